This is an optimization exercise on Yosys and OpenROAD, whose aim is small area, not a production implementation.
Where RTL was checked, it was by simulation tests only, not by an equivalence proof against the original.
Order is by start time. A run may have started before the one above it ended, and the first run may already hold edits.
Not every run is shown, and edits may drop behaviour that the tests do not exercise.
For run 16, only the layout was checked, not whether the RTL still works.
No driver is modelled on the clock port, so clocking that relies on it looks cheaper here than on a real chip.
Power and IR drop assume default switching activity.

==> flow/design.v <==
module apb_slave#(
    parameter DATA_SIZE     = 32    ,
    parameter ADDR_SIZE     = 32    ,
    parameter PSTRB_SIZE    = 4     
)
(
    input                           pclk        ,
    input                           prst_n      ,
    input                           pwrite      ,
    input                           psel        ,
    input                           penable     ,
    input                           err_en      ,  
    input [DATA_SIZE -  1 : 0  ]    pwdata      ,
    input [PSTRB_SIZE - 1 : 0  ]    pstrb       ,
    input [ADDR_SIZE -  1 : 0  ]    addr        ,
    output[DATA_SIZE -  1 : 0  ]    wdata       ,
    output                          wr_en       , 
    output                          rd_en       ,
    output                          pready      ,
    output                          pslverr
);
    reg     pready_r    ;
    wire    pready_tmp  ;
    assign pready_tmp = !pready_r ? psel && penable : ~pready_r;
    always@(posedge pclk or negedge prst_n) begin
        if(!prst_n)
            pready_r <= 0;
        else 
            pready_r <= pready_tmp;
    end
    assign wdata   = pwdata;
    assign pready  = pready_r;
    assign wr_en   = pready_r && psel && penable && pwrite;
    assign rd_en   = pready_r && psel && penable && !pwrite;
    assign pslverr = err_en;
endmodule
module counter#
(
    parameter DATA_SIZE = 32,
    parameter CNT_SIZE  = 64
)
(
    input clk, rst_n,
    input cnt_en,
    input [DATA_SIZE-1 : 0] wdata,
    input [7 : 0] reg_sel,
    input wr_en,
    input timer_en,
    output [CNT_SIZE-1 : 0] cnt
);
    reg                      timer_en_d;
    reg     [CNT_SIZE-1 : 0] cnt_r;
    wire    [CNT_SIZE-1 : 0] cnt_tmp;
    wire    [CNT_SIZE-1 : 0] cnt_nxt;
    wire tdr0_sel, tdr1_sel;
    assign tdr0_sel = wr_en && reg_sel[1];
    assign tdr1_sel = wr_en && reg_sel[2];
    assign cnt_tmp[31 :  0] = tdr0_sel ? wdata : cnt_r[31 :  0]  ;
    assign cnt_tmp[63 : 32] = tdr1_sel ? wdata : cnt_r[63 : 32]  ;
    assign cnt_nxt          = timer_en_d & !timer_en ? 64'b0 : tdr1_sel || tdr0_sel ? cnt_tmp :
                                                     cnt_en  ? cnt_r + 1 : cnt_r;
    always@(posedge clk or negedge rst_n) begin
        if(!rst_n)
            cnt_r <= 0;
        else 
            cnt_r <= cnt_nxt;
    end
    always@(posedge clk or negedge rst_n) begin
        if(!rst_n)
            timer_en_d <= 0;
        else 
            timer_en_d <= timer_en;
    end
    assign cnt = cnt_r;
endmodule 
module counter_ctrl(
    input clk, rst_n,
    input div_en, timer_en, halt_req,
    input [3 : 0] div_val,
    output cnt_en
);
    reg timer_en_d;
    wire default_mode;
    reg [7 : 0] limit;
    assign default_mode = timer_en && !div_en && !(halt_req);
    wire ctrl_mode;
    always@(*) begin
        if(div_en) begin
            case(div_val) 
                4'b0000 : limit = 8'd0;
                4'b0001 : limit = 8'd1;
                4'b0010 : limit = 8'd3;
                4'b0011 : limit = 8'd7;
                4'b0100 : limit = 8'd15;
                4'b0101 : limit = 8'd31;
                4'b0110 : limit = 8'd63;
                4'b0111 : limit = 8'd127;
                4'b1000 : limit = 8'd255;
                default : limit = 8'd0;
            endcase
        end else begin
            limit = 1;
        end
    end
    wire [7 : 0] cnt_limit_tmp;
    reg  [7 : 0] cnt_limit_r;
    assign cnt_limit_tmp = timer_en_d & !timer_en ? 8'b0 :  cnt_limit_r == limit && !(halt_req) ? 0 : 
                                                    div_en && timer_en && !(halt_req) ? 
                                                                                    cnt_limit_r + 1 : cnt_limit_r;
    always@(posedge clk or negedge rst_n) begin
        if(!rst_n) begin
            cnt_limit_r <= 0;
            timer_en_d  <= 0;
            end
        else begin
            cnt_limit_r <= cnt_limit_tmp;
            timer_en_d  <= timer_en;
            end
    end
    assign ctrl_mode = cnt_limit_r == limit && timer_en && div_en && !(halt_req);
    assign cnt_en    =  div_en && !(halt_req)? ctrl_mode : default_mode;
endmodule
module reg_file#(
    parameter ADDR_SIZE     = 12    ,
    parameter DATA_SIZE     = 32    ,
    parameter PSTRB_SIZE    = 4     ,
    parameter DIV_VAL_SIZE  = 4     
)
(
    input                           sys_clk, sys_rst_n,  
    input                           wr_en, rd_en,  
    input   [ADDR_SIZE-1 : 0]       addr,    
    input   [DATA_SIZE-1 : 0]       wdata, 
    input   [63 : 0]                cnt,  
    input                           dbg_mode,  
    input   [3 : 0]                 pstrb, 
    output  [DATA_SIZE-1 : 0]       rdata,
    output                          div_en,  
    output  [DIV_VAL_SIZE-1 : 0]    div_val,  
    output                          halt_req_out,  
    output                          timer_en,
    output                          err_en,
    output  [DATA_SIZE-1 : 0]       wdata_counter,
    output  [7 : 0]                 reg_sel_out,
    output                          int_en
);
    parameter TCR_ADDR      = 12'h00;
    parameter TDR0_ADDR     = 12'h04;
    parameter TDR1_ADDR     = 12'h08;
    parameter TCMP0_ADDR    = 12'h0c;
    parameter TCMP1_ADDR    = 12'h10;
    parameter TIER_ADDR     = 12'h14;
    parameter TISR_ADDR     = 12'h18;
    parameter THCSR_ADDR    = 12'h1c;
    parameter DEFAULT_VAL   = 0     ;
    reg [7 : 0] reg_sel;
    reg [DATA_SIZE-1 : 0] tdr0_r    ;
    reg [DATA_SIZE-1 : 0] tdr1_r    ;
    reg [DATA_SIZE-1 : 0] tcmp0_r   ;
    reg [DATA_SIZE-1 : 0] tcmp1_r   ;
    reg [DATA_SIZE-1 : 0] tier_r    ;
    reg [DATA_SIZE-1 : 0] tisr_r    ;
    reg  [31 : 0] tcr_r;
    wire [31 : 0]           low_cnt         ;
    wire [DATA_SIZE-1 : 0]  tcmp0_tmp       ;
    wire [DATA_SIZE-1 : 0]  tcmp1_tmp       ;
    wire [DATA_SIZE-1 : 0]  tier_tmp        ;
    wire [DATA_SIZE-1 : 0]  tisr_tmp        ;
    wire                    div_en_tmp      ;
    wire                    timer_en_tmp    ;               
    wire [3 : 0]            div_val_tmp     ;
    wire [DATA_SIZE-1 : 0]  high_cnt        ;
    wire err_div_en;
    wire err_div_val0;
    wire err_div_val1;
    wire [31 : 0] tcr_tmp;
    wire [31 : 0] tcr_tmp1;
    always@(*) begin
        case(addr) 
            TCR_ADDR    :   reg_sel = 8'b00000001;
            TDR0_ADDR   :   reg_sel = 8'b00000010;
            TDR1_ADDR   :   reg_sel = 8'b00000100;
            TCMP0_ADDR  :   reg_sel = 8'b00001000;
            TCMP1_ADDR  :   reg_sel = 8'b00010000;
            TIER_ADDR   :   reg_sel = 8'b00100000;
            TISR_ADDR   :   reg_sel = 8'b01000000;
            THCSR_ADDR  :   reg_sel = 8'b10000000;
            default     :   reg_sel = 8'b00000000;
        endcase
    end
    wire [31 : 0] mask;
    assign mask = { {8{pstrb[3]}}, {8{pstrb[2]}}, {8{pstrb[1]}}, {8{pstrb[0]} }};
    assign low_cnt  = cnt[DATA_SIZE-1 : 0];
    always@(*) begin
        if(!sys_rst_n) 
            tdr0_r = DEFAULT_VAL;
        else
            tdr0_r = low_cnt;
    end
    assign high_cnt = cnt[63 : 32];
    always@(*) begin
        if(!sys_rst_n)
            tdr1_r = DEFAULT_VAL;
        else 
            tdr1_r = high_cnt;
    end
    assign err_div_en   = timer_en && wr_en && reg_sel[0] && (wdata[1] != div_en) && mask[1] == 1'b1;
    assign err_div_val0 = (reg_sel[0] && wr_en) && (wdata[11 : 8] >= 9) && mask[11 : 8] == 4'b1111;
    assign err_div_val1 = timer_en & wr_en & reg_sel[0] & (wdata[11 : 8] != div_val) & mask[11 : 8] == 4'b1111;
    assign err_en       = err_div_en | err_div_val0 | err_div_val1;
    assign timer_en_tmp = wr_en && reg_sel[0] && !err_en && mask[0] ? wdata[0] : timer_en;
    assign div_en_tmp = !timer_en && wr_en && reg_sel[0] && !err_en && mask[1] ? wdata[1] : div_en;
    assign div_val_tmp = !timer_en && wr_en && reg_sel[0] && (wdata[11 : 8] < 9) && mask[11 : 8] && !err_en ? wdata[11 : 8]  : div_val;
    assign tcr_tmp1 = {20'b0, div_val_tmp, 6'b0, div_en_tmp, timer_en_tmp};
    assign tcr_tmp = wr_en && reg_sel[0] ? (tcr_r & ~mask) | (tcr_tmp1 & mask) : tcr_r;
    always@(posedge sys_clk or negedge sys_rst_n) begin
        if(!sys_rst_n) 
            tcr_r <= {20'b0, 4'b0001, 6'b0, 1'b0, 1'b0};
        else
            tcr_r <= tcr_tmp;
    end
    assign div_val  =   tcr_r[11 : 8];
    assign div_en   =   tcr_r[1];
    assign timer_en =   tcr_r[0];
    assign tcmp0_tmp = wr_en && reg_sel[3] ? (tcmp0_r & ~mask) | (wdata & mask) : tcmp0_r;
    always@(posedge sys_clk or negedge sys_rst_n) begin
        if(!sys_rst_n) 
            tcmp0_r <= 32'hffffffff;
        else 
            tcmp0_r <= tcmp0_tmp;
    end
    assign tcmp1_tmp = wr_en && reg_sel[4] ? (tcmp1_r & ~mask) | (wdata & mask) : tcmp1_r;
    always@(posedge sys_clk or negedge sys_rst_n) begin
        if(!sys_rst_n) 
            tcmp1_r <= 32'hffffffff;
        else 
            tcmp1_r <= tcmp1_tmp;
    end
    assign tier_tmp = wr_en && reg_sel[5] ? (tier_r[0] & ~mask) | (wdata[0] & mask) : tier_r;
    always@(posedge sys_clk or negedge sys_rst_n) begin
        if(!sys_rst_n)
            tier_r <= DEFAULT_VAL;
        else 
            tier_r <= tier_tmp;
    end
    assign int_en = tier_r[0] ? tisr_r[0] : 0;
    assign tisr_tmp = wdata[0] && wr_en && reg_sel[6] ? DEFAULT_VAL : 
                                                        ({tcmp1_r, tcmp0_r} == {tdr1_r, tdr0_r} ? 1'b1 : tisr_r);
    always@(posedge sys_clk or negedge sys_rst_n) begin
        if(!sys_rst_n) 
            tisr_r <= DEFAULT_VAL;
        else 
            tisr_r <= tisr_tmp;
    end
    wire halt_ack_tmp;
    reg halt_req_r;
    wire halt_req_tmp;
    reg halt_ack_r;
    assign halt_ack_tmp = dbg_mode & halt_req_r;
    always@(*) begin
        if(!sys_rst_n)
            halt_ack_r = 0;
        else 
            halt_ack_r = halt_ack_tmp;
    end
    assign halt_req_tmp = wr_en && reg_sel[7] ? (halt_req_r & ~mask) | (wdata[0] & mask) : halt_req_r;
    always@(posedge sys_clk or negedge sys_rst_n) begin
        if(!sys_rst_n) 
            halt_req_r <= 0;
        else 
            halt_req_r <= halt_req_tmp;
    end
    assign halt_req_out = halt_ack_r;
    reg [DATA_SIZE-1 : 0] rdata_r;
    always@(*) begin
        if(rd_en) begin
            case(addr)
                TCR_ADDR    : rdata_r = {20'b0, tcr_r[11 : 8], 6'b0, tcr_r[1 : 0]};
                TDR0_ADDR   : rdata_r = tdr0_r;
                TDR1_ADDR   : rdata_r = tdr1_r;
                TCMP0_ADDR  : rdata_r = tcmp0_r;
                TCMP1_ADDR  : rdata_r = tcmp1_r;
                TIER_ADDR   : rdata_r = tier_r;
                TISR_ADDR   : rdata_r = tisr_r;
                THCSR_ADDR  : rdata_r = {30'h0,halt_ack_r, halt_req_r};
                default     : rdata_r = DEFAULT_VAL;
            endcase
        end else begin
            rdata_r = DEFAULT_VAL;
        end
    end
    assign rdata = rdata_r;
    assign reg_sel_out = reg_sel;
    assign wdata_counter   = wr_en && reg_sel[1] ? (tdr0_r & ~mask) | (wdata & mask) : (tdr1_r & ~mask) | (wdata & mask);
endmodule
module top(
    input               sys_clk, sys_rst_n                  ,
    input               tim_psel, tim_pwrite, tim_penable   ,
    input   [31 : 0]    tim_paddr                            ,
    input   [31 : 0]    tim_pwdata                          ,
    output  [31 : 0]    tim_prdata                          , 
    input   [3 :  0]    tim_pstrb                           ,
    output              tim_pready                          ,
    output              tim_pslverr                         ,
    output              tim_int                             ,
    input               dbg_mode
);
    reg                 tim_pslverr_r               ;
    wire                pslverr, tim_pslverr_tmp    ;
    wire                err_en_tmp, pready_tmp      ;
    wire                wr_en_tmp, rd_en_tmp        ; 
    wire [31 : 0]       rdata_tmp                   ;
    wire [63 : 0]       cnt_tmp                     ;
    wire [31 : 0]       wdata                       ;
    wire                halt_req_tmp                ;
    wire                cnt_en_tmp                  ;
    wire                timer_en_tmp                ;
    wire [7 : 0]        reg_sel_tmp                 ;
    wire [3 : 0]        div_val_tmp                 ;
    wire                div_en_tmp                  ;
    wire [31 : 0]       wdt                         ;
    assign tim_prdata = rdata_tmp;
    assign tim_pready = pready_tmp;
    apb_slave slave(
                     .pwdata    ( tim_pwdata  )     ,
                     .addr      ( tim_paddr   )     ,  
                     .pclk      ( sys_clk     )     ,
                     .prst_n    ( sys_rst_n   )     ,
                     .psel      ( tim_psel    )     ,
                     .penable   ( tim_penable )     ,
                     .pwrite    ( tim_pwrite  )     ,
                     .pstrb     ( tim_pstrb   )     ,
                     .pready    ( pready_tmp  )     ,
                     .pslverr   ( tim_pslverr )     ,
                     .err_en    ( err_en_tmp  )     ,
                     .wr_en     ( wr_en_tmp   )     ,
                     .wdata     ( wdata       )     ,
                     .rd_en     ( rd_en_tmp   )
    );
    reg_file register(
                    .dbg_mode       ( dbg_mode          )   ,
                    .sys_clk        ( sys_clk           )   ,
                    .sys_rst_n      ( sys_rst_n         )   ,
                    .wr_en          ( wr_en_tmp         )   ,
                    .rd_en          ( rd_en_tmp         )   ,      
                    .addr           ( tim_paddr[11 : 0] )   ,
                    .wdata          ( wdata             )   ,
                    .rdata          ( rdata_tmp         )   ,
                    .cnt            ( cnt_tmp           )   ,
                    .div_en         ( div_en_tmp        )   ,
                    .div_val        ( div_val_tmp       )   ,
                    .halt_req_out   ( halt_req_tmp      )   ,
                    .timer_en       ( timer_en_tmp      )   ,
                    .err_en         ( err_en_tmp        )   ,
                    .int_en         ( tim_int           )   ,
                    .reg_sel_out    ( reg_sel_tmp       )   ,
                    .wdata_counter  ( wdt               )   ,
                    .pstrb          ( tim_pstrb         )
    );
    counter_ctrl counter_contrl(
                               .clk         ( sys_clk       )   ,
                               .rst_n       ( sys_rst_n     )   ,
                               .div_en      ( div_en_tmp    )   ,
                               .div_val     ( div_val_tmp   )   ,
                               .halt_req    ( halt_req_tmp  )   ,
                               .cnt_en      ( cnt_en_tmp    )   ,
                               .timer_en    ( timer_en_tmp  )
    );
    counter cnt(
                .timer_en   ( timer_en_tmp  )   ,
                .clk        ( sys_clk       )   ,
                .rst_n      ( sys_rst_n     )   ,
                .cnt_en     ( cnt_en_tmp    )   ,
                .wdata      ( wdt           )   ,
                .reg_sel    ( reg_sel_tmp   )   ,
                .wr_en      ( wr_en_tmp     )   ,
                .cnt        ( cnt_tmp       )
    );
endmodule
==> flow/run.sh <==
#!/bin/bash
# synth_recipe.tcl (not shown) runs the flow's synth.tcl, then flattens the netlist and writes it again
# the make line also repeats each setting of config.mk as NAME=value (left out here)
make -C /OpenROAD-flow-scripts/flow DESIGN_CONFIG=/design/flow/config.mk WORK_HOME=/design/flow/orfs CLKGATE_MAP_FILE= SYNTH_SCRIPT=/design/flow/synth_recipe.tcl finish
==> flow/config.mk <==
export PLATFORM = sky130hd
export DESIGN_NAME = top
export DESIGN_NICKNAME = top
export VERILOG_FILES = /design/flow/design.v
export SDC_FILE = /design/flow/constraint.sdc
export NUM_CORES = 4
export LEC_CHECK = 0
export CAP_MARGIN = 20
export CORE_MARGIN = 2
export CORE_UTILIZATION = 40
export SLEW_MARGIN = 20
==> flow/constraint.sdc <==
create_clock -name core_clock -period 6.0 [get_ports {sys_clk}]
set_input_delay 1.2000 -clock core_clock [delete_from_list [all_inputs] [get_ports {sys_clk}]]
set_output_delay 1.2000 -clock core_clock [all_outputs]
set_load 0.01 [all_outputs]
==> notes.md, run 1 <==
RSZ-0062 raised after global routing=no; WP data required=4.80 ns; clock latency on the worst-skew pair=0.44 ns; initial antenna violation count=0; final worst-path cycle share=0.9446; fin crit period=5.668 ns; initial core utilization=0.4036; Post-Place Worst Slack=0.4414 ns; Synth Instances=1353; total gr overflow=0; pwr dens=185.6 nW/um2; fmax=0.1764 GHz; Die H=171.0 um; Worst Tran Pin Value=1.099 ns; Setup TNS Final=0 ns; Post-DP HPWL=29.11 mm; Nets=1427; TritonCTS clock tree=done; syn_area_per_cell=8.242 um2; slowest cell delay on critical path=0.62 ns; Routed WL=41.01 mm; Post-synth EDFFs=0; Hold Path Class=reg -> reg; Top FF cell, synth=dfrtp_1; clk root buf=clkbuf_16; CORE AREA=27630 um2; synth-to-layout area growth=14.80%; DRC=0; crit-path leading delay family=simple AND/OR/NAND/NOR gates; DR vias/cell=6.387; crit end category=output port; initial DRC count=1335; first-pass GRT wire length=62.81 mm; GRT Total Usage=0.2831; multi-input combinational cell area=6706 um2; # IOs=109; P_leak=4.885 nW; DRT Pass-1 Iters=5; post-cts sizing count=0; post-route ant nets=0; final hold violations=0; Cell variety after synth=83; filler instances=2695; Relative slew margins=0.2631; Register Area=3760 um2; drt wl/cell=23.54 um; layout cells sized above 1=0.1642; syn_nets=1429; outcome=finished clean; flop2flop setup slack=2.43 ns; crit path max-delay cell type=clkdlybuf4s50_1; Critical path buffers and inverters=3; Worst-path clk slew=0.06 ns; Vias=11130; Rows=61; peak fanout along the critical path=22; Final setup viols=0; clock buffer depth=2; Top cell by count, worst path=clkdlybuf4s50_1; crit path DAT=4.47 ns; asr flop ratio synth=1.000; CTS HTree Levels=4; Post-CTS Hold Buffers=0; Worst setup SP type=primary input; Clock Skews=0.01197 ns; Yosys reg bits=147; number of global-route vias before repair=10370; yosys warns=4; number of port buffers=88; Inserted Diodes=0; max-slew violation count=0; max-cap violation count=0; Clock Sinks=147; Die Footprint=29230 um2; Worst IR Drop VDD=0.1899 mV; area of the mapped netlist=11150 um2; Post-CTS Setup Bufs=0; largest net degree at the start of global routing=84; RePlAce Congestion=0.9181; Num CTS Buffers=17; Setup CP Type=in -> out; CP Cell Sequence=clkdlybuf4s50_1 > or4_4 > nor4_1 > and2_1 > nand2_1 > nor3_4 > buf_12 > a22oi_1 > a21oi_1 > clkdlybuf4s50_1; setup ws final=0.3324 ns; Horiz. Die Dim=171.0 um; register area share after synthesis=0.3371
-- per-stage QoR --
step / utilization / instances / area, um2 / hold slack, ns / total power, W
floorplan: - / 1353 / 11150 / 0.3519 / 0.001046
global placement: 0.4390 / 1710 / 12130 / 0.4595 / 0.001130
detailed placement: 0.4390 / 1710 / 12130 / 0.4614 / 0.001130
CTS: 0.4634 / 1742 / 12800 / 0.4694 / 0.002389
global route: 0.4634 / 1742 / 12800 / 0.4994 / 0.002437
finish: 0.4634 / 1742 / 12800 / 0.4689 / 0.002377
-- cells in the mapped netlist (32+ instances only) --
cell type / number / share of area
a21oi_1: 179 / 0.080
a22oi_1: 69 / 0.046
buf_2: 39 / 0.018
clkbuf_1: 78 / 0.026
dfrtp_1: 82 / 0.18
dfstp_2: 65 / 0.15
mux2_2: 65 / 0.066
mux2i_1: 36 / 0.032
nand2_1: 86 / 0.029
nand3_1: 69 / 0.031
nor2_1: 100 / 0.034
o21ai_0: 143 / 0.064
xnor2_1: 32 / 0.025
-- cells by family (layout without fill, tap and decap cells) --
kind of cell / after synthesis / in the layout / share of synthesized area
AO/OA/AOI/OAI: 495 / 495 / 0.2689
AND/OR/NAND/NOR: 407 / 407 / 0.1939
buffers and inverters: 157 / 168 / 0.06406
flip-flops: 147 / 147 / 0.3371
multiplexers: 102 / 102 / 0.09997
XOR/XNOR: 43 / 43 / 0.03377
adder cells (fa/ha/maj): 2 / 2 / 0.002244
-- layout make-up --
cell class / count / area share
Multi-Input combinational cell: 1049 / 0.5238
Timing Repair Buffer: 111 / 0.08552
Sequential cell: 147 / 0.2937
Tap cell: 378 / 0.03694
Inverter: 25 / 0.007330
Clock buffer: 20 / 0.03489
Clock inverter: 12 / 0.01779
-- path summary, 6_finish.rpt --
check | end | cells past startpoint | start
hold reg to reg | slave.pready_r$_DFF_PN0_ | 1 | slave.pready_r$_DFF_PN0_
min in group asynchronous | asynchronous set/reset pin | 1 | sys_rst_n
setup / recovery | tim_prdata[13] | 10 | tim_paddr[8]
hold / removal | slave.pready_r$_DFF_PN0_ | 1 | slave.pready_r$_DFF_PN0_
setup reg to reg | cnt.cnt_r[48]$_DFFE_PN0P_ | 8 | cnt.cnt_r[1]$_DFFE_PN0P_
max in group asynchronous | asynchronous set/reset pin | 2 | sys_rst_n
-- layout by cell type (no fill, tap or decap), types with 25 or more instances in the layout --
master / netlist / layout
mux2_2: 65 / 65
dfrtp_1: 82 / 82
clkdlybuf4s50_1: 0 / 87
nand2_1: 86 / 86
nand3_1: 69 / 68
nand3b_1: 25 / 25
dfstp_2: 65 / 65
mux2i_1: 36 / 36
xnor2_1: 32 / 32
o21ai_0: 143 / 143
a22oi_1: 69 / 69
inv_1: 25 / 25
a21oi_1: 179 / 179
nor2_1: 100 / 99
-- where the power goes --
part           switching, W  total, W  internal (W)
sequential      0.000000857  0.000995      0.000994
combinational     0.0000727  0.000120     0.0000473
clock              0.000467   0.00126      0.000795
-- layer usage --
| layer | vias up | wire (um) | GRT usage |
|---|---|---|---|
| met5 | - | 0 | 0 |
| met4 | 0 | 1792 | 0.1223 |
| met3 | 97 | 3299 | 0.04673 |
| met2 | 538 | 18400 | 0.4425 |
| met1 | 5470 | 17520 | 0.3862 |
| li1 | 5022 | - | - |
==> run 2: changes to the inputs <==
==> flow/design.v (replaced) <==
module top(
    input               sys_clk, sys_rst_n                  ,
    input               tim_psel, tim_pwrite, tim_penable   ,
    input   [31 : 0]    tim_paddr                           ,
    input   [31 : 0]    tim_pwdata                          ,
    output  [31 : 0]    tim_prdata                          ,
    input   [3 :  0]    tim_pstrb                           ,
    output              tim_pready                          ,
    output              tim_pslverr                         ,
    output              tim_int                             ,
    input               dbg_mode
);
    reg pready_r;
    wire acc = tim_psel & tim_penable;
    always @(posedge sys_clk or negedge sys_rst_n)
        if (!sys_rst_n) pready_r <= 1'b0;
        else            pready_r <= acc & ~pready_r;
    assign tim_pready = pready_r;
    wire wr = pready_r & acc & tim_pwrite;
    wire [11:0] a = tim_paddr[11:0];
    wire        a_ok = ~|{a[11:5], a[1:0]};
    wire [7:0]  sel = {8{a_ok}} & (8'b1 << a[4:2]);
    wire [31:0] wd = tim_pwdata;
    wire [3:0]  be = tim_pstrb;
    reg       timer_en, div_en;
    reg [3:0] div_val;
    wire err = sel[0] & (
                 (timer_en & be[0] & (wd[1] ^ div_en)) |
                 (be[1] & ((wd[11] & |wd[10:8]) | (timer_en & (wd[11:8] != div_val)))));
    assign tim_pslverr = tim_pwrite & err;
    wire tcr_we = wr & sel[0] & ~err;
    always @(posedge sys_clk or negedge sys_rst_n)
        if (!sys_rst_n) begin
            timer_en <= 1'b0;
            div_en   <= 1'b0;
            div_val  <= 4'd1;
        end else if (tcr_we) begin
            if (be[0]) begin timer_en <= wd[0]; div_en <= wd[1]; end
            if (be[1]) div_val <= wd[11:8];
        end
    reg halt_req, int_en;
    always @(posedge sys_clk or negedge sys_rst_n)
        if (!sys_rst_n) begin
            halt_req <= 1'b0;
            int_en   <= 1'b0;
        end else begin
            if (wr & sel[7] & be[0]) halt_req <= wd[0];
            if (wr & sel[5] & be[0]) int_en   <= wd[0];
        end
    wire halt = dbg_mode & halt_req;
    reg       ten_d;
    reg [7:0] pre;
    always @(posedge sys_clk) begin
        ten_d <= timer_en;
        if (!timer_en)           pre <= 8'd0;
        else if (div_en & ~halt) pre <= pre + 8'd1;
    end
    wire [7:0] pmask = ~(8'hff << div_val);
    wire tick = &(pre | ~pmask);
    wire cnt_en = timer_en & ~halt & (~div_en | tick);
    reg  [63:0] cnt;
    wire clear  = ten_d & ~timer_en;
    wire tdr_wr = wr & (sel[1] | sel[2]);
    wire inc    = cnt_en & ~tdr_wr;
    wire [7:0] ld = {8{clear}} | {{4{wr & sel[2]}} & be, {4{wr & sel[1]}} & be};
    wire [31:0] wdc = wd & {32{~clear}};
    wire [63:0] cnt_inc = cnt + {63'd0, inc};
    integer i;
    always @(posedge sys_clk or negedge sys_rst_n)
        if (!sys_rst_n) cnt <= 64'd0;
        else for (i = 0; i < 64; i = i + 1)
            cnt[i] <= ld[i/8] ? wdc[i%32] : cnt_inc[i];
    reg [63:0] cmp;
    wire [7:0] cmp_we = {{4{wr & sel[4]}} & be, {4{wr & sel[3]}} & be};
    always @(posedge sys_clk or negedge sys_rst_n)
        if (!sys_rst_n) cmp <= {64{1'b1}};
        else for (i = 0; i < 64; i = i + 1)
            if (cmp_we[i/8]) cmp[i] <= wd[i%32];
    reg isr;
    always @(posedge sys_clk or negedge sys_rst_n)
        if (!sys_rst_n) isr <= 1'b0;
        else if (wr & sel[6] & wd[0]) isr <= 1'b0;
        else if (cmp == cnt)          isr <= 1'b1;
    assign tim_int = int_en & isr;
    assign tim_prdata =
          ({32{sel[1]}} & cnt[31:0])
        | ({32{sel[2]}} & cnt[63:32])
        | ({32{sel[3]}} & cmp[31:0])
        | ({32{sel[4]}} & cmp[63:32])
        | ({32{sel[0]}} & {20'd0, div_val, 6'd0, div_en, timer_en})
        | {31'd0, sel[5] & int_en}
        | {31'd0, sel[6] & isr}
        | {30'd0, sel[7] & halt, sel[7] & halt_req};
endmodule
==> notes.md, run 2 <==
Switching Fraction=0.2242 (-0.003046); cell count after placement=1204 (-30%); crit path DAT=4.00 ns (-0.47 ns); Num CTS Buffers=17 (unchanged); fmax=0.1925 GHz (+9.1%); Vias=7120 (-36%); TritonCTS clock tree=done; Cell variety after synth=53 (-36%); Psw=0.0004858 W (-10%); Clock Sinks=147 (unchanged); clk root buf=clkbuf_16; DR vias/cell=5.761 (-9.8%); CTS HTree Levels=4 (unchanged); syn_area_per_cell=9.875 um2 (+20%); Post-CTS Hold Buffers=0 (unchanged); Worst R2R Path Depth=15 (+7); initial core utilization=0.4104 (+0.006804); Clock Skews=0.008059 ns (-0.003910 ns); Die Footprint=22970 um2 (-21%); Worst-path clk slew=0.06 ns (about the same); clock power share=0.503 (-0.028); number of global-route vias before repair=6980 (-33%); overall power=0.002166 W (-8.8%); filler instances=2022 (-25%); most common cell in the netlist=nand2_1; yosys warns=1 (-3); RSZ-0062 raised after global routing=no; share of the synthesized area in the top cell type=0.2097 (+0.02574); total gr overflow=0 (unchanged); clock buffer depth=2 (unchanged); final hold violations=0 (unchanged); syn_nets=959 (-33%); final worst-path cycle share=0.8658 (-0.07875); Relative slew margins=0.3376 (+0.07451); hold depth=1 (unchanged); max-slew violation count=0 (unchanged); area of the mapped netlist=8710 um2 (-22%); most frequent cells in the layout=106 x nand2_1, 90 x xor2_1, 87 x clkdlybuf4s50_1; initial antenna violation count=0 (unchanged); Synth area leader=dfrtp_1; RePlAce Congestion=0.8916 (-2.9%); Register Area=3715 um2 (-1.2%); flop2flop setup slack=2.14 ns (-0.29 ns); pwr dens=208.2 nW/um2 (+12%); max-cap violation count=0 (unchanged); Hold Path Sink=pready_r$_DFF_PN0_; DRC=0 (unchanged); Fin Hold WS=0.4489 ns (-0.02001 ns); R2R Path Start=div_val[1]$_DFFE_PN0P_; DRT Pass-1 Iters=5 (unchanged); most common cell after layout, fill and taps aside=nand2_1; clock latency on the worst-skew pair=0.43 ns (about the same); P_leak=4.476 nW (-8.4%); crit end category=output port; Post-synth EDFFs=0 (unchanged); peak fanout along the critical path=34 (+55%); Post-DP HPWL=19.32 mm (-34%); layout cells sized above 1=0.2154 (+0.05118); Routed WL=26.41 mm (-36%); largest net degree at the start of global routing=98 (+17%); Synth top cells by count=106 x nand2_1, 90 x xor2_1, 73 x dfrtp_1; Horiz. Die Dim=151.6 um (-11%); Worst setup SP type=primary input; Die H=151.6 um (-11%); hold_sp=pready_r$_DFF_PN0_; Setup TNS Final=0 ns (unchanged); combinational share of power=0.038 (-0.012); Post-CTS Setup Bufs=0 (unchanged); top flop regs=cmp (64), cnt (64), pre (8); FF-to-FF End=cnt[60]$_DFF_PN0_; Inserted Diodes=0 (unchanged); CORE AREA=21220 um2 (-23%); Rows=53 (-13%); post-cts sizing count=0 (unchanged); WP data required=4.80 ns (about the same); Nets=1025 (-28%); Hold Path Class=reg -> reg; GRT Total Usage=0.2382 (-0.04490); top post-synthesis cells by area=dfrtp_1 21%, dfstp_2 20%, mux2_2 9.3%; initial DRC count=519 (-61%); first-pass GRT wire length=41.26 mm (-34%); multi-input combinational cell area=4750 um2 (-29%); number of port buffers=88 (unchanged); post-route ant nets=0 (unchanged); synth-to-layout area growth=19.49%; register share of total power=0.459 (+0.040); Yosys reg bits=147 (unchanged); Power Internal=0.001681 W (-8.5%); Worst Tran Pin Value=0.9890 ns (-0.1104 ns); Synth Instances=882 (-35%); Setup CP Type=in -> out; register area share after synthesis=0.4265 (+0.08937); Finished Layout Cells=1236 (-29%); asr flop ratio synth=0.9388 (-0.06122); Final setup viols=0 (unchanged); Top FF cell, synth=dfrtp_1; outcome=finished clean; Worst IR Drop VDD=0.1496 mV (-21%); # IOs=109 (unchanged); drt wl/cell=21.37 um (-9.2%); fin crit period=5.195 ns (-0.4725 ns)
[run 2: changes by cell type after synthesis, sizes merged, moves of 16 or more]
cell	before	now
nand3b	25	0
xnor2	32	48
nand3	71	29
o21ai	154	50
nor2	102	50
nand2	86	106
clkbuf	79	32
inv	25	8
xor2	11	90
buf	53	22
a21oi	181	3
mux2i	36	3
[run 2: worst max path at each step]
| stage | startpoint | end | slack, ns | cells after the start |
|---|---|---|---|---|
| after floorplan | tim_paddr[7] | cnt[45]$_DFF_PN0_ | 2.03 | 14 |
| after global placement | tim_paddr[10] | cnt[60]$_DFF_PN0_ | 0.64 | 16 |
| after detailed placement | tim_paddr[9] | cnt[60]$_DFF_PN0_ | 0.55 | 16 |
| after CTS | tim_paddr[7] | tim_prdata[28] | 0.85 | 8 |
| after global routing | tim_paddr[7] | tim_prdata[7] | 0.58 | 8 |
| final | tim_paddr[7] | tim_prdata[7] | 0.80 | 8 |
[run 2: cell type report]
cell class                      instances  area share
Clock buffer                           18     0.04124
Timing Repair Buffer                  101     0.09413
Inverter                                8    0.002885
Clock inverter                         14     0.01539
Tap cell                              275     0.03306
Multi-Input combinational cell        673      0.4564
Sequential cell                       147      0.3569
[run 2: worst max-delay path, stage by stage]
cell	delay, ns
clkdlybuf4s50_1	0.40
nor4_1	0.43
nand4b_1	0.43
nor2b_2	0.21
buf_4	0.41
a22oi_1	0.16
nand2_1	0.18
clkdlybuf4s50_1	0.57
[run 2: layer usage]
layer | vias up | track usage | routed length (um)
met1 | 3546 | 0.3347 | 11910
met2 | 242 | 0.3765 | 12300
li1 | 3297 | - | -
met4 | 0 | 0.07037 | 568
met3 | 35 | 0.04281 | 1625
met5 | - | 0 | 0
[run 2: metrics by stage]
stage | cell area (um2) | utilization | setup slack [ns]
6_report | 10410 | 0.4904 | 0.8049
5_1_grt | 10410 | 0.4904 | 0.5754
2_1_floorplan | 8710 | - | 2.031
3_5_place_dp | 9813 | 0.4624 | 0.5524
3_3_place_gp | 9813 | 0.4624 | 0.6365
4_1_cts | 10400 | 0.4902 | 0.8538
[run 2: cell families (layout without fill, tap and decap cells)]
family	Yosys count	count (layout)	share of synthesized area
xor gates and xnor gates	138	138	0.1388
muxes	76	76	0.09912
adders and majority gates	3	3	0.004310
AOI/OAI and AO/OA	146	146	0.1144
DFF	147	147	0.4265
buffers and inverters	62	141	0.03031
and+or+nand+nor	310	310	0.1866
[run 2: power groups by stage]
| stage | clock, W | sequential, W | combinational, W |
|---|---|---|---|
| after floorplan | 0 | 0.00101 | 0.00000750 |
| after global placement | 0 | 0.00101 | 0.0000840 |
| after detailed placement | 0 | 0.00101 | 0.0000838 |
| after CTS | 0.00110 | 0.000994 | 0.0000841 |
| after global routing | 0.00114 | 0.000993 | 0.0000909 |
| final | 0.00109 | 0.000994 | 0.0000831 |
==> run 3: changes to the inputs <==
==> flow/flow/run.sh (new file) <==
#!/bin/bash
set -euo pipefail
bash standard.sh \
  "BUFFER_PORTS_ARGS=-buffer_cell sky130_fd_sc_hd__buf_1" \
  "CTS_ARGS=-sink_clustering_enable -repair_clock_nets -buf_list sky130_fd_sc_hd__clkbuf_8" \
  finish > standard.log 2>&1
==> flow/standard.sh (new file) <==
#!/bin/bash
# synth_recipe.tcl (not shown) runs the flow's synth.tcl, then flattens the netlist and writes it again
# the make line also repeats each setting of config.mk as NAME=value (left out here)
make -C /OpenROAD-flow-scripts/flow DESIGN_CONFIG=/design/flow/config.mk WORK_HOME=/design/flow/orfs CLKGATE_MAP_FILE= SYNTH_SCRIPT=/design/flow/synth_recipe.tcl "${@:-finish}"
removed: flow/run.sh
==> notes.md, run 3 <==
Final setup viols=0 (unchanged); syn_area_per_cell=9.875 um2 (unchanged); Nets=1023 (-0.20%); top post-synthesis cells by area=dfrtp_1 21%, dfstp_2 20%, mux2_2 9.3%; most frequent cells in the layout=106 x nand2_1, 90 x xor2_1, 87 x buf_1; Top FF cell, synth=dfrtp_1; fmax=0.2216 GHz (+15%); Hold Path Class=reg -> reg; Worst Tran Pin Value=0.9359 ns (-0.05301 ns); Setup CP Type=in -> out; first-pass GRT wire length=40.93 mm (-0.79%); Post-DP HPWL=19.25 mm (-0.36%); crit end category=output port; DP Area=9255 um2 (-5.7%); Routed WL=26.26 mm (-0.58%); TritonCTS clock tree=done; fin crit period=4.512 ns (-0.6831 ns); Clock Skews=0.01431 ns (+0.006249 ns); slowest cell delay on critical path=0.43 ns (-0.14 ns); Fin Hold WS=0.4467 ns (-0.002175 ns); clock latency on the worst-skew pair=0.48 ns (+0.05 ns); max-cap violation count=0 (unchanged); final worst-path cycle share=0.7520 (-0.1138); WP data required=4.80 ns (about the same); Worst R2R Path Depth=15 (unchanged); Critical path buffers and inverters=3 (unchanged); CTS HTree Levels=4 (unchanged); syn_nets=959 (unchanged); DRC=0 (unchanged); hold depth=1 (unchanged); # IOs=109 (unchanged); multiplexer area fraction after synthesis=0.09912 (unchanged); Post-Synth Adder-Cell Area=0.004310 (unchanged); Worst setup SP type=primary input; overall power=0.001789 W (-17%); Post-synth EDFFs=0 (unchanged); crit path DAT=3.31 ns (-0.69 ns); post-synthesis xor/xnor area fraction=0.1388 (unchanged); Inserted Diodes=0 (unchanged); clk root buf=clkbuf_8; initial antenna violation count=0 (unchanged); Synth Area in Simple Gates=0.1866 (unchanged); total gr overflow=0 (unchanged); Setup TNS Final=0 ns (unchanged); Crit path depth=8 (unchanged); Cell variety after synth=53 (unchanged); RSZ-0062 raised after global routing=no; largest family of logic cells by synthesized area=simple AND/OR/NAND/NOR gates; asr flop ratio synth=0.9388 (unchanged); share of the synthesized area in the top cell type=0.2097 (unchanged); Die Footprint=22970 um2 (unchanged); max-slew violation count=0 (unchanged); Post-CTS Hold Buffers=0 (unchanged); peak fanout along the critical path=37 (+8.8%); Relative slew margins=0.3731 (+0.03551); post-route ant nets=0 (unchanged); Die H=151.6 um (unchanged); Synth area leader=dfrtp_1; Compound-Gate Fraction of Synth Area=0.1144 (unchanged); DRT Pass-1 Iters=5 (unchanged); most common cell after layout, fill and taps aside=nand2_1; clock buffer depth=2 (unchanged); Synth Instances=882 (unchanged); flop2flop setup slack=2.13 ns (about the same); drt wl/cell=21.28 um (-0.42%); area of the mapped netlist=8710 um2 (unchanged); P_leak=4.122 nW (-7.9%); GRT Total Usage=0.2362 (-0.001976); final hold violations=0 (unchanged); setup ws final=1.488 ns (+0.6831 ns); most common cell in the netlist=nand2_1; register area share after synthesis=0.4265 (unchanged); CORE AREA=21220 um2 (unchanged); synth-to-layout area growth=10.34%; crit-path leading delay family=simple AND/OR/NAND/NOR gates; Horiz. Die Dim=151.6 um (unchanged); initial core utilization=0.4104 (unchanged); Vias=7108 (-0.17%); Yosys reg bits=147 (unchanged); number of port buffers=88 (unchanged); Post-CTS Setup Bufs=0 (unchanged); Top cell by count, worst path=buf_1; Clock Sinks=147 (unchanged); Post-Place Worst Slack=1.291 ns (+0.7389 ns); Worst IR Drop VDD=0.1212 mV (-19%); top flop regs=cmp (64), cnt (64), pre (8); DR vias/cell=5.760 (about the same); outcome=finished clean; Rows=53 (unchanged); initial DRC count=541 (+4.2%); Worst-path clk slew=0.09 ns (+0.03 ns); crit path max-delay cell type=buf_4; number of global-route vias before repair=7004 (+0.34%); design area=9610 um2 (-7.7%); yosys warns=1 (unchanged); layout cells sized above 1=0.2148 (-0.0005935); Synth top cells by count=106 x nand2_1, 90 x xor2_1, 73 x dfrtp_1; largest net degree at the start of global routing=52 (-47%); RePlAce Congestion=0.8832 (-0.94%); Num CTS Buffers=17 (unchanged); pwr dens=186.1 nW/um2 (-11%); CP Cell Sequence=buf_1 > nor4_1 > nand4b_1 > nor2_2 > buf_4 > a22oi_1 > nand2_1 > buf_1; post-cts sizing count=0 (unchanged)
run 3: path summary, 6_finish.rpt:
| path | to | start |
|---|---|---|
| max reg2reg | cnt[56]$_DFF_PN0_ | div_val[1]$_DFFE_PN0P_ |
| min in group asynchronous | cnt[3]$_DFF_PN0_ | sys_rst_n |
| min | pready_r$_DFF_PN0_ | pready_r$_DFF_PN0_ |
| min reg2reg | pready_r$_DFF_PN0_ | pready_r$_DFF_PN0_ |
| max in group asynchronous | cnt[46]$_DFF_PN0_ | sys_rst_n |
| max | tim_prdata[7] | tim_paddr[7] |
run 3: power breakdown:
group	leakage, nW	internal [W]	switching (W)
sequential	1.75	0.000992	0.000000542
clock	0.173	0.000296	0.000440
combinational	2.20	0.0000134	0.0000468
run 3: metrics by stage:
step / utilization / instances
3_5_place_dp: 0.4361 / 1202
6_report: 0.4529 / 1234
5_1_grt: 0.4529 / 1234
3_3_place_gp: 0.4359 / 1202
4_1_cts: 0.4529 / 1234
2_1_floorplan: - / 882
run 3: cell families after synthesis:
| group | count (synthesis) |
|---|---|
| buffers and inverters | 62 |
| adder cells (fa/ha/maj) | 3 |
| multiplexers | 76 |
| flip-flops | 147 |
| AND/OR/NAND/NOR | 310 |
| AO/OA/AOI/OAI | 146 |
| XOR/XNOR | 138 |
run 3: cell type report:
| cell class | instances | area (um2) |
|---|---|---|
| well taps | 275 | 344.1 |
| clock buffers | 17 | 234.0 |
| flip-flops and latches | 147 | 3715 |
| fillers | 2135 | 11610 |
| multi-input cells | 673 | 4750 |
| clock inverters | 15 | 121.4 |
| repair buffers | 99 | 416.7 |
| inverters | 8 | 30.03 |
run 3: routing by layer:
metal / vias up / global-route usage / part of all wire
met5: - / 0 / 0
met4: 0 / 0.06667 / 0.019
met3: 36 / 0.04222 / 0.060
met2: 244 / 0.3787 / 0.47
met1: 3536 / 0.3287 / 0.46
li1: 3292 / - / -
==> run 4: changes to the inputs <==
--- a/flow/design.v
+++ b/flow/design.v
@@ -70,12 +70,13 @@
         if (!sys_rst_n) cnt <= 64'd0;
         else for (i = 0; i < 64; i = i + 1)
             cnt[i] <= ld[i/8] ? wdc[i%32] : cnt_inc[i];
-    reg [63:0] cmp;
+    reg [63:0] ncmp;
+    wire [63:0] cmp = ~ncmp;
     wire [7:0] cmp_we = {{4{wr & sel[4]}} & be, {4{wr & sel[3]}} & be};
     always @(posedge sys_clk or negedge sys_rst_n)
-        if (!sys_rst_n) cmp <= {64{1'b1}};
+        if (!sys_rst_n) ncmp <= 64'd0;
         else for (i = 0; i < 64; i = i + 1)
-            if (cmp_we[i/8]) cmp[i] <= wd[i%32];
+            if (cmp_we[i/8]) ncmp[i] <= ~wd[i%32];
     reg isr;
     always @(posedge sys_clk or negedge sys_rst_n)
         if (!sys_rst_n) isr <= 1'b0;
==> flow/flow/run.sh (replaced) <==
#!/bin/bash
set -euo pipefail
bash standard.sh \
  "BUFFER_PORTS_ARGS=-buffer_cell sky130_fd_sc_hd__buf_1" \
  "CTS_ARGS=-sink_clustering_enable -repair_clock_nets -root_buf sky130_fd_sc_hd__clkbuf_8 -buf_list sky130_fd_sc_hd__clkbuf_8 -dont_use_dummy_load" \
  finish > standard.log 2>&1
==> notes.md, run 4 <==
Post-Synth Adder-Cell Area=0.004391 (+0.00008138); clk root buf=clkbuf_8; clock buffer depth=2 (unchanged); flop2flop setup slack=1.85 ns (-0.28 ns); slowest cell delay on critical path=0.76 ns (+0.33 ns); Post-synth EDFFs=0 (unchanged); # IOs=109 (unchanged); first-pass GRT wire length=41.21 mm (+0.69%); hold depth=1 (unchanged); Top FF cell, synth=dfrtp_1; asr flop ratio synth=0.9388 (unchanged); peak fanout along the critical path=38 (+2.7%); Power Internal=0.001254 W (-3.6%); largest net degree at the start of global routing=70 (+35%); crit path DAT=3.78 ns (+0.47 ns); yosys warns=1 (unchanged); RSZ-0062 raised after global routing=no; Die Footprint=22560 um2 (-1.8%); Synth top cells by count=137 x dfrtp_1, 121 x nor2_1, 115 x xnor2_1; multiplexer area fraction after synthesis=0.01522 (-0.08390); fin crit period=4.983 ns (+0.4707 ns); Fin Hold WS=0.4526 ns (+0.005900 ns); Die H=150.2 um (-0.91%); Nets=1104 (+7.9%); max-cap violation count=0 (unchanged); hold_sp=pready_r$_DFF_PN0_; top post-synthesis cells by area=dfrtp_1 40%, xnor2_1 12%, nor2_1 5.3%; Worst-path clk slew=0.08 ns (about the same); Clock Sinks=147 (unchanged); Setup TNS Final=0 ns (unchanged); Final setup viols=0 (unchanged); Horiz. Die Dim=150.2 um (-0.91%); Relative slew margins=0.3246 (-0.04856); Post-CTS Hold Buffers=0 (unchanged); clock latency on the worst-skew pair=0.46 ns (-0.02 ns); combinational share of power=0.039 (+0.005); initial DRC count=710 (+31%); Worst R2R Path Depth=13 (-2); Worst IR Drop VDD=0.1084 mV (-11%); RePlAce Congestion=0.9059 (+2.6%); Psw=0.0003930 W (-19%); top flop regs=cnt (64), ncmp (64), pre (8); register area share after synthesis=0.4252 (-0.001314); Switching Fraction=0.2386 (-0.03401); DRT Pass-1 Iters=5 (unchanged); Cell variety after synth=61 (+15%); total gr overflow=0 (unchanged); register share of total power=0.601 (+0.046); final worst-path cycle share=0.8305 (+0.07845); synth-to-layout area growth=8.446%; initial antenna violation count=0 (unchanged); pwr dens=177.7 nW/um2 (-4.5%); Inserted Diodes=0 (unchanged); TritonCTS clock tree=done; Hold Path Class=reg -> reg; CTS HTree Levels=4 (unchanged); crit end category=output port; final hold violations=0 (unchanged); Hold Path Sink=pready_r$_DFF_PN0_; fmax=0.2007 GHz (-9.4%); FF-to-FF End=cnt[63]$_DFF_PN0_; share of the synthesized area in the top cell type=0.4011 (+0.1913); Worst setup SP type=primary input; Setup CP Type=in -> out; number of port buffers=88 (unchanged); Rows=53 (unchanged); most common cell in the netlist=dfrtp_1; area of the mapped netlist=8548 um2 (-1.9%); drt wl/cell=20.67 um (-2.8%); overall power=0.001647 W (-7.9%); most frequent cells in the layout=137 x dfrtp_1, 118 x nor2_1, 115 x xnor2_1; Routed WL=26.88 mm (+2.4%); Vias=7492 (+5.4%); clock power share=0.360 (-0.051); post-route ant nets=0 (unchanged); initial core utilization=0.4066 (-0.003794); Post-DP HPWL=19.56 mm (+1.7%); layout cells sized above 1=0.05756 (-0.1572); Synth area leader=dfrtp_1; most common cell after layout, fill and taps aside=dfrtp_1; number of global-route vias before repair=7015 (+0.16%); crit path max-delay cell type=or4_1; DRC=0 (unchanged); WP data required=4.80 ns (about the same); max-slew violation count=0 (unchanged); Clock Skews=0.03224 ns (+0.01794 ns); Num CTS Buffers=17 (unchanged); GRT Total Usage=0.2438 (+0.007585); syn_nets=1046 (+9.1%); CORE AREA=21020 um2 (-0.94%); Yosys reg bits=147 (unchanged); Compound-Gate Fraction of Synth Area=0.1559 (+0.04153); Worst Tran Pin Value=1.005 ns (+0.06884 ns); P_leak=3.466 nW (-16%); Post-CTS Setup Bufs=0 (unchanged); post-cts sizing count=0 (unchanged); Synth Instances=969 (+9.9%); R2R Path Start=div_val[1]$_DFFE_PN0P_; syn_area_per_cell=8.822 um2 (-11%); largest family of logic cells by synthesized area=simple AND/OR/NAND/NOR gates; CP Cell Sequence=buf_1 > or4_1 > or4_1 > or2_4 > nor2_1 > a221oi_1 > o211ai_1 > buf_1; post-synthesis xor/xnor area fraction=0.1414 (+0.002620); DR vias/cell=5.763 (about the same); outcome=finished clean; Synth Area in Simple Gates=0.2177 (+0.03104)
[run 4: how the worst max path moves through the flow]
stage | from | endpoint | slack [ns] | cells past startpoint
6_report | tim_paddr[7] | tim_prdata[9] | 1.02 | 8
5_1_grt | tim_paddr[7] | tim_prdata[16] | 0.90 | 8
4_1_cts | tim_paddr[7] | tim_prdata[9] | 1.04 | 8
3_5_place_dp | tim_paddr[10] | cnt[63]$_DFF_PN0_ | 0.97 | 14
3_3_place_gp | tim_paddr[10] | cnt[63]$_DFF_PN0_ | 0.98 | 14
2_1_floorplan | tim_paddr[7] | tim_prdata[10] | 1.54 | 9
[run 4: power groups by stage]
| stage | logic (W) | clock network, W | registers (W) |
|---|---|---|---|
| floorplan | 0.0000109 | 0 | 0.00101 |
| global placement | 0.0000647 | 0 | 0.00101 |
| detailed placement | 0.0000647 | 0 | 0.00101 |
| CTS | 0.0000648 | 0.000600 | 0.000991 |
| global route | 0.0000711 | 0.000637 | 0.000991 |
| finish | 0.0000639 | 0.000592 | 0.000991 |
[run 4: critical path, delay by kind of cell]
| kind | cells | cell delay [ns] |
|---|---|---|
| buffers and inverters | 2 | 0.24 |
| AO/OA/AOI/OAI | 2 | 0.25 |
| AND/OR/NAND/NOR | 4 | 2.04 |
[run 4: kinds of logic (layout without fill, tap and decap cells)]
kind of cell | Yosys count | in the layout
AND/OR/NAND/NOR | 380 | 380
AO/OA/AOI/OAI | 214 | 214
XOR/XNOR | 138 | 138
adder cells (fa/ha/maj) | 3 | 3
flip-flops | 147 | 147
buffers and inverters | 76 | 132
multiplexers | 11 | 11
[run 4: cell type report]
class / instances / area [um2]
clock buffer: 17 / 234.0
tap: 275 / 344.1
timing repair buffer: 99 / 420.4
inverter: 16 / 60.06
sequential: 147 / 3635
fill: 2139 / 11750
multi-input combinational: 746 / 4577
[run 4: per-stage QoR]
step,setup WS (ns),instances,instance area [um2],utilization
after detailed placement,0.9660,1283,9031,0.4296
after floorplan,1.535,969,8548,-
after global routing,0.9015,1300,9270,0.4410
after CTS,1.037,1300,9265,0.4407
after global placement,0.9792,1282,9020,0.4291
final,1.017,1300,9270,0.4410
[run 4: layer usage]
layer  global-route usage  wire length [um]  share of wire
met4              0.07453               603          0.022
met3              0.04303              1739          0.065
met1               0.3492             12170           0.45
met2               0.3769             12360           0.46
met5                    0                 0              0
==> run 5: changes to the inputs <==
==> flow/flow/run.sh (replaced) <==
#!/bin/bash
# The standard layout with: ABC area recovery in synthesis (same registers and
# names), plain buf_1 port buffers, and a clkbuf_4 clock tree whose heavily loaded
# leaf buffers are upsized after CTS.
set -euo pipefail
W=$PWD
export ALT_ABC_SCRIPT=$W/flow/abc_alt.script
export FLOW_SYNTH_TCL=$W/synth_recipe.tcl
bash standard.sh \
  "SYNTH_SCRIPT=$W/flow/synth_alt.tcl" \
  "BUFFER_PORTS_ARGS=-buffer_cell sky130_fd_sc_hd__buf_1" \
  "CTS_ARGS=-sink_clustering_enable -repair_clock_nets -root_buf sky130_fd_sc_hd__clkbuf_16 -buf_list sky130_fd_sc_hd__clkbuf_4 -dont_use_dummy_load" \
  "POST_CTS_TCL=$W/flow/cts_post.tcl" \
  finish > standard.log 2>&1
==> flow/flow/abc_alt.script (new file) <==
&get -n
&st
&dch
&nf -R 1000
&st
&syn2
&if -g -K 6
&synch2
&nf -R 1000
&st
&syn2
&if -g -K 6
&synch2
&nf -R 1000
&st
&syn2
&if -g -K 6
&synch2
&nf -R 1000
&st
&syn2
&if -g -K 6
&synch2
&nf -R 1000
&st
&syn2
&if -g -K 6
&synch2
&nf -R 1000
&put
buffer -c
topo
stime -c

dnsize -c
==> flow/flow/cts_post.tcl (new file) <==
estimate_parasitics -placement
set upsized 0
foreach inst [[ord::get_db_block] getInsts] {
  if {[[$inst getMaster] getName] ne "sky130_fd_sc_hd__clkbuf_4"} { continue }
  set net [[$inst findITerm X] getNet]
  if {$net eq "NULL"} { continue }
  set fanout 0
  set worst 0.0
  foreach it [$net getITerms] {
    if {[$it isOutputSignal]} { continue }
    incr fanout
    set pin [get_pins "[[$it getInst] getName]/[[$it getMTerm] getName]"]
    set s [get_property $pin slew_max]
    if {$s > $worst} { set worst $s }
  }
  if {$fanout >= 10 || $worst > 0.095} {
    puts "cts_post: upsizing [$inst getName] (fanout $fanout, slew $worst)"
    replace_cell [$inst getName] sky130_fd_sc_hd__clkbuf_8
    incr upsized
  }
}
puts "cts_post: upsized $upsized clock buffers"
if {$upsized} {
  detailed_placement
  check_placement -verbose
  estimate_parasitics -placement
}
==> flow/flow/synth_alt.tcl (new file) <==
# The standard flow's synthesis script unchanged, except that ABC runs flow/abc_alt.script
# (ORFS's speed script with more area recovery in &nf and without upsize -c).
proc abc {args} {
  set i [lsearch $args -script]
  if {$i >= 0} { lset args [expr {$i + 1}] $::env(ALT_ABC_SCRIPT) }
  yosys abc {*}$args
}
source $::env(FLOW_SYNTH_TCL)
==> notes.md, run 5 <==
outcome=finished clean; largest net degree at the start of global routing=51 (-27%); asr flop ratio synth=0.9388 (unchanged); Synth area leader=dfrtp_1; hold depth=1 (unchanged); Yosys reg bits=147 (unchanged); synth-to-layout area growth=10.13%; Setup CP Type=in -> reg; Inserted Diodes=0 (unchanged); first-pass GRT wire length=39.69 mm (-3.7%); Synth top cells by count=137 x dfrtp_1, 127 x nor2_1, 119 x nand2_1; Routed WL=25.17 mm (-6.4%); Horiz. Die Dim=147.4 um (-1.8%); most frequent cells in the layout=137 x dfrtp_1, 121 x nor2_1, 119 x nand2_1; Register Area=3635 um2 (unchanged); max-slew violation count=0 (unchanged); crit end category=register; layout cells sized above 1=0.04912 (-0.008445); DR vias/cell=5.626 (-2.4%); number of global-route vias before repair=6889 (-1.8%); # IOs=109 (unchanged); Setup TNS Final=0 ns (unchanged); yosys warns=1 (unchanged); DRT Pass-1 Iters=5 (unchanged); syn_nets=1022 (-2.3%); share of the synthesized area in the top cell type=0.4167 (+0.01568); max-cap violation count=0 (unchanged); initial antenna violation count=0 (unchanged); Top FF cell, synth=dfrtp_1; register area share after synthesis=0.4418 (+0.01662); hold_sp=pready_r$_DFF_PN0_; top post-synthesis cells by area=dfrtp_1 42%, xnor2_1 10%, nor2_1 5.8%; Worst Tran Pin Value=1.126 ns (+0.1209 ns); Finished Layout Cells=1288 (-0.92%); DRC=0 (unchanged); RePlAce Congestion=0.8731 (-3.6%); final hold violations=0 (unchanged); Critical Path Start=tim_paddr[3]; pwr dens=176.4 nW/um2 (-0.73%); total gr overflow=0 (unchanged); peak fanout along the critical path=9 (-76%); area of the mapped netlist=8227 um2 (-3.8%); initial core utilization=0.4066 (about the same); Fin Hold WS=0.4516 ns (-0.0009630 ns); most common cell after layout, fill and taps aside=dfrtp_1; Worst IR Drop VDD=0.1188 mV (+9.5%); multi-input combinational cell area=4380 um2 (-4.3%); drt wl/cell=19.54 um (-5.5%); Die Footprint=21730 um2 (-3.7%); Clock Skews=0.02732 ns (-0.004924 ns); crit path DAT=4.92 ns (+1.14 ns); Cell variety after synth=40 (-34%); Die H=147.4 um (-1.8%); Vias=7246 (-3.3%); Clock Sinks=147 (unchanged); Rows=52 (-1.9%); clock latency on the worst-skew pair=0.38 ns (-0.08 ns); Worst-path clk slew=0.10 ns (+0.02 ns); GRT Total Usage=0.2386 (-0.005235); syn_area_per_cell=8.705 um2 (-1.3%); Nets=1097 (-0.63%); Relative slew margins=0.2432 (-0.08141); post-route ant nets=0 (unchanged); most common cell in the netlist=dfrtp_1; Worst R2R Path Depth=16 (+3); top flop regs=cnt (64), ncmp (64), pre (8); initial DRC count=562 (-21%); number of port buffers=88 (unchanged); final worst-path cycle share=0.7788 (-0.05163); fin crit period=4.673 ns (-0.3098 ns); overall power=0.001598 W (-3.0%); WP data required=6.25 ns (+1.45 ns); cell count after placement=1268 (-1.2%); RSZ-0062 raised after global routing=no; design area=9060 um2 (-2.3%); fmax=0.2140 GHz (+6.6%); TritonCTS clock tree=done; Synth Instances=945 (-2.5%); R2R Path Start=div_val[1]$_DFFE_PN0P_; Post-DP HPWL=18.44 mm (-5.7%); Post-synth EDFFs=0 (unchanged); Worst setup SP type=primary input; filler instances=2120 (-0.89%); DP Area=8820 um2 (-2.3%); CORE AREA=20230 um2 (-3.7%); Final setup viols=0 (unchanged); Hold Path Class=reg -> reg; P_leak=3.427 nW (-1.1%)
[run 5: worst max-delay path, cell delays in order]
cell	delay (ns)
buf_1	0.26
nand2b_1	0.32
nor2_2	0.06
o21ai_0	0.19
nand3_1	0.09
a21oi_1	0.20
ha_1	0.24
ha_1	0.29
nand3_1	0.30
or4_1	0.74
nor3_1	0.40
nand4_1	0.23
nor2_1	0.18
xnor2_1	0.12
o21ai_0	0.08
[run 5: metal layers]
layer,share of wire,track usage
met1,0.46,0.3434
met2,0.44,0.3565
met3,0.076,0.05185
met4,0.027,0.08365
met5,0,0
[run 5: worst paths after layout]
kind,endpoint,slack (ns)
min in group asynchronous,div_val[1]$_DFFE_PN0P_,0.73
hold / removal,pready_r$_DFF_PN0_,0.45
setup reg to reg,cnt[62]$_DFF_PN0_,1.91
setup / recovery,cnt[62]$_DFF_PN0_,1.33
hold reg to reg,pready_r$_DFF_PN0_,0.45
max in group asynchronous,ncmp[27]$_DFFE_PN0P_,4.22
[run 5: logic make-up after synthesis]
logic type	after synthesis	synth area share
AND/OR/NAND/NOR	378	0.2065
multiplexers	13	0.01856
adder cells (fa/ha/maj)	3	0.004563
flip-flops	147	0.4418
AO/OA/AOI/OAI	206	0.1541
buffers and inverters	60	0.02753
XOR/XNOR	138	0.1469
[run 5: power breakdown]
| part | total, W | switching (W) | internal [W] |
|---|---|---|---|
| combinational | 0.0000628 | 0.0000486 | 0.0000142 |
| sequential | 0.000990 | 0.000000590 | 0.000990 |
| clock | 0.000545 | 0.000326 | 0.000219 |
[run 5: area by class of cell]
cell class / instances / area share
clock buffers: 17 / 0.02223
flip-flops and latches: 147 / 0.4012
inverters: 12 / 0.004972
well taps: 270 / 0.03729
multi-input cells: 738 / 0.4835
repair buffers: 104 / 0.05082
[run 5: metrics by stage]
stage,utilization,setup slack (ns)
2_1_floorplan,-,1.349
3_3_place_gp,0.4359,1.042
3_5_place_dp,0.4359,1.030
5_1_grt,0.4477,1.081
6_report,0.4477,1.327
==> run 6: changes to the inputs <==
--- a/flow/flow/run.sh
+++ b/flow/flow/run.sh
@@ -4,10 +4,7 @@
 # leaf buffers are upsized after CTS.
 set -euo pipefail
 W=$PWD
-export ALT_ABC_SCRIPT=$W/flow/abc_alt.script
-export FLOW_SYNTH_TCL=$W/synth_recipe.tcl
 bash standard.sh \
-  "SYNTH_SCRIPT=$W/flow/synth_alt.tcl" \
   "BUFFER_PORTS_ARGS=-buffer_cell sky130_fd_sc_hd__buf_1" \
   "CTS_ARGS=-sink_clustering_enable -repair_clock_nets -root_buf sky130_fd_sc_hd__clkbuf_16 -buf_list sky130_fd_sc_hd__clkbuf_4 -dont_use_dummy_load" \
   "POST_CTS_TCL=$W/flow/cts_post.tcl" \
removed: flow/flow/abc_alt.script
removed: flow/flow/synth_alt.tcl
==> notes.md, run 6 <==
syn_area_per_cell=8.822 um2 (+1.3%); Relative slew margins=0.3260 (+0.08282); post-route ant nets=0 (unchanged); Clock Sinks=147 (unchanged); Horiz. Die Dim=150.2 um (+1.9%); max-slew violation count=0 (unchanged); number of port buffers=88 (unchanged); Inserted Diodes=0 (unchanged); Setup CP Type=in -> out; drt wl/cell=20.80 um (+6.4%); pwr dens=174.9 nW/um2 (-0.84%); slowest cell delay on critical path=0.76 ns (+0.02 ns); layout cells sized above 1=0.05756 (+0.008445); most common cell after layout, fill and taps aside=dfrtp_1; final worst-path cycle share=0.8305 (+0.05163); largest net degree at the start of global routing=70 (+37%); Top FF cell, synth=dfrtp_1; Clock Skews=0.03075 ns (+0.003433 ns); Worst Tran Pin Value=1.003 ns (-0.1230 ns); crit path DAT=3.78 ns (-1.14 ns); Hold Path Class=reg -> reg; crit end category=output port; RSZ-0062 raised after global routing=no; Post-DP HPWL=19.56 mm (+6.1%); fin crit period=4.983 ns (+0.3098 ns); Worst setup SP type=primary input; Fin Hold WS=0.4515 ns (-0.0001450 ns); asr flop ratio synth=0.9388 (unchanged); Final setup viols=0 (unchanged); GRT Total Usage=0.2443 (+0.005754); DR vias/cell=5.786 (+2.9%); Critical path buffers and inverters=2 (+1); Post-Place Worst Slack=0.9660 ns (-0.06364 ns); CP Cell Sequence=buf_1 > or4_1 > or4_1 > or2_4 > nor2_1 > a221oi_1 > o211ai_1 > buf_1; crit-path leading delay family=simple AND/OR/NAND/NOR gates; RePlAce Congestion=0.9059 (+3.8%); filler instances=2133 (+0.61%); Die H=150.2 um (+1.9%); # IOs=109 (unchanged); clock latency on the worst-skew pair=0.39 ns (about the same); peak fanout along the critical path=38 (+29); final hold violations=0 (unchanged); Vias=7522 (+3.8%); WP data required=4.80 ns (-1.45 ns); P_leak=3.458 nW (+0.92%); initial DRC count=658 (+17%); yosys warns=1 (unchanged); area of the mapped netlist=8548 um2 (+3.9%); Die Footprint=22560 um2 (+3.8%); top flop regs=cnt (64), ncmp (64), pre (8); number of global-route vias before repair=7064 (+2.5%); Worst IR Drop VDD=0.1100 mV (-7.4%); Nets=1104 (+0.64%); synth-to-layout area growth=8.211%; setup ws final=1.017 ns (-0.3098 ns); register area share after synthesis=0.4252 (-0.01662); most common cell in the netlist=dfrtp_1; max-cap violation count=0 (unchanged); Yosys reg bits=147 (unchanged); fmax=0.2007 GHz (-6.2%); overall power=0.001618 W (+1.2%); total gr overflow=0 (unchanged); top post-synthesis cells by area=dfrtp_1 40%, xnor2_1 12%, nor2_1 5.3%; CORE AREA=21020 um2 (+3.9%); Cell variety after synth=61 (+53%); syn_nets=1046 (+2.3%); Post-synth EDFFs=0 (unchanged); Synth Instances=969 (+2.5%); Routed WL=27.04 mm (+7.4%); most frequent cells in the layout=137 x dfrtp_1, 118 x nor2_1, 115 x xnor2_1; DRC=0 (unchanged); Synth area leader=dfrtp_1; Rows=53 (+1.9%); Setup TNS Final=0 ns (unchanged); TritonCTS clock tree=done; post-layout util=0.4400 (-0.007716); initial core utilization=0.4066 (about the same); Worst-path clk slew=0.08 ns (-0.02 ns); initial antenna violation count=0 (unchanged); outcome=finished clean; Synth top cells by count=137 x dfrtp_1, 121 x nor2_1, 115 x xnor2_1; share of the synthesized area in the top cell type=0.4011 (-0.01568); first-pass GRT wire length=41.39 mm (+4.3%); DRT Pass-1 Iters=6 (+1); crit path max-delay cell type=or4_1
==> run 6: cell types whose count changed in the layout (fill, tap and decap cells not counted), sizes merged, moves of 8 or more <==
cell / change
a22oi: -20
and3: -8
o221ai: -18
xor2: -18
a221o: +21
nand2: -8
o22ai: +21
xnor2: +18
==> run 6: logic make-up (layout without fill, tap and decap cells) <==
logic type	Yosys count	after routing	share of synthesized area
DFF	147	147	0.4252
and+or+nand+nor	380	380	0.2177
muxes	11	11	0.01522
buffers and inverters	76	132	0.04025
adders and majority gates	3	3	0.004392
AOI/OAI and AO/OA	214	214	0.1559
xor gates and xnor gates	138	138	0.1414
==> run 6: metal layers <==
metal / part of all wire / track usage
met4: 0.022 / 0.07406
met5: 0 / 0
met3: 0.071 / 0.04303
met2: 0.46 / 0.3781
met1: 0.45 / 0.3500
==> run 6: final timing paths <==
kind,from,to,slack [ns],depth (start not counted)
setup / recovery,tim_paddr[7],tim_prdata[9],1.02,8
min in group asynchronous,sys_rst_n,cnt[21]$_DFF_PN0_,0.84,1
hold reg to reg,pready_r$_DFF_PN0_,pready_r$_DFF_PN0_,0.45,1
hold / removal,pready_r$_DFF_PN0_,pready_r$_DFF_PN0_,0.45,1
max in group asynchronous,sys_rst_n,div_val[0]$_DFFE_PN1P_,4.22,2
setup reg to reg,div_val[1]$_DFFE_PN0P_,cnt[63]$_DFF_PN0_,1.89,13
==> run 6: worst reg2reg max path, stage by stage (launching register included) <==
cell and delay, ns:
dfrtp_1 0.48, inv_1 0.11, a21oi_1 0.06, a211o_1 0.27, a211oi_1 0.19, o21ai_0 0.14
a21oi_1 0.22, ha_1 0.22, nand4_1 0.23, nor4_4 0.74, nand4_2 0.49, nor4_1 0.56
xnor2_1 0.17, o21ai_0 0.08
==> run 6: stage by stage <==
stage / instances / cell area [um2]
2_1_floorplan: 969 / 8548
6_report: 1300 / 9250
3_5_place_dp: 1283 / 9031
5_1_grt: 1300 / 9250
3_3_place_gp: 1282 / 9020
==> run 6: area by class of cell <==
cell class,count,area [um2],share of cell area
clock buffer,17,207.7,0.02245
inverter,16,60.06,0.006493
multi-input combinational,746,4577,0.4948
tap,275,344.1,0.03720
sequential,147,3635,0.3929
timing repair buffer,99,426.7,0.04612
==> run 6: where the power goes <==
| group | switching, W | internal, W |
|---|---|---|
| Sequential | 0.000000624 | 0.000990 |
| Clock | 0.000337 | 0.000226 |
| Combinational | 0.0000498 | 0.0000145 |
==> run 7: changes to the inputs <==
--- a/flow/flow/run.sh
+++ b/flow/flow/run.sh
@@ -4,7 +4,10 @@
 # leaf buffers are upsized after CTS.
 set -euo pipefail
 W=$PWD
+export ALT_ABC_SCRIPT=$W/flow/abc_alt.script
+export FLOW_SYNTH_TCL=$W/synth_recipe.tcl
 bash standard.sh \
+  "SYNTH_SCRIPT=$W/flow/synth_alt.tcl" \
   "BUFFER_PORTS_ARGS=-buffer_cell sky130_fd_sc_hd__buf_1" \
   "CTS_ARGS=-sink_clustering_enable -repair_clock_nets -root_buf sky130_fd_sc_hd__clkbuf_16 -buf_list sky130_fd_sc_hd__clkbuf_4 -dont_use_dummy_load" \
   "POST_CTS_TCL=$W/flow/cts_post.tcl" \
==> flow/flow/abc_alt.script (new file) <==
&get -n
&st
&dch
&nf -R 1000
&st
&syn2
&if -g -K 6
&synch2
&nf -R 1000
&st
&syn2
&if -g -K 6
&synch2
&nf -R 1000
&st
&syn2
&if -g -K 6
&synch2
&nf -R 1000
&st
&syn2
&if -g -K 6
&synch2
&nf -R 1000
&st
&syn2
&if -g -K 6
&synch2
&nf -R 1000
&put
buffer -c
topo
stime -c

dnsize -c
--- a/flow/flow/cts_post.tcl
+++ b/flow/flow/cts_post.tcl
@@ -2,6 +2,7 @@
 set upsized 0
 foreach inst [[ord::get_db_block] getInsts] {
   if {[[$inst getMaster] getName] ne "sky130_fd_sc_hd__clkbuf_4"} { continue }
+  if {![string match "clkbuf_*" [$inst getName]]} { continue }
   set net [[$inst findITerm X] getNet]
   if {$net eq "NULL"} { continue }
   set fanout 0
==> flow/flow/synth_alt.tcl (new file) <==
# The standard flow's synthesis script unchanged, except that ABC runs flow/abc_alt.script
# (ORFS's speed script with more area recovery in &nf and without upsize -c).
proc abc {args} {
  set i [lsearch $args -script]
  if {$i >= 0} { lset args [expr {$i + 1}] $::env(ALT_ABC_SCRIPT) }
  yosys abc {*}$args
}
source $::env(FLOW_SYNTH_TCL)
==> notes.md, run 7 <==
outcome=finished clean; FF-to-FF End=cnt[62]$_DFF_PN0_; Synth Instances=945 (-2.5%); Final setup viols=0 (unchanged); multiplexer area fraction after synthesis=0.01856 (+0.003333); slowest cell delay on critical path=0.74 ns (-0.02 ns); Post-synth EDFFs=0 (unchanged); drt wl/cell=19.52 um (-6.1%); most common cell in the netlist=dfrtp_1; top post-synthesis cells by area=dfrtp_1 42%, xnor2_1 10%, nor2_1 5.8%; Worst R2R Path Depth=16 (+3); layout cells sized above 1=0.04912 (-0.008445); initial antenna violation count=0 (unchanged); Synth top cells by count=137 x dfrtp_1, 127 x nor2_1, 119 x nand2_1; most frequent cells in the layout=137 x dfrtp_1, 121 x nor2_1, 119 x nand2_1; design area=9054 um2 (-2.1%); clock latency on the worst-skew pair=0.38 ns (about the same); crit path max-delay cell type=or4_1; final worst-path cycle share=0.7770 (-0.05347); Post-Place Worst Slack=1.030 ns (+0.06364 ns); total gr overflow=0 (unchanged); Synth Area in Simple Gates=0.2065 (-0.01111); post-synthesis xor/xnor area fraction=0.1469 (+0.005527); syn_nets=1022 (-2.3%); post-layout util=0.4474 (+0.007407); CORE AREA=20230 um2 (-3.7%); Rows=52 (-1.9%); Worst Tran Pin Value=1.119 ns (+0.1159 ns); DRT Pass-1 Iters=7 (+1); Vias=7251 (-3.6%); Setup CP Type=in -> reg; Post-Synth Adder-Cell Area=0.004563 (+0.0001716); peak fanout along the critical path=9 (-76%); crit path DAT=4.91 ns (+1.13 ns); hold_sp=pready_r$_DFF_PN0_; Synth area leader=dfrtp_1; crit end category=register; GRT Total Usage=0.2386 (-0.005754); post-route ant nets=0 (unchanged); number of global-route vias before repair=6889 (-2.5%); initial core utilization=0.4066 (about the same); synth-to-layout area growth=10.05%; largest net degree at the start of global routing=51 (-27%); top flop regs=cnt (64), ncmp (64), pre (8); final hold violations=0 (unchanged); CP Cell Sequence=buf_1 > nand2b_1 > nor2_2 > o21ai_0 > nand3_1 > a21oi_1 > ha_1 > ha_1 > nand3_1 > or4_1 > nor3_1 > nand4_1 > nor2_1 > xnor2_1 > o21ai_0; TritonCTS clock tree=done; WP data required=6.25 ns (+1.45 ns); RePlAce Congestion=0.8731 (-3.6%); fmax=0.2145 GHz (+6.9%); Nets=1097 (-0.63%); flop2flop setup slack=1.91 ns (+0.02 ns); Hold Path Class=reg -> reg; DR vias/cell=5.630 (-2.7%); register area share after synthesis=0.4418 (+0.01662); Critical path buffers and inverters=1 (-1); P_leak=3.424 nW (-0.98%); RSZ-0062 raised after global routing=no; Worst setup SP type=primary input; Compound-Gate Fraction of Synth Area=0.1541 (-0.001816); syn_area_per_cell=8.705 um2 (-1.3%); Post-DP HPWL=18.44 mm (-5.7%); DP Area=8820 um2 (-2.3%); DRC=0 (unchanged); Clock Sinks=147 (unchanged); max-slew violation count=0 (unchanged); Inserted Diodes=0 (unchanged); first-pass GRT wire length=39.69 mm (-4.1%); number of port buffers=88 (unchanged); Critical Path Start=tim_paddr[3]; R2R Path Start=div_val[1]$_DFFE_PN0P_; hold depth=1 (unchanged); most common cell after layout, fill and taps aside=dfrtp_1; area of the mapped netlist=8227 um2 (-3.8%); Die Footprint=21730 um2 (-3.7%); largest family of logic cells by synthesized area=simple AND/OR/NAND/NOR gates; Horiz. Die Dim=147.4 um (-1.8%); Die H=147.4 um (-1.8%); Routed WL=25.14 mm (-7.0%); Relative slew margins=0.2479 (-0.07806); Worst IR Drop VDD=0.1194 mV (+8.6%); Setup TNS Final=0 ns (unchanged); # IOs=109 (unchanged); pwr dens=176.6 nW/um2 (+0.97%); setup ws final=1.338 ns (+0.3208 ns); asr flop ratio synth=0.9388 (unchanged); initial DRC count=562 (-15%); fin crit period=4.662 ns (-0.3208 ns); Yosys reg bits=147 (unchanged); Cell variety after synth=40 (-34%); Hold Path Sink=pready_r$_DFF_PN0_; Clock Skews=0.02764 ns (-0.003117 ns); max-cap violation count=0 (unchanged); Top FF cell, synth=dfrtp_1; crit-path leading delay family=simple AND/OR/NAND/NOR gates; share of the synthesized area in the top cell type=0.4167 (+0.01568); yosys warns=1 (unchanged); Worst-path clk slew=0.10 ns (+0.02 ns)
-- run 7: cells by family after synthesis --
family / count (synthesis)
mux: 13
fa+ha+maj: 3
xor+xnor: 138
compound gates: 206
simple gates: 378
buf+inv: 60
flops: 147
-- run 7: cell type report --
class                      instances  area, um2
inverter                          12      45.04
sequential                       147       3635
clock buffer                      17      201.4
fill                            2120      11180
multi-input combinational        738       4380
tap                              270      337.8
timing repair buffer             104      454.2
-- run 7: worst max-delay path by stage --
stage / to / slack [ns] / depth (start not counted)
2_1_floorplan: cnt[62]$_DFF_PN0_ / 1.35 / 16
3_3_place_gp: cnt[62]$_DFF_PN0_ / 1.04 / 15
3_5_place_dp: cnt[62]$_DFF_PN0_ / 1.03 / 15
5_1_grt: cnt[62]$_DFF_PN0_ / 1.08 / 15
6_report: cnt[62]$_DFF_PN0_ / 1.34 / 15
-- run 7: stage by stage --
step	instances	total power (W)	hold slack [ns]
after floorplan	945	0.001021	0.4316
after global placement	1268	0.001074	0.4424
after detailed placement	1268	0.001073	0.4430
after global routing	1288	0.001662	0.4729
final	1288	0.001599	0.4516
-- run 7: where the power goes --
part | internal (W) | switching (W) | leakage, nW
clock network | 0.000219 | 0.000327 | 0.109
registers | 0.000990 | 0.000000591 | 1.97
logic | 0.0000138 | 0.0000486 | 1.35
-- run 7: metal layers --
metal / global-route usage / vias to the layer above / part of all wire
met5: 0 / - / 0
met1: 0.3434 / 3508 / 0.46
li1: - / 3441 / -
met3: 0.05185 / 39 / 0.072
met4: 0.08365 / 0 / 0.025
met2: 0.3565 / 263 / 0.44
==> run 8: changes to the inputs <==
--- a/flow/config.mk
+++ b/flow/config.mk
@@ -5,7 +5,8 @@
 export SDC_FILE = /design/flow/constraint.sdc
 export NUM_CORES = 4
 export LEC_CHECK = 0
-export CAP_MARGIN = 20
+export CAP_MARGIN = 0
 export CORE_MARGIN = 2
 export CORE_UTILIZATION = 40
-export SLEW_MARGIN = 20
+export GPL_TIMING_DRIVEN = 0
+export SLEW_MARGIN = 0
==> notes.md, run 8 <==
outcome=finished clean; DP Area=8974 um2 (+1.7%); Yosys reg bits=147 (unchanged); number of port buffers=84 (-4.5%); Worst-path clk slew=0.10 ns (about the same); final worst-path cycle share=0.9258 (+0.1488); Worst setup SP type=primary input; Worst Tran Pin Value=1.115 ns (-0.003102 ns); initial core utilization=0.4066 (unchanged); cell count after placement=1303 (+2.8%); yosys warns=1 (unchanged); Finished Layout Cells=1320 (+2.5%); most frequent cells in the layout=137 x dfrtp_1, 127 x nor2_1, 119 x nand2_1; layout cells sized above 1=0.03524 (-0.01388); Synth Instances=945 (unchanged); asr flop ratio synth=0.9388 (unchanged); max-cap violation count=0 (unchanged); Hold Path Class=reg -> reg; P_leak=3.443 nW (+0.54%); Relative slew margins=0.2495 (+0.001585); crit path DAT=5.78 ns (+0.87 ns); GRT met1 Usage=0.3695 (+0.02614); Setup CP Type=in -> reg; WP data required=6.23 ns (-0.02 ns); top flop regs=cnt (64), ncmp (64), pre (8); Vias=7456 (+2.8%); GRT Total Usage=0.2528 (+0.01422); first-pass GRT wire length=41.79 mm (+5.3%); Die Footprint=21730 um2 (unchanged); CORE AREA=20230 um2 (unchanged); most common cell after layout, fill and taps aside=dfrtp_1; register area share after synthesis=0.4418 (unchanged); GR Util met3=0.05463 (+0.002778); initial DRC count=626 (+11%); final hold violations=0 (unchanged); TritonCTS clock tree=done; design area=9205 um2 (+1.7%); DRT Pass-1 Iters=7 (unchanged); Horiz. Die Dim=147.4 um (unchanged); # IOs=109 (unchanged); Inserted Diodes=0 (unchanged); drt wl/cell=20.45 um (+4.8%); most common cell in the netlist=dfrtp_1; Synth top cells by count=137 x dfrtp_1, 127 x nor2_1, 119 x nand2_1; Final setup viols=0 (unchanged); top post-synthesis cells by area=dfrtp_1 42%, xnor2_1 10%, nor2_1 5.8%; Nets=1129 (+2.9%); area of the mapped netlist=8227 um2 (unchanged); Top Usage Layer GRT=met2; Routed WL=27.00 mm (+7.4%); Rows=52 (unchanged); Clock Sinks=147 (unchanged); global-route met2 utilization=0.3762 (+0.01963); Post-DP HPWL=20.42 mm (+11%); total gr overflow=0 (unchanged); peak fanout along the critical path=10 (+1); post-layout util=0.4549 (+0.007482); Top FF cell, synth=dfrtp_1; RePlAce Congestion=0.9195 (+5.3%); Synth area leader=dfrtp_1; Worst IR Drop VDD=0.1304 mV (+9.2%); RSZ-0062 raised after global routing=no; largest net degree at the start of global routing=39 (-24%); post-route ant nets=0 (unchanged); pwr dens=177.7 nW/um2 (+0.64%); Die H=147.4 um (unchanged); DR vias/cell=5.648 (+0.33%); crit end category=register; initial antenna violation count=0 (unchanged); synth-to-layout area growth=11.89%; overall power=0.001636 W (+2.3%); number of global-route vias before repair=7068 (+2.6%); fmax=0.1800 GHz (-16%); Cell variety after synth=40 (unchanged); syn_area_per_cell=8.705 um2 (unchanged); DRC=0 (unchanged); fin crit period=5.555 ns (+0.8926 ns); Post-synth EDFFs=0 (unchanged); syn_nets=1022 (unchanged); max-slew violation count=0 (unchanged); clock latency on the worst-skew pair=0.39 ns (about the same); Fin Hold WS=0.4596 ns (+0.007985 ns); Clock Skews=0.03041 ns (+0.002776 ns); share of the synthesized area in the top cell type=0.4167 (unchanged)
## run 8: cell counts after synthesis
No cell type changed its count.
## run 8: layout make-up
type | count | area, um2
clock buffer | 17 | 220.2
buffer | 48 | 181.4
tap | 270 | 337.8
sequential | 147 | 3635
multi-input combinational | 738 | 4389
fill | 2028 | 11030
inverter | 12 | 45.04
timing repair buffer | 88 | 396.6
## run 8: routing by layer
| metal | part of all wire | routed length, um |
|---|---|---|
| met1 | 0.46 | 12320 |
| met2 | 0.44 | 11900 |
| met3 | 0.076 | 2055 |
| met4 | 0.027 | 728 |
| met5 | 0 | 0 |
## run 8: worst max-delay path, stage by stage
cell and delay [ns]:
clkbuf_1 0.26, nand2b_1 0.37, nor2_1 0.09, clkbuf_1 0.29, o21ai_0 0.24, nand3_1 0.09
a21oi_1 0.21, ha_1 0.24, ha_1 0.32, nand3_1 0.35, or4_1 0.79, nor3_2 0.59
nand4_1 0.32, nor2_1 0.20, xnor2_1 0.14, o21ai_0 0.09
## run 8: final timing paths
kind                            slack, ns                   end              startpoint  cells past startpoint
max in group asynchronous            4.17  ncmp[20]$_DFFE_PN0P_               sys_rst_n                      4
worst min-delay path                 0.46    pready_r$_DFF_PN0_      pready_r$_DFF_PN0_                      1
worst max register to register       1.40     cnt[62]$_DFF_PN0_  div_val[1]$_DFFE_PN0P_                     16
worst min register to register       0.46    pready_r$_DFF_PN0_      pready_r$_DFF_PN0_                      1
worst max-delay path                 0.45     cnt[62]$_DFF_PN0_            tim_paddr[3]                     16
min in group asynchronous            0.78      cnt[9]$_DFF_PN0_               sys_rst_n                      1
## run 8: metrics by stage
stage | setup WS, ns | TNS [ns]
floorplan | 1.349 | 0
global route | 0.3342 | 0
global placement | -3.052 | -416.79
finish | 0.4454 | 0
detailed placement | -0.05288 | -0.05288
## run 8: power breakdown
| part | total, W | switching (W) | internal [W] | leakage [nW] |
|---|---|---|---|---|
| sequential | 0.000990 | 0.000000561 | 0.000990 | 1.97 |
| clock | 0.000579 | 0.000339 | 0.000240 | 0.117 |
| combinational | 0.0000669 | 0.0000488 | 0.0000181 | 1.36 |
| total | 0.00164 | 0.000388 | 0.00125 | 3.44 |
## run 8: cell families after synthesis
group                    Yosys count  synth area share
buffers and inverters             60           0.02753
XOR/XNOR                         138            0.1469
flip-flops                       147            0.4418
multiplexers                      13           0.01856
AND/OR/NAND/NOR                  378            0.2065
adder cells (fa/ha/maj)            3          0.004563
AO/OA/AOI/OAI                    206            0.1541
==> run 9: changes to the inputs <==
--- a/flow/flow/abc_alt.script
+++ b/flow/flow/abc_alt.script
@@ -27,8 +27,22 @@
 &if -g -K 6
 &synch2
 &nf -R 1000
+&st
+&syn2
+&if -g -K 6
+&synch2
+&nf -R 1000
+&st
+&syn2
+&if -g -K 6
+&synch2
+&nf -R 1000
+&st
+&syn2
+&if -g -K 6
+&synch2
+&nf -R 1000
 &put
-buffer -c
 topo
 stime -c
 
==> flow/flow/synth_alt.tcl (replaced) <==
# The standard flow's synthesis script unchanged, except that ABC runs flow/abc_alt.script
# (ORFS's speed script with more rounds, more area recovery in &nf, and no buffer -c or upsize -c).
proc abc {args} {
  set i [lsearch $args -script]
  if {$i >= 0} { lset args [expr {$i + 1}] $::env(ALT_ABC_SCRIPT) }
  yosys abc {*}$args
}
source $::env(FLOW_SYNTH_TCL)
--- a/flow/config.mk
+++ b/flow/config.mk
@@ -5,8 +5,8 @@
 export SDC_FILE = /design/flow/constraint.sdc
 export NUM_CORES = 4
 export LEC_CHECK = 0
-export CAP_MARGIN = 0
+export CAP_MARGIN = 20
 export CORE_MARGIN = 2
 export CORE_UTILIZATION = 40
 export GPL_TIMING_DRIVEN = 0
-export SLEW_MARGIN = 0
+export SLEW_MARGIN = 20
==> notes.md, run 9 <==
fin crit period=5.427 ns (-0.1280 ns); number of global-route vias before repair=6985 (-1.2%); DR vias/cell=5.749 (+1.8%); final hold violations=0 (unchanged); largest net degree at the start of global routing=32 (-18%); pwr dens=175.9 nW/um2 (-1.0%); Setup TNS Final=0 ns (unchanged); combinational share of power=0.042 (about the same); max-slew violation count=0 (unchanged); Clock Sinks=147 (unchanged); share of the synthesized area in the top cell type=0.4267 (+0.009928); GRT Total Usage=0.2442 (-0.008558); P_leak=3.466 nW (+0.67%); Inserted Diodes=0 (unchanged); Clock Skews=0.02878 ns (-0.001628 ns); Post-DP HPWL=18.95 mm (-7.2%); initial core utilization=0.4102 (+0.003601); final worst-path cycle share=0.9044 (-0.02133); Power Internal=0.001235 W (-1.0%); Worst-path clk slew=0.08 ns (-0.02 ns); Die Footprint=21240 um2 (-2.3%); most frequent cells in the layout=137 x dfrtp_1, 117 x nor2_1, 103 x xnor2_1; Yosys reg bits=147 (unchanged); Vias=7221 (-3.2%); top post-synthesis cells by area=dfrtp_1 43%, xnor2_1 11%, nor2_1 5.7%; Nets=1070 (-5.2%); CORE AREA=19590 um2 (-3.2%); first-pass GRT wire length=40.50 mm (-3.1%); setup ws final=0.5734 ns (+0.1280 ns); Worst IR Drop VDD=0.1248 mV (-4.2%); Rows=51 (-1.9%); Top FF cell, synth=dfrtp_1; crit end category=register; TritonCTS clock tree=done; synth-to-layout area growth=13.95%; syn_nets=953 (-6.8%); Critical path buffers and inverters=2 (unchanged); register area share after synthesis=0.4524 (+0.01053); register share of total power=0.615 (+0.010); layout cells sized above 1=0.03835 (+0.003107); initial DRC count=570 (-8.9%); outcome=finished clean; Die H=145.7 um (-1.1%); # IOs=109 (unchanged); yosys warns=1 (unchanged); CP Cell Sequence=buf_1 > nor4_1 > nand2_1 > or4_1 > clkinv_1 > nand2_1 > nor2_4 > o21ai_0 > nand3_1 > a21oi_1 > ha_1 > ha_1 > nand3_1 > or2_0 > nor3_1 > and3_1 > nand4_1 > nor3_1 > xnor2_1 > o21ai_0; Worst Tran Pin Value=1.083 ns (-0.03282 ns); clock power share=0.343 (-0.011); total gr overflow=0 (unchanged); fmax=0.1843 GHz (+2.4%); Post-Place Worst Slack=0.2089 ns (+0.2618 ns); Fin Hold WS=0.4583 ns (-0.001236 ns); area of the mapped netlist=8035 um2 (-2.3%); Worst setup SP type=primary input; WP data required=6.21 ns (-0.02 ns); max-cap violation count=0 (unchanged); Synth Instances=876 (-7.3%); Synth top cells by count=137 x dfrtp_1, 122 x nor2_1, 103 x xnor2_1; crit path DAT=5.64 ns (-0.14 ns); Routed WL=25.28 mm (-6.4%); top flop regs=cnt (64), ncmp (64), pre (8); Synth area leader=dfrtp_1; DRT Pass-1 Iters=7 (unchanged); clock latency on the worst-skew pair=0.38 ns (about the same); Switching Fraction=0.2330 (-0.004152); overall power=0.001610 W (-1.6%); Psw=0.0003752 W (-3.3%); crit path max-delay cell type=nor3_1; post-route ant nets=0 (unchanged); crit-path leading delay family=simple AND/OR/NAND/NOR gates; asr flop ratio synth=0.9388 (unchanged); Post-synth EDFFs=0 (unchanged); Final setup viols=0 (unchanged); drt wl/cell=20.13 um (-1.6%); slowest cell delay on critical path=0.77 ns (-0.02 ns); RePlAce Congestion=0.9165 (-0.33%); RSZ-0062 raised after global routing=no; Cell variety after synth=39 (-2.5%); Hold Path Class=reg -> reg; number of port buffers=88 (+4.8%); Setup CP Type=in -> reg; Horiz. Die Dim=145.7 um (-1.1%); initial antenna violation count=0 (unchanged); most common cell in the netlist=dfrtp_1; most common cell after layout, fill and taps aside=dfrtp_1; syn_area_per_cell=9.173 um2 (+5.4%); peak fanout along the critical path=20 (+10); Relative slew margins=0.2756 (+0.02607); DRC=0 (unchanged)
run 9: changes by cell type in the layout (fill, tap and decap cells not counted), sizes merged, moves of 6 or more:
cell,delta
o22ai,+21
o21ai,-15
a22oi,-22
a221o,+21
xnor2,+6
xor2,-6
nand2,-18
inv,-12
o221ai,-19
clkbuf,-40
clkinv,+9
a22o,+16
run 9: worst paths after layout:
path | from | endpoint | slack, ns | depth (start not counted)
max in group asynchronous | sys_rst_n | div_val[0]$_DFFE_PN1P_ | 4.32 | 4
hold / removal | pready_r$_DFF_PN0_ | pready_r$_DFF_PN0_ | 0.46 | 1
setup / recovery | tim_paddr[7] | cnt[60]$_DFF_PN0_ | 0.57 | 20
min in group asynchronous | sys_rst_n | ncmp[58]$_DFFE_PN0P_ | 0.74 | 1
setup reg to reg | div_val[1]$_DFFE_PN0P_ | cnt[60]$_DFF_PN0_ | 1.36 | 17
hold reg to reg | pready_r$_DFF_PN0_ | pready_r$_DFF_PN0_ | 0.46 | 1
run 9: cell type report:
cell class | instances | area, um2
fill | 1961 | 10430
multi-input combinational | 720 | 4395
sequential | 147 | 3635
timing repair buffer | 98 | 553.0
tap | 265 | 331.6
clock buffer | 17 | 207.7
inverter | 9 | 33.78
run 9: logic make-up after synthesis:
kind of cell,count (synthesis),synth area share
buffers and inverters,9,0.004204
AOI/OAI and AO/OA,209,0.1679
muxes,12,0.01619
and+or+nand+nor,358,0.2043
xor gates and xnor gates,138,0.1504
DFF,147,0.4524
adders and majority gates,3,0.004672
run 9: power by group through the flow:
stage | sequential (W) | combinational (W) | clock [W]
floorplan | 0.00101 | 0.00000775 | 0
global placement | 0.00101 | 0.0000595 | 0
detailed placement | 0.00101 | 0.0000687 | 0
global route | 0.000990 | 0.0000759 | 0.000607
finish | 0.000990 | 0.0000673 | 0.000553
run 9: worst reg2reg max path, cell delays in order, from the launching register on:
cell,delay (ns)
dfrtp_1,0.47
nor2_1,0.14
nor2_1,0.05
nor3_1,0.17
a41oi_1,0.07
nor3_1,0.13
o21ai_0,0.11
a21oi_1,0.22
ha_1,0.27
ha_1,0.22
nand3_1,0.30
or2_0,0.41
nor3_1,0.78
and3_1,0.30
nand4_1,0.26
nor3_1,0.35
xnor2_1,0.15
o21ai_0,0.08
run 9: per-stage QoR:
stage          instances  utilization  area (um2)
6_report            1256       0.4674        9156
5_1_grt             1256       0.4674        9156
3_5_place_dp        1239       0.4564        8941
3_3_place_gp        1229       0.4440        8697
2_1_floorplan        876            -        8035
run 9: layer usage:
layer / routed length [um] / GRT usage / vias up / share of wire
met5: 0 / 0 / - / 0
met4: 554 / 0.06814 / 0 / 0.022
met3: 1615 / 0.05361 / 30 / 0.064
met2: 11570 / 0.3804 / 253 / 0.46
met1: 11540 / 0.3440 / 3538 / 0.46
li1: - / - / 3400 / -
==> run 10: changes to the inputs <==
--- a/flow/config.mk
+++ b/flow/config.mk
@@ -8,5 +8,4 @@
 export CAP_MARGIN = 20
 export CORE_MARGIN = 2
 export CORE_UTILIZATION = 40
-export GPL_TIMING_DRIVEN = 0
 export SLEW_MARGIN = 20
==> notes.md, run 10 <==
Worst IR Drop VDD=0.1141 mV (-8.6%); P_leak=3.412 nW (-1.6%); initial DRC count=471 (-17%); Worst setup SP type=primary input; layout cells sized above 1=0.03131 (-0.007032); Rows=51 (unchanged); most common cell after layout, fill and taps aside=dfrtp_1; final hold violations=0 (unchanged); syn_area_per_cell=9.173 um2 (unchanged); Nets=1069 (-0.093%); largest net degree at the start of global routing=54 (+69%); Post-synth EDFFs=0 (unchanged); fmax=0.2042 GHz (+11%); overall power=0.001621 W (+0.69%); DR vias/cell=5.689 (-1.0%); clock latency on the worst-skew pair=0.38 ns (about the same); post-route ant nets=0 (unchanged); Cell variety after synth=39 (unchanged); peak fanout along the critical path=7 (-65%); filler instances=1988 (+1.4%); max-slew violation count=0 (unchanged); top post-synthesis cells by area=dfrtp_1 43%, xnor2_1 11%, nor2_1 5.7%; number of port buffers=88 (unchanged); Synth top cells by count=137 x dfrtp_1, 122 x nor2_1, 103 x xnor2_1; Synth area leader=dfrtp_1; FF-to-FF End=cnt[60]$_DFF_PN0_; Final setup viols=0 (unchanged); hold depth=1 (unchanged); syn_nets=953 (unchanged); first-pass GRT wire length=38.92 mm (-3.9%); DRT Pass-1 Iters=6 (-1); WP data required=4.80 ns (-1.41 ns); fin crit period=4.896 ns (-0.5302 ns); pwr dens=180.1 nW/um2 (+2.4%); Relative slew margins=0.2958 (+0.02019); Worst Tran Pin Value=1.052 ns (-0.03017 ns); RSZ-0062 raised after global routing=no; GRT Total Usage=0.2365 (-0.007768); most common cell in the netlist=dfrtp_1; initial core utilization=0.4102 (unchanged); final worst-path cycle share=0.8161 (-0.08837); register area share after synthesis=0.4524 (unchanged); RePlAce Congestion=0.9091 (-0.81%); crit end category=output port; total gr overflow=0 (unchanged); Clock Sinks=147 (unchanged); max-cap violation count=0 (unchanged); Die Footprint=21240 um2 (unchanged); synth-to-layout area growth=12.02%; Yosys reg bits=147 (unchanged); # IOs=109 (unchanged); Routed WL=25.20 mm (-0.32%); asr flop ratio synth=0.9388 (unchanged); drt wl/cell=20.08 um (-0.24%); Hold Path Class=reg -> reg; Horiz. Die Dim=145.7 um (unchanged); crit path DAT=3.70 ns (-1.94 ns); DRC=0 (unchanged); Vias=7140 (-1.1%); Die H=145.7 um (unchanged); setup ws final=1.104 ns (+0.5302 ns); Worst R2R Path Depth=18 (+1); top flop regs=cnt (64), ncmp (64), pre (8); CORE AREA=19590 um2 (unchanged); Clock Skews=0.02667 ns (-0.002113 ns); number of global-route vias before repair=6874 (-1.6%); yosys warns=1 (unchanged); Worst-path clk slew=0.07 ns (about the same); Post-Place Worst Slack=1.071 ns (+0.8622 ns); initial antenna violation count=0 (unchanged); Synth Instances=876 (unchanged); share of the synthesized area in the top cell type=0.4267 (unchanged); most frequent cells in the layout=137 x dfrtp_1, 119 x nor2_1, 103 x xnor2_1; Setup CP Type=in -> out; area of the mapped netlist=8035 um2 (unchanged); TritonCTS clock tree=done; Setup crit end=tim_prdata[10]; outcome=finished clean; R2R Path Start=div_val[1]$_DFFE_PN0P_; Setup TNS Final=0 ns (unchanged); Post-DP HPWL=18.24 mm (-3.7%); Critical Path Start=tim_paddr[7]; Inserted Diodes=0 (unchanged); flop2flop setup slack=2.11 ns (+0.75 ns); Top FF cell, synth=dfrtp_1
## run 10: cell types whose count changed in the layout (fill, tap and decap cells not counted), sizes merged
cell	change
clkbuf	+1
buf	-2
## run 10: worst max-delay path, cell delays in order
cell,delay [ns]
buf_1,0.07
nor4_1,0.27
nand2_1,0.15
or4_1,0.49
clkinv_1,0.09
nand2_1,0.11
nor3_1,0.75
a221oi_1,0.18
o211ai_1,0.20
buf_1,0.19
## run 10: per-stage QoR
step	instances	hold slack [ns]	util	area, um2
detailed placement	1237	0.4450	0.4476	8768
finish	1255	0.4616	0.4595	9001
global placement	1237	0.4410	0.4476	8768
global route	1255	0.5124	0.4595	9001
floorplan	876	0.4608	-	8035
## run 10: metal layers
layer  wire (um)  part of all wire  track usage  up-vias
li1            -                 -            -     3397
met1       11250              0.45       0.3173     3450
met2       11670              0.46       0.3816      265
met3        1803             0.072      0.05987       28
met4         483             0.019      0.06422        0
met5           0                 0            0        -
## run 10: final cells by class
| type | instances | area, um2 | share of cell area |
|---|---|---|---|
| clock buffers | 17 | 220.2 | 0.02446 |
| repair buffers | 97 | 401.6 | 0.04462 |
| inverters | 9 | 33.78 | 0.003753 |
| flip-flops and latches | 147 | 3635 | 0.4038 |
| multi-input cells | 720 | 4379 | 0.4865 |
| well taps | 265 | 331.6 | 0.03684 |
## run 10: worst min-delay path by stage
stage | end | slack [ns] | startpoint
3_3_place_gp | pready_r$_DFF_PN0_ | 0.44 | pready_r$_DFF_PN0_
2_1_floorplan | pre[1]$_SDFFE_PN0P_ | 0.46 | pre[1]$_SDFFE_PN0P_
3_5_place_dp | pready_r$_DFF_PN0_ | 0.45 | pready_r$_DFF_PN0_
6_report | pready_r$_DFF_PN0_ | 0.46 | pready_r$_DFF_PN0_
5_1_grt | pready_r$_DFF_PN0_ | 0.51 | pready_r$_DFF_PN0_
## run 10: cell families after synthesis
kind of cell	after synthesis	share of synthesized area
xor gates and xnor gates	138	0.1504
AOI/OAI and AO/OA	209	0.1679
adders and majority gates	3	0.004672
DFF	147	0.4524
buffers and inverters	9	0.004204
muxes	12	0.01619
and+or+nand+nor	358	0.2043
## run 10: power by group
group / total (W) / switching (W) / internal [W]
combinational: 0.0000603 / 0.0000469 / 0.0000134
clock: 0.000571 / 0.000331 / 0.000240
sequential: 0.000990 / 0.000000602 / 0.000990
total: 0.00162 / 0.000378 / 0.00124
==> run 11: changes to the inputs <==
==> flow/flow/abc_alt.script (replaced) <==
&get -n
&st
&dch
&nf -R 1000
&st
&deepsyn -T 40
&st
&dch
&nf -R 1000
&put
topo
stime -c

dnsize -c
==> flow/flow/synth_alt.tcl (replaced) <==
# The standard flow's synthesis script unchanged, except that ABC runs flow/abc_alt.script
# (area-oriented: &deepsyn for 40 s between &nf mappings with extra area recovery; no buffer -c or upsize -c).
proc abc {args} {
  set i [lsearch $args -script]
  if {$i >= 0} { lset args [expr {$i + 1}] $::env(ALT_ABC_SCRIPT) }
  yosys abc {*}$args
}
source $::env(FLOW_SYNTH_TCL)
==> notes.md, run 11 <==
outcome=complete, but fails checks; Blocking Checks=setup timing; post-synthesis xor/xnor area fraction=0.009168 (-0.1413); Hold Path Class=reg -> reg; initial DRC count=962 (+100%); RePlAce Congestion=0.9616 (+5.8%); Die Footprint=20230 um2 (-4.8%); layout cells sized above 1=0.2274 (+0.1960); register share of total power=0.611 (about the same); multiplexer area fraction after synthesis=0.01179 (-0.004407); Power Internal=0.001241 W (-0.19%); largest family of logic cells by synthesized area=compound AO/OA/AOI/OAI gates; Synth Area in Simple Gates=0.2025 (-0.001776); Synth top cells by count=148 x nor2_1, 146 x a21oi_1, 137 x dfrtp_1; Clock Sinks=147 (unchanged); GRT Total Usage=0.3044 (+0.06792); fmax=0.1302 GHz (-36%); top post-synthesis cells by area=dfrtp_1 45%, a21oi_1 9.6%, nor2_1 7.3%; Horiz. Die Dim=142.2 um (-2.4%); Vias=8375 (+17%); syn_nets=954 (+0.10%); max-slew violation count=0 (unchanged); Yosys reg bits=147 (unchanged); Setup CP Type=in -> reg; setup ws final=-1.682 ns (-2.786 ns); Relative slew margins=0.3048 (+0.009080); crit end category=register; total gr overflow=0 (unchanged); WP data required=6.22 ns (+1.42 ns); Post-synth EDFFs=0 (unchanged); initial antenna violation count=0 (unchanged); Worst-path clk slew=0.09 ns (+0.02 ns); first-pass GRT wire length=46.54 mm (+20%); P_leak=4.244 nW (+24%); Psw=0.0003811 W (+0.73%); Post-DP HPWL=21.89 mm (+20%); peak fanout along the critical path=3 (-4); number of global-route vias before repair=7942 (+16%); largest net degree at the start of global routing=71 (+31%); DR vias/cell=6.158 (+8.2%); Final setup viols=23 (+23); max-cap violation count=0 (unchanged); combinational share of power=0.042 (+0.005); most frequent cells in the layout=143 x a21oi_1, 141 x nor2_1, 137 x dfrtp_1; most common cell after layout, fill and taps aside=a21oi_1; RSZ-0062 raised after global routing=yes; DRC=0 (unchanged); share of the synthesized area in the top cell type=0.4486 (+0.02193); Top FF cell, synth=dfrtp_1; Inserted Diodes=0 (unchanged); asr flop ratio synth=0.9388 (unchanged); crit path DAT=7.90 ns (+4.20 ns); syn_area_per_cell=8.714 um2 (-5.0%); crit path max-delay cell type=and4_4; drt wl/cell=22.29 um (+11%); Fin Hold WS=0.5141 ns (+0.05251 ns); most common cell in the netlist=nor2_1; TritonCTS clock tree=done; Routed WL=30.31 mm (+20%); Die H=142.2 um (-2.4%); top flop regs=cnt (64), ncmp (64), pre (8); crit-path leading delay family=simple AND/OR/NAND/NOR gates; yosys warns=1 (unchanged); initial core utilization=0.4086 (-0.001606); Cell variety after synth=47 (+21%); final worst-path cycle share=1.280 (+0.4643); Post-Synth Adder-Cell Area=0.004912 (+0.0002401); DRT Pass-1 Iters=6 (unchanged); clock latency on the worst-skew pair=0.39 ns (about the same); Worst setup SP type=primary input; filler instances=1762 (-11%); Compound-Gate Fraction of Synth Area=0.2906 (+0.1227); # IOs=109 (unchanged); clock power share=0.348 (-0.004); final hold violations=0 (unchanged); post-route ant nets=0 (unchanged); Synth Instances=877 (+0.11%); slowest cell delay on critical path=0.23 ns (-0.52 ns); Critical path buffers and inverters=1 (-2); CORE AREA=18710 um2 (-4.5%); Synth area leader=dfrtp_1; Clock Skews=0.02873 ns (+0.002062 ns); Finished Layout Cells=1360 (+8.4%); area of the mapped netlist=7642 um2 (-4.9%); register area share after synthesis=0.4756 (+0.02325); Switching Fraction=0.2349 (+0.001640); synth-to-layout area growth=32.84%; Rows=50 (-2.0%); fin crit period=7.682 ns (+2.786 ns); Nets=1205 (+13%); Top cell by count, worst path=and3_4; pwr dens=159.8 nW/um2 (-11%); Worst Tran Pin Value=1.035 ns (-0.01769 ns); cell count after placement=1301 (+5.2%); number of port buffers=88 (unchanged); Worst IR Drop VDD=0.1312 mV (+15%)
## run 11: cell count changes in the layout (fill, tap and decap cells not counted), sizes merged, moves of 18 or more
| cell | before | now |
|---|---|---|
| buf | 96 | 231 |
| xnor2 | 103 | 2 |
| a21oi | 70 | 146 |
| o31ai | 1 | 49 |
| and3 | 11 | 48 |
| xor2 | 35 | 6 |
| nor2 | 122 | 148 |
| a221o | 21 | 2 |
| nand3 | 30 | 12 |
| nand4 | 23 | 5 |
| nor4 | 21 | 3 |
| o211ai | 9 | 27 |
## run 11: cell families (layout without fill, tap and decap cells)
family	count (synthesis)	count (layout)
and+or+nand+nor	354	354
AOI/OAI and AO/OA	347	347
DFF	147	147
buffers and inverters	11	260
xor gates and xnor gates	8	8
muxes	7	7
adders and majority gates	3	3
## run 11: cell type report
cell class | count | area (um2) | area share
flip-flops and latches | 147 | 3635 | 0.3580
inverters | 11 | 41.29 | 0.004067
multi-input cells | 719 | 4481 | 0.4413
well taps | 234 | 292.8 | 0.02884
clock buffers | 17 | 214.0 | 0.02107
repair buffers | 232 | 1489 | 0.1467
## run 11: worst paths after layout
kind	start	to	slack, ns	cells after the start
setup / recovery	tim_paddr[9]	cnt[62]$_DFF_PN0_	-1.68	43
hold / removal	div_val[0]$_DFFE_PN1P_	div_val[0]$_DFFE_PN1P_	0.51	2
setup reg to reg	div_val[0]$_DFFE_PN1P_	cnt[62]$_DFF_PN0_	-1.54	44
hold reg to reg	div_val[0]$_DFFE_PN1P_	div_val[0]$_DFFE_PN1P_	0.51	2
max in group asynchronous	sys_rst_n	ncmp[34]$_DFFE_PN0P_	3.81	2
min in group asynchronous	sys_rst_n	cnt[45]$_DFF_PN0_	0.96	1
## run 11: power groups by stage
stage / Clock (W) / Combinational [W] / Sequential, W
2_1_floorplan: 0 / 0.00000776 / 0.00101
3_3_place_gp: 0 / 0.0000652 / 0.00101
3_5_place_dp: 0 / 0.0000658 / 0.00101
5_1_grt: 0.000610 / 0.0000753 / 0.000990
6_report: 0.000564 / 0.0000675 / 0.000990
## run 11: metrics by stage
step | setup TNS (ns) | cell area, um2 | setup WS, ns | total power [W] | utilization
after global routing | -26.27 | 10150 | -1.921 | 0.001676 | 0.5427
final | -22.17 | 10150 | -1.682 | 0.001622 | 0.5427
after floorplan | -40.57 | 7965 | -2.463 | 0.001018 | -
after global placement | -30.22 | 9358 | -2.082 | 0.001075 | 0.5003
after detailed placement | -33.06 | 9358 | -2.205 | 0.001076 | 0.5003
## run 11: layer usage
metal,track usage,vias to the layer above,share of wire
met4,0.09895,0,0.028
li1,-,3816,-
met2,0.4816,428,0.46
met5,0,-,0
met1,0.4196,4075,0.42
met3,0.06292,56,0.084
## run 11: worst register-to-register path: cells and delay by family, from the launching register on
kind            cells  cell delay (ns)
compound gates      5             0.81
xor+xnor            1             0.14
fa+ha+maj           2             0.28
buf+inv             1             0.06
flops               1             0.38
simple gates       35             5.72
==> run 12: changes to the inputs <==
==> flow/flow/abc_alt.script (replaced) <==
&get -n
&st
&dch
&nf -R 1000
&st
&deepsyn -J 100 -T 120
&st
&syn2
&if -g -K 6
&synch2
&nf -R 1000
&st
&syn2
&if -g -K 6
&synch2
&nf -R 1000
&put
topo
stime -c
dnsize -c
==> flow/flow/synth_alt.tcl (replaced) <==
# The standard flow's synthesis script unchanged, except that ABC runs flow/abc_alt.script
# (area-oriented: &deepsyn, stopped after 100 steps without gain, between &nf mappings with extra area recovery; no buffer -c or upsize -c).
proc abc {args} {
  set i [lsearch $args -script]
  if {$i >= 0} { lset args [expr {$i + 1}] $::env(ALT_ABC_SCRIPT) }
  yosys abc {*}$args
}
source $::env(FLOW_SYNTH_TCL)
==> notes.md, run 12 <==
outcome=finished clean; hold depth=1 (-1); Rows=51 (+2.0%); Setup CP Type=in -> out; most common cell in the netlist=nand2_1; Post-synth EDFFs=0 (unchanged); Power Internal=0.001244 W (+0.24%); Synth top cells by count=206 x nand2_1, 137 x dfrtp_1, 130 x o21ai_0; WP data required=4.80 ns (-1.42 ns); CP Cell Sequence=buf_1 > or4_1 > nor3_1 > nand3b_1 > or2_1 > buf_4 > nor2_1 > a221oi_1 > o211ai_1 > buf_1; clock power share=0.351 (+0.003); R2R Path Start=div_val[3]$_DFFE_PN0P_; largest net degree at the start of global routing=139 (+96%); initial antenna violation count=0 (unchanged); peak fanout along the critical path=17 (+14); TritonCTS clock tree=done; setup ws final=0.9932 ns (+2.675 ns); register area share after synthesis=0.4574 (-0.01820); Final setup viols=0 (-100%); Hold Path Class=reg -> reg; Nets=1097 (-9.0%); synth-to-layout area growth=12.36%; Top FF cell, synth=dfrtp_1; crit path max-delay cell type=or2_1; number of port buffers=88 (unchanged); top post-synthesis cells by area=dfrtp_1 43%, nand2_1 9.7%, o21ai_0 8.2%; DR vias/cell=5.995 (-2.6%); fin crit period=5.007 ns (-2.675 ns); most common cell after layout, fill and taps aside=nand2_1; top flop regs=cnt (64), ncmp (64), pre (8); Die Footprint=21010 um2 (+3.9%); combinational share of power=0.036 (-0.006); Worst Tran Pin Value=1.229 ns (+0.1946 ns); Top cell by count, worst path=buf_1; Worst-path clk slew=0.07 ns (-0.02 ns); flop2flop setup slack=1.85 ns (+3.39 ns); post-route ant nets=0 (unchanged); Post-Place Worst Slack=0.9537 ns (+3.159 ns); cell count after placement=1266 (-2.7%); crit path DAT=3.81 ns (-4.09 ns); Switching Fraction=0.2307 (-0.004245); initial core utilization=0.4083 (about the same); slowest cell delay on critical path=0.62 ns (+0.39 ns); Setup TNS Final=0 ns (+22.17 ns); total gr overflow=0 (unchanged); Synth area leader=dfrtp_1; Yosys reg bits=147 (unchanged); Routed WL=28.02 mm (-7.5%); Vias=7692 (-8.2%); Psw=0.0003730 W (-2.1%); syn_area_per_cell=8.790 um2 (+0.87%); drt wl/cell=21.84 um (-2.0%); Worst setup SP type=primary input; max-slew violation count=0 (unchanged); final hold violations=0 (unchanged); pwr dens=181.1 nW/um2 (+13%); area of the mapped netlist=7946 um2 (+4.0%); asr flop ratio synth=0.9388 (unchanged); register share of total power=0.613 (+0.002); Clock Sinks=147 (unchanged); DRC=0 (unchanged); DRT Pass-1 Iters=5 (-1); overall power=0.001617 W (-0.31%); RSZ-0062 raised after global routing=no; fmax=0.1997 GHz (+53%); first-pass GRT wire length=43.59 mm (-6.3%); Finished Layout Cells=1283 (-5.7%); share of the synthesized area in the top cell type=0.4314 (-0.01716); yosys warns=1 (unchanged); number of global-route vias before repair=7429 (-6.5%); FF-to-FF End=cnt[46]$_DFF_PN0_; Relative slew margins=0.1741 (-0.1307); Cell variety after synth=43 (-8.5%); most frequent cells in the layout=206 x nand2_1, 137 x dfrtp_1, 130 x o21ai_0; # IOs=109 (unchanged); syn_nets=981 (+2.8%); layout cells sized above 1=0.03143 (-0.1959); Worst IR Drop VDD=0.1157 mV (-12%); Die H=144.9 um (+1.9%); P_leak=3.443 nW (-19%); post-layout util=0.4588 (-0.08398); Worst R2R Path Depth=17 (-61%); Hold Path Sink=pready_r$_DFF_PN0_; GRT Total Usage=0.2692 (-0.03517); Inserted Diodes=0 (unchanged); crit end category=output port; Post-DP HPWL=20.01 mm (-8.6%); max-cap violation count=0 (unchanged); Horiz. Die Dim=144.9 um (+1.9%); Clock Skews=0.02829 ns (-0.0004452 ns); Synth Instances=904 (+3.1%); initial DRC count=702 (-27%); clock latency on the worst-skew pair=0.38 ns (about the same); CORE AREA=19460 um2 (+4.0%); RePlAce Congestion=0.9988 (+3.9%); final worst-path cycle share=0.8345 (-0.4459); hold_sp=pready_r$_DFF_PN0_
-- run 12: changes by cell type in the layout (fill, tap and decap cells not counted), sizes merged, moves of 19 or more --
| cell | delta |
|---|---|
| nand3 | +23 |
| nor2 | -96 |
| buf | -135 |
| o31ai | -28 |
| xnor2 | +30 |
| xor2 | +41 |
| nand2 | +90 |
| a221o | +19 |
| o21ai | +95 |
| o22ai | +19 |
| nand4 | +20 |
| and3 | -29 |
| a21oi | -131 |
-- run 12: final cells by class --
cell class / instances / area (um2)
timing repair buffer: 97 / 414.1
multi-input combinational: 748 / 4294
inverter: 9 / 33.78
clock buffer: 17 / 220.2
sequential: 147 / 3635
tap: 265 / 331.6
fill: 1960 / 10530
-- run 12: power by group through the flow --
stage | Clock, W | Combinational [W] | Sequential [W]
detailed placement | 0 | 0.0000600 | 0.00101
finish | 0.000568 | 0.0000589 | 0.000990
floorplan | 0 | 0.00000732 | 0.00101
global route | 0.000626 | 0.0000669 | 0.000990
global placement | 0 | 0.0000599 | 0.00101
-- run 12: logic make-up (layout without fill, tap and decap cells) --
family	Yosys count	in the layout	synth area share
AOI/OAI and AO/OA	266	266	0.2113
buffers and inverters	9	123	0.004251
and+or+nand+nor	390	390	0.2198
DFF	147	147	0.4574
adders and majority gates	3	3	0.004724
muxes	10	10	0.01543
xor gates and xnor gates	79	79	0.08707
-- run 12: routing by layer --
| metal | GRT usage | wire (um) | vias up |
|---|---|---|---|
| li1 | - | - | 3556 |
| met1 | 0.3649 | 11960 | 3700 |
| met2 | 0.4171 | 12520 | 362 |
| met3 | 0.06132 | 2445 | 74 |
| met4 | 0.1099 | 1094 | 0 |
| met5 | 0 | 0 | - |
-- run 12: metrics by stage --
step	instance area, um2	hold slack, ns
floorplan	7951	0.4648
global placement	8708	0.4397
detailed placement	8708	0.4539
global route	8929	0.4895
finish	8929	0.4611
-- run 12: worst max-delay path, delay by kind of cell --
family | cells | cell delay, ns
AOI/OAI and AO/OA | 2 | 0.24
buffers and inverters | 3 | 0.63
and+or+nand+nor | 5 | 1.72
-- run 12: worst max path at each step --
| stage | endpoint | cells after the start | start |
|---|---|---|---|
| floorplan | cnt[46]$_DFF_PN0_ | 17 | tim_paddr[7] |
| global placement | cnt[46]$_DFF_PN0_ | 19 | tim_paddr[10] |
| detailed placement | cnt[60]$_DFF_PN0_ | 19 | tim_paddr[10] |
| global route | tim_prdata[11] | 10 | tim_paddr[7] |
| finish | tim_prdata[11] | 10 | tim_paddr[7] |
==> run 13: changes to the inputs <==
--- a/flow/flow/cts_post.tcl
+++ b/flow/flow/cts_post.tcl
@@ -14,7 +14,7 @@
     set s [get_property $pin slew_max]
     if {$s > $worst} { set worst $s }
   }
-  if {$fanout >= 10 || $worst > 0.095} {
+  if {$worst > 0.110} {
     puts "cts_post: upsizing [$inst getName] (fanout $fanout, slew $worst)"
     replace_cell [$inst getName] sky130_fd_sc_hd__clkbuf_8
     incr upsized
==> notes.md, run 13 <==
most frequent cells in the layout=206 x nand2_1, 137 x dfrtp_1, 130 x o21ai_0; pwr dens=174.9 nW/um2 (-3.4%); Setup TNS Final=0 ns (unchanged); Power Internal=0.001188 W (-4.5%); Rows=51 (unchanged); share of the synthesized area in the top cell type=0.4314 (unchanged); number of global-route vias before repair=7469 (+0.54%); Synth area leader=dfrtp_1; Die Footprint=21010 um2 (unchanged); outcome=finished clean; CORE AREA=19460 um2 (unchanged); area of the mapped netlist=7946 um2 (unchanged); most common cell after layout, fill and taps aside=nand2_1; register share of total power=0.638 (+0.025); first-pass GRT wire length=43.64 mm (+0.11%); drt wl/cell=21.81 um (-0.14%); Post-synth EDFFs=0 (unchanged); final worst-path cycle share=0.8303 (-0.004143); Fin Hold WS=0.4665 ns (+0.005399 ns); final hold violations=0 (unchanged); Nets=1097 (unchanged); fmax=0.2007 GHz (+0.50%); RePlAce Congestion=0.9988 (unchanged); WP data required=4.80 ns (about the same); total gr overflow=0 (unchanged); yosys warns=1 (unchanged); Final setup viols=0 (unchanged); Routed WL=27.98 mm (-0.14%); DR vias/cell=5.973 (-0.36%); Die H=144.9 um (unchanged); asr flop ratio synth=0.9388 (unchanged); Inserted Diodes=0 (unchanged); Cell variety after synth=43 (unchanged); Worst IR Drop VDD=0.1042 mV (-9.9%); fin crit period=4.982 ns (-0.02486 ns); Post-DP HPWL=20.01 mm (unchanged); Psw=0.0003656 W (-2.0%); clock latency on the worst-skew pair=0.38 ns (about the same); # IOs=109 (unchanged); syn_area_per_cell=8.790 um2 (unchanged); initial core utilization=0.4083 (unchanged); peak fanout along the critical path=17 (unchanged); top post-synthesis cells by area=dfrtp_1 43%, nand2_1 9.7%, o21ai_0 8.2%; synth-to-layout area growth=11.73%; Vias=7664 (-0.36%); Setup CP Type=in -> out; Worst-path clk slew=0.11 ns (+0.04 ns); DRC=0 (unchanged); crit path DAT=3.78 ns (-0.03 ns); RSZ-0062 raised after global routing=no; combinational share of power=0.038 (+0.002); TritonCTS clock tree=done; GRT Total Usage=0.2683 (-0.0008797); Relative slew margins=0.1895 (+0.01543); crit end category=output port; top flop regs=cnt (64), ncmp (64), pre (8); syn_nets=981 (unchanged); layout cells sized above 1=0.03143 (unchanged); largest net degree at the start of global routing=139 (unchanged); post-route ant nets=0 (unchanged); Register Area=3635 um2 (unchanged); Worst setup SP type=primary input; Yosys reg bits=147 (unchanged); DRT Pass-1 Iters=5 (unchanged); Horiz. Die Dim=144.9 um (unchanged); Synth top cells by count=206 x nand2_1, 137 x dfrtp_1, 130 x o21ai_0; number of port buffers=88 (unchanged); Clock Sinks=147 (unchanged); clock power share=0.324 (-0.027); max-slew violation count=0 (unchanged); post-layout util=0.4562 (-0.002571); Switching Fraction=0.2354 (+0.004689); Synth Instances=904 (unchanged); multi-input combinational cell area=4294 um2 (unchanged); initial DRC count=668 (-4.8%); initial antenna violation count=0 (unchanged); Clock Skews=0.03462 ns (+0.006332 ns); filler instances=1969 (+0.46%); most common cell in the netlist=nand2_1; max-cap violation count=0 (unchanged); P_leak=3.423 nW (-0.60%); register area share after synthesis=0.4574 (unchanged); Worst Tran Pin Value=1.206 ns (-0.02297 ns); Top FF cell, synth=dfrtp_1; Hold Path Class=reg -> reg
==> run 13: cell counts after synthesis <==
Identical to the previous run, type by type.
==> run 13: through the flow <==
step | setup WS, ns | instances | cell area, um2 | total power [W]
3_3_place_gp | 1.021 | 1266 | 8708 | 0.001070
2_1_floorplan | 0.7046 | 904 | 7951 | 0.001017
5_1_grt | 0.7345 | 1283 | 8879 | 0.001618
3_5_place_dp | 0.9537 | 1266 | 8708 | 0.001070
6_report | 1.018 | 1283 | 8879 | 0.001553
==> run 13: logic make-up after synthesis <==
logic type | Yosys count | synth area share
fa+ha+maj | 3 | 0.004724
flops | 147 | 0.4574
mux | 10 | 0.01543
compound gates | 266 | 0.2113
simple gates | 390 | 0.2198
xor+xnor | 79 | 0.08707
buf+inv | 9 | 0.004251
==> run 13: power by group through the flow <==
stage	Sequential, W	Clock (W)	Combinational [W]
floorplan	0.00101	0	0.00000732
global placement	0.00101	0	0.0000599
detailed placement	0.00101	0	0.0000600
global route	0.000990	0.000561	0.0000668
finish	0.000990	0.000504	0.0000592
==> run 13: final timing paths <==
check	start	end	slack, ns	cells past startpoint
setup / recovery	tim_paddr[7]	tim_prdata[11]	1.02	10
min in group asynchronous	sys_rst_n	cnt[17]$_DFF_PN0_	0.95	2
hold / removal	pready_r$_DFF_PN0_	pready_r$_DFF_PN0_	0.47	1
hold reg to reg	pready_r$_DFF_PN0_	pready_r$_DFF_PN0_	0.47	1
max in group asynchronous	sys_rst_n	timer_en$_DFFE_PN0P_	4.39	2
setup reg to reg	div_val[3]$_DFFE_PN0P_	cnt[46]$_DFF_PN0_	1.79	17
==> run 13: critical path, cell delays in order <==
cell      delay [ns]
buf_1           0.06
or4_1           0.51
nor3_1          0.20
nand3b_1        0.27
or2_1           0.61
buf_4           0.37
nor2_1          0.12
a221oi_1        0.07
o211ai_1        0.17
buf_1           0.19
==> run 13: area by class of cell <==
class,instances,area share
multi-input cells,748,0.4837
flip-flops and latches,147,0.4094
repair buffers,97,0.04665
well taps,265,0.03734
clock buffers,17,0.01917
inverters,9,0.003805
==> run 13: metal layers <==
| metal | global-route usage | part of all wire | vias up | wire [um] |
|---|---|---|---|---|
| li1 | - | - | 3563 | - |
| met1 | 0.3627 | 0.43 | 3688 | 12100 |
| met2 | 0.4193 | 0.45 | 348 | 12570 |
| met3 | 0.06384 | 0.085 | 65 | 2373 |
| met4 | 0.1005 | 0.034 | 0 | 938 |
| met5 | 0 | 0 | - | 0 |
==> run 14: changes to the inputs <==
--- a/flow/config.mk
+++ b/flow/config.mk
@@ -7,5 +7,5 @@
 export LEC_CHECK = 0
 export CAP_MARGIN = 20
 export CORE_MARGIN = 2
-export CORE_UTILIZATION = 40
+export CORE_UTILIZATION = 65
 export SLEW_MARGIN = 20
==> notes.md, run 14 <==
layout cells sized above 1=0.03048 (-0.0009524); Crit path depth=10 (unchanged); first-pass GRT wire length=41.43 mm (-5.0%); multi-input combinational cell area=4294 um2 (unchanged); max-cap violation count=0 (unchanged); crit end category=output port; Cell variety after synth=43 (unchanged); slowest cell delay on critical path=0.50 ns (-0.11 ns); Worst R2R Path Depth=17 (unchanged); Setup CP Type=in -> out; flop2flop setup slack=1.68 ns (-0.11 ns); top flop regs=cnt (64), ncmp (64), pre (8); design area=8717 um2 (-1.8%); Inserted Diodes=0 (unchanged); outcome=finished clean; final hold violations=0 (unchanged); Register Area=3635 um2 (unchanged); Fin Hold WS=0.4549 ns (-0.01169 ns); Routed WL=26.87 mm (-4.0%); clock latency on the worst-skew pair=0.39 ns (about the same); Rows=40 (-22%); Clock Skews=0.03721 ns (+0.002591 ns); post-route ant nets=0 (unchanged); syn_nets=981 (unchanged); crit path max-delay cell type=or4_1; Synth top cells by count=206 x nand2_1, 137 x dfrtp_1, 130 x o21ai_0; number of global-route vias before repair=7571 (+1.4%); most common cell after layout, fill and taps aside=nand2_1; Critical Path Start=tim_paddr[7]; fmax=0.2029 GHz (+1.1%); number of port buffers=88 (unchanged); Critical path buffers and inverters=3 (unchanged); synth-to-layout area growth=9.699%; asr flop ratio synth=0.9388 (unchanged); Vias=8099 (+5.7%); Switching Fraction=0.2323 (-0.003068); GRT Total Usage=0.4220 (+0.1536); DR vias/cell=6.958 (+16%); register area share after synthesis=0.4574 (unchanged); syn_area_per_cell=8.790 um2 (unchanged); Yosys reg bits=147 (unchanged); Power Internal=0.001180 W (-0.62%); combinational share of power=0.037 (about the same); Worst Tran Pin Value=1.177 ns (-0.02891 ns); Worst setup SP type=primary input; share of the synthesized area in the top cell type=0.4314 (unchanged); most common cell in the netlist=nand2_1; R2R Path Start=div_val[3]$_DFFE_PN0P_; DRT Pass-1 Iters=8 (+3); Clock Sinks=147 (unchanged); Relative slew margins=0.2090 (+0.01942); Synth area leader=dfrtp_1; CORE AREA=11960 um2 (-39%); filler instances=934 (-53%); Worst IR Drop VDD=0.1385 mV (+33%); Top cell by count, worst path=buf_1; total gr overflow=0 (unchanged); Horiz. Die Dim=114.6 um (-21%); drt wl/cell=23.08 um (+5.8%); Setup TNS Final=0 ns (unchanged); initial antenna violation count=0 (unchanged); register share of total power=0.644 (+0.006); top post-synthesis cells by area=dfrtp_1 43%, nand2_1 9.7%, o21ai_0 8.2%; initial core utilization=0.6643 (+0.2560); peak fanout along the critical path=17 (unchanged); Setup crit end=tim_prdata[9]; RePlAce Congestion=1.011 (+1.3%); P_leak=3.414 nW (-0.23%); Final setup viols=0 (unchanged); WP data required=4.80 ns (about the same); Hold Path Class=reg -> reg; area of the mapped netlist=7946 um2 (unchanged); Die Footprint=13130 um2 (-38%); max-slew violation count=0 (unchanged); yosys warns=1 (unchanged); pwr dens=176.4 nW/um2 (+0.81%); clock power share=0.319 (-0.005); Psw=0.0003572 W (-2.3%); Worst-path clk slew=0.10 ns (about the same); largest net degree at the start of global routing=139 (unchanged); RSZ-0062 raised after global routing=no; final worst-path cycle share=0.8216 (-0.008692); DRC=0 (unchanged); Nets=1096 (-0.091%); TritonCTS clock tree=done; FF-to-FF End=cnt[46]$_DFF_PN0_; initial DRC count=1134 (+70%); most frequent cells in the layout=206 x nand2_1, 137 x dfrtp_1, 130 x o21ai_0; Post-synth EDFFs=0 (unchanged); DP Area=8553 um2 (-1.8%); Post-DP HPWL=19.06 mm (-4.8%); # IOs=109 (unchanged); crit-path leading delay family=simple AND/OR/NAND/NOR gates; Die H=114.6 um (-21%); fin crit period=4.930 ns (-0.05215 ns); Synth Instances=904 (unchanged); crit path DAT=3.73 ns (-0.05 ns); Top FF cell, synth=dfrtp_1; CP Cell Sequence=buf_1 > or4_1 > nor3_1 > and3_1 > nand2_1 > buf_4 > nor2_1 > a221oi_1 > o211ai_1 > buf_1
-- run 14: power groups by stage --
stage	Sequential (W)	Combinational [W]	Clock [W]
2_1_floorplan	0.00101	0.00000732	0
3_3_place_gp	0.00101	0.0000552	0
3_5_place_dp	0.00101	0.0000567	0
5_1_grt	0.000990	0.0000643	0.000527
6_report	0.000990	0.0000571	0.000490
-- run 14: worst min-delay path by stage --
| stage | startpoint | to | slack [ns] | depth (start not counted) |
|---|---|---|---|---|
| 6_report | pready_r$_DFF_PN0_ | pready_r$_DFF_PN0_ | 0.45 | 1 |
| 5_1_grt | pready_r$_DFF_PN0_ | pready_r$_DFF_PN0_ | 0.48 | 1 |
| 2_1_floorplan | pre[7]$_SDFFE_PN0P_ | pre[7]$_SDFFE_PN0P_ | 0.46 | 2 |
| 3_3_place_gp | pready_r$_DFF_PN0_ | pready_r$_DFF_PN0_ | 0.44 | 1 |
| 3_5_place_dp | pready_r$_DFF_PN0_ | pready_r$_DFF_PN0_ | 0.44 | 1 |
-- run 14: cell type report --
cell class / count / share of cell area
well taps: 147 / 0.02110
clock buffers: 17 / 0.01880
inverters: 9 / 0.003875
multi-input cells: 748 / 0.4926
repair buffers: 96 / 0.04665
flip-flops and latches: 147 / 0.4170
-- run 14: metrics by stage --
step	util	total power, W	cells	worst slack (ns)
after floorplan	-	0.001017	904	0.7046
after global placement	0.7151	0.001065	1147	1.052
after detailed placement	0.7151	0.001067	1147	0.9308
after global routing	0.7288	0.001581	1164	0.8615
final	0.7288	0.001537	1164	1.070
-- run 14: logic make-up after synthesis --
group | Yosys count | share of synthesized area
compound gates | 266 | 0.2113
fa+ha+maj | 3 | 0.004724
flops | 147 | 0.4574
xor+xnor | 79 | 0.08707
simple gates | 390 | 0.2198
buf+inv | 9 | 0.004251
mux | 10 | 0.01543
-- run 14: metal layers --
metal	wire, um	global-route usage	vias to the layer above
met5	0	0	-
met4	1271	0.2089	0
met3	3222	0.1223	115
met2	12320	0.6501	603
met1	10050	0.5465	3834
li1	-	-	3547
==> run 15: changes to the inputs <==
==> flow/config.mk (replaced) <==
export PLATFORM = sky130hd
export DESIGN_NAME = top
export DESIGN_NICKNAME = top
export VERILOG_FILES = /design/flow/design.v
export SDC_FILE = /design/flow/constraint.sdc
export NUM_CORES = 4
export LEC_CHECK = 0
export CAP_MARGIN = 0
export CORE_MARGIN = 2
export CORE_UTILIZATION = 40
export SLEW_MARGIN = 0
==> notes.md, run 15 <==
Die Footprint=21010 um2 (+60%); Synth area leader=dfrtp_1; DR vias/cell=5.973 (-14%); max-cap violation count=0 (unchanged); peak fanout along the critical path=17 (unchanged); Fin Hold WS=0.4665 ns (+0.01169 ns); WP data required=4.80 ns (about the same); Hold Path Class=reg -> reg; number of global-route vias before repair=7469 (-1.3%); top flop regs=cnt (64), ncmp (64), pre (8); crit end category=output port; Synth Instances=904 (unchanged); drt wl/cell=21.81 um (-5.5%); Compound-Gate Fraction of Synth Area=0.2113 (unchanged); crit path DAT=3.78 ns (+0.05 ns); Horiz. Die Dim=144.9 um (+27%); Top FF cell, synth=dfrtp_1; Post-Synth Adder-Cell Area=0.004724 (unchanged); Finished Layout Cells=1283 (+10%); Worst Tran Pin Value=1.206 ns (+0.02891 ns); most common cell after layout, fill and taps aside=nand2_1; syn_nets=981 (unchanged); Setup TNS Final=0 ns (unchanged); area of the mapped netlist=7946 um2 (unchanged); register area share after synthesis=0.4574 (unchanged); Post-synth EDFFs=0 (unchanged); TritonCTS clock tree=done; overall power=0.001553 W (+1.0%); setup ws final=1.018 ns (-0.05215 ns); layout cells sized above 1=0.03143 (+0.0009524); Worst setup SP type=primary input; register share of total power=0.638 (-0.006); RePlAce Congestion=0.9988 (-1.2%); Routed WL=27.98 mm (+4.2%); cell count after placement=1266 (+10%); Post-DP HPWL=20.01 mm (+5.0%); largest family of logic cells by synthesized area=simple AND/OR/NAND/NOR gates; yosys warns=1 (unchanged); final worst-path cycle share=0.8303 (+0.008692); synth-to-layout area growth=11.73%; clock latency on the worst-skew pair=0.38 ns (about the same); Worst IR Drop VDD=0.1042 mV (-25%); post-route ant nets=0 (unchanged); syn_area_per_cell=8.790 um2 (unchanged); Inserted Diodes=0 (unchanged); multiplexer area fraction after synthesis=0.01543 (unchanged); first-pass GRT wire length=43.64 mm (+5.3%); initial antenna violation count=0 (unchanged); most common cell in the netlist=nand2_1; number of port buffers=88 (unchanged); initial core utilization=0.4083 (-0.2560); Clock Sinks=147 (unchanged); Synth Area in Simple Gates=0.2198 (unchanged); outcome=finished clean; Top cell by count, worst path=buf_1; GRT Total Usage=0.2683 (-0.1536); fin crit period=4.982 ns (+0.05215 ns); post-synthesis xor/xnor area fraction=0.08707 (unchanged); Yosys reg bits=147 (unchanged); share of the synthesized area in the top cell type=0.4314 (unchanged); Switching Fraction=0.2354 (+0.003068); Nets=1097 (+0.091%); Final setup viols=0 (unchanged); most frequent cells in the layout=206 x nand2_1, 137 x dfrtp_1, 130 x o21ai_0; Rows=51 (+28%); Cell variety after synth=43 (unchanged); largest net degree at the start of global routing=139 (unchanged); initial DRC count=668 (-41%); Worst-path clk slew=0.11 ns (about the same); CP Cell Sequence=buf_1 > or4_1 > nor3_1 > nand3b_1 > or2_1 > buf_4 > nor2_1 > a221oi_1 > o211ai_1 > buf_1; Clock Skews=0.03462 ns (-0.002591 ns); Psw=0.0003656 W (+2.4%); top post-synthesis cells by area=dfrtp_1 43%, nand2_1 9.7%, o21ai_0 8.2%; fmax=0.2007 GHz (-1.0%); pwr dens=174.9 nW/um2 (-0.81%); Relative slew margins=0.1895 (-0.01942); clock power share=0.324 (+0.005); Die H=144.9 um (+27%); asr flop ratio synth=0.9388 (unchanged); # IOs=109 (unchanged); crit path max-delay cell type=or2_1; slowest cell delay on critical path=0.61 ns (+0.11 ns); Power Internal=0.001188 W (+0.63%); final hold violations=0 (unchanged); Post-Place Worst Slack=0.9537 ns (+0.02299 ns); combinational share of power=0.038 (about the same); Synth top cells by count=206 x nand2_1, 137 x dfrtp_1, 130 x o21ai_0; total gr overflow=0 (unchanged); P_leak=3.423 nW (+0.23%); DRC=0 (unchanged); max-slew violation count=0 (unchanged); CORE AREA=19460 um2 (+63%); Setup CP Type=in -> out; Vias=7664 (-5.4%); RSZ-0062 raised after global routing=no; DRT Pass-1 Iters=5 (-3)
## run 15: cell types whose count changed in the layout (fill, tap and decap cells not counted)
cell / previous run / this run
clkbuf_4: 14 / 13
clkbuf_8: 3 / 4
buf_4: 7 / 8
## run 15: critical path: cells and delay by family
family                 cells  cell delay, ns
and+or+nand+nor            5            1.71
buffers and inverters      3            0.62
AOI/OAI and AO/OA          2            0.24
## run 15: power by group through the flow
stage          registers, W   logic [W]  clock network, W
3_3_place_gp        0.00101   0.0000599                 0
5_1_grt            0.000990   0.0000668          0.000561
3_5_place_dp        0.00101   0.0000600                 0
6_report           0.000990   0.0000592          0.000504
2_1_floorplan       0.00101  0.00000732                 0
## run 15: per-stage QoR
stage	utilization	area, um2
after floorplan	-	7951
after global placement	0.4474	8708
after detailed placement	0.4474	8708
after global routing	0.4562	8879
final	0.4562	8879
## run 15: logic make-up after synthesis
logic type | count (synthesis)
AND/OR/NAND/NOR | 390
AO/OA/AOI/OAI | 266
flip-flops | 147
XOR/XNOR | 79
multiplexers | 10
buffers and inverters | 9
adder cells (fa/ha/maj) | 3
## run 15: final cells by class
type / instances / area, um2
inverter: 9 / 33.78
fill: 1969 / 10580
tap: 265 / 331.6
multi-input combinational: 748 / 4294
timing repair buffer: 97 / 414.1
clock buffer: 17 / 170.2
sequential: 147 / 3635
## run 15: final timing paths
kind,from,endpoint,slack [ns],cells after the start
worst min-delay path,pready_r$_DFF_PN0_,pready_r$_DFF_PN0_,0.47,1
min in group asynchronous,sys_rst_n,cnt[17]$_DFF_PN0_,0.95,2
worst max-delay path,tim_paddr[7],tim_prdata[11],1.02,10
max in group asynchronous,sys_rst_n,timer_en$_DFFE_PN0P_,4.39,2
worst min register to register,pready_r$_DFF_PN0_,pready_r$_DFF_PN0_,0.47,1
worst max register to register,div_val[3]$_DFFE_PN0P_,cnt[46]$_DFF_PN0_,1.79,17
## run 15: per-layer routing
metal / vias to the layer above / wire, um / GRT usage
li1: 3563 / - / -
met1: 3688 / 12100 / 0.3627
met2: 348 / 12570 / 0.4193
met3: 65 / 2373 / 0.06384
met4: 0 / 938 / 0.1005
met5: - / 0 / 0
==> run 16: changes to the inputs <==
--- a/flow/design.v
+++ b/flow/design.v
@@ -50,8 +50,10 @@
     wire halt = dbg_mode & halt_req;
     reg       ten_d;
     reg [7:0] pre;
+    always @(posedge sys_clk or negedge sys_rst_n)
+        if (!sys_rst_n) ten_d <= 1'b0;
+        else            ten_d <= timer_en;
     always @(posedge sys_clk) begin
-        ten_d <= timer_en;
         if (!timer_en)           pre <= 8'd0;
         else if (div_en & ~halt) pre <= pre + 8'd1;
     end
--- a/flow/config.mk
+++ b/flow/config.mk
@@ -5,7 +5,7 @@
 export SDC_FILE = /design/flow/constraint.sdc
 export NUM_CORES = 4
 export LEC_CHECK = 0
-export CAP_MARGIN = 0
+export CAP_MARGIN = 20
 export CORE_MARGIN = 2
 export CORE_UTILIZATION = 40
-export SLEW_MARGIN = 0
+export SLEW_MARGIN = 20
==> notes.md, run 16 <==
overall power=0.001583 W (+1.9%); Clock Sinks=147 (unchanged); post-route ant nets=0 (unchanged); Synth Instances=896 (-0.88%); fin crit period=4.737 ns (-0.2446 ns); syn_nets=973 (-0.82%); P_leak=3.542 nW (+3.5%); most frequent cells in the layout=140 x nand2_1, 138 x dfrtp_1, 103 x nor2_1; syn_area_per_cell=8.848 um2 (+0.65%); layout cells sized above 1=0.04126 (+0.009823); Worst-path clk slew=0.10 ns (about the same); Clock Skews=0.03361 ns (-0.001008 ns); Synth area leader=dfrtp_1; Die H=144.8 um (-0.11%); most common cell in the netlist=nand2_1; Setup CP Type=in -> out; register area share after synthesis=0.4591 (+0.001714); Relative slew margins=0.3409 (+0.1513); CORE AREA=19460 um2 (unchanged); initial antenna violation count=0 (unchanged); RSZ-0062 raised after global routing=no; area of the mapped netlist=7928 um2 (-0.24%); Setup TNS Final=0 ns (unchanged); final hold violations=0 (unchanged); # IOs=109 (unchanged); Worst R2R Path Depth=18 (+1); R2R Path Start=pre[2]$_SDFFE_PN0P_; outcome=finished clean; DRT Pass-1 Iters=5 (unchanged); Synth top cells by count=140 x nand2_1, 138 x dfrtp_1, 106 x nor2_1; GRT Total Usage=0.2710 (+0.002658); Post-synth EDFFs=0 (unchanged); Fin Hold WS=0.4623 ns (-0.004262 ns); max-cap violation count=0 (unchanged); drt wl/cell=21.34 um (-2.1%); Post-DP HPWL=20.22 mm (+1.0%); Routed WL=27.38 mm (-2.1%); Nets=1097 (unchanged); Vias=7735 (+0.93%); number of port buffers=88 (unchanged); Hold Path Class=reg -> reg; fmax=0.2111 GHz (+5.2%); yosys warns=1 (unchanged); first-pass GRT wire length=42.39 mm (-2.9%); TritonCTS clock tree=done; filler instances=1978 (+0.46%); asr flop ratio synth=0.9456 (+0.006803); pwr dens=177.0 nW/um2 (+1.2%); Worst setup SP type=primary input; Top FF cell, synth=dfrtp_1; number of global-route vias before repair=7183 (-3.8%); Setup crit end=tim_prdata[16]; clock latency on the worst-skew pair=0.39 ns (about the same); DP Area=8750 um2 (+0.47%); RePlAce Congestion=0.9770 (-2.2%); final worst-path cycle share=0.7895 (-0.04077); initial core utilization=0.4073 (-0.0009643); DRC=0 (unchanged); synth-to-layout area growth=12.85%; total gr overflow=0 (unchanged); most common cell after layout, fill and taps aside=nand2_1; Yosys reg bits=147 (unchanged); largest net degree at the start of global routing=73 (-47%); top flop regs=cnt (64), ncmp (64), pre (8); crit path DAT=3.54 ns (-0.24 ns); WP data required=4.80 ns (about the same); max-slew violation count=0 (unchanged); DR vias/cell=6.029 (+0.93%); peak fanout along the critical path=22 (+5); Worst Tran Pin Value=0.9811 ns (-0.2253 ns); Die Footprint=20960 um2 (-0.23%); Critical Path Start=tim_paddr[7]; share of the synthesized area in the top cell type=0.4356 (+0.004178); top post-synthesis cells by area=dfrtp_1 44%, nand2_1 6.6%, o21ai_0 5.5%; Final setup viols=0 (unchanged); flop2flop setup slack=2.36 ns (+0.57 ns); Rows=51 (unchanged); initial DRC count=669 (+0.15%); Cell variety after synth=40 (-7.0%); post-layout util=0.4597 (+0.003471); FF-to-FF End=cnt[24]$_DFF_PN0_; crit end category=output port; Worst IR Drop VDD=0.1346 mV (+29%); Inserted Diodes=0 (unchanged); design area=8946 um2 (+0.76%); Horiz. Die Dim=144.8 um (-0.11%)
-- run 16: cell count changes after synthesis, moves of 7 or more --
cell and delta:
a21oi_1 +56, o211ai_1 -9, o22ai_1 -16, o21ai_0 -43
a22oi_1 +26, nor2_1 +54, nand2_1 -66, a221o_1 -20
clkinv_1 -7, o31ai_1 -17, o221ai_1 +28
-- run 16: final cells by class --
class                   count  area [um2]  area share
clock buffers              17       188.9     0.02112
inverters                   2       7.507   0.0008392
multi-input cells         747        4304      0.4811
flip-flops and latches    147        3640      0.4069
well taps                 265       331.6     0.03706
repair buffers            105       474.2     0.05301
-- run 16: kinds of logic (layout without fill, tap and decap cells) --
group / after synthesis / in the layout / share of synthesized area
XOR/XNOR: 82 / 82 / 0.09059
AND/OR/NAND/NOR: 378 / 378 / 0.2135
flip-flops: 147 / 147 / 0.4591
AO/OA/AOI/OAI: 274 / 274 / 0.2172
multiplexers: 10 / 10 / 0.01389
buffers and inverters: 2 / 124 / 0.0009473
adder cells (fa/ha/maj): 3 / 3 / 0.004735
-- run 16: through the flow --
stage               instances  worst slack [ns]
floorplan                 896             1.306
global placement         1266             1.230
detailed placement       1266             1.194
global route             1283             1.062
finish                   1283             1.263
-- run 16: how the worst min path moves through the flow --
stage | start | end | slack [ns] | cells past startpoint
final | pready_r$_DFF_PN0_ | pready_r$_DFF_PN0_ | 0.46 | 1
after global routing | pready_r$_DFF_PN0_ | pready_r$_DFF_PN0_ | 0.49 | 1
after detailed placement | pready_r$_DFF_PN0_ | pready_r$_DFF_PN0_ | 0.44 | 1
after global placement | pready_r$_DFF_PN0_ | pready_r$_DFF_PN0_ | 0.44 | 1
after floorplan | pre[6]$_SDFFE_PN0P_ | pre[6]$_SDFFE_PN0P_ | 0.47 | 2
-- run 16: where the power goes --
part,switching [W],internal [W],total (W)
logic,0.0000456,0.0000141,0.0000597
clock network,0.000328,0.000205,0.000533
registers,0.000000677,0.000990,0.000990
total,0.000374,0.00121,0.00158
-- run 16: worst max-delay path, cell delays in order --
cell and delay [ns]:
buf_1 0.07, nor4_1 0.26, nand2_1 0.14, nor2_1 0.12, nand2_1 0.12, or3_1 0.69
buf_4 0.38, o221ai_1 0.33, buf_1 0.19
-- run 16: per-layer routing --
metal	wire length, um	global-route usage	vias to the layer above	share of wire
met3	2009	0.04837	42	0.073
met5	0	0	-	0
met1	12380	0.3855	3783	0.45
li1	-	-	3576	-
met4	663	0.09044	0	0.024
met2	12330	0.4176	334	0.45
==> run 17: changes to the inputs <==
--- a/flow/design.v
+++ b/flow/design.v
@@ -50,10 +50,8 @@
     wire halt = dbg_mode & halt_req;
     reg       ten_d;
     reg [7:0] pre;
-    always @(posedge sys_clk or negedge sys_rst_n)
-        if (!sys_rst_n) ten_d <= 1'b0;
-        else            ten_d <= timer_en;
     always @(posedge sys_clk) begin
+        ten_d <= timer_en;
         if (!timer_en)           pre <= 8'd0;
         else if (div_en & ~halt) pre <= pre + 8'd1;
     end
--- a/flow/config.mk
+++ b/flow/config.mk
@@ -8,4 +8,5 @@
 export CAP_MARGIN = 20
 export CORE_MARGIN = 2
 export CORE_UTILIZATION = 40
+export GPL_ROUTABILITY_DRIVEN = 0
 export SLEW_MARGIN = 20
==> notes.md, run 17 <==
synth-to-layout area growth=11.67%; Hold Path Sink=pready_r$_DFF_PN0_; TritonCTS clock tree=done; WP data required=4.80 ns (about the same); DP Area=8703 um2 (-0.53%); crit path DAT=3.56 ns (+0.02 ns); FF-to-FF End=cnt[46]$_DFF_PN0_; Synth Instances=904 (+0.89%); hold_sp=pready_r$_DFF_PN0_; Cell variety after synth=43 (+7.5%); first-pass GRT wire length=43.21 mm (+1.9%); RSZ-0062 raised after global routing=no; fin crit period=4.762 ns (+0.02514 ns); asr flop ratio synth=0.9388 (-0.006803); Worst setup SP type=primary input; setup ws final=1.238 ns (-0.02514 ns); fmax=0.2100 GHz (-0.53%); Synth area leader=dfrtp_1; Post-DP HPWL=20.09 mm (-0.65%); Synth top cells by count=206 x nand2_1, 137 x dfrtp_1, 130 x o21ai_0; Yosys reg bits=147 (unchanged); DRC=0 (unchanged); Inserted Diodes=0 (unchanged); post-route ant nets=0 (unchanged); hold depth=1 (unchanged); Worst-path clk slew=0.10 ns (about the same); area of the mapped netlist=7946 um2 (+0.24%); Critical Path Start=tim_paddr[7]; initial DRC count=635 (-5.1%); overall power=0.001552 W (-2.0%); DR vias/cell=5.921 (-1.8%); crit end category=output port; Worst IR Drop VDD=0.1101 mV (-18%); Die Footprint=21010 um2 (+0.23%); Post-Place Worst Slack=0.9655 ns (-0.2289 ns); Die H=144.9 um (+0.11%); Worst R2R Path Depth=17 (-1); Relative slew margins=0.2363 (-0.1046); total gr overflow=0 (unchanged); max-cap violation count=0 (unchanged); top post-synthesis cells by area=dfrtp_1 43%, nand2_1 9.7%, o21ai_0 8.2%; Hold Path Class=reg -> reg; initial core utilization=0.4083 (+0.0009643); final worst-path cycle share=0.7937 (+0.004190); Routed WL=27.54 mm (+0.57%); share of the synthesized area in the top cell type=0.4314 (-0.004178); peak fanout along the critical path=7 (-68%); flop2flop setup slack=1.83 ns (-0.53 ns); syn_nets=981 (+0.82%); pwr dens=174.9 nW/um2 (-1.2%); design area=8874 um2 (-0.81%); largest net degree at the start of global routing=53 (-27%); Final setup viols=0 (unchanged); outcome=finished clean; final hold violations=0 (unchanged); initial antenna violation count=0 (unchanged); register area share after synthesis=0.4574 (-0.001714); # IOs=109 (unchanged); GRT Total Usage=0.2652 (-0.005731); Setup TNS Final=0 ns (unchanged); number of global-route vias before repair=7380 (+2.7%); max-slew violation count=0 (unchanged); clock latency on the worst-skew pair=0.38 ns (about the same); layout cells sized above 1=0.03238 (-0.008873); R2R Path Start=div_val[3]$_DFFE_PN0P_; Worst Tran Pin Value=1.137 ns (+0.1556 ns); most frequent cells in the layout=206 x nand2_1, 137 x dfrtp_1, 130 x o21ai_0; Vias=7603 (-1.7%); Horiz. Die Dim=144.9 um (+0.11%); DRT Pass-1 Iters=6 (+1); P_leak=3.423 nW (-3.4%); most common cell in the netlist=nand2_1; cell count after placement=1267 (+0.079%); top flop regs=cnt (64), ncmp (64), pre (8); CORE AREA=19460 um2 (unchanged); Top FF cell, synth=dfrtp_1; Nets=1098 (+0.091%); Clock Sinks=147 (unchanged); Clock Skews=0.03607 ns (+0.002461 ns); number of port buffers=88 (unchanged); Rows=51 (unchanged); syn_area_per_cell=8.790 um2 (-0.65%); most common cell after layout, fill and taps aside=nand2_1; drt wl/cell=21.45 um (+0.50%); Post-synth EDFFs=0 (unchanged); Finished Layout Cells=1284 (+0.078%); Setup CP Type=in -> out; yosys warns=1 (unchanged)
-- run 17: kinds of logic after synthesis --
family          count (synthesis)  synth area share
compound gates                266            0.2113
xor+xnor                       79           0.08707
fa+ha+maj                       3          0.004724
buf+inv                         9          0.004251
flops                         147            0.4574
mux                            10           0.01543
simple gates                  390            0.2198
-- run 17: area by class of cell --
cell class	count	area [um2]
flip-flops and latches	147	3635
inverters	9	33.78
well taps	265	331.6
multi-input cells	748	4294
repair buffers	98	409.1
clock buffers	17	170.2
fillers	1994	10590
-- run 17: worst max-delay path by stage --
stage                   endpoint  cells after the start
2_1_floorplan  cnt[46]$_DFF_PN0_                     17
3_3_place_gp   cnt[46]$_DFF_PN0_                     19
3_5_place_dp   cnt[46]$_DFF_PN0_                     19
5_1_grt            tim_prdata[0]                      9
6_report           tim_prdata[0]                      9
-- run 17: routing by layer --
layer,track usage,part of all wire,vias up,wire length (um)
met5,0,0,-,0
met4,0.09208,0.032,0,874
met3,0.04969,0.062,62,1710
met2,0.4219,0.46,314,12760
met1,0.3640,0.44,3668,12200
li1,-,-,3559,-
-- run 17: where the power goes --
part	switching, W	leakage [nW]	internal, W	total [W]
Clock	0.000319	0.0963	0.000184	0.000503
Sequential	0.000000577	1.99	0.000990	0.000990
Combinational	0.0000453	1.33	0.0000136	0.0000590
Total	0.000365	3.42	0.00119	0.00155
-- run 17: critical path, cell delays in order --
cell	delay, ns
buf_1	0.07
or4_1	0.51
nor3_1	0.19
nand3b_1	0.28
nor3_1	0.74
a22oi_1	0.12
o21ai_0	0.13
a221o_1	0.16
buf_1	0.16
-- run 17: stage by stage --
step | hold WS (ns) | utilization
2_1_floorplan | 0.4648 | -
3_3_place_gp | 0.4458 | 0.4472
3_5_place_dp | 0.4450 | 0.4472
5_1_grt | 0.4961 | 0.4559
6_report | 0.4638 | 0.4559
==> run 18: changes to the inputs <==
--- a/flow/flow/run.sh
+++ b/flow/flow/run.sh
@@ -9,6 +9,6 @@
 bash standard.sh \
   "SYNTH_SCRIPT=$W/flow/synth_alt.tcl" \
   "BUFFER_PORTS_ARGS=-buffer_cell sky130_fd_sc_hd__buf_1" \
-  "CTS_ARGS=-sink_clustering_enable -repair_clock_nets -root_buf sky130_fd_sc_hd__clkbuf_16 -buf_list sky130_fd_sc_hd__clkbuf_4 -dont_use_dummy_load" \
+  "CTS_ARGS=-sink_clustering_enable -repair_clock_nets -root_buf sky130_fd_sc_hd__clkbuf_8 -buf_list sky130_fd_sc_hd__clkbuf_4 -dont_use_dummy_load" \
   "POST_CTS_TCL=$W/flow/cts_post.tcl" \
   finish > standard.log 2>&1
--- a/flow/config.mk
+++ b/flow/config.mk
@@ -8,5 +8,4 @@
 export CAP_MARGIN = 20
 export CORE_MARGIN = 2
 export CORE_UTILIZATION = 40
-export GPL_ROUTABILITY_DRIVEN = 0
 export SLEW_MARGIN = 20
==> notes.md, run 18 <==
initial DRC count=648 (+2.0%); first-pass GRT wire length=43.64 mm (+0.99%); most common cell after layout, fill and taps aside=nand2_1; final hold violations=0 (unchanged); final worst-path cycle share=0.8288 (+0.03505); Worst-path clk slew=0.11 ns (about the same); RSZ-0062 raised after global routing=no; DRT Pass-1 Iters=7 (+1); Post-DP HPWL=20.01 mm (-0.39%); register area share after synthesis=0.4574 (unchanged); peak fanout along the critical path=17 (+10); Worst setup SP type=primary input; overall power=0.001535 W (-1.1%); Vias=7696 (+1.2%); number of port buffers=88 (unchanged); syn_nets=981 (unchanged); register share of total power=0.645 (+0.007); synth-to-layout area growth=11.59% (about the same); total gr overflow=0 (unchanged); TritonCTS clock tree=done; P_leak=3.417 nW (-0.16%); crit path DAT=3.77 ns (+0.21 ns); Setup CP Type=in -> out; GRT Total Usage=0.2683 (+0.003073); crit end category=output port; Worst IR Drop VDD=0.09736 mV (-12%); Psw=0.0003641 W (-0.19%); cell count after placement=1266 (-0.079%); most common cell in the netlist=nand2_1; Clock Skews=0.03345 ns (-0.002620 ns); top flop regs=cnt (64), ncmp (64), pre (8); Setup TNS Final=0 ns (unchanged); R2R Path Start=div_val[3]$_DFFE_PN0P_; outcome=finished clean; Horiz. Die Dim=144.9 um (unchanged); clock power share=0.317 (-0.007); number of global-route vias before repair=7469 (+1.2%); Relative slew margins=0.1791 (-0.05724); Post-synth EDFFs=0 (unchanged); Finished Layout Cells=1283 (-0.078%); Routed WL=27.96 mm (+1.5%); top post-synthesis cells by area=dfrtp_1 43%, nand2_1 9.7%, o21ai_0 8.2%; yosys warns=1 (unchanged); hold_sp=pready_r$_DFF_PN0_; largest net degree at the start of global routing=139 (+160%); drt wl/cell=21.79 um (+1.6%); area of the mapped netlist=7946 um2 (unchanged); Nets=1097 (-0.091%); layout cells sized above 1=0.03143 (-0.0009505); WP data required=4.80 ns (about the same); combinational share of power=0.038 (about the same); setup ws final=1.027 ns (-0.2103 ns); initial core utilization=0.4083 (unchanged); # IOs=109 (unchanged); DR vias/cell=5.998 (+1.3%); Post-Place Worst Slack=0.9537 ns (-0.01174 ns); Inserted Diodes=0 (unchanged); Hold Path Class=reg -> reg; RePlAce Congestion=0.9988; initial antenna violation count=0 (unchanged); share of the synthesized area in the top cell type=0.4314 (unchanged); Synth area leader=dfrtp_1; fin crit period=4.973 ns (+0.2103 ns); DRC=0 (unchanged); Critical Path Start=tim_paddr[7]; Hold Path Sink=pready_r$_DFF_PN0_; FF-to-FF End=cnt[46]$_DFF_PN0_; fmax=0.2011 GHz (-4.2%); max-slew violation count=0 (unchanged); post-layout util=0.4556 (about the same); CORE AREA=19460 um2 (unchanged); Power Internal=0.001171 W (-1.3%); Final setup viols=0 (unchanged); Worst Tran Pin Value=1.222 ns (+0.08520 ns); pwr dens=173.1 nW/um2 (-1.0%); Worst R2R Path Depth=17 (unchanged); Synth top cells by count=206 x nand2_1, 137 x dfrtp_1, 130 x o21ai_0; Synth Instances=904 (unchanged); Rows=51 (unchanged); Die H=144.9 um (unchanged); clock latency on the worst-skew pair=0.43 ns (+0.05 ns); post-route ant nets=0 (unchanged); syn_area_per_cell=8.790 um2 (unchanged); Clock Sinks=147 (unchanged); Yosys reg bits=147 (unchanged); hold depth=1 (unchanged); max-cap violation count=0 (unchanged); flop2flop setup slack=1.79 ns (-0.04 ns); Cell variety after synth=43 (unchanged); Die Footprint=21010 um2 (unchanged); most frequent cells in the layout=206 x nand2_1, 137 x dfrtp_1, 130 x o21ai_0; Top FF cell, synth=dfrtp_1; Switching Fraction=0.2372 (+0.002097); asr flop ratio synth=0.9388 (unchanged)
[run 18: cell counts after synthesis]
No cell type changed its count.
[run 18: worst max-delay path by stage]
stage	to	slack, ns	cells past startpoint
after detailed placement	cnt[60]$_DFF_PN0_	0.95	19
after global placement	cnt[46]$_DFF_PN0_	1.02	19
after floorplan	cnt[46]$_DFF_PN0_	0.70	17
after global routing	tim_prdata[11]	0.73	10
final	tim_prdata[11]	1.03	10
[run 18: logic make-up after synthesis]
kind of cell               after synthesis  synth area share
muxes                                   10           0.01543
DFF                                    147            0.4574
xor gates and xnor gates                79           0.08707
buffers and inverters                    9          0.004251
AOI/OAI and AO/OA                      266            0.2113
adders and majority gates                3          0.004724
and+or+nand+nor                        390            0.2198
[run 18: power by group through the flow]
stage	clock network [W]	registers, W	logic [W]
2_1_floorplan	0	0.00101	0.00000732
3_3_place_gp	0	0.00101	0.0000599
3_5_place_dp	0	0.00101	0.0000600
5_1_grt	0.000544	0.000990	0.0000668
6_report	0.000486	0.000990	0.0000589
[run 18: stage by stage]
| step | hold WS (ns) | area, um2 |
|---|---|---|
| floorplan | 0.4648 | 7951 |
| global placement | 0.4397 | 8708 |
| detailed placement | 0.4539 | 8708 |
| global route | 0.4962 | 8867 |
| finish | 0.4666 | 8867 |
[run 18: worst max-delay path, stage by stage]
cell,delay (ns)
buf_1,0.06
or4_1,0.51
nor3_1,0.20
nand3b_1,0.27
or2_1,0.61
buf_4,0.37
nor2_1,0.12
a221oi_1,0.07
o211ai_1,0.17
buf_1,0.19
[run 18: area by class of cell]
type,count,area [um2]
Clock buffer,17,158.9
Fill cell,1972,10600
Inverter,9,33.78
Multi-Input combinational cell,748,4294
Sequential cell,147,3635
Tap cell,265,331.6
Timing Repair Buffer,97,414.1
[run 18: routing by layer]
metal	part of all wire	up-vias	track usage	wire length [um]
li1	-	3562	-	-
met1	0.44	3709	0.3627	12170
met2	0.45	355	0.4193	12550
met3	0.080	70	0.06384	2244
met4	0.036	0	0.1005	999
met5	0	-	0	0
==> run 19: changes to the inputs <==
--- a/flow/config.mk
+++ b/flow/config.mk
@@ -7,5 +7,5 @@
 export LEC_CHECK = 0
 export CAP_MARGIN = 20
 export CORE_MARGIN = 2
-export CORE_UTILIZATION = 40
+export CORE_UTILIZATION = 65
 export SLEW_MARGIN = 20
==> notes.md, run 19 <==
Worst-path clk slew=0.10 ns (about the same); Synth Instances=904 (unchanged); number of global-route vias before repair=7575 (+1.4%); initial antenna violation count=0 (unchanged); crit end category=output port; Top FF cell, synth=dfrtp_1; slowest cell delay on critical path=0.50 ns (-0.11 ns); DRC=0 (unchanged); Yosys reg bits=147 (unchanged); Setup CP Type=in -> out; crit-path leading delay family=simple AND/OR/NAND/NOR gates; Horiz. Die Dim=114.6 um (-21%); # IOs=109 (unchanged); flop2flop setup slack=1.67 ns (-0.12 ns); Synth top cells by count=206 x nand2_1, 137 x dfrtp_1, 130 x o21ai_0; hold_sp=pready_r$_DFF_PN0_; WP data required=4.80 ns (about the same); Inserted Diodes=0 (unchanged); clock latency on the worst-skew pair=0.45 ns (+0.02 ns); Vias=8107 (+5.3%); register area share after synthesis=0.4574 (unchanged); Worst Tran Pin Value=1.072 ns (-0.1499 ns); layout cells sized above 1=0.03147 (about the same); fin crit period=4.957 ns (-0.01621 ns); GR Util met3=0.1308 (+0.06692); FF-to-FF End=cnt[46]$_DFF_PN0_; P_leak=3.410 nW (-0.22%); top flop regs=cnt (64), ncmp (64), pre (8); DR vias/cell=6.965 (+16%); crit path DAT=3.76 ns (about the same); CORE AREA=11960 um2 (-39%); GRT met1 Usage=0.5420 (+0.1793); final worst-path cycle share=0.8261 (-0.002702); overall power=0.001522 W (-0.85%); CP Cell Sequence=buf_1 > or4_1 > nor3_1 > and3_1 > nand2_1 > buf_4 > nor2_1 > a221oi_1 > o211ai_1 > buf_1; max-cap violation count=0 (unchanged); total gr overflow=0 (unchanged); largest net degree at the start of global routing=139 (unchanged); area of the mapped netlist=7946 um2 (unchanged); post-layout util=0.7282 (+0.2726); initial core utilization=0.6643 (+0.2560); filler instances=934 (-53%); Finished Layout Cells=1164 (-9.3%); outcome=finished clean; Setup TNS Final=0 ns (unchanged); Synth area leader=dfrtp_1; Top Usage Layer GRT=met2; Worst setup SP type=primary input; Final setup viols=0 (unchanged); RePlAce Congestion=1.011 (+1.3%); Die H=114.6 um (-21%); Hold Path Class=reg -> reg; DRT Pass-1 Iters=7 (unchanged); Clock Sinks=147 (unchanged); TritonCTS clock tree=done; synth-to-layout area growth=9.620%; Cell variety after synth=43 (unchanged); hold depth=1 (unchanged); Hold Path Sink=pready_r$_DFF_PN0_; Register Area=3635 um2 (unchanged); RSZ-0062 raised after global routing=no; Rows=40 (-22%); Relative slew margins=0.2827 (+0.1036); Worst IR Drop VDD=0.1380 mV (+42%); Routed WL=26.93 mm (-3.7%); final hold violations=0 (unchanged); syn_area_per_cell=8.790 um2 (unchanged); drt wl/cell=23.14 um (+6.2%); most common cell in the netlist=nand2_1; yosys warns=1 (unchanged); syn_nets=981 (unchanged); most common cell after layout, fill and taps aside=nand2_1; fmax=0.2018 GHz (+0.33%); Worst R2R Path Depth=17 (unchanged); crit path max-delay cell type=or4_1; Top cell by count, worst path=buf_1; number of port buffers=88 (unchanged); peak fanout along the critical path=17 (unchanged); asr flop ratio synth=0.9388 (unchanged); max-slew violation count=0 (unchanged); post-route ant nets=0 (unchanged); pwr dens=174.7 nW/um2 (+0.93%); Fin Hold WS=0.4566 ns (-0.01004 ns); Clock Skews=0.03618 ns (+0.002728 ns); Post-synth EDFFs=0 (unchanged); cell count after placement=1147 (-9.4%); share of the synthesized area in the top cell type=0.4314 (unchanged); most frequent cells in the layout=206 x nand2_1, 137 x dfrtp_1, 130 x o21ai_0; multi-input combinational cell area=4299 um2 (+0.12%); R2R Path Start=div_val[3]$_DFFE_PN0P_; Critical path buffers and inverters=3 (unchanged); global-route met2 utilization=0.6485 (+0.2292); top post-synthesis cells by area=dfrtp_1 43%, nand2_1 9.7%, o21ai_0 8.2%; first-pass GRT wire length=41.41 mm (-5.1%); Die Footprint=13130 um2 (-38%); Nets=1096 (-0.091%); GRT Total Usage=0.4223 (+0.1540); initial DRC count=1117 (+72%); Post-DP HPWL=19.06 mm (-4.8%)
[run 19: cell counts after synthesis]
No cell type changed its count.
[run 19: routing by layer]
metal | wire (um) | share of wire
met1 | 10040 | 0.37
met2 | 12270 | 0.46
met3 | 3275 | 0.12
met4 | 1346 | 0.050
met5 | 0 | 0
[run 19: report_power, final]
group / leakage, nW / total [W] / internal (W) / switching, W
Sequential: 1.99 / 0.000990 / 0.000990 / 0.000000554
Combinational: 1.33 / 0.0000571 / 0.0000141 / 0.0000430
Clock: 0.0886 / 0.000475 / 0.000160 / 0.000315
[run 19: cell type report]
cell class | instances | area share
Inverter | 9 | 0.003878
Sequential cell | 147 | 0.4173
Timing Repair Buffer | 96 | 0.04668
Clock buffer | 17 | 0.01752
Multi-Input combinational cell | 748 | 0.4935
Tap cell | 147 | 0.02111
[run 19: stage by stage]
step                setup slack [ns]  area [um2]
finish                         1.044        8711
global route                  0.9339        8711
detailed placement            0.9308        8553
global placement               1.052        8553
floorplan                     0.7046        7951
[run 19: kinds of logic after synthesis]
family                   Yosys count  share of synthesized area
AND/OR/NAND/NOR                  390                     0.2198
multiplexers                      10                    0.01543
buffers and inverters              9                   0.004251
adder cells (fa/ha/maj)            3                   0.004724
XOR/XNOR                          79                    0.08707
AO/OA/AOI/OAI                    266                     0.2113
flip-flops                       147                     0.4574
[run 19: worst max path at each step]
stage	start	to	cells past startpoint
after floorplan	tim_paddr[7]	cnt[46]$_DFF_PN0_	17
after global placement	tim_paddr[10]	cnt[46]$_DFF_PN0_	19
after detailed placement	tim_paddr[3]	cnt[46]$_DFF_PN0_	17
after global routing	tim_paddr[3]	cnt[60]$_DFF_PN0_	17
final	tim_paddr[7]	tim_prdata[9]	10

-- port drivers added, routing unchanged --
Ports are ideal in the flow. The routed layouts listed here were re-timed in OpenROAD.
Step 1 assumes that a clkbuf_16 drives the clock port and a buf_2 every other input.
Step 2, shift: input delay + t, output delay - t, t = (earliest + latest rising clock arrival at the registers) / 2. This alone moves slack from input paths to output paths.
Slacks: no drivers / after step 1 / after step 2; pairs: no drivers / after step 1.
| run | t (ns) | slack for setup (ns) | hold WS [ns] | worst register clock-pin slew, ns | cell pins on the clock port's net |
|---|---|---|---|---|---|
| run 1 | 0.486 | 0.332 / 0.307 / 0.307 | 0.469 / 0.469 / 0.469 | 0.07 / 0.07 | 1 |
| run 2 | 0.476 | 0.805 / 0.785 / 0.556 | 0.449 / 0.449 / 0.449 | 0.07 / 0.07 | 1 |
| run 3 | 0.516 | 1.488 / 1.467 / 1.218 | 0.447 / 0.447 / 0.447 | 0.10 / 0.10 | 1 |
| run 4 | 0.486 | 1.017 / 0.996 / 0.895 | 0.453 / 0.453 / 0.453 | 0.09 / 0.09 | 1 |
| run 5 | 0.413 | 1.327 / 1.350 / 0.936 | 0.452 / 0.452 / 0.452 | 0.10 / 0.10 | 1 |
| run 6 | 0.416 | 1.017 / 0.996 / 0.920 | 0.451 / 0.451 / 0.451 | 0.10 / 0.10 | 1 |
| run 7 | 0.415 | 1.338 / 1.361 / 0.946 | 0.452 / 0.452 / 0.452 | 0.10 / 0.10 | 1 |
| run 8 | 0.418 | 0.445 / 0.469 / 0.051 | 0.460 / 0.460 / 0.460 | 0.10 / 0.10 | 1 |
| run 9 | 0.413 | 0.573 / 0.592 / 0.179 | 0.458 / 0.458 / 0.458 | 0.09 / 0.09 | 1 |
| run 10 | 0.415 | 1.104 / 1.082 / 1.024 | 0.462 / 0.462 / 0.462 | 0.09 / 0.09 | 1 |
| run 11 | 0.420 | -1.682 / -1.656 / -2.076 | 0.514 / 0.514 / 0.514 | 0.09 / 0.09 | 1 |
| run 12 | 0.415 | 0.993 / 0.971 / 0.876 | 0.461 / 0.461 / 0.461 | 0.09 / 0.09 | 1 |
| run 13 | 0.406 | 1.018 / 0.996 / 0.862 | 0.467 / 0.467 / 0.467 | 0.11 / 0.11 | 1 |
| run 14 | 0.414 | 1.070 / 1.050 / 0.806 | 0.455 / 0.455 / 0.455 | 0.11 / 0.11 | 1 |
| run 15 | 0.406 | 1.018 / 0.996 / 0.862 | 0.467 / 0.467 / 0.467 | 0.11 / 0.11 | 1 |
| run 16 | 0.419 | 1.263 / 1.243 / 1.124 | 0.462 / 0.462 / 0.462 | 0.11 / 0.11 | 1 |
| run 17 | 0.409 | 1.238 / 1.218 / 0.892 | 0.464 / 0.464 / 0.464 | 0.11 / 0.11 | 1 |
| run 18 | 0.461 | 1.027 / 1.005 / 0.858 | 0.467 / 0.467 / 0.467 | 0.11 / 0.11 | 1 |
| run 19 | 0.473 | 1.044 / 1.023 / 0.804 | 0.457 / 0.457 / 0.457 | 0.11 / 0.11 | 1 |
